This is an optimization exercise on Yosys and OpenROAD, whose aim is small area and few clock cycles, not a production implementation. At most, simulation tests tie the RTL to the original design; equivalence was not proved. Order is by start time. A run may have started before the one above it ended, and the first run may already hold edits. The series may have gaps, and a smaller design here may also do less where the tests do not look. No functional check of the RTL was part of runs 5, 6 and 20. No driver is modelled on the clock port, so clocking that relies on it looks cheaper here than on a real chip.

==> design.v <==
module positive_edge_detector(
	clk,
	in,
	out
);
input clk;
input in;
output reg out;
reg in_delay;
always @ (posedge clk)
begin
	in_delay <= in;
end
always @ (posedge clk)
begin
	out <= in & ~in_delay;
end
endmodule
module data_reg #(
        parameter APB_DW = 8
)
(
        clk,
        rst,
        i_load,
        i_data,
        o_data
);
input                           clk;
input                           rst;
input                           i_load;
input [APB_DW - 1 : 0]          i_data;
output reg [APB_DW - 1 : 0]     o_data;
always @ (posedge clk, negedge rst)
begin
        if (rst == 1'b0) begin
                o_data <= 0;
        end else
        begin
                if(i_load == 1'b1) begin
                        o_data <= i_data;
                end
        end
end
endmodule
module demux #(
        parameter RATIO = 4,
        parameter logRATIO = 2
)
( 
        i_load, 
        i_load_sel, 
        o_load
);
input                   i_load;
input   [logRATIO-1:0]  i_load_sel;
output  [RATIO-1:0]     o_load; 
genvar i;
generate 
        for (i = 0; i < RATIO; i = i + 1) begin : demux_out 
                assign o_load[i] = i_load_sel == i ? i_load : 1'b0;
        end
endgenerate
endmodule
module hwdata_mux #(
        parameter AHB_DW = 32,
        parameter APB_DW = 8,
        parameter RATIO = 4,
        parameter logRATIO = 2
)
(
        in,
        sel,
        out
);
input [AHB_DW - 1 : 0]          in;
input [logRATIO - 1 : 0]        sel;
output [APB_DW - 1 : 0]         out;
wire [APB_DW - 1 : 0] in_partial [RATIO - 1 : 0];
genvar i;
generate
        for (i = 0; i < RATIO; i = i + 1) begin : mux_inputs
                assign in_partial[i] = in [(i + 1)*APB_DW - 1 : i*APB_DW];
        end
endgenerate
assign out = in_partial[sel];
endmodule
module hrdata_reg  #(
        parameter AHB_DW = 32,
        parameter APB_DW = 8
) 
(
        clk,
        rst,
        i_PRDATA,
        i_load,
        o_HRDATA
);
localparam RATIO = AHB_DW / APB_DW;
input                   clk;
input                   rst;
input [APB_DW - 1 : 0]  i_PRDATA;
input [RATIO - 1 : 0]   i_load;
output [AHB_DW - 1 : 0] o_HRDATA;
genvar i;
generate
        for (i = 0; i < RATIO; i = i + 1) begin : regs
                data_reg #(
                        .APB_DW(APB_DW)
                )
                r_data (
                        .clk(clk),
                        .rst(rst),
                        .i_load(i_load[i]),
                        .i_data(i_PRDATA),
                        .o_data(o_HRDATA[((i+1)*APB_DW - 1): i*APB_DW])
                );
        end
endgenerate
endmodule
module fifo_memory #(
        parameter AHB_AW = 32,
        parameter AHB_DW = 32,
        parameter FIFO_SIZE = 8
)
(
        clk,
        rst_n,
        i_haddr,
        i_hwdata,
        i_hsize,
        o_haddr,
        o_hwdata,
        o_hsize,
        o_fifo_full,
        o_fifo_empty,
        i_write,
        i_read
);
localparam FIFO_WIDTH = AHB_AW + AHB_DW + 3;
localparam logSIZE = clog2(FIFO_SIZE);
input                   clk;
input                   rst_n;
input [AHB_AW - 1 : 0]  i_haddr;
input [AHB_DW - 1 : 0]  i_hwdata;
input [2 : 0]           i_hsize;
input                   i_write;
input                   i_read;
output [AHB_AW - 1 : 0] o_haddr;
output [AHB_DW - 1 : 0] o_hwdata;
output [2 : 0]          o_hsize;
output reg              o_fifo_full;
output reg              o_fifo_empty;
reg [logSIZE : 0]               r_ptr_r;                                 
reg [logSIZE : 0]               w_ptr_r;                                 
reg [AHB_AW - 1 : 0]            fifo_mem_haddr_r [FIFO_SIZE - 1 : 0];    
reg [AHB_DW - 1 : 0]            fifo_mem_hwdata_r [FIFO_SIZE - 1 : 0];   
reg [2 : 0]                     fifo_mem_hsize_r [FIFO_SIZE - 1 : 0];    
wire    fifo_we_w;               
wire    fifo_re_w;               
wire    fifo_msb_comp_w;         
wire    pointer_equal_w;         
function integer clog2 (input integer n); 
integer j; 
begin 
        if(n > 1) begin
                n = n - 1;
                for (j = 0; n > 0; j = j + 1)        
                        n = n >> 1;
                clog2 = j;
        end else
        begin
                clog2 = 1;
        end
end
endfunction
assign fifo_msb_comp_w = w_ptr_r[logSIZE] ^ r_ptr_r[logSIZE];
assign fifo_we_w = (~o_fifo_full) & i_write;
assign fifo_re_w = (~o_fifo_empty) & i_read;
assign pointer_equal_w = (w_ptr_r[logSIZE - 1 : 0] - r_ptr_r [logSIZE - 1 : 0]) ? 1'b0 : 1'b1;
always @ (*)
begin
        o_fifo_full = fifo_msb_comp_w & pointer_equal_w;
        o_fifo_empty = (~fifo_msb_comp_w) & pointer_equal_w;
end 
always @ (posedge clk)
begin
        if(fifo_we_w) begin
                fifo_mem_haddr_r[w_ptr_r[logSIZE - 1 : 0]] <= i_haddr;
                fifo_mem_hwdata_r[w_ptr_r[logSIZE - 1 : 0]] <= i_hwdata;
                fifo_mem_hsize_r[w_ptr_r[logSIZE - 1 : 0]] <= i_hsize;
        end
end
assign o_haddr = fifo_mem_haddr_r[r_ptr_r[logSIZE - 1 : 0]];
assign o_hwdata = fifo_mem_hwdata_r[r_ptr_r[logSIZE - 1 : 0]];
assign o_hsize = fifo_mem_hsize_r[r_ptr_r[logSIZE - 1 : 0]];
always @ (posedge clk, negedge rst_n)
begin
        if (rst_n == 1'b0) begin
                r_ptr_r <= 0;
        end else
        begin
                if(fifo_re_w) begin
                        r_ptr_r <= r_ptr_r + 1'b1;
                end
        end
end
always @ (posedge clk, negedge rst_n)
begin
        if (rst_n == 1'b0) begin
                w_ptr_r <= 0;
        end else
        begin
                if(fifo_we_w) begin
                        w_ptr_r <= w_ptr_r + 1'b1;
                end
        end
end
endmodule
module internal_logic #(
        parameter AHB_AW = 32,
        parameter AHB_DW = 32
)
(
        hclk,
        rst_n,
        i_haddr_read,
        i_haddr_write,
        i_hsize_read,
        i_hsize_write,
        i_hready,
        o_haddr,
        o_hsize,
        i_fifo_empty,
        i_read_transfer,
        o_start_transfer
);
input hclk;
input rst_n;
input [AHB_AW - 1 : 0]  i_haddr_read;
input [AHB_AW - 1 : 0]  i_haddr_write;
input [2:0]             i_hsize_read;
input [2:0]             i_hsize_write;
input                   i_hready;
output [AHB_AW - 1 : 0] o_haddr;
output [2:0]            o_hsize;
input                   i_fifo_empty;
input                   i_read_transfer;
output                  o_start_transfer;
wire                    w_start_read_transfer;
wire                    w_start_write_transfer;
wire                    w_fifo_not_empty_detector;
wire                    w_start_read_transfer_detector;
wire                    w_start_write_transfer_detector;
reg                     r_hready_delay;
assign o_haddr = i_fifo_empty ? i_haddr_read : i_haddr_write;
assign o_hsize = i_fifo_empty ? i_hsize_read : i_hsize_write;
assign w_start_read_transfer = i_read_transfer & i_fifo_empty;
assign w_start_write_transfer = (r_hready_delay & (~i_fifo_empty)) | w_fifo_not_empty_detector;
always @ (posedge hclk)
begin
        r_hready_delay <= i_hready;
end
assign o_start_transfer = w_start_read_transfer_detector | w_start_write_transfer_detector;  
positive_edge_detector START_READ_TRANSFER(
        .clk(hclk),
        .in(w_start_read_transfer),
        .out(w_start_read_transfer_detector)
);
positive_edge_detector START_WRITE_TRANSFER(
        .clk(hclk),
        .in(w_start_write_transfer),
        .out(w_start_write_transfer_detector)
);
positive_edge_detector FIFO_NOT_EMPTY_DETECTOR(
        .clk(hclk),
        .in(~i_fifo_empty),
        .out(w_fifo_not_empty_detector)
);
endmodule
module ahb
#(
	parameter AHB_AW = 32,
	parameter AHB_DW = 32,
        parameter APB_DW = 8
)
(
	HCLK,				 
	HRESETn,			 
	i_HADDR,			 
	o_HADDR,			 
	i_HWRITE,			 
	i_HSIZE,			 
	o_HSIZE,			 
	o_HREADY,			 
	i_HREADY,			 
	i_HSEL,			         
	o_start_read_transfer, 	         
        o_start_write_transfer,          
        i_fifo_full,                     
        i_fifo_empty,                    
	i_HRESP,			 
	o_HRESP,			 
	i_HRDATA,		         
	o_HRDATA			 
);
input                   HCLK;
input                   HRESETn;
input [(AHB_AW-1):0]    i_HADDR;
input [2:0]             i_HSIZE;
input                   i_HWRITE;
input                   i_HREADY;
input                   i_HSEL;
input [(AHB_DW-1):0]    i_HRDATA;
input                   i_HRESP;
input                   i_fifo_full;
input                   i_fifo_empty;
output reg [(AHB_AW-1):0] o_HADDR;
output reg [2:0] o_HSIZE;
output reg o_start_read_transfer;
output reg o_start_write_transfer;
output reg o_HREADY;
output reg[(AHB_DW-1):0] o_HRDATA;
output o_HRESP;
localparam [1:0]
AHB_IDLE = 2'b00,
AHB_READ = 2'b01,
AHB_WRITE = 2'b10;
reg [1:0] r_current_state;
reg [1:0] r_next_state;
always @ (posedge HCLK, negedge HRESETn)
begin
	if(HRESETn == 0) begin
		r_current_state <= AHB_IDLE;
	end else
	begin
		r_current_state <= r_next_state;
	end
end
always @ (*)
begin
	r_next_state = r_current_state;
	case(r_current_state)
		AHB_IDLE: begin
			if (i_HSEL == 1'b1) begin 
				if (i_HWRITE == 1'b1) begin
                                        r_next_state = AHB_WRITE;
                                end else
                                begin
                                        r_next_state = AHB_READ;
                                end
			end
                end
		AHB_READ: begin
			if(i_HREADY == 1'b1 && i_fifo_empty == 1'b1) begin
                                if (i_HSEL == 1'b1) begin
                                        if (i_HWRITE == 1'b1) begin
                                                r_next_state = AHB_WRITE;
                                        end
                                end else
                                begin
                                        r_next_state = AHB_IDLE;
                                end
			end
		end
                AHB_WRITE: begin
                        if (i_fifo_full == 1'b0) begin
                                if (i_HSEL == 1'b0) begin
                                        r_next_state = AHB_IDLE;
                                end else
                                begin
                                        if (i_HWRITE == 1'b0) begin
                                                r_next_state = AHB_READ;
                                        end
                                end
                        end
                end
		default: begin
			r_next_state = AHB_IDLE;
		end
	endcase
end
always @ (*)
begin
	case(r_current_state)
		AHB_IDLE: begin
			o_start_read_transfer = 1'b0;
			o_HREADY = 1'b1;
                        o_start_write_transfer = 1'b0;
		end
		AHB_READ: begin
			o_HREADY = 1'b0;
			o_start_read_transfer = 1'b1;
                        o_start_write_transfer = 1'b0;
		end
                AHB_WRITE: begin
                        o_start_read_transfer = 1'b0;
                        o_start_write_transfer = 1'b1;
                        if (i_fifo_full == 1'b1) begin
                                o_HREADY = 1'b0;
                        end else
                        begin
                                o_HREADY = 1'b1;
                        end
                end
		default: begin
			o_start_read_transfer = 1'b0;
			o_HREADY = 1'b1;
                        o_start_write_transfer = 1'b0;
		end
	endcase
end
always @ (posedge HCLK, negedge HRESETn)
begin
        if(HRESETn == 1'b0) begin
		o_HADDR <= 0;
		o_HSIZE <= 0;
	end else
	begin
                if (o_HREADY == 1'b1 && i_HSEL == 1'b1) begin
                        o_HADDR <= i_HADDR;
			o_HSIZE <= i_HSIZE;
                end
	end
end
assign o_HRESP = i_HRESP;
always @ (*)
begin
        if(o_HSIZE < APB_DW) begin
                case(APB_DW)
			16: begin
                                if (o_HADDR[0] == 1'b1) begin
                                        o_HRDATA = {i_HRDATA[7:0],i_HRDATA[AHB_DW - 1 : 8]};
                                end else
                                begin
                                        o_HRDATA = i_HRDATA;
                                end
                        end
                        32: begin
                                case (o_HADDR[1:0])
                                        2'b00: begin
                                                o_HRDATA = i_HRDATA;
                                        end
                                        2'b01: begin
                                                o_HRDATA = {i_HRDATA[7:0],i_HRDATA[AHB_DW - 1 : 8]};
                                        end
                                        2'b10: begin
                                                o_HRDATA = {i_HRDATA[15:0],i_HRDATA[AHB_DW - 1 : 16]};
                                        end
                                        2'b11: begin
                                                o_HRDATA = {i_HRDATA[23:0],i_HRDATA[AHB_DW - 1 : 24]};
                                        end
                                        default: begin
                                                o_HRDATA = i_HADDR;
                                        end
                                endcase
                        end
                        default: begin
                                o_HRDATA = i_HRDATA;
                        end
                endcase
        end else
        begin
                o_HRDATA = i_HRDATA;
        end
end
endmodule
module apb
#(
        parameter AHB_AW = 32,
        parameter APB_AW = 32,
        parameter AHB_DW = 32,
        parameter APB_DW = 8
)
(
        PCLK,                    
        PRESETn,                 
        i_HADDR,                 
        i_HSIZE,                 
        i_HWDATA,                
        o_HRESP,                 
        o_HREADY,                
        i_start_transfer,        
        o_load,                  
        i_fifo_empty,            
        o_PADDR,                 
        o_PSEL,                  
        o_PENABLE,               
        o_PWRITE,                
        o_PWDATA,                
        i_PREADY,                
        i_PSLVERR                
);
localparam APB_DW_B = APB_DW / 8;        
localparam RATIO = AHB_DW / APB_DW;      
localparam logRATIO = clog2(RATIO);       
input [(AHB_AW-1):0]    i_HADDR;
input [2:0]             i_HSIZE;
input [AHB_DW - 1 : 0]  i_HWDATA;
input                   i_start_transfer;
output [RATIO - 1 : 0]  o_load;
input                   i_fifo_empty;
output o_HREADY;
output o_HRESP;
input PCLK;
input PRESETn;
input i_PREADY;
input i_PSLVERR;
output reg[(APB_AW-1):0] o_PADDR;
output reg o_PWRITE;
output reg o_PSEL;
output reg o_PENABLE;
output [(APB_DW - 1) : 0] o_PWDATA;
reg [7:0] r_cnt;
reg [7:0] r_hsize_byte_decoded;
reg [(logRATIO - 1):0] r_load_sel;
reg hready;
localparam [1:0]
APB_IDLE = 2'b00,
APB_SETUP = 2'b01,
APB_ACCESS = 2'b10;
reg [1:0] r_current_state;
reg [1:0] r_next_state;
function integer clog2 (input integer n); 
integer j; 
begin 
        if(n > 1) begin
                n = n - 1;
                for (j = 0; n > 0; j = j + 1)        
                        n = n >> 1;
                clog2 = j;
        end else
        begin
                clog2 = 1;
        end
end
endfunction
always @ (posedge PCLK, negedge PRESETn)
begin
        if(PRESETn == 0) begin
                r_current_state <= APB_IDLE;
        end else
        begin
                r_current_state <= r_next_state;
        end
end
always @ (*)
begin
        r_next_state = r_current_state;
        case(r_current_state)
                APB_IDLE: begin
                        if(i_start_transfer == 1'b1) begin
                                r_next_state = APB_SETUP;
                        end
                end
                APB_SETUP: begin
                        r_next_state = APB_ACCESS;
                end
                APB_ACCESS: begin
                        if(i_PREADY == 1'b1) begin
                                if(r_cnt == 0) begin
                                        r_next_state = APB_IDLE;
                                end else
                                begin
                                        r_next_state = APB_SETUP;
                                end
                        end
                end
                default: begin
                r_next_state = APB_IDLE;
                end
        endcase
end
always @ (*)
begin
        case(r_current_state)
                APB_IDLE: begin
                        hready = 1'b1;
                        o_PSEL = 1'b0;
                        o_PENABLE = 1'b0;
                end
                APB_SETUP: begin
                        hready = 1'b0;
                        o_PSEL = 1'b1;
                        o_PENABLE = 1'b0;
                end
                APB_ACCESS: begin
                        hready = 1'b0;
                        o_PSEL = 1'b1;
                        o_PENABLE = 1'b1;
                end
                default: begin
                        hready = 1'b1;
                        o_PSEL = 1'b0;
                        o_PENABLE = 1'b0;
                end
        endcase
end
always @ (*)
begin
        case(i_HSIZE)
                3'b000: begin
                        r_hsize_byte_decoded = 1;
                end
                3'b001: begin
                        r_hsize_byte_decoded = 2;
                end
                3'b010: begin
                        r_hsize_byte_decoded = 4;
                end
                3'b011: begin
                        r_hsize_byte_decoded = 8;
                end
                3'b100: begin
                        r_hsize_byte_decoded = 16;
                end
                3'b101: begin
                        r_hsize_byte_decoded = 32;
                end
                3'b110: begin
                        r_hsize_byte_decoded = 64;
                end
                3'b111: begin
                        r_hsize_byte_decoded = 128;
                end
                default: begin
                        r_hsize_byte_decoded = 4;
                end
        endcase
end
always @ (posedge PCLK, negedge PRESETn)
begin
        if(PRESETn == 1'b0) begin
                r_cnt <= 0;
                r_load_sel <= 0;
        end else
        begin
                case(r_current_state) 
                        APB_IDLE: begin
                                r_load_sel <= 0;
                                if(r_hsize_byte_decoded > APB_DW_B) begin
                                        r_cnt <= r_hsize_byte_decoded;
                                end else
                                begin
                                        r_cnt <= APB_DW_B;
                                end
                        end
                        APB_SETUP: begin
                                r_cnt <= r_cnt - APB_DW_B;
                        end
                        APB_ACCESS: begin
                                if (i_PREADY == 1'b1 && r_cnt > 0) begin
                                        r_load_sel <= r_load_sel + 1'b1;
                                end
                        end
                endcase
        end
end
always @ (posedge PCLK)
begin
        if (i_fifo_empty == 1'b1) begin
                o_PWRITE <= 1'b0;
        end else
        begin
                o_PWRITE <= 1'b1;
        end
end
always @ (posedge PCLK, negedge PRESETn)
begin
        if(PRESETn == 1'b0) begin
                o_PADDR <= 0;
        end else
        begin
                case(r_current_state)
                        APB_IDLE: begin
                                o_PADDR <= i_HADDR;  
                                case (APB_DW_B)
                                        2: begin
                                                o_PADDR [0] <= 1'b0;
                                        end
                                        4: begin
                                                o_PADDR [1:0] <= 2'b0;
                                        end
                                endcase
                        end
                        APB_ACCESS: begin
                                if (i_PREADY == 1'b1) begin
                                        o_PADDR <= o_PADDR + APB_DW_B;
                                end
                        end
                endcase
        end
end
assign o_HRESP = i_PSLVERR;
generate
        if(RATIO > 1) begin
                hwdata_mux #(
                        .AHB_DW(AHB_DW),
                        .APB_DW(APB_DW),
                        .RATIO(RATIO),
                        .logRATIO(logRATIO)
                )
                HWDATA_MUX(
                        .in(i_HWDATA),
                        .sel(r_load_sel),
                        .out(o_PWDATA)
                );
        end else
        begin
                assign o_PWDATA = i_HWDATA;
        end
endgenerate
demux #(
        .RATIO(RATIO),
        .logRATIO(logRATIO)
)
load_demux(
        .i_load(i_PREADY),
        .i_load_sel(r_load_sel),
        .o_load(o_load)
);
positive_edge_detector hready_detector(
        .clk(PCLK),
        .in(hready),
        .out(o_HREADY)
);
endmodule
module ahb_to_apb_bridge
#(
        parameter AHB_AW = 32,
        parameter APB_AW = 32,
        parameter AHB_DW = 32,
        parameter APB_DW = 8,
        parameter FIFO_SIZE = 8
)
(
        HCLK,        
        HRESETn,     
        HADDR,       
        HSIZE,       
        HWDATA,      
        HWRITE,      
        HRDATA,      
        HREADY,      
        HRESP,       
        HSELAPB,     
        PADDR,       
        PSEL,        
        PENABLE,     
        PWRITE,      
        PWDATA,      
        PRDATA,      
        PREADY,      
        PSLVERR      
);
localparam RATIO = AHB_DW / APB_DW;
input                   HCLK;
input                   HRESETn;
input [(AHB_AW-1):0]    HADDR;
input [2:0]             HSIZE;
input [(AHB_DW-1):0]    HWDATA;
input                   HWRITE;
input                   HSELAPB;
output [(AHB_DW-1):0]   HRDATA;
output                  HREADY;
output                  HRESP;
input [(APB_DW-1):0]    PRDATA;
input                   PREADY;
input                   PSLVERR;
output [(APB_AW-1):0]   PADDR;
output                  PSEL;
output                  PENABLE;
output                  PWRITE;
output [(APB_DW-1):0]   PWDATA;
wire                    w_hwrite_ahb_to_apb;
wire [AHB_DW - 1 : 0]   w_hrdata_apb_to_ahb;
wire [AHB_AW - 1 : 0]   w_haddr;
wire [2:0]              w_hsize;
wire                    w_hready;
wire                    w_fifo_empty;
wire                    w_fifo_full;
wire [AHB_DW - 1 : 0]   w_hrdata_hrdata_r_to_ahb;
wire                    w_hresp_apb_to_ahb;
wire                    w_read_transfer_ahb_to_internal_logic;
wire                    w_write_transfer_ahb_to_fifo;
wire [AHB_AW - 1 : 0]   w_haddr_fifo_to_internal_logic;
wire [AHB_DW - 1 : 0]   w_hwdata_fifo_to_apb;
wire [2:0]              w_hsize_fifo_to_internal_logic;
wire [AHB_AW - 1 : 0]   w_haddr_internal_logic_to_apb;
wire [2:0]              w_hsize_internal_logic_to_apb;
wire                    w_start_transfer_internal_logic_to_apb;
wire [RATIO - 1 : 0]    w_load_apb_to_hrdata_r;
ahb #(
        .AHB_AW(AHB_AW),
        .AHB_DW(AHB_DW),
        .APB_DW(APB_DW))
AHB (
        .HCLK(HCLK),
        .HRESETn(HRESETn),
        .i_HADDR(HADDR),
        .o_HADDR(w_haddr),
        .i_HSIZE(HSIZE),
        .o_HSIZE(w_hsize),
        .i_HWRITE(HWRITE),
        .i_HRDATA(w_hrdata_hrdata_r_to_ahb),
        .o_HRDATA(HRDATA),
        .i_HREADY(w_hready),
        .o_HREADY(HREADY),
        .i_HRESP(w_hresp_apb_to_ahb),
        .o_HRESP(HRESP),
        .i_HSEL(HSELAPB),
        .o_start_read_transfer(w_read_transfer_ahb_to_internal_logic),
        .o_start_write_transfer(w_write_transfer_ahb_to_fifo),
        .i_fifo_full(w_fifo_full),
        .i_fifo_empty(w_fifo_empty)
);
fifo_memory #(
        .AHB_AW(AHB_AW),
        .AHB_DW(AHB_DW),
        .FIFO_SIZE(FIFO_SIZE))
FIFO_MEMORY(
        .clk(HCLK),
        .rst_n(HRESETn),
        .i_haddr(w_haddr),
        .i_hwdata(HWDATA),
        .i_hsize(w_hsize),
        .o_haddr(w_haddr_fifo_to_internal_logic),
        .o_hwdata(w_hwdata_fifo_to_apb),
        .o_hsize(w_hsize_fifo_to_internal_logic),
        .o_fifo_full(w_fifo_full),
        .o_fifo_empty(w_fifo_empty),
        .i_write(w_write_transfer_ahb_to_fifo),
        .i_read(w_hready)
);
internal_logic #(
        .AHB_AW(AHB_AW),
        .AHB_DW(AHB_DW))
INTERNAL_LOGIC(
        .hclk(HCLK),
        .rst_n(HRESETn),
        .i_haddr_read(w_haddr),
        .i_haddr_write(w_haddr_fifo_to_internal_logic),
        .i_hsize_read(w_hsize),
        .i_hsize_write(w_hsize_fifo_to_internal_logic),
        .i_hready(w_hready),
        .o_haddr(w_haddr_internal_logic_to_apb),
        .o_hsize(w_hsize_internal_logic_to_apb),
        .i_fifo_empty(w_fifo_empty),
        .i_read_transfer(w_read_transfer_ahb_to_internal_logic),
        .o_start_transfer(w_start_transfer_internal_logic_to_apb)
); 
hrdata_reg #(
        .AHB_DW(AHB_DW),
        .APB_DW(APB_DW))
HRDATA_REG (
        .clk(HCLK),
        .rst(HRESETn),
        .i_PRDATA(PRDATA),
        .i_load(w_load_apb_to_hrdata_r),
        .o_HRDATA(w_hrdata_hrdata_r_to_ahb)
);
apb #(
        .AHB_AW(AHB_AW),
        .APB_AW(APB_AW),
        .AHB_DW(AHB_DW),
        .APB_DW(APB_DW))
APB (
        .PCLK(HCLK),                         
        .PRESETn(HRESETn),                   
        .i_HADDR(w_haddr_internal_logic_to_apb),             
        .i_HSIZE(w_hsize_internal_logic_to_apb),            
        .i_HWDATA(w_hwdata_fifo_to_apb),          
        .o_HRESP(w_hresp_apb_to_ahb),            
        .o_HREADY(w_hready),          
        .i_start_transfer(w_start_transfer_internal_logic_to_apb),    
        .i_fifo_empty(w_fifo_empty),
        .o_PADDR(PADDR),                       
        .o_PENABLE(PENABLE),                   
        .o_PSEL(PSEL),                         
        .i_PREADY(PREADY),                     
        .o_PWRITE(PWRITE),                     
        .i_PSLVERR(PSLVERR),                   
        .o_PWDATA(PWDATA),                     
        .o_load(w_load_apb_to_hrdata_r)
);
endmodule
==> run.sh <==
#!/bin/bash
# synth_recipe.tcl (not shown) runs the flow's synth.tcl, then flattens the netlist and writes it again
# the make line also repeats each setting of config.mk as NAME=value (left out here)
make -C /OpenROAD-flow-scripts/flow DESIGN_CONFIG=/design/flow/config.mk WORK_HOME=/design/flow/orfs CLKGATE_MAP_FILE= SYNTH_SCRIPT=/design/flow/synth_recipe.tcl finish
==> config.mk <==
export PLATFORM = sky130hd
export DESIGN_NAME = ahb_to_apb_bridge
export DESIGN_NICKNAME = ahb_to_apb_bridge
export VERILOG_FILES = /design/flow/design.v
export SDC_FILE = /design/flow/constraint.sdc
export NUM_CORES = 4
export LEC_CHECK = 0
export CAP_MARGIN = 20
export CORE_MARGIN = 2
export CORE_UTILIZATION = 40
export SLEW_MARGIN = 20
==> constraint.sdc <==
create_clock -name core_clock -period 6.0 [get_ports {HCLK}]
set_input_delay 1.2000 -clock core_clock [delete_from_list [all_inputs] [get_ports {HCLK}]]
set_output_delay 1.2000 -clock core_clock [all_outputs]
set_load 0.01 [all_outputs]
==> out/qor.log, run 1 <==
INFO  synthesis      synth_area_per_cell=18.5squm
INFO  finish         fin_nets=1730
INFO  detailed_routing drtPass1Iterations=5
INFO  clocking       post_cts_hold_buffer_count=0
INFO  floorplan      std_cell_rows=94
INFO  outcome        run_status=timing/DRC/antenna clean
INFO  timing         finalSetupViolations=0
INFO  clocking       clkSlewWorstSetupHoldPaths=0.06ns
INFO  floorplan      die_y_extent=263microns
INFO  grt            first_global_vias=14795
INFO  grt            maximum_number_of_pins_on_one_net_before_global_route_repair=81
INFO  grt            grt_pass1_wl=96600microns
INFO  worst_setup_path critical-path-max-stage-delay=0.72ns
INFO  clocking       clock_path_buffers=3
INFO  clocking       cts_root_buffer=clkbuf_16
INFO  floorplan      fp.dieW=263microns
INFO  worst_setup_path path_buf_inv=2
INFO  clocking       post_cts.repair.setup_buffers=0
INFO  synthesis      synth_seq_cells=666
INFO  synthesis      leading_cell_types_by_count_after_synthesis=edfxtp_1 (536), mux4_2 (133), dfrtp_1 (121)
INFO  synthesis      synth_enable_flop_cells=536
INFO  synthesis      synth.most_common_cell=edfxtp_1
INFO  clocking       cts_resized=0
INFO  timing         worst_pin_slew=1.08ns
INFO  floorplan      placeableCoreArea=0.0661sqmm
INFO  grt            grt_antenna_before_repair=7
INFO  detailed_routing wirelength=63900microns
INFO  clocking       cts-buffers-inserted=71
INFO  timing         setup-tns-final=0ns
INFO  worst_setup_path critPathCaptureType=output pin
INFO  worst_setup_path r2r_cells=8
INFO  worst_setup_path worst_setup_path_start_kind=flip-flop
INFO  clocking       clock_sinks=666
INFO  detailed_routing drc=0
INFO  detailed_routing detail_route.iter0.violations=1279
INFO  finish         num-fill-cells=5531
INFO  worst_setup_path critical_path.cell_chain=buf_4, mux4_2, a22o_1, a221oi_1, a22oi_1, clkdlybuf4s50_1
INFO  grt            grtUsageTotal=0.187
INFO  synthesis      syn_inst=1448
INFO  run            cap_violations=0
INFO  min_path       min_path_cells=1
INFO  timing         total_count_of_max_transition_violations_in_the_final_report=0
INFO  timing         period_needed=4.68ns
INFO  grt            grt_overflow=0
INFO  finish         drive_above_1_share=0.214
INFO  min_path       class_of_the_worst_hold_path=reg -> reg
INFO  floorplan      num_io_pins=158
INFO  placed_design  dp.final_hpwl=37500microns
INFO  timing         timing.slew.headroom=0.275
INFO  finish         synthToLayoutAreaGrowth=18.4%
INFO  placed_design  gp_routability_congestion=0.792
INFO  synthesis      netlist.top_cell.by_area=edfxtp_1
INFO  worst_setup_path crit_fanout=24
INFO  placed_design  io_buffer_count=155
INFO  detailed_routing total_number_of_vias=14413
INFO  synthesis      ys_types=65
INFO  synthesis      netlist.area_leader.share=0.600
INFO  detailed_routing final_antenna_net_count=0
INFO  worst_setup_path worstPathArrival=3.48ns
INFO  synthesis      postSynth.asyncResetShare=0.182
INFO  synthesis      netlist_area=0.0268sqmm
INFO  worst_setup_path critical_path.slowest_cell=dfrtp_4
INFO  synthesis      synthesis.yosys.warnings=7
INFO  floorplan      initial_standard_cell_utilization_of_the_core=0.406
INFO  worst_setup_path critical_path.top_delay_family=buffers and inverters
INFO  timing         min_period_over_period=0.780
INFO  synthesis      postSynth.topFlopCell=edfxtp_1
INFO  worst_setup_path timing_worst_setup_path_type=reg -> out
INFO  clocking       tritoncts=done
INFO  worst_setup_path worst-path-stages=6
INFO  timing         max_freq=0.214GHz
INFO  clocking       skew_pair_late_insertion_delay=0.61ns
INFO  detailed_routing vias_per_cell=5.65
INFO  detailed_routing drt-wirelength-per-cell=25.0microns
INFO  synthesis      synth.top_cells.by_area=edfxtp_1 (60%), dfrtp_1 (11%), mux4_2 (11%), mux2_2 (1.8%), mux2_4 (1.7%)
INFO  synthesis      synth_nets=1545
INFO  synthesis      synth.yosys.seq_area_share=0.719
INFO  timing         finalHoldViolCount=0
INFO  timing         grt_setup_unrepaired=false
INFO  timing         final_clock_skew=0.0324ns
INFO  worst_setup_path worst_ep_required_time=4.80ns
INFO  clocking       cts.htree.levels=3
INFO  floorplan      die_outline_area=0.0692sqmm
INFO  finish         num_antenna_cells=0
-- path summary, 6_finish.rpt --
| kind | slack (ns) | start | to |
|---|---|---|---|
| setup / recovery | 1.32 | FIFO_MEMORY.r_ptr_r[0]$_DFFE_PN0P_ | PWDATA[4] |
| hold / removal | 0.38 | APB.hready_detector.in_delay$_DFF_P_ | APB.hready_detector.out$_DFF_P_ |
| setup reg to reg | 2.07 | FIFO_MEMORY.r_ptr_r[1]$_DFFE_PN0P_ | AHB.o_HADDR[17]$_DFFE_PN0P_ |
| hold reg to reg | 0.38 | APB.hready_detector.in_delay$_DFF_P_ | APB.hready_detector.out$_DFF_P_ |
| max in group asynchronous | 4.27 | HRESETn | HRDATA_REG.regs[0].r_data.o_data[1]$_DFFE_PN0P_ |
| min in group asynchronous | 0.66 | HRESETn | APB.r_cnt[4]$_DFFE_PN0P_ |
-- worst reg2reg max path, cell delays in order, from the launching register on --
cell     delay, ns
dfrtp_4       0.91
inv_1         0.18
ha_1          0.23
nor2b_1       0.25
xor2_2        0.42
o41a_1        0.30
and2_2        0.64
buf_4         0.48
mux2_2        0.42
-- sequential cells by signal, summed over array words and instances, names as in the netlist, 2 cells and up --
name / flops
FIFO_MEMORY.fifo_mem_haddr_r: 256
FIFO_MEMORY.fifo_mem_hwdata_r: 256
AHB.o_HADDR: 32
APB.o_PADDR: 32
HRDATA_REG.regs.r_data.o_data: 32
FIFO_MEMORY.fifo_mem_hsize_r: 24
APB.r_cnt: 8
FIFO_MEMORY.r_ptr_r: 4
FIFO_MEMORY.w_ptr_r: 4
AHB.o_HSIZE: 3
AHB.r_current_state: 2
APB.r_current_state: 2
APB.r_load_sel: 2
-- placed cells by master, fill, tap and decap left out, types with 7 or more instances in the layout --
master / n
edfxtp_1: 536
clkdlybuf4s50_1: 154
mux4_2: 133
dfrtp_1: 118
nand2_1: 86
clkbuf_16: 75
mux2_2: 42
mux2i_1: 39
nor2_1: 33
buf_4: 33
mux2_4: 30
nand3_1: 28
o21ai_0: 23
a221oi_1: 20
a21oi_1: 20
and3_1: 20
a22oi_1: 19
clkbuf_1: 19
inv_1: 18
nor3_1: 16
ha_1: 16
o22ai_1: 13
clkinv_1: 11
dfxtp_1: 9
nor2b_1: 9
xnor2_1: 9
nand4_1: 9
and2_1: 7
a32oi_1: 7
nand2b_1: 7
xor2_1: 7
clkinv_2: 7
-- layout make-up --
type	count	area [sq um]	area share
sequential	666	19300	0.608
clock buffer	99	2020	0.0635
clock inverter	29	295	0.00929
timing repair buffer	190	1830	0.0575
multi-input combinational	684	7160	0.225
inverter	20	75.1	0.00236
tap	864	1080	0.0340
-- metal layers --
metal / global-route usage / up-vias / wire [microns]
li1: - / 6225 / -
met1: 0.260 / 7603 / 27500
met2: 0.300 / 473 / 30800
met3: 0.0394 / 108 / 4200
met4: 0.0479 / 4 / 1400
met5: 0 / - / 29
-- per-stage QoR --
stage	util	setup slack, ns	cells	hold slack (ns)	instance area (sq um)
floorplan	-	-1.53	1448	0.363	26900
global placement	0.446	1.91	2423	0.374	29400
CTS	0.481	1.25	2551	0.382	31800
finish	0.481	1.32	2552	0.382	31800
detailed placement	0.446	1.92	2423	0.370	29400
global route	0.481	1.06	2552	0.396	31800
-- logic make-up (layout without fill, tap and decap cells) --
| kind of cell | Yosys count | in the layout | share of synthesized area |
|---|---|---|---|
| and+or+nand+nor | 250 | 250 | 0.0463 |
| adders and majority gates | 16 | 16 | 0.00746 |
| muxes | 244 | 244 | 0.161 |
| buffers and inverters | 98 | 338 | 0.0178 |
| xor gates and xnor gates | 18 | 18 | 0.00643 |
| DFF | 666 | 666 | 0.719 |
| AOI/OAI and AO/OA | 156 | 156 | 0.0420 |
Testbench counts, summed over its fixed seeds: cycles 57,776.
Power of run 1 is not shown: the default activity estimate is doubtful for this run.
==> run 2, diff against run 1 <==
==> design.v (replaced) <==
module ahb_to_apb_bridge (
        input             HCLK,
        input             HRESETn,
        input      [31:0] HADDR,
        input      [2:0]  HSIZE,
        input      [31:0] HWDATA,
        input             HWRITE,
        output     [31:0] HRDATA,
        output            HREADY,
        output            HRESP,
        input             HSELAPB,
        output     [31:0] PADDR,
        output            PSEL,
        output reg        PENABLE,
        output            PWRITE,
        output     [7:0]  PWDATA,
        input      [7:0]  PRDATA,
        input             PREADY,
        input             PSLVERR
);
assign HRESP = PSLVERR;
reg  [31:0] s_addr;
reg  [1:0]  s_size;
reg         s_wr;
reg         dp;                  
wire acc = HSELAPB & HREADY;     
always @(posedge HCLK)
        if (acc) begin
                s_addr <= HADDR;
                s_size <= HSIZE[1:0];
                s_wr   <= HWRITE;
        end
reg  [31:0] f_addr [0:7];
reg  [31:0] f_data [0:7];
reg  [1:0]  f_size [0:7];
reg  [3:0]  wptr;
reg  [3:0]  rptr;
wire f_empty = (wptr == rptr);
wire f_full  = (wptr[3] != rptr[3]) && (wptr[2:0] == rptr[2:0]);
wire [31:0] h_addr = f_addr[rptr[2:0]];
wire [31:0] h_data = f_data[rptr[2:0]];
wire [1:0]  h_size = f_size[rptr[2:0]];
reg  [1:0]  beat;
reg         psel_r;
wire        rd_now   = HSELAPB & ~HWRITE & ~psel_r & ~dp & f_empty & HRESETn;
assign PSEL = psel_r | rd_now;
wire [31:0] src_addr = f_empty ? (dp ? s_addr : HADDR) : h_addr;
wire [1:0]  src_size = f_empty ? s_size : h_size;
wire        last     = (beat == {src_size[1], src_size[1] | src_size[0]});
wire        beat_end = PENABLE & PREADY;
wire        xfer_end = beat_end & last;
wire        pop      = xfer_end & ~f_empty;
wire        rd_done  = xfer_end & f_empty;
assign HREADY = ~dp | (s_wr ? (~f_full | pop) : rd_done);
wire push = dp & s_wr & HREADY;
always @(posedge HCLK)
        if (push) begin
                f_addr[wptr[2:0]] <= s_addr;
                f_data[wptr[2:0]] <= HWDATA;
                f_size[wptr[2:0]] <= s_size;
        end
assign PADDR  = src_addr + {30'd0, beat};
assign PWRITE = ~f_empty | (dp ? s_wr : HWRITE);
assign PWDATA = f_empty ? HWDATA[7:0] : h_data[8*beat +: 8];
wire [3:0] wptr_n = wptr + {3'd0, push};
wire [3:0] rptr_n = rptr + {3'd0, pop};
wire dp_next = acc | (dp & ~HREADY);
wire more    = (wptr_n != rptr_n) | dp_next;    
always @(posedge HCLK or negedge HRESETn)
        if (!HRESETn) begin
                dp      <= 1'b0;
                wptr    <= 4'd0;
                rptr    <= 4'd0;
                psel_r  <= 1'b0;
                PENABLE <= 1'b0;
                beat    <= 2'd0;
        end else begin
                dp <= dp_next;
                wptr <= wptr_n;
                rptr <= rptr_n;
                if (!psel_r) begin
                        psel_r  <= more;
                        PENABLE <= rd_now;
                        beat    <= 2'd0;
                end else if (!PENABLE) begin
                        PENABLE <= 1'b1;
                end else if (PREADY) begin
                        PENABLE <= 1'b0;
                        if (last) begin
                                psel_r <= more;
                                beat <= 2'd0;
                        end else
                                beat <= beat + 2'd1;
                end
        end
reg [7:0] r0, r1, r2;
always @(posedge HCLK)
        if (beat_end) begin
                if (beat == 2'd0) r0 <= PRDATA;
                if (beat == 2'd1) r1 <= PRDATA;
                if (beat == 2'd2) r2 <= PRDATA;
        end
assign HRDATA = {PRDATA, r2,
                 (beat == 2'd1) ? PRDATA : r1,
                 (beat == 2'd0) ? PRDATA : r0};
endmodule
==> run 2 against run 1 <==
Still clean. Core utilization up 0.093 points. Via count fell by 16%. Critical path depth up 8. Register-to-register slack got worse by 1.1 ns. Critical path type is now in -> out.
==> out/qor.log, run 2 <==
INFO  detailed_routing drt-wirelength-per-cell=24.0microns
INFO  clocking       clock_path_buffers=3
INFO  synthesis      synth.top_cells.by_area=edfxtp_1 (71%), mux4_2 (9.1%), mux4_1 (4.9%), mux2i_1 (2.4%), dfrtp_1 (1.3%)
INFO  clocking       cts-buffers-inserted=66
INFO  timing         min_period_over_period=0.968
INFO  synthesis      synth_seq_cells=600
INFO  synthesis      ys_types=71
INFO  finish         layout_common_cells=edfxtp_1 (587), clkdlybuf4s50_1 (147), mux4_2 (100), clkbuf_16 (68), mux2i_1 (60)
INFO  synthesis      netlist.top_cell.by_area=edfxtp_1
INFO  worst_setup_path worstPathArrival=4.61ns
INFO  finish         leading_cell_type_in_the_layout_fill_and_taps_excluded=edfxtp_1
INFO  worst_setup_path critical_path.cell_chain=clkdlybuf4s50_1, mux2i_1, a21oi_1, ha_1, inv_1, fa_1, or4_1, o31ai_2, nor2b_4, buf_4, nand3_1, xor2_1, buf_4, clkdlybuf4s50_1
INFO  timing         grt_setup_unrepaired=false
INFO  finish         post-route-cell-area=0.0296sqmm
INFO  min_path       class_of_the_worst_hold_path=reg -> reg
INFO  placed_design  worst_setup_slack_before_clock_tree_synthesis=-0.147ns
INFO  grt            grt_overflow=0
INFO  grt            grt_pass1_wl=81100microns
INFO  detailed_routing total_number_of_vias=12143
INFO  timing         finalHoldViolCount=0
INFO  clocking       clock_sinks=600
INFO  synthesis      synth_enable_flop_cells=587
INFO  grt            grt_antenna_before_repair=3
INFO  floorplan      placeableCoreArea=0.0615sqmm
INFO  timing         max_freq=0.172GHz
INFO  synthesis      synth_area_per_cell=20.7squm
INFO  detailed_routing detailroute.wirelength.met3=2480microns
INFO  synthesis      synth.most_common_cell=edfxtp_1
INFO  floorplan      die_outline_area=0.0641sqmm
INFO  floorplan      initial_standard_cell_utilization_of_the_core=0.404
INFO  timing         total_count_of_max_transition_violations_in_the_final_report=0
INFO  finish         synthToLayoutAreaGrowth=19.3%
INFO  worst_setup_path worst_ep_required_time=4.80ns
INFO  synthesis      syn_inst=1201
INFO  worst_setup_path crit_fanout=4
INFO  synthesis      synth.yosys.seq_area_share=0.723
INFO  worst_setup_path critPathCaptureType=output pin
INFO  floorplan      std_cell_rows=91
INFO  detailed_routing drc=0
INFO  worst_setup_path timing_worst_setup_path_type=in -> out
INFO  timing         period_needed=5.81ns
INFO  worst_setup_path critical_path.top_delay_family=buffers and inverters
INFO  synthesis      postSynth.asyncResetShare=0.0217
INFO  clocking       tritoncts=done
INFO  timing         final_clock_skew=0.0143ns
INFO  floorplan      num_io_pins=158
INFO  synthesis      postSynth.topFlopCell=edfxtp_1
INFO  grt            first_global_vias=12765
INFO  synthesis      netlist_area=0.0248sqmm
INFO  outcome        run_status=timing/DRC/antenna clean
INFO  detailed_routing route.top_layer_used=met5
INFO  placed_design  dp.final_hpwl=29900microns
INFO  finish         fin_util=0.482
INFO  finish         num-fill-cells=5102
INFO  detailed_routing final_antenna_net_count=0
INFO  detailed_routing vias_per_cell=5.43
INFO  detailed_routing routed-wl-met2=27100microns
INFO  floorplan      die_y_extent=253microns
INFO  timing         worst_pin_slew=1.08ns
INFO  worst_setup_path critical-path-max-stage-delay=0.56ns
INFO  floorplan      fp.dieW=253microns
INFO  synthesis      leading_cell_types_by_count_after_synthesis=edfxtp_1 (587), mux4_2 (100), mux2i_1 (60)
INFO  timing         timing.slew.headroom=0.282
INFO  detailed_routing drtPass1Iterations=6
INFO  synthesis      netlist.area_leader.share=0.710
INFO  clocking       cts.htree.levels=3
INFO  finish         fin_nets=1489
INFO  worst_setup_path worst_setup_path_start_kind=input pin
INFO  placed_design  io_buffer_count=154
INFO  detailed_routing wirelength=53700microns
INFO  clocking       cts_root_buffer=clkbuf_16
INFO  grt            grtUsageTotal=0.172
INFO  clocking       skew_pair_late_insertion_delay=0.60ns
INFO  synthesis      synth_nets=1292
INFO  clocking       clkSlewWorstSetupHoldPaths=0.06ns
INFO  worst_setup_path critical_path.slowest_cell=or4_1
INFO  finish         drive_above_1_share=0.214
INFO  placed_design  gp_routability_congestion=0.749
INFO  timing         finalSetupViolations=0
INFO  synthesis      synthesis.yosys.warnings=1
INFO  grt            maximum_number_of_pins_on_one_net_before_global_route_repair=71
INFO  detailed_routing wirelength_met1=23100microns
INFO  clocking       post_cts_hold_buffer_count=0
INFO  placed_design  placed_area=0.0274sqmm
INFO  run            cap_violations=0
INFO  detailed_routing detail_route.iter0.violations=829
INFO  worst_setup_path path_buf_inv=5
INFO  timing         post-route-worst-setup-slack=0.190ns
run 2: cell types whose count changed after synthesis, sizes merged, moves of 11 or more:
cell,before,now
mux2i,39,60
xnor2,9,28
nor3,20,7
mux2,72,24
a221oi,20,0
edfxtp,536,587
nand2,86,35
mux4,133,146
and3,20,5
a22oi,19,1
dfrtp,121,13
o22ai,13,2
inv,19,7
run 2: logic make-up (layout without fill, tap and decap cells):
group,Yosys count,in the layout,share of synthesized area
other,0,1,0
multiplexers,230,230,0.174
flip-flops,600,600,0.723
XOR/XNOR,43,43,0.0152
adder cells (fa/ha/maj),10,10,0.00534
AND/OR/NAND/NOR,157,157,0.0362
buffers and inverters,80,326,0.0222
AO/OA/AOI/OAI,81,81,0.0235
run 2: layout make-up:
cell class / count / area (sq um) / area share
multi-input cells: 521 / 6460 / 0.218
clock buffers: 85 / 1770 / 0.0596
flip-flops and latches: 600 / 18000 / 0.607
diodes: 1 / 2.50 / 0.0000845
inverters: 7 / 26.3 / 0.000887
clock inverters: 32 / 349 / 0.0118
repair buffers: 202 / 2060 / 0.0695
well taps: 790 / 988 / 0.0334
run 2: path summary, 6_finish.rpt:
kind / startpoint / endpoint / slack (ns) / cells after the start
setup / recovery: HADDR[0] / PADDR[30] / 0.19 / 14
hold / removal: rptr[3]$_DFF_PN0_ / rptr[3]$_DFF_PN0_ / 0.53 / 1
setup reg to reg: rptr[1]$_DFF_PN0_ / psel_r$_DFF_PN0_ / 0.93 / 15
hold reg to reg: rptr[3]$_DFF_PN0_ / rptr[3]$_DFF_PN0_ / 0.53 / 1
max in group asynchronous: HRESETn / rptr[1]$_DFF_PN0_ / 4.48 / 1
min in group asynchronous: HRESETn / rptr[0]$_DFF_PN0_ / 1.02 / 1
run 2: what timing repair did:
action / CTS / global route
resized for setup: 5 / 17
endpoints found under the setup margin: 10 / 13
buffers inserted: 0 / 0
pin swaps: 0 / 0
run 2: metrics by stage:
step	setup TNS (ns)	hold slack, ns	std cells
after floorplan	-271.07	0.500	1201
after global placement	-0.483	0.521	2120
after detailed placement	-0.514	0.521	2120
after CTS	0	0.534	2237
after global routing	0	0.559	2237
final	0	0.533	2238
run 2: routing by layer:
metal,vias up,global-route usage
met1,6389,0.229
met2,281,0.288
met3,70,0.0351
met5,-,0
li1,5397,-
met4,6,0.0445
run 2: worst reg2reg max path, delay by kind of cell (launching register included):
kind	cells	cell delay [ns]
multiplexers	2	0.73
flip-flops	1	0.43
XOR/XNOR	2	0.34
AO/OA/AOI/OAI	3	1.22
buffers and inverters	3	1.19
adder cells (fa/ha/maj)	2	0.42
AND/OR/NAND/NOR	3	0.61
Testbench counts for the RTL of run 2, summed over its fixed seeds: cycles 32,537.
Power of run 2 is not shown: the default activity estimate is doubtful for this run.
==> run 3, diff against run 2 <==
--- a/design.v
+++ b/design.v
@@ -33,3 +33,6 @@
 reg  [31:0] f_addr [0:7];
-reg  [31:0] f_data [0:7];
+reg  [7:0]  f_d0 [0:7];          
+reg  [7:0]  f_d1 [0:7];
+reg  [7:0]  f_d2 [0:7];
+reg  [7:0]  f_d3 [0:7];
 reg  [1:0]  f_size [0:7];
@@ -39,5 +42,17 @@
 wire f_full  = (wptr[3] != rptr[3]) && (wptr[2:0] == rptr[2:0]);
-wire [31:0] h_addr = f_addr[rptr[2:0]];
-wire [31:0] h_data = f_data[rptr[2:0]];
-wire [1:0]  h_size = f_size[rptr[2:0]];
+wire [7:0]  rsel = 8'd1 << rptr[2:0];
+reg  [31:0] h_addr;
+reg  [31:0] h_data;
+reg  [1:0]  h_size;
+integer j;
+always @(*) begin
+        h_addr = 32'd0;
+        h_data = 32'd0;
+        h_size = 2'd0;
+        for (j = 0; j < 8; j = j + 1) begin
+                h_addr = h_addr | ({32{rsel[j]}} & f_addr[j]);
+                h_data = h_data | ({32{rsel[j]}} & {f_d3[j], f_d2[j], f_d1[j], f_d0[j]});
+                h_size = h_size | ({2{rsel[j]}} & f_size[j]);
+        end
+end
 reg  [1:0]  beat;
@@ -46,3 +61,4 @@
 assign PSEL = psel_r | rd_now;
-wire [31:0] src_addr = f_empty ? (dp ? s_addr : HADDR) : h_addr;
+wire [31:0] src_addr = ({32{~f_empty}} & h_addr) | ({32{f_empty & dp}} & s_addr) |
+                       ({32{f_empty & ~dp}} & HADDR);
 wire [1:0]  src_size = f_empty ? s_size : h_size;
@@ -55,11 +71,20 @@
 wire push = dp & s_wr & HREADY;
-always @(posedge HCLK)
+wire rd_st = beat_end & f_empty;
+always @(posedge HCLK) begin
         if (push) begin
                 f_addr[wptr[2:0]] <= s_addr;
-                f_data[wptr[2:0]] <= HWDATA;
                 f_size[wptr[2:0]] <= s_size;
+                f_d3[wptr[2:0]]   <= HWDATA[31:24];
         end
+        if (push | rd_st & (beat == 2'd0)) f_d0[wptr[2:0]] <= push ? HWDATA[7:0]   : PRDATA;
+        if (push | rd_st & (beat == 2'd1)) f_d1[wptr[2:0]] <= push ? HWDATA[15:8]  : PRDATA;
+        if (push | rd_st & (beat == 2'd2)) f_d2[wptr[2:0]] <= push ? HWDATA[23:16] : PRDATA;
+end
 assign PADDR  = src_addr + {30'd0, beat};
 assign PWRITE = ~f_empty | (dp ? s_wr : HWRITE);
-assign PWDATA = f_empty ? HWDATA[7:0] : h_data[8*beat +: 8];
+assign PWDATA = ({8{f_empty}} & HWDATA[7:0]) |
+                ({8{~f_empty & (beat == 2'd0)}} & h_data[7:0]) |
+                ({8{~f_empty & (beat == 2'd1)}} & h_data[15:8]) |
+                ({8{~f_empty & (beat == 2'd2)}} & h_data[23:16]) |
+                ({8{~f_empty & (beat == 2'd3)}} & h_data[31:24]);
 wire [3:0] wptr_n = wptr + {3'd0, push};
@@ -95,12 +120,5 @@
         end
-reg [7:0] r0, r1, r2;
-always @(posedge HCLK)
-        if (beat_end) begin
-                if (beat == 2'd0) r0 <= PRDATA;
-                if (beat == 2'd1) r1 <= PRDATA;
-                if (beat == 2'd2) r2 <= PRDATA;
-        end
-assign HRDATA = {PRDATA, r2,
-                 (beat == 2'd1) ? PRDATA : r1,
-                 (beat == 2'd0) ? PRDATA : r0};
+assign HRDATA = {PRDATA, h_data[23:16],
+                 (beat == 2'd1) ? PRDATA : h_data[15:8],
+                 (beat == 2'd0) ? PRDATA : h_data[7:0]};
 endmodule
==> run 3 against run 2 <==
Sequential share of layout area down 0.30 points. Fmax down 0.13%. Register-to-register slack better by 0.55 ns. Still clean.
==> out/qor.log, run 3 <==
INFO  grt            grt_overflow=0
INFO  worst_setup_path critical-path-max-stage-delay=0.60ns
INFO  clocking       cts-buffers-inserted=57
INFO  worst_setup_path path_buf_inv=2
INFO  timing         finalHoldViolCount=0
INFO  grt            grt_pass1_wl=96900microns
INFO  timing         grt_setup_unrepaired=false
INFO  synthesis      synth_seq_cells=576
INFO  finish         drive_above_1_share=0.181
INFO  clocking       tritoncts=done
INFO  floorplan      placeableCoreArea=0.0590sqmm
INFO  synthesis      synth.top_cells.by_area=edfxtp_1 (71%), a22oi_1 (3.6%), mux2_2 (3.4%), mux2i_1 (2.3%), mux4_2 (1.5%)
INFO  timing         max_freq=0.172GHz
INFO  clocking       cts.htree.levels=2
INFO  synthesis      postSynth.topFlopCell=edfxtp_1
INFO  synthesis      netlist.top_cell.by_area=edfxtp_1
INFO  run            cap_violations=0
INFO  timing         final_clock_skew=0.0256ns
INFO  grt            grt_antenna_before_repair=3
INFO  worst_setup_path critPathCaptureType=output pin
INFO  placed_design  dp.final_hpwl=41700microns
INFO  timing         worst_pin_slew=0.700ns
INFO  synthesis      synth_nets=1538
INFO  grt            maximum_number_of_pins_on_one_net_before_global_route_repair=43
INFO  synthesis      ys_types=85
INFO  finish         flip_flop_count_of_the_largest_register_all_copies_and_words_added=256
INFO  synthesis      postSynth.asyncResetShare=0.0226
INFO  finish         num_antenna_cells=0
INFO  clocking       skew_pair_late_insertion_delay=0.62ns
INFO  synthesis      synth.most_common_cell=edfxtp_1
INFO  timing         setup-tns-final=0ns
INFO  worst_setup_path crit_fanout=25
INFO  detailed_routing drc=0
INFO  placed_design  io_buffer_count=154
INFO  detailed_routing drt-wirelength-per-cell=26.7microns
INFO  synthesis      netlist_area=0.0239sqmm
INFO  synthesis      synth_enable_flop_cells=563
INFO  worst_setup_path critical_path.slowest_cell=clkdlybuf4s50_1
INFO  floorplan      die_outline_area=0.0618sqmm
INFO  detailed_routing final_antenna_net_count=0
INFO  timing         period_needed=5.82ns
INFO  min_path       class_of_the_worst_hold_path=reg -> reg
INFO  finish         fin_nets=1752
INFO  detailed_routing vias_per_cell=5.76
INFO  finish         synthToLayoutAreaGrowth=19.5%
INFO  synthesis      synth_area_per_cell=16.5squm
INFO  detailed_routing total_number_of_vias=14229
INFO  floorplan      fp.dieW=249microns
INFO  detailed_routing detail_route.iter0.violations=1315
INFO  clocking       post_cts_hold_buffer_count=0
INFO  worst_setup_path worstPathArrival=4.62ns
INFO  floorplan      std_cell_rows=89
INFO  timing         total_count_of_max_transition_violations_in_the_final_report=0
INFO  clocking       cts_root_buffer=clkbuf_16
INFO  synthesis      leading_cell_types_by_count_after_synthesis=edfxtp_1 (563), a22oi_1 (115), mux2_2 (72)
INFO  detailed_routing wirelength=66000microns
INFO  detailed_routing drtPass1Iterations=6
INFO  outcome        run_status=timing/DRC/antenna clean
INFO  timing         min_period_over_period=0.970
INFO  clocking       clock_sinks=576
INFO  finish         num-fill-cells=5026
INFO  synthesis      syn_inst=1446
INFO  worst_setup_path timing_worst_setup_path_type=reg -> out
INFO  finish         layout_common_cells=edfxtp_1 (563), clkdlybuf4s50_1 (154), a22oi_1 (115), buf_4 (84), mux2_2 (72)
INFO  floorplan      die_y_extent=249microns
INFO  worst_setup_path critical_path.cell_chain=xnor2_1, and4_4, buf_4, o31ai_1, or4b_1, or3_4, nor3_1, xor2_1, clkdlybuf4s50_1
INFO  floorplan      initial_standard_cell_utilization_of_the_core=0.405
INFO  synthesis      synthesis.yosys.warnings=1
INFO  worst_setup_path worst_setup_path_start_kind=flip-flop
INFO  clocking       clock_path_buffers=3
INFO  synthesis      synth.yosys.seq_area_share=0.721
INFO  grt            first_global_vias=14415
INFO  synthesis      netlist.area_leader.share=0.707
INFO  finish         leading_cell_type_in_the_layout_fill_and_taps_excluded=edfxtp_1
INFO  timing         finalSetupViolations=0
INFO  placed_design  gp_routability_congestion=0.818
INFO  clocking       clkSlewWorstSetupHoldPaths=0.06ns
INFO  worst_setup_path critical_path.top_delay_family=simple AND/OR/NAND/NOR gates
INFO  timing         timing.slew.headroom=0.529
INFO  floorplan      num_io_pins=158
INFO  worst_setup_path worst_ep_required_time=4.80ns
INFO  grt            grtUsageTotal=0.210
==> run 3: per-stage QoR <==
step	cells	worst slack (ns)	hold WS (ns)	utilization	cell area, sq um
after detailed placement	2364	0.154	0.586	0.453	26700
after floorplan	1446	0.896	0.505	-	23900
after global placement	2364	0.157	0.564	0.453	26700
after CTS	2463	0.00352	0.598	0.483	28500
final	2471	0.182	0.588	0.484	28600
after global routing	2471	0.00375	0.618	0.484	28600
==> run 3: area by class of cell <==
cell class	instances	area (sq um)	share of cell area
Clock buffer	70	1500	0.0524
Inverter	8	33.8	0.00118
Timing Repair Buffer	256	2510	0.0877
Clock inverter	27	214	0.00749
Multi-Input combinational cell	761	6110	0.214
Tap cell	773	967	0.0339
Sequential cell	576	17200	0.604
==> run 3: final timing paths <==
| path | from | slack, ns | end | cells past startpoint |
|---|---|---|---|---|
| setup reg to reg | rptr[0]$_DFF_PN0_ | 1.48 | psel_r$_DFF_PN0_ | 15 |
| hold / removal | psel_r$_DFF_PN0_ | 0.59 | PENABLE$_DFF_PN0_ | 1 |
| max in group asynchronous | HRESETn | 4.52 | rptr[0]$_DFF_PN0_ | 1 |
| hold reg to reg | psel_r$_DFF_PN0_ | 0.59 | PENABLE$_DFF_PN0_ | 1 |
| setup / recovery | rptr[2]$_DFF_PN0_ | 0.18 | PADDR[26] | 9 |
| min in group asynchronous | HRESETn | 0.98 | PENABLE$_DFF_PN0_ | 1 |
==> run 3: metal layers <==
metal / wire length (microns) / up-vias / global-route usage
met5: 37 / - / 0
met4: 1190 / 6 / 0.0496
met3: 4410 / 85 / 0.0351
met2: 32300 / 563 / 0.350
met1: 28000 / 7294 / 0.288
li1: - / 6281 / -
==> run 3: cells by family (layout without fill, tap and decap cells) <==
kind of cell,count (synthesis),after routing,share of synthesized area
fa+ha+maj,11,11,0.00607
compound gates,329,329,0.102
buf+inv,109,361,0.0283
simple gates,235,235,0.0558
xor+xnor,42,42,0.0154
mux,144,144,0.0724
flops,576,576,0.721
==> run 3: timing repair <==
| item | 4_1_cts | 5_1_grt |
|---|---|---|
| pin swaps | 0 | 3 |
| resized for setup | 4 | 7 |
| buffers inserted | 2 | 8 |
| endpoints found under the setup margin | 19 | 13 |
==> run 3: worst reg2reg max path: stages, from the launching register on <==
cell and delay, ns:
dfrtp_4 0.57, buf_4 0.25, inv_1 0.34, buf_4 0.27
nand2_1 0.08, a31oi_1 0.54, mux2i_1 0.23, o21ai_2 0.27
a31o_2 0.60, inv_1 0.11, ha_1 0.23, ha_1 0.19
xor2_1 0.24, xnor2_1 0.15, nand4_1 0.10, a211o_1 0.23
Testbench counts for the RTL of run 3, summed over its fixed seeds: cycles 32,537.
Power of run 3 is not shown: the default activity estimate is doubtful for this run.
==> run 4, diff against run 3 <==
--- a/config.mk
+++ b/config.mk
@@ -10,2 +10,3 @@
 export CORE_UTILIZATION = 40
+export CTS_BUF_LIST = sky130_fd_sc_hd__clkbuf_4
 export SLEW_MARGIN = 20
==> run 4 against run 3 <==
Still clean on timing, DRC and antenna. Critical path depth up 5. Count of clock-buffer cells in the layout is 141 higher. Core utilization increased by 1.1 points. Fmax fell by 2.4%. Sequential cell count unchanged. Sequential share of layout area fell by 1.4 points. Synthesized cell count is the same. Global-route usage grew 0.86 points. Register-to-register slack is essentially flat. Critical endpoint is now PADDR[31]. Largest cell class unchanged.
==> out/qor.log, run 4 <==
INFO  timing         timing.hold.ws=0.578ns
INFO  worst_setup_path r2r_cells=16
INFO  timing         setup-tns-final=0ns
INFO  synthesis      synth_seq_cells=576
INFO  worst_setup_path critical_path.reg2reg.startpoint=rptr[0]$_DFF_PN0_
INFO  grt            grt_pass1_wl=99800microns
INFO  detailed_routing drc=0
INFO  finish         leading_cell_type_in_the_layout_fill_and_taps_excluded=edfxtp_1
INFO  worst_setup_path critical_path.cell_chain=buf_16, nor2b_1, buf_4, a221oi_1, a31o_1, a31oi_2, buf_4, or4b_1, or3_4, buf_4, buf_4, nor4_4, xnor2_1, dlygate4sd2_1
INFO  synthesis      synth_enable_flop_cells=563
INFO  placed_design  placed_area=0.0267sqmm
INFO  worst_setup_path critical_path.slowest_cell=dfrtp_4
INFO  grt            first_global_vias=15413
INFO  worst_setup_path path_buf_inv=6
INFO  synthesis      synth_nets=1538
INFO  worst_setup_path worstPathArrival=4.76ns
INFO  timing         max_freq=0.168GHz
INFO  worst_setup_path worstSetupStartpoint=rptr[0]$_DFF_PN0_
INFO  grt            grt_use_met3=0.0529
INFO  worst_setup_path worst-path-stages=14
INFO  worst_setup_path timing_worst_setup_path_type=reg -> out
INFO  clocking       tritoncts=done
INFO  placed_design  dp.final_hpwl=41700microns
INFO  synthesis      netlist.top_cell.by_area=edfxtp_1
INFO  finish         post-route-cell-area=0.0292sqmm
INFO  run            cap_violations=0
INFO  clocking       clock_sinks=576
INFO  floorplan      die_y_extent=249microns
INFO  finish         flip_flop_count_of_the_largest_register_all_copies_and_words_added=256
INFO  floorplan      fp.dieW=249microns
INFO  synthesis      synth.top_cells.by_area=edfxtp_1 (71%), a22oi_1 (3.6%), mux2_2 (3.4%), mux2i_1 (2.3%), mux4_2 (1.5%)
INFO  clocking       cts_root_buffer=clkbuf_4
INFO  clocking       cts.htree.levels=4
INFO  floorplan      placeableCoreArea=0.0590sqmm
INFO  clocking       clkSlewWorstSetupHoldPaths=0.06ns
INFO  synthesis      syn_inst=1446
INFO  worst_setup_path critical-path-max-stage-delay=0.56ns
INFO  detailed_routing final_antenna_net_count=0
INFO  detailed_routing drtPass1Iterations=5
INFO  worst_setup_path worst_ep_required_time=4.80ns
INFO  timing         min_period_over_period=0.994
INFO  synthesis      synth.most_common_cell=edfxtp_1
INFO  worst_setup_path timing.reg2reg.setup_slack=1.47ns
INFO  grt            use_met2=0.357
INFO  timing         total_count_of_max_transition_violations_in_the_final_report=0
INFO  detailed_routing drt-wirelength-per-cell=25.6microns
INFO  worst_setup_path critical-path-top-cell-by-count=buf_4
INFO  worst_setup_path crit_fanout=17
INFO  floorplan      initial_standard_cell_utilization_of_the_core=0.405
INFO  floorplan      std_cell_rows=89
INFO  finish         synthToLayoutAreaGrowth=22.3%
INFO  grt            grtUsageTotal=0.219
INFO  detailed_routing wirelength=68300microns
INFO  grt            global_route.usage.met1=0.289
INFO  worst_setup_path worst_setup_path_start_kind=flip-flop
INFO  synthesis      synthesis.yosys.warnings=1
INFO  outcome        run_status=timing/DRC/antenna clean
INFO  timing         timing.slew.headroom=0.491
INFO  min_path       min_path_cells=1
INFO  finish         layout_common_cells=edfxtp_1 (563), clkbuf_4 (212), clkdlybuf4s50_1 (136), a22oi_1 (115), buf_4 (115)
INFO  clocking       clock_path_buffers=3
INFO  floorplan      num_io_pins=158
INFO  timing         finalSetupViolations=0
INFO  timing         finalHoldViolCount=0
INFO  timing         final_clock_skew=0.0700ns
INFO  finish         drive_above_1_share=0.273
INFO  synthesis      synth.yosys.seq_area_share=0.721
INFO  synthesis      netlist.area_leader.share=0.707
INFO  detailed_routing detail_route.iter0.violations=1374
INFO  placed_design  gp_routability_congestion=0.818
INFO  floorplan      die_outline_area=0.0618sqmm
INFO  timing         grt_setup_unrepaired=true
INFO  detailed_routing total_number_of_vias=15092
INFO  worst_setup_path critical_path.top_delay_family=simple AND/OR/NAND/NOR gates
INFO  clocking       cts-buffers-inserted=148
INFO  worst_setup_path rr_endpoint=psel_r$_DFF_PN0_
INFO  clocking       skew_pair_late_insertion_delay=1.01ns
INFO  placed_design  io_buffer_count=154
INFO  synthesis      postSynth.topFlopCell=edfxtp_1
INFO  grt            grt_antenna_before_repair=5
INFO  finish         fin_nets=1880
INFO  synthesis      synth_area_per_cell=16.5squm
INFO  synthesis      postSynth.asyncResetShare=0.0226
INFO  grt            maximum_number_of_pins_on_one_net_before_global_route_repair=43
INFO  grt            busiest_layer=met2
INFO  worst_setup_path crit_path_capture=PADDR[31]
INFO  worst_setup_path critPathCaptureType=output pin
INFO  finish         fin_util=0.495
INFO  synthesis      ys_types=85
INFO  detailed_routing vias_per_cell=5.65
INFO  synthesis      leading_cell_types_by_count_after_synthesis=edfxtp_1 (563), a22oi_1 (115), mux2_2 (72)
INFO  grt            grt_overflow=0
INFO  synthesis      netlist_area=0.0239sqmm
INFO  timing         period_needed=5.96ns
INFO  min_path       class_of_the_worst_hold_path=reg -> reg
INFO  timing         worst_pin_slew=0.756ns
## run 4: per-layer routing
metal  up-vias  part of all wire
met4         6             0.017
li1       6650                 -
met3        98             0.075
met1      7663              0.42
met5         -           0.00050
met2       675              0.49
## run 4: stage by stage
stage	setup slack (ns)	cells
5_1_grt	-0.161	2667
6_report	0.0368	2670
4_1_cts	-0.0309	2635
3_3_place_gp	0.157	2364
2_1_floorplan	0.896	1446
3_5_place_dp	0.154	2364
## run 4: cell type report
class | instances | area (sq um)
well taps | 773 | 967
repair buffers | 293 | 2900
clock inverters | 41 | 283
multi-input cells | 761 | 6210
fillers | 5068 | 29800
flip-flops and latches | 576 | 17200
clock buffers | 211 | 1580
diodes | 7 | 17.5
inverters | 8 | 37.5
## run 4: worst min path at each step
stage / slack [ns] / end / start
detailed placement: 0.59 / rptr[3]$_DFF_PN0_ / rptr[3]$_DFF_PN0_
CTS: 0.53 / wptr[2]$_DFF_PN0_ / HRESETn
finish: 0.58 / beat[0]$_DFFE_PN0P_ / psel_r$_DFF_PN0_
global placement: 0.56 / rptr[3]$_DFF_PN0_ / rptr[3]$_DFF_PN0_
floorplan: 0.50 / PENABLE$_DFF_PN0_ / psel_r$_DFF_PN0_
global route: 0.60 / beat[0]$_DFFE_PN0P_ / HRESETn
## run 4: cell families after synthesis
| kind of cell | Yosys count | synth area share |
|---|---|---|
| AND/OR/NAND/NOR | 235 | 0.0558 |
| flip-flops | 576 | 0.721 |
| AO/OA/AOI/OAI | 329 | 0.102 |
| buffers and inverters | 109 | 0.0283 |
| multiplexers | 144 | 0.0724 |
| adder cells (fa/ha/maj) | 11 | 0.00607 |
| XOR/XNOR | 42 | 0.0154 |
## run 4: what timing repair did
item | 4_1_cts | 5_1_grt
pin swaps | 5 | 8
hold buffers | 0 | 0
setup endpoints to repair | 29 | 16
cloned | 0 | 2
buffers inserted | 19 | 26
resized for setup | 20 | 39
Power of run 4 is not shown: the default activity estimate is doubtful for this run.
==> run 5, diff against run 4 <==
--- a/design.v
+++ b/design.v
@@ -40,3 +40,3 @@
 reg  [3:0]  rptr;
-wire f_empty = (wptr == rptr);
+reg  f_empty;                    
 wire f_full  = (wptr[3] != rptr[3]) && (wptr[2:0] == rptr[2:0]);
@@ -92,3 +92,4 @@
 wire dp_next = acc | (dp & ~HREADY);
-wire more    = (wptr_n != rptr_n) | dp_next;    
+wire one    = (rptr + 4'd1 == wptr);           
+wire more    = dp_next | push | ~f_empty & ~(pop & one);    
 always @(posedge HCLK or negedge HRESETn)
@@ -96,2 +97,3 @@
                 dp      <= 1'b0;
+                f_empty <= 1'b1;
                 wptr    <= 4'd0;
@@ -103,2 +105,3 @@
                 dp <= dp_next;
+                f_empty <= f_empty ? ~push : (pop & one & ~push);
                 wptr <= wptr_n;
--- a/config.mk
+++ b/config.mk
@@ -10,3 +10,2 @@
 export CORE_UTILIZATION = 40
-export CTS_BUF_LIST = sky130_fd_sc_hd__clkbuf_4
 export SLEW_MARGIN = 20
==> run 5 against run 4 <==
Fmax grew 3.0%. Non-clock buffer count fell by 67. Critical path depth decreased by 1. Count of clock-buffer cells in the layout is 135 lower. Core utilization fell by 1.2 points. First-iteration DRC count rose by 7.1%.
==> out/qor.log, run 5 <==
INFO  synthesis      postSynth.topFlopCell=edfxtp_1
INFO  timing         min_period_over_period=0.965
INFO  clocking       cts-buffers-inserted=59
INFO  floorplan      std_cell_rows=89
INFO  synthesis      synthesis.yosys.warnings=1
INFO  finish         seq_area=0.0173sqmm
INFO  synthesis      netlist.area_leader.share=0.713
INFO  worst_setup_path timing_worst_setup_path_type=reg -> out
INFO  worst_setup_path critPathCaptureType=output pin
INFO  synthesis      synth_enable_flop_cells=563
INFO  floorplan      fp.dieW=247microns
INFO  finish         synthToLayoutAreaGrowth=19.9%
INFO  grt            grtUsageTotal=0.208
INFO  clocking       skew_pair_late_insertion_delay=0.62ns
INFO  synthesis      synth_area_per_cell=16.7squm
INFO  synthesis      leading_cell_types_by_count_after_synthesis=edfxtp_1 (563), a22oi_1 (72), nand2_1 (68)
INFO  placed_design  worst_setup_slack_before_clock_tree_synthesis=0.165ns
INFO  timing         worst_pin_slew=0.873ns
INFO  synthesis      synth.yosys.seq_area_share=0.728
INFO  grt            grt_pass1_wl=92900microns
INFO  clocking       clock_sinks=577
INFO  grt            first_global_vias=13874
INFO  clocking       clkSlewWorstSetupHoldPaths=0.06ns
INFO  min_path       class_of_the_worst_hold_path=reg -> reg
INFO  clocking       clock_path_buffers=3
INFO  timing         max_freq=0.173GHz
INFO  finish         leading_cell_type_in_the_layout_fill_and_taps_excluded=edfxtp_1
INFO  placed_design  dp.final_hpwl=36900microns
INFO  worst_setup_path worst_setup_path_start_kind=flip-flop
INFO  timing         total_count_of_max_transition_violations_in_the_final_report=0
INFO  timing         final_clock_skew=0.0232ns
INFO  placed_design  io_buffer_count=154
INFO  timing         finalHoldViolCount=0
INFO  grt            maximum_number_of_pins_on_one_net_before_global_route_repair=74
INFO  detailed_routing detail_route.iter0.violations=1471
INFO  detailed_routing wirelength=64600microns
INFO  placed_design  gp_routability_congestion=0.778
INFO  detailed_routing drt-wirelength-per-cell=26.6microns
INFO  detailed_routing drc=0
INFO  run            cap_violations=0
INFO  synthesis      ys_types=73
INFO  timing         timing.slew.headroom=0.418
INFO  detailed_routing final_antenna_net_count=0
INFO  grt            grt_overflow=0
INFO  worst_setup_path crit_fanout=20
INFO  detailed_routing drtPass1Iterations=6
INFO  clocking       tritoncts=done
INFO  outcome        run_status=timing/DRC/antenna clean
INFO  finish         layout_common_cells=edfxtp_1 (563), clkdlybuf4s50_1 (151), a22oi_1 (72), nand2_1 (67), mux2i_1 (65)
INFO  finish         flip_flop_count_of_the_largest_register_all_copies_and_words_added=256
INFO  timing         finalSetupViolations=0
INFO  synthesis      netlist_area=0.0237sqmm
INFO  floorplan      placeableCoreArea=0.0588sqmm
INFO  finish         fin_util=0.484
INFO  worst_setup_path worst_ep_required_time=4.80ns
INFO  finish         num-fill-cells=4955
INFO  synthesis      syn_inst=1422
INFO  synthesis      postSynth.asyncResetShare=0.0243
INFO  clocking       cts_root_buffer=clkbuf_16
INFO  synthesis      netlist.top_cell.by_area=edfxtp_1
INFO  finish         multiInputGateArea=0.00593sqmm
INFO  timing         setup-tns-final=0ns
INFO  synthesis      synth_nets=1520
INFO  clocking       cts.htree.levels=2
INFO  detailed_routing vias_per_cell=5.82
INFO  timing         post-route-worst-setup-slack=0.210ns
INFO  finish         fin_nets=1703
INFO  grt            grt_antenna_before_repair=3
INFO  synthesis      synth_seq_cells=577
INFO  timing         period_needed=5.79ns
INFO  clocking       post_cts_hold_buffer_count=0
INFO  floorplan      die_y_extent=247microns
INFO  floorplan      initial_standard_cell_utilization_of_the_core=0.403
INFO  detailed_routing total_number_of_vias=14125
INFO  synthesis      synth.top_cells.by_area=edfxtp_1 (71%), mux2i_1 (2.7%), a22oi_1 (2.3%), a222oi_1 (2.0%), mux2_2 (1.8%)
INFO  floorplan      die_outline_area=0.0612sqmm
INFO  worst_setup_path worstPathArrival=4.59ns
INFO  synthesis      synth.most_common_cell=edfxtp_1
INFO  floorplan      num_io_pins=158
INFO  finish         drive_above_1_share=0.160
-- run 5: cell count changes after synthesis, moves of 19 or more --
cell / previous run / this run
o22ai_1: 5 / 56
a222oi_1: 3 / 48
a22oi_1: 115 / 72
mux2_2: 72 / 38
nand3_1: 37 / 10
mux2_4: 0 / 20
nand3b_1: 4 / 23
-- run 5: cells by family (layout without fill, tap and decap cells) --
kind of cell / after synthesis / after routing / share of synthesized area
AO/OA/AOI/OAI: 345 / 345 / 0.111
flip-flops: 577 / 577 / 0.728
adder cells (fa/ha/maj): 17 / 17 / 0.00929
buffers and inverters: 121 / 352 / 0.0296
AND/OR/NAND/NOR: 191 / 191 / 0.0454
other: 0 / 1 / 0
multiplexers: 128 / 128 / 0.0605
XOR/XNOR: 43 / 43 / 0.0159
-- run 5: path summary, 6_finish.rpt --
| path | from | to | slack (ns) | cells after the start |
|---|---|---|---|---|
| worst max-delay path | rptr[0]$_DFF_PN0_ | PADDR[28] | 0.21 | 13 |
| worst min-delay path | rptr[3]$_DFF_PN0_ | rptr[3]$_DFF_PN0_ | 0.49 | 1 |
| worst max register to register | rptr[0]$_DFF_PN0_ | f_addr[1][4]$_DFFE_PP_ | 1.53 | 12 |
| worst min register to register | rptr[3]$_DFF_PN0_ | rptr[3]$_DFF_PN0_ | 0.49 | 1 |
| max in group asynchronous | HRESETn | f_empty$_DFF_PN1_ | 4.81 | 2 |
| min in group asynchronous | HRESETn | PENABLE$_DFF_PN0_ | 0.95 | 2 |
-- run 5: worst max-delay path, stage by stage (launching register included) --
cell	delay, ns
dfrtp_2	0.47
inv_1	0.13
ha_1	0.21
buf_4	0.32
and2b_1	0.38
a32o_1	0.18
o32ai_1	0.08
buf_4	0.17
nor4_4	0.44
nand4_2	0.29
buf_4	0.27
nor4_2	0.30
xnor2_1	0.15
clkdlybuf4s50_1	0.56
-- run 5: per-stage QoR --
step,std cells,hold WS [ns],area [sq um]
final,2427,0.491,28400
after global routing,2427,0.527,28400
after CTS,2423,0.494,28300
after detailed placement,2312,0.487,26400
after global placement,2312,0.483,26400
after floorplan,1422,0.466,23700
-- run 5: area by class of cell --
type	count	area share
clock inverters	33	0.0105
flip-flops and latches	577	0.607
well taps	773	0.0340
multi-input cells	724	0.209
repair buffers	226	0.0826
clock buffers	76	0.0549
inverters	17	0.00238
diodes	1	0.0000880
-- run 5: what timing repair did --
item	CTS	global route
cloned	1	1
pin swaps	1	5
endpoints found under the hold margin	0	0
endpoints found under the setup margin	15	23
buffers inserted	1	2
resized for setup	3	19
-- run 5: layer usage --
metal | share of wire | routed length [microns] | track usage | vias up
li1 | - | - | - | 6198
met2 | 0.47 | 30300 | 0.329 | 554
met5 | 0.00034 | 22 | 0 | -
met4 | 0.032 | 2060 | 0.0715 | 4
met1 | 0.43 | 27500 | 0.288 | 7270
met3 | 0.072 | 4650 | 0.0410 | 99
Power of run 5 is not shown: the default activity estimate is doubtful for this run.
==> run 6, diff against run 5 <==
--- a/config.mk
+++ b/config.mk
@@ -10,2 +10,3 @@
 export CORE_UTILIZATION = 40
+export GPL_TIMING_DRIVEN = 0
 export SLEW_MARGIN = 20
==> run 6 against run 5 <==
Still clean on timing, DRC and antenna. Register-to-register slack got worse by 0.42 ns. First-iteration DRC count increased by 9.6%. Final cell count increased by 2.5%. Synthesized cell count unchanged. Fmax decreased by 1.8%. Via count increased by 3.4%. Worst setup slack got worse by 0.10 ns. Sequential share of layout area decreased by 1.6 points. Critical path depth increased by 5. Core utilization increased by 1.3 points. Critical path type unchanged.
==> out/qor.log, run 6 <==
INFO  run            cap_violations=0
INFO  detailed_routing vias_per_cell=5.87
INFO  synthesis      synth.yosys.seq_area_share=0.728
INFO  finish         layout_common_cells=edfxtp_1 (563), clkdlybuf4s50_1 (130), a22oi_1 (72), nand2_1 (67), mux2i_1 (65)
INFO  synthesis      postSynth.asyncResetShare=0.0243
INFO  placed_design  gp_routability_congestion=0.870
INFO  grt            global_route.usage.met1=0.313
INFO  timing         finalSetupViolations=0
INFO  floorplan      initial_standard_cell_utilization_of_the_core=0.403
INFO  detailed_routing drt-wirelength-per-cell=27.7microns
INFO  finish         drive_above_1_share=0.198
INFO  timing         total_count_of_max_transition_violations_in_the_final_report=0
INFO  synthesis      synth_seq_cells=577
INFO  placed_design  io_buffer_count=155
INFO  min_path       class_of_the_worst_hold_path=reg -> reg
INFO  worst_setup_path crit_fanout=19
INFO  placed_design  dp.final_hpwl=46100microns
INFO  floorplan      die_outline_area=0.0612sqmm
INFO  timing         max_freq=0.170GHz
INFO  synthesis      netlist.area_leader.share=0.713
INFO  synthesis      synth_nets=1520
INFO  worst_setup_path critPathCaptureType=output pin
INFO  worst_setup_path critical-path-max-stage-delay=0.61ns
INFO  grt            busiest_layer=met2
INFO  finish         fin_nets=1766
INFO  timing         finalHoldViolCount=0
INFO  grt            maximum_number_of_pins_on_one_net_before_global_route_repair=38
INFO  detailed_routing total_number_of_vias=14605
INFO  clocking       clock_sinks=577
INFO  floorplan      die_y_extent=247microns
INFO  finish         flip_flop_count_of_the_largest_register_all_copies_and_words_added=256
INFO  worst_setup_path critical_path.slowest_cell=or4b_4
INFO  detailed_routing detail_route.iter0.violations=1612
INFO  clocking       cts_root_buffer=clkbuf_16
INFO  synthesis      netlist_area=0.0237sqmm
INFO  synthesis      synth_area_per_cell=16.7squm
INFO  synthesis      postSynth.topFlopCell=edfxtp_1
INFO  worst_setup_path worst_setup_path_start_kind=flip-flop
INFO  finish         post-route-cell-area=0.0292sqmm
INFO  timing         grt_setup_unrepaired=false
INFO  detailed_routing drc=0
INFO  clocking       tritoncts=done
INFO  floorplan      std_cell_rows=89
INFO  timing         period_needed=5.89ns
INFO  timing         timing.slew.headroom=0.253
INFO  outcome        run_status=timing/DRC/antenna clean
INFO  synthesis      ys_types=73
INFO  clocking       skew_pair_late_insertion_delay=0.62ns
INFO  worst_setup_path critical_path.cell_chain=ha_2, ha_2, buf_6, buf_8, clkbuf_16, a222oi_1, nand2_1, nor3_2, a21oi_2, ha_1, a21oi_2, or4b_4, buf_12, nor3_4, buf_4, nor4b_4, xnor2_1, buf_2
INFO  floorplan      num_io_pins=158
INFO  clocking       cts-buffers-inserted=57
INFO  grt            first_global_vias=14318
INFO  synthesis      syn_inst=1422
INFO  finish         synthToLayoutAreaGrowth=23.2%
INFO  clocking       clock_path_buffers=3
INFO  detailed_routing final_antenna_net_count=0
INFO  detailed_routing drtPass1Iterations=7
INFO  synthesis      synth.top_cells.by_area=edfxtp_1 (71%), mux2i_1 (2.7%), a22oi_1 (2.3%), a222oi_1 (2.0%), mux2_2 (1.8%)
INFO  worst_setup_path worst_ep_required_time=4.80ns
INFO  worst_setup_path r2r_cells=18
INFO  synthesis      synth.most_common_cell=edfxtp_1
INFO  grt            grt_antenna_before_repair=2
INFO  synthesis      synthesis.yosys.warnings=1
INFO  floorplan      placeableCoreArea=0.0588sqmm
INFO  worst_setup_path timing_worst_setup_path_type=reg -> out
INFO  timing         final_clock_skew=0.0236ns
INFO  synthesis      synth_enable_flop_cells=563
INFO  grt            grt_use_met3=0.0372
INFO  grt            grt_pass1_wl=99000microns
INFO  placed_design  placed_area=0.0267sqmm
INFO  clocking       clkSlewWorstSetupHoldPaths=0.06ns
INFO  timing         min_period_over_period=0.982
INFO  detailed_routing wirelength=69000microns
INFO  finish         leading_cell_type_in_the_layout_fill_and_taps_excluded=edfxtp_1
INFO  min_path       min_path_cells=1
INFO  synthesis      netlist.top_cell.by_area=edfxtp_1
INFO  grt            grt_overflow=0
INFO  finish         num_antenna_cells=0
INFO  floorplan      fp.dieW=247microns
INFO  clocking       cts.htree.levels=2
INFO  worst_setup_path worstPathArrival=4.69ns
INFO  grt            grtUsageTotal=0.224
INFO  synthesis      leading_cell_types_by_count_after_synthesis=edfxtp_1 (563), a22oi_1 (72), nand2_1 (68)
INFO  grt            use_met2=0.362
INFO  timing         worst_pin_slew=1.12ns
==> run 6: cell counts after synthesis <==
Identical to the previous run, type by type.
==> run 6: through the flow <==
| stage | util | TNS, ns | setup slack, ns | instances | hold WS, ns |
|---|---|---|---|---|---|
| floorplan | - | 0 | 0.304 | 1422 | 0.466 |
| global placement | 0.446 | -1130.06 | -4.50 | 2350 | 0.484 |
| detailed placement | 0.454 | -124.23 | -3.30 | 2367 | 0.489 |
| CTS | 0.496 | -0.313 | -0.122 | 2487 | 0.497 |
| global route | 0.497 | 0 | 0.00796 | 2487 | 0.511 |
| finish | 0.497 | 0 | 0.107 | 2487 | 0.492 |
==> run 6: worst paths after layout <==
| path | startpoint | slack, ns | to |
|---|---|---|---|
| min in group asynchronous | HRESETn | 1.03 | wptr[3]$_DFF_PN0_ |
| min | rptr[3]$_DFF_PN0_ | 0.49 | rptr[3]$_DFF_PN0_ |
| max reg2reg | rptr[2]$_DFF_PN0_ | 1.11 | f_addr[2][10]$_DFFE_PP_ |
| min reg2reg | rptr[3]$_DFF_PN0_ | 0.49 | rptr[3]$_DFF_PN0_ |
| max in group asynchronous | HRESETn | 4.43 | rptr[2]$_DFF_PN0_ |
| max | rptr[0]$_DFF_PN0_ | 0.11 | PADDR[15] |
==> run 6: timing repair <==
item / CTS / global route
endpoints found under the setup margin: 81 / 22
buffers inserted: 23 / 12
pin swaps: 13 / 15
resized for setup: 191 / 28
hold buffers: 0 / 0
cloned: 1 / 0
==> run 6: per-layer routing <==
metal	vias up	wire length [microns]
met4	4	1760
met3	125	5220
met2	647	33100
met1	7505	28900
li1	6324	-
met5	-	22
==> run 6: worst max-delay path: cells and delay by family, from the launching register on <==
kind | cells | cell delay (ns)
XOR/XNOR | 1 | 0.14
AO/OA/AOI/OAI | 3 | 0.46
AND/OR/NAND/NOR | 5 | 1.24
adder cells (fa/ha/maj) | 3 | 0.73
buffers and inverters | 6 | 1.08
flip-flops | 1 | 0.43
==> run 6: final cells by class <==
type	count	area, sq um
plain buffers	84	812
clock buffers	72	1530
clock inverters	33	325
fillers	4875	29600
inverters	17	77.6
multi-input cells	724	6060
flip-flops and latches	577	17300
well taps	773	967
repair buffers	207	2180
==> run 6: logic make-up (layout without fill, tap and decap cells) <==
logic type / Yosys count / count (layout) / synth area share
simple gates: 191 / 191 / 0.0454
compound gates: 345 / 345 / 0.111
xor+xnor: 43 / 43 / 0.0159
flops: 577 / 577 / 0.728
buf+inv: 121 / 413 / 0.0296
fa+ha+maj: 17 / 17 / 0.00929
mux: 128 / 128 / 0.0605
Power of run 6 is not shown: the default activity estimate is doubtful for this run.
==> run 7, diff against run 6 <==
--- a/design.v
+++ b/design.v
@@ -37,3 +37,3 @@
 reg  [7:0]  f_d3 [0:7];
-reg  [1:0]  f_size [0:7];
+reg         f_word [0:7];        
 reg  [3:0]  wptr;
@@ -45,3 +45,3 @@
 reg  [31:0] h_data;
-reg  [1:0]  h_size;
+reg         h_word;
 integer j;
@@ -50,3 +50,3 @@
         h_data = 32'd0;
-        h_size = 2'd0;
+        h_word = 1'b0;
         for (j = 0; j < 8; j = j + 1) begin
@@ -54,3 +54,3 @@
                 h_data = h_data | ({32{rsel[j]}} & {f_d3[j], f_d2[j], f_d1[j], f_d0[j]});
-                h_size = h_size | ({2{rsel[j]}} & f_size[j]);
+                h_word = h_word | (rsel[j] & f_word[j]);
         end
@@ -63,2 +63,3 @@
                        ({32{f_empty & ~dp}} & HADDR);
+wire [1:0]  h_size   = {h_word, ~h_word & h_data[31]};
 wire [1:0]  src_size = f_empty ? s_size : h_size;
@@ -75,4 +76,4 @@
                 f_addr[wptr[2:0]] <= s_addr;
-                f_size[wptr[2:0]] <= s_size;
-                f_d3[wptr[2:0]]   <= HWDATA[31:24];
+                f_word[wptr[2:0]] <= s_size[1];
+                f_d3[wptr[2:0]]   <= {s_size[1] ? HWDATA[31] : s_size[0], HWDATA[30:24]};
         end
--- a/config.mk
+++ b/config.mk
@@ -10,3 +10,4 @@
 export CORE_UTILIZATION = 40
-export GPL_TIMING_DRIVEN = 0
+export CTS_CLUSTER_DIAMETER = 120
+export CTS_CLUSTER_SIZE = 30
 export SLEW_MARGIN = 20
==> run 7 against run 6 <==
Still clean. Cell area decreased by 8.5%. Non-clock buffer count is 81 lower. Global-route usage fell by 2.4 points. Sequential cell count is 8 lower. Routed wire length down 9.6%. Via count down 6.4%. Final cell count fell by 6.8%. Register-to-register slack improved by 0.39 ns. Area after synthesis shrank 0.68%. Sequential share of layout area is 4.6 points higher. Worst setup slack improved by 0.11 ns. Highest routed layer is now met4.
==> out/qor.log, run 7 <==
INFO  timing         timing.slew.headroom=0.314
INFO  synthesis      synth_seq_cells=569
INFO  placed_design  placed_area=0.0258sqmm
INFO  grt            first_global_vias=13426
INFO  synthesis      synth.top_cells.by_area=edfxtp_1 (71%), mux2_2 (3.1%), mux2i_1 (2.4%), a221oi_1 (2.3%), a222oi_1 (2.2%)
INFO  finish         synthToLayoutAreaGrowth=13.4%
INFO  worst_setup_path timing.reg2reg.setup_slack=1.50ns
INFO  clocking       clkSlewWorstSetupHoldPaths=0.12ns
INFO  synthesis      leading_cell_types_by_count_after_synthesis=edfxtp_1 (555), mux2_2 (64), a221oi_1 (63)
INFO  worst_setup_path r2r_cells=12
INFO  placed_design  dp.final_hpwl=36400microns
INFO  detailed_routing drtPass1Iterations=7
INFO  clocking       cts_root_buffer=clkbuf_16
INFO  min_path       class_of_the_worst_hold_path=reg -> reg
INFO  grt            grt_antenna_before_repair=1
INFO  timing         final_clock_skew=0.0231ns
INFO  floorplan      num_io_pins=158
INFO  worst_setup_path crit_path_capture=PADDR[30]
INFO  floorplan      placeableCoreArea=0.0579sqmm
INFO  worst_setup_path crit_fanout=36
INFO  floorplan      std_cell_rows=88
INFO  floorplan      initial_standard_cell_utilization_of_the_core=0.407
INFO  finish         fin_nets=1634
INFO  synthesis      synth.yosys.seq_area_share=0.723
INFO  placed_design  placed_cells=2258
INFO  finish         leading_cell_type_in_the_layout_fill_and_taps_excluded=edfxtp_1
INFO  run            cap_violations=0
INFO  finish         drive_above_1_share=0.133
INFO  grt            grtUsageTotal=0.199
INFO  worst_setup_path worst_setup_path_start_kind=flip-flop
INFO  clocking       clock_sinks=569
INFO  timing         total_count_of_max_transition_violations_in_the_final_report=0
INFO  placed_design  io_buffer_count=154
INFO  finish         post-route-cell-area=0.0267sqmm
INFO  timing         finalSetupViolations=0
INFO  clocking       clock_path_buffers=3
INFO  timing         max_freq=0.173GHz
INFO  detailed_routing drc=0
INFO  synthesis      synth_area_per_cell=16.7squm
INFO  clocking       cts-buffers-inserted=22
INFO  synthesis      synth_nets=1506
INFO  synthesis      syn_inst=1408
INFO  detailed_routing detail_route.iter0.violations=1546
INFO  worst_setup_path worstPathArrival=4.59ns
INFO  detailed_routing vias_per_cell=5.90
INFO  finish         instances_no_fill=2318
INFO  timing         min_period_over_period=0.964
INFO  finish         num-fill-cells=5078
INFO  floorplan      fp.dieW=247microns
INFO  timing         setup-tns-final=0ns
INFO  clocking       tritoncts=done
INFO  synthesis      postSynth.asyncResetShare=0.0246
INFO  floorplan      die_outline_area=0.0608sqmm
INFO  synthesis      postSynth.topFlopCell=edfxtp_1
INFO  clocking       cts.htree.levels=1
INFO  detailed_routing total_number_of_vias=13677
INFO  worst_setup_path critPathCaptureType=output pin
INFO  synthesis      ys_types=80
INFO  floorplan      die_y_extent=247microns
INFO  synthesis      netlist.area_leader.share=0.708
INFO  worst_setup_path worst_ep_required_time=4.80ns
INFO  timing         period_needed=5.79ns
INFO  synthesis      synthesis.yosys.warnings=1
INFO  detailed_routing drt-wirelength-per-cell=26.9microns
INFO  worst_setup_path worstSetupStartpoint=rptr[2]$_DFF_PN0_
INFO  finish         seq_area=0.0170sqmm
INFO  finish         flip_flop_count_of_the_largest_register_all_copies_and_words_added=256
INFO  detailed_routing final_antenna_net_count=0
INFO  detailed_routing wirelength=62300microns
INFO  synthesis      synth_enable_flop_cells=555
INFO  outcome        run_status=timing/DRC/antenna clean
INFO  synthesis      netlist.top_cell.by_area=edfxtp_1
INFO  worst_setup_path rr_endpoint=f_d1[0][3]$_DFFE_PP_
INFO  finish         layout_common_cells=edfxtp_1 (555), clkdlybuf4s50_1 (153), mux2_2 (64), a221oi_1 (63), mux2i_1 (57)
INFO  grt            grt_pass1_wl=90000microns
INFO  synthesis      synth.most_common_cell=edfxtp_1
INFO  grt            grt_overflow=0
INFO  synthesis      netlist_area=0.0236sqmm
INFO  clocking       skew_pair_late_insertion_delay=0.59ns
INFO  worst_setup_path critical_path.reg2reg.startpoint=rptr[1]$_DFF_PN0_
INFO  worst_setup_path timing_worst_setup_path_type=reg -> out
INFO  placed_design  gp_routability_congestion=0.798
INFO  timing         worst_pin_slew=1.03ns
INFO  timing         finalHoldViolCount=0
INFO  finish         multiInputGateArea=0.00591sqmm
INFO  grt            maximum_number_of_pins_on_one_net_before_global_route_repair=100
run 7: worst min path at each step:
stage / from / end / slack, ns / cells past startpoint
2_1_floorplan: wptr[3]$_DFF_PN0_ / wptr[3]$_DFF_PN0_ / 0.47 / 1
3_3_place_gp: rptr[3]$_DFF_PN0_ / rptr[3]$_DFF_PN0_ / 0.49 / 1
3_5_place_dp: wptr[3]$_DFF_PN0_ / wptr[3]$_DFF_PN0_ / 0.49 / 1
4_1_cts: wptr[3]$_DFF_PN0_ / wptr[3]$_DFF_PN0_ / 0.51 / 1
5_1_grt: rptr[3]$_DFF_PN0_ / rptr[3]$_DFF_PN0_ / 0.52 / 1
6_report: wptr[3]$_DFF_PN0_ / wptr[3]$_DFF_PN0_ / 0.51 / 1
run 7: layout make-up:
class	instances	area share
Multi-Input combinational cell	717	0.221
Sequential cell	569	0.637
Timing Repair Buffer	210	0.0792
Clock buffer	40	0.0239
Tap cell	765	0.0358
Inverter	16	0.00225
Antenna cell	1	0.0000937
run 7: logic make-up after synthesis:
logic type,count (synthesis),share of synthesized area
xor gates and xnor gates,43,0.0160
adders and majority gates,17,0.00935
DFF,569,0.723
muxes,127,0.0587
buffers and inverters,122,0.0315
AOI/OAI and AO/OA,353,0.123
and+or+nand+nor,177,0.0394
run 7: routing by layer:
metal	part of all wire	vias up	wire length, microns	global-route usage
li1	-	6017	-	-
met1	0.44	7015	27400	0.287
met2	0.47	591	29400	0.327
met3	0.072	54	4490	0.0262
met4	0.017	0	1070	0.0379
met5	0	-	0	0
run 7: metrics by stage:
stage	hold slack [ns]	setup WS, ns	utilization
final	0.506	0.214	0.461
after global routing	0.515	-0.0225	0.461
after CTS	0.505	0.0141	0.458
after detailed placement	0.487	0.249	0.446
after global placement	0.486	0.237	0.446
after floorplan	0.466	0.436	-
run 7: repair_timing:
| item | 4_1_cts | 5_1_grt |
|---|---|---|
| setup buffers | 3 | 14 |
| pin swaps | 1 | 4 |
| setup endpoints to repair | 8 | 20 |
| hold buffers | 0 | 0 |
| gates resized for setup | 3 | 8 |
| cloned | 1 | 1 |
run 7: worst max-delay path, cell delays in order (launching register included):
cell             delay (ns)
dfrtp_4                0.62
inv_2                  0.11
ha_2                   0.23
buf_6                  0.38
a221oi_1               0.18
o21ai_1                0.13
o22ai_1                0.25
a2111oi_4              0.52
nand4_4                0.33
nor4_1                 0.43
xnor2_1                0.19
clkdlybuf4s50_1        0.57
Testbench counts for the RTL of run 7, summed over its fixed seeds: cycles 32,537.
Power of run 7 is not shown: the default activity estimate is doubtful for this run.
==> run 8, diff against run 7 <==
==> flow/run.sh (new file) <==
#!/bin/bash
# The standard layout (standard.sh), with plain buf_2 cells as the port buffers.
export BUFFER_PORTS_ARGS="-buffer_cell sky130_fd_sc_hd__buf_2"
bash standard.sh > standard.log 2>&1
==> standard.sh (new file) <==
#!/bin/bash
# synth_recipe.tcl (not shown) runs the flow's synth.tcl, then flattens the netlist and writes it again
# the make line also repeats each setting of config.mk as NAME=value (left out here)
make -C /OpenROAD-flow-scripts/flow DESIGN_CONFIG=/design/flow/config.mk WORK_HOME=/design/flow/orfs CLKGATE_MAP_FILE= SYNTH_SCRIPT=/design/flow/synth_recipe.tcl "${@:-finish}"
--- a/config.mk
+++ b/config.mk
@@ -10,3 +10,3 @@
 export CORE_UTILIZATION = 40
-export CTS_CLUSTER_DIAMETER = 120
+export CTS_CLUSTER_DIAMETER = 60
 export CTS_CLUSTER_SIZE = 30
removed: run.sh
==> run 8 against run 7 <==
First-iteration DRC count shrank 6.0%. Critical endpoint is now PADDR[28]. Critical path depth increased by 5. Count of clock-buffer cells in the layout unchanged.
==> out/qor.log, run 8 <==
INFO  outcome        run_status=timing/DRC/antenna clean
INFO  timing         min_period_over_period=0.939
INFO  clocking       skew_pair_late_insertion_delay=0.59ns
INFO  clocking       cts.htree.levels=2
INFO  clocking       clkSlewWorstSetupHoldPaths=0.08ns
INFO  clocking       cts_root_buffer=clkbuf_16
INFO  run            cap_violations=0
INFO  synthesis      postSynth.topFlopCell=edfxtp_1
INFO  min_path       hold-path-endpoint=rptr[3]$_DFF_PN0_
INFO  synthesis      synth.top_cells.by_area=edfxtp_1 (71%), mux2_2 (3.1%), mux2i_1 (2.4%), a221oi_1 (2.3%), a222oi_1 (2.2%)
INFO  synthesis      postSynth.asyncResetShare=0.0246
INFO  clocking       clock_path_buffers=3
INFO  clocking       tritoncts=done
INFO  grt            grtUsageTotal=0.201
INFO  grt            grt_antenna_before_repair=0
INFO  clocking       cts-buffers-inserted=36
INFO  synthesis      netlist.area_leader.share=0.708
INFO  placed_design  dp.final_hpwl=36100microns
INFO  finish         seq_area=0.0170sqmm
INFO  synthesis      synthesis.yosys.warnings=1
INFO  timing         setup-tns-final=0ns
INFO  synthesis      netlist_area=0.0236sqmm
INFO  finish         drive_above_1_share=0.242
INFO  placed_design  io_buffer_count=154
INFO  worst_setup_path timing_worst_setup_path_type=reg -> out
INFO  synthesis      synth_enable_flop_cells=555
INFO  worst_setup_path r2r_cells=11
INFO  detailed_routing drtPass1Iterations=6
INFO  placed_design  gp_routability_congestion=0.795
INFO  synthesis      synth_area_per_cell=16.7squm
INFO  floorplan      die_y_extent=247microns
INFO  floorplan      std_cell_rows=88
INFO  synthesis      parity_gate_share_of_the_synthesized_area_counting_xor_and_xnor_cells=0.0160
INFO  timing         final_clock_skew=0.0379ns
INFO  worst_setup_path crit_fanout=25
INFO  timing         finalSetupViolations=0
INFO  timing         worst_pin_slew=1.03ns
INFO  timing         period_needed=5.64ns
INFO  timing         grt_setup_unrepaired=false
INFO  finish         num-fill-cells=5076
INFO  clocking       post_cts_hold_buffer_count=0
INFO  synthesis      synth_seq_cells=569
INFO  synthesis      basic_gate_share_of_the_synthesized_area_counting_and_or_nand_and_nor_cells=0.0394
INFO  grt            maximum_number_of_pins_on_one_net_before_global_route_repair=97
INFO  synthesis      synth_nets=1506
INFO  synthesis      synth.most_common_cell=edfxtp_1
INFO  worst_setup_path worstPathArrival=4.44ns
INFO  grt            first_global_vias=13587
INFO  detailed_routing vias_per_cell=5.92
INFO  synthesis      syn_inst=1408
INFO  finish         layout_common_cells=edfxtp_1 (555), buf_2 (154), mux2_2 (64), a221oi_1 (63), mux2i_1 (57)
INFO  timing         max_freq=0.177GHz
INFO  worst_setup_path worstSetupStartpoint=rptr[1]$_DFF_PN0_
INFO  floorplan      die_outline_area=0.0608sqmm
INFO  timing         total_count_of_max_transition_violations_in_the_final_report=0
INFO  min_path       worst_hold_startpoint=rptr[3]$_DFF_PN0_
INFO  synthesis      synth.yosys.seq_area_share=0.723
INFO  finish         fin_nets=1632
INFO  min_path       class_of_the_worst_hold_path=reg -> reg
INFO  floorplan      num_io_pins=158
INFO  finish         multiInputGateArea=0.00590sqmm
INFO  min_path       min_path_cells=1
INFO  worst_setup_path critical_path.reg2reg.startpoint=rptr[1]$_DFF_PN0_
INFO  worst_setup_path timing.reg2reg.setup_slack=1.22ns
INFO  synthesis      post_synth_mux_area_share=0.0587
INFO  synthesis      netlist.top_cell.by_area=edfxtp_1
INFO  floorplan      fp.dieW=247microns
INFO  synthesis      ys_types=80
INFO  worst_setup_path worst_setup_path_start_kind=flip-flop
INFO  synthesis      compound_gate_fraction_of_synth_area=0.123
INFO  finish         leading_cell_type_in_the_layout_fill_and_taps_excluded=edfxtp_1
INFO  detailed_routing drc=0
INFO  timing         finalHoldViolCount=0
INFO  synthesis      leading_cell_types_by_count_after_synthesis=edfxtp_1 (555), mux2_2 (64), a221oi_1 (63)
INFO  detailed_routing detail_route.iter0.violations=1453
INFO  floorplan      initial_standard_cell_utilization_of_the_core=0.407
INFO  finish         flip_flop_count_of_the_largest_register_all_copies_and_words_added=256
INFO  finish         num_antenna_cells=0
INFO  timing         timing.slew.headroom=0.309
INFO  worst_setup_path rr_endpoint=f_d2[1][5]$_DFFE_PP_
INFO  detailed_routing final_antenna_net_count=0
INFO  worst_setup_path critPathCaptureType=output pin
INFO  detailed_routing total_number_of_vias=13786
INFO  clocking       clock_sinks=569
INFO  synthesis      synth_fa_ha_area_frac=0.00935
INFO  worst_setup_path worst_ep_required_time=4.80ns
INFO  grt            grt_overflow=0
INFO  floorplan      placeableCoreArea=0.0579sqmm
INFO  detailed_routing drt-wirelength-per-cell=26.3microns
INFO  finish         synthToLayoutAreaGrowth=11.8%
INFO  synthesis      synth_top_family_by_area=compound AO/OA/AOI/OAI gates
INFO  detailed_routing wirelength=61300microns
INFO  grt            grt_pass1_wl=90100microns
-- run 8: cell counts after synthesis --
No cell type changed its count.
-- run 8: per-layer routing --
metal  part of all wire  global-route usage
met2               0.48               0.326
met1               0.44               0.288
met5                  0                   0
met4              0.018              0.0489
met3              0.069              0.0259
-- run 8: what timing repair did --
| item | CTS | global route |
|---|---|---|
| gates resized for setup | 0 | 2 |
| buffers inserted | 0 | 2 |
| setup endpoints to repair | 0 | 3 |
-- run 8: how the worst max path moves through the flow --
stage / endpoint / cells after the start / slack [ns]
detailed placement: PADDR[28] / 16 / 0.90
CTS: PADDR[28] / 16 / 0.23
finish: PADDR[28] / 16 / 0.36
floorplan: PADDR[28] / 21 / 0.44
global placement: PADDR[28] / 16 / 0.99
global route: PADDR[28] / 15 / 0.03
-- run 8: area by class of cell --
class                           instances  area share
Inverter                               16     0.00228
Timing Repair Buffer                  194      0.0440
Clock inverter                         26      0.0111
Tap cell                              765      0.0364
Multi-Input combinational cell        717       0.224
Clock buffer                           40      0.0356
Sequential cell                       569       0.647
-- run 8: kinds of logic (layout without fill, tap and decap cells) --
family | after synthesis | count (layout)
fa+ha+maj | 17 | 17
simple gates | 177 | 177
mux | 127 | 127
compound gates | 353 | 353
flops | 569 | 569
xor+xnor | 43 | 43
buf+inv | 122 | 276
-- run 8: critical path, stage by stage (launching register included) --
cell	delay [ns]
dfrtp_1	0.48
inv_1	0.18
ha_4	0.40
nor2b_2	0.23
nand2_1	0.07
nand2_1	0.06
nor3_1	0.04
a21oi_1	0.16
ha_1	0.22
fa_1	0.32
o211ai_2	0.15
a2111oi_2	0.36
buf_4	0.22
nand3_2	0.28
nor4_2	0.32
xnor2_1	0.19
buf_2	0.17
-- run 8: metrics by stage --
step	hold WS, ns	setup WS, ns	instances	area (sq um)	util
6_report	0.500	0.364	2327	26300	0.455
5_1_grt	0.530	0.0288	2327	26300	0.455
4_1_cts	0.497	0.228	2325	26300	0.454
3_5_place_dp	0.491	0.895	2259	25100	0.433
3_3_place_gp	0.482	0.989	2259	25100	0.433
2_1_floorplan	0.466	0.436	1408	23600	-
Power of run 8 is not shown: the default activity estimate is doubtful for this run.
==> run 9, diff against run 8 <==
==> flow/run.sh (replaced) <==
#!/bin/bash
# The standard layout (standard.sh), with plain buf_1 cells as the port buffers.
export BUFFER_PORTS_ARGS="-buffer_cell sky130_fd_sc_hd__buf_1"
bash standard.sh > standard.log 2>&1
--- a/config.mk
+++ b/config.mk
@@ -10,3 +10,3 @@
 export CORE_UTILIZATION = 40
-export CTS_CLUSTER_DIAMETER = 60
+export CTS_CLUSTER_DIAMETER = 120
 export CTS_CLUSTER_SIZE = 30
==> run 9 against run 8 <==
Largest cell class unchanged. Via count fell by 1.2%. Critical endpoint is now PADDR[26]. Core utilization fell by 1.3 points. Still clean. Count of clock-buffer cells in the layout did not move. Hold slack improved by 0.0034 ns. Die area did not move. Fmax barely moved. Register-to-register slack got worse by 0.16 ns. Non-clock buffer count fell by 4. Critical path depth rose by 1. Final cell count fell by 1.3%. Worst setup slack barely moved. Routed wire length fell by 1.0%.
==> out/qor.log, run 9 <==
INFO  grt            grt_use_met3=0.0325
INFO  clocking       cts.htree.levels=1
INFO  synthesis      postSynth.asyncResetShare=0.0246
INFO  synthesis      synth_enable_flop_cells=555
INFO  timing         finalHoldViolCount=0
INFO  grt            grt_overflow=0
INFO  placed_design  placed_area=0.0249sqmm
INFO  synthesis      synth_area_per_cell=16.7squm
INFO  detailed_routing final_antenna_net_count=0
INFO  worst_setup_path critical_path.reg2reg.startpoint=rptr[0]$_DFF_PN0_
INFO  finish         drive_above_1_share=0.121
INFO  placed_design  gp_routability_congestion=0.793
INFO  synthesis      synth.yosys.seq_area_share=0.723
INFO  grt            busiest_layer=met2
INFO  detailed_routing drtPass1Iterations=6
INFO  clocking       clkSlewWorstSetupHoldPaths=0.12ns
INFO  timing         total_count_of_max_transition_violations_in_the_final_report=0
INFO  min_path       hold-path-endpoint=rptr[3]$_DFF_PN0_
INFO  grt            maximum_number_of_pins_on_one_net_before_global_route_repair=119
INFO  min_path       class_of_the_worst_hold_path=reg -> reg
INFO  detailed_routing drc=0
INFO  detailed_routing wirelength=60600microns
INFO  finish         post-route-cell-area=0.0255sqmm
INFO  clocking       clock_path_buffers=3
INFO  timing         period_needed=5.64ns
INFO  detailed_routing total_number_of_vias=13619
INFO  clocking       clock_sinks=569
INFO  finish         flip_flop_count_of_the_largest_register_all_copies_and_words_added=256
INFO  synthesis      syn_inst=1408
INFO  worst_setup_path worstPathArrival=4.44ns
INFO  synthesis      netlist.top_cell.by_area=edfxtp_1
INFO  clocking       tritoncts=done
INFO  timing         grt_setup_unrepaired=false
INFO  min_path       worst_hold_startpoint=rptr[3]$_DFF_PN0_
INFO  grt            grtUsageTotal=0.196
INFO  worst_setup_path critical_path.cell_chain=inv_1, ha_4, nor2b_2, buf_4, nand2_1, nand2_1, nor3_1, a21oi_1, ha_1, fa_1, o211ai_2, a2111oi_2, buf_4, nand3_2, nor3_1, xnor2_1, buf_1
INFO  timing         setup-tns-final=0ns
INFO  clocking       cts-buffers-inserted=22
INFO  clocking       cts_root_buffer=clkbuf_16
INFO  finish         seq_area=0.0170sqmm
INFO  floorplan      die_outline_area=0.0608sqmm
INFO  worst_setup_path critical-path-max-stage-delay=0.49ns
INFO  outcome        run_status=timing/DRC/antenna clean
INFO  detailed_routing detail_route.iter0.violations=1500
INFO  grt            first_global_vias=13249
INFO  synthesis      synth_seq_cells=569
INFO  min_path       min_path_cells=1
INFO  grt            grt_pass1_wl=88500microns
INFO  synthesis      netlist_area=0.0236sqmm
INFO  timing         min_period_over_period=0.939
INFO  synthesis      ys_types=80
INFO  synthesis      synth.top_cells.by_area=edfxtp_1 (71%), mux2_2 (3.1%), mux2i_1 (2.4%), a221oi_1 (2.3%), a222oi_1 (2.2%)
INFO  synthesis      synth_nets=1506
INFO  detailed_routing drt-wirelength-per-cell=26.4microns
INFO  floorplan      placeableCoreArea=0.0579sqmm
INFO  synthesis      leading_cell_types_by_count_after_synthesis=edfxtp_1 (555), mux2_2 (64), a221oi_1 (63)
INFO  finish         leading_cell_type_in_the_layout_fill_and_taps_excluded=edfxtp_1
INFO  finish         multiInputGateArea=0.00590sqmm
INFO  run            cap_violations=0
INFO  worst_setup_path rr_endpoint=f_d2[1][5]$_DFFE_PP_
INFO  worst_setup_path critPathCaptureType=output pin
INFO  worst_setup_path timing.reg2reg.setup_slack=1.06ns
INFO  worst_setup_path r2r_cells=11
INFO  worst_setup_path path_buf_inv=4
INFO  synthesis      synthesis.yosys.warnings=1
INFO  placed_design  io_buffer_count=154
INFO  synthesis      netlist.area_leader.share=0.708
INFO  finish         num_antenna_cells=0
INFO  worst_setup_path worst_ep_required_time=4.80ns
INFO  clocking       skew_pair_late_insertion_delay=0.58ns
INFO  worst_setup_path critical_path.top_delay_family=simple AND/OR/NAND/NOR gates
INFO  floorplan      die_y_extent=247microns
INFO  grt            grt_antenna_before_repair=0
INFO  floorplan      initial_standard_cell_utilization_of_the_core=0.407
INFO  timing         timing.slew.headroom=0.290
INFO  worst_setup_path crit_fanout=14
INFO  finish         synthToLayoutAreaGrowth=8.48%
INFO  finish         fin_nets=1614
INFO  grt            use_met2=0.316
INFO  floorplan      fp.dieW=247microns
INFO  floorplan      std_cell_rows=88
INFO  finish         num-fill-cells=5179
INFO  worst_setup_path timing_worst_setup_path_type=reg -> out
INFO  detailed_routing vias_per_cell=5.93
INFO  timing         final_clock_skew=0.0208ns
INFO  placed_design  dp.final_hpwl=35500microns
INFO  clocking       post_cts_hold_buffer_count=0
INFO  timing         worst_pin_slew=1.05ns
INFO  synthesis      postSynth.topFlopCell=edfxtp_1
INFO  synthesis      synth.most_common_cell=edfxtp_1
INFO  floorplan      num_io_pins=158
INFO  timing         max_freq=0.177GHz
INFO  worst_setup_path critical_path.slowest_cell=dfrtp_1
INFO  finish         layout_common_cells=edfxtp_1 (555), buf_1 (154), mux2_2 (64), a221oi_1 (63), mux2i_1 (57)
INFO  timing         finalSetupViolations=0
INFO  worst_setup_path worst_setup_path_start_kind=flip-flop
INFO  grt            global_route.usage.met1=0.280
[run 9: cell families (layout without fill, tap and decap cells)]
logic type / count (synthesis) / in the layout / synth area share
AOI/OAI and AO/OA: 353 / 353 / 0.123
xor gates and xnor gates: 43 / 43 / 0.0160
adders and majority gates: 17 / 17 / 0.00935
buffers and inverters: 122 / 246 / 0.0315
DFF: 569 / 569 / 0.723
muxes: 127 / 127 / 0.0587
and+or+nand+nor: 177 / 177 / 0.0394
[run 9: worst max-delay path by stage]
stage / from / to / slack (ns) / cells past startpoint
after global routing: rptr[0]$_DFF_PN0_ / PADDR[30] / 0.05 / 15
final: rptr[1]$_DFF_PN0_ / PADDR[26] / 0.36 / 17
after CTS: rptr[0]$_DFF_PN0_ / PADDR[28] / 0.11 / 11
after global placement: rptr[1]$_DFF_PN0_ / PADDR[30] / 0.82 / 11
after floorplan: rptr[2]$_DFF_PN0_ / PADDR[28] / 0.44 / 21
after detailed placement: rptr[0]$_DFF_PN0_ / PADDR[28] / 0.79 / 11
[run 9: routing by layer]
layer	vias to the layer above	routed length, microns
met5	-	0
met1	6980	26600
met2	596	28100
met4	0	1200
met3	62	4730
li1	5981	-
[run 9: cell type report]
class | instances | area share
multi-input cells | 717 | 0.231
flip-flops and latches | 569 | 0.666
clock buffers | 40 | 0.0250
well taps | 765 | 0.0375
repair buffers | 190 | 0.0381
inverters | 16 | 0.00235
[run 9: per-stage QoR]
| stage | instances | setup WS (ns) | util | hold WS (ns) |
|---|---|---|---|---|
| finish | 2297 | 0.363 | 0.441 | 0.503 |
| global route | 2297 | 0.0505 | 0.441 | 0.552 |
| detailed placement | 2253 | 0.792 | 0.429 | 0.484 |
| floorplan | 1408 | 0.436 | - | 0.466 |
| global placement | 2253 | 0.818 | 0.429 | 0.482 |
| CTS | 2293 | 0.107 | 0.440 | 0.502 |
[run 9: repair_timing]
action | CTS | global route
gates resized for setup | 0 | 3
buffers inserted | 0 | 4
endpoints found under the setup margin | 0 | 13
endpoints found under the hold margin | 0 | 0
Power of run 9 is not shown: the default activity estimate is doubtful for this run.
==> run 10, diff against run 9 <==
--- a/config.mk
+++ b/config.mk
@@ -9,3 +9,3 @@
 export CORE_MARGIN = 2
-export CORE_UTILIZATION = 40
+export CORE_UTILIZATION = 60
 export CTS_CLUSTER_DIAMETER = 120
==> run 10 against run 9 <==
Still clean. Core utilization is 21 points higher. Non-clock buffer count is 5 higher. Sequential cell count stayed put. First-iteration DRC count is 4.1% lower. Sequential share of layout area is 0.85 points higher. Via count is 0.18% lower. Clock skew is 0.0036 ns lower. Cell area is 1.3% lower. Die area is 33% lower. Area after synthesis stayed put. Fmax is 1.9% lower. Routed wire length is 4.7% lower.
==> out/qor.log, run 10 <==
INFO  timing         finalSetupViolations=0
INFO  finish         synthToLayoutAreaGrowth=7.11%
INFO  run            cap_violations=0
INFO  timing         max_freq=0.174GHz
INFO  timing         grt_setup_unrepaired=false
INFO  grt            grt_overflow=0
INFO  finish         num-fill-cells=2776
INFO  timing         total_count_of_max_transition_violations_in_the_final_report=0
INFO  worst_setup_path r2r_cells=11
INFO  floorplan      die_y_extent=202microns
INFO  timing         setup-tns-final=0ns
INFO  grt            grt_pass1_wl=85700microns
INFO  worst_setup_path timing_worst_setup_path_type=reg -> out
INFO  min_path       worst_hold_startpoint=rptr[3]$_DFF_PN0_
INFO  placed_design  gp_routability_congestion=0.833
INFO  finish         seq_area=0.0170sqmm
INFO  grt            grt_antenna_before_repair=2
INFO  synthesis      synth_seq_cells=569
INFO  clocking       post_cts_hold_buffer_count=0
INFO  synthesis      synth_enable_flop_cells=555
INFO  worst_setup_path crit_fanout=93
INFO  timing         period_needed=5.75ns
INFO  clocking       cts_root_buffer=clkbuf_16
INFO  finish         leading_cell_type_in_the_layout_fill_and_taps_excluded=edfxtp_1
INFO  synthesis      synthesis.yosys.warnings=1
INFO  clocking       cts_resized=0
INFO  placed_design  io_buffer_count=154
INFO  timing         timing.slew.headroom=0.334
INFO  detailed_routing drc=0
INFO  floorplan      initial_standard_cell_utilization_of_the_core=0.608
INFO  timing         final_clock_skew=0.0172ns
INFO  synthesis      leading_cell_types_by_count_after_synthesis=edfxtp_1 (555), mux2_2 (64), a221oi_1 (63)
INFO  clocking       clock_sinks=569
INFO  worst_setup_path rr_endpoint=f_d2[2][2]$_DFFE_PP_
INFO  worst_setup_path critical_path.reg2reg.startpoint=rptr[1]$_DFF_PN0_
INFO  placed_design  dp.final_hpwl=34200microns
INFO  synthesis      synth.yosys.seq_area_share=0.723
INFO  worst_setup_path critPathCaptureType=output pin
INFO  worst_setup_path worstPathArrival=4.55ns
INFO  floorplan      placeableCoreArea=0.0387sqmm
INFO  min_path       class_of_the_worst_hold_path=reg -> reg
INFO  finish         flip_flop_count_of_the_largest_register_all_copies_and_words_added=256
INFO  detailed_routing final_antenna_net_count=0
INFO  synthesis      netlist.top_cell.by_area=edfxtp_1
INFO  finish         fin_nets=1619
INFO  floorplan      fp.dieW=202microns
INFO  grt            maximum_number_of_pins_on_one_net_before_global_route_repair=104
INFO  clocking       clkSlewWorstSetupHoldPaths=0.12ns
INFO  synthesis      synth_nets=1506
INFO  synthesis      synth.most_common_cell=edfxtp_1
INFO  synthesis      synth_area_per_cell=16.7squm
INFO  synthesis      ys_types=80
INFO  finish         layout_common_cells=edfxtp_1 (555), buf_1 (154), mux2_2 (64), a221oi_1 (63), mux2i_1 (57)
INFO  finish         multiInputGateArea=0.00589sqmm
INFO  clocking       tritoncts=done
INFO  clocking       clock_path_buffers=3
INFO  min_path       min_path_cells=1
INFO  detailed_routing vias_per_cell=6.61
INFO  detailed_routing total_number_of_vias=13594
INFO  floorplan      die_outline_area=0.0409sqmm
INFO  timing         min_period_over_period=0.958
INFO  finish         drive_above_1_share=0.122
INFO  synthesis      postSynth.asyncResetShare=0.0246
INFO  synthesis      synth.top_cells.by_area=edfxtp_1 (71%), mux2_2 (3.1%), mux2i_1 (2.4%), a221oi_1 (2.3%), a222oi_1 (2.2%)
INFO  clocking       cts.htree.levels=1
INFO  detailed_routing drt-wirelength-per-cell=28.1microns
INFO  detailed_routing detail_route.iter0.violations=1439
INFO  synthesis      netlist_area=0.0236sqmm
INFO  outcome        run_status=timing/DRC/antenna clean
INFO  synthesis      netlist.area_leader.share=0.708
INFO  worst_setup_path worst_ep_required_time=4.80ns
INFO  floorplan      std_cell_rows=72
INFO  detailed_routing wirelength=57800microns
INFO  worst_setup_path timing.reg2reg.setup_slack=1.27ns
INFO  grt            grtUsageTotal=0.281
INFO  clocking       skew_pair_late_insertion_delay=0.57ns
INFO  floorplan      num_io_pins=158
INFO  detailed_routing drtPass1Iterations=6
INFO  synthesis      postSynth.topFlopCell=edfxtp_1
INFO  timing         worst_pin_slew=0.995ns
INFO  min_path       hold-path-endpoint=rptr[3]$_DFF_PN0_
INFO  synthesis      syn_inst=1408
INFO  grt            first_global_vias=13356
INFO  worst_setup_path worst_setup_path_start_kind=flip-flop
INFO  clocking       cts-buffers-inserted=22
INFO  timing         finalHoldViolCount=0
-- run 10: layer usage --
| metal | routed length [microns] | track usage |
|---|---|---|
| met2 | 27800 | 0.461 |
| met3 | 4400 | 0.0374 |
| met4 | 1200 | 0.0628 |
| met1 | 24400 | 0.409 |
| met5 | 7 | 0 |
-- run 10: final cells by class --
cell class | instances | area share
antenna | 1 | 0.0000992
clock buffer | 40 | 0.0253
inverter | 16 | 0.00238
multi-input combinational | 717 | 0.233
sequential | 569 | 0.675
tap | 518 | 0.0257
timing repair buffer | 195 | 0.0384
-- run 10: how the worst max path moves through the flow --
stage	from	cells past startpoint	slack [ns]	end
after global routing	rptr[1]$_DFF_PN0_	16	0.04	PADDR[28]
after floorplan	rptr[2]$_DFF_PN0_	21	0.44	PADDR[28]
after CTS	rptr[1]$_DFF_PN0_	16	0.07	PADDR[28]
after global placement	rptr[1]$_DFF_PN0_	16	0.71	PADDR[28]
final	rptr[1]$_DFF_PN0_	11	0.25	PADDR[31]
after detailed placement	rptr[1]$_DFF_PN0_	16	0.72	PADDR[28]
-- run 10: kinds of logic (layout without fill, tap and decap cells) --
logic type	Yosys count	in the layout	share of synthesized area
xor+xnor	43	43	0.0160
buf+inv	122	251	0.0315
flops	569	569	0.723
simple gates	177	177	0.0394
other cells	0	1	0
fa+ha+maj	17	17	0.00935
mux	127	127	0.0587
compound gates	353	353	0.123
-- run 10: timing repair --
action	4_1_cts	5_1_grt
setup buffers	0	3
hold endpoints to repair	0	0
endpoints found under the setup margin	0	9
-- run 10: critical path: stages, from the launching register on --
cell and delay [ns]:
dfrtp_1 0.48, inv_1 0.19, ha_4 0.44, buf_12 0.46, a22oi_1 0.13, o21ai_1 0.19
o22ai_1 0.23, nor4_4 0.60, nand3_4 0.25, nor4b_2 0.37, xor2_1 0.33, buf_1 0.20
-- run 10: through the flow --
stage,hold WS (ns),util,setup WS (ns),cell area [sq um],instances
after detailed placement,0.483,0.634,0.715,24600,2012
after CTS,0.503,0.650,0.0730,25200,2052
final,0.503,0.651,0.253,25200,2056
after global placement,0.482,0.634,0.710,24600,2012
after global routing,0.524,0.651,0.0361,25200,2055
after floorplan,0.466,-,0.436,23600,1408
Power of run 10 is not shown: the default activity estimate is doubtful for this run.
==> run 11, diff against run 10 <==
==> flow/run.sh (replaced) <==
#!/bin/bash
# The standard layout (standard.sh) with two changes:
#  - synthesis maps the logic with flow/abc_area.script (area-oriented ABC
#    mapping without ABC's own buffering and gate sizing; OpenROAD repairs
#    timing and slew later in the flow as usual);
#  - the port buffers are plain buf_1 cells.
set -e
mkdir -p scripts
for f in "$FLOW_HOME"/scripts/*; do ln -sf "$f" scripts/; done
rm -f scripts/abc_area.script
cp flow/abc_area.script scripts/abc_area.script
export SCRIPTS_DIR="$PWD/scripts"
export ABC_AREA=1
export BUFFER_PORTS_ARGS="-buffer_cell sky130_fd_sc_hd__buf_1"
bash standard.sh > standard.log 2>&1
==> flow/abc_area.script (new file) <==
strash
&get -n
&st
&dc2
&syn2
&dch
&nf -R 1000
&put
topo
--- a/config.mk
+++ b/config.mk
@@ -9,3 +9,3 @@
 export CORE_MARGIN = 2
-export CORE_UTILIZATION = 60
+export CORE_UTILIZATION = 40
 export CTS_CLUSTER_DIAMETER = 120
==> run 11 against run 10 <==
Via count shrank 2.7%. Synthesized cell count fell by 8.8%. Sequential cell count unchanged. Routed wire length up 2.2%. Global-route usage decreased by 7.7 points. Worst setup slack got worse by 0.061 ns. First-iteration DRC count is 12% higher. Critical path type unchanged.
==> out/qor.log, run 11 <==
INFO  outcome        run_status=timing/DRC/antenna clean
INFO  floorplan      std_cell_rows=85
INFO  worst_setup_path rr_endpoint=f_d2[1][2]$_DFFE_PP_
INFO  synthesis      netlist.top_cell.by_area=edfxtp_1
INFO  min_path       hold-path-endpoint=rptr[3]$_DFF_PN0_
INFO  finish         instances_no_fill=2253
INFO  worst_setup_path timing_worst_setup_path_type=reg -> out
INFO  floorplan      fp.dieW=237microns
INFO  detailed_routing wirelength_met1=24800microns
INFO  synthesis      postSynth.asyncResetShare=0.0246
INFO  finish         leading_cell_type_in_the_layout_fill_and_taps_excluded=edfxtp_1
INFO  timing         min_period_over_period=0.968
INFO  detailed_routing drc=0
INFO  worst_setup_path crit_fanout=8
INFO  finish         fin_nets=1637
INFO  synthesis      postSynth.topFlopCell=edfxtp_1
INFO  timing         grt_setup_unrepaired=true
INFO  grt            grtUsageTotal=0.204
INFO  clocking       clock_path_buffers=3
INFO  timing         max_freq=0.172GHz
INFO  floorplan      initial_standard_cell_utilization_of_the_core=0.405
INFO  clocking       tritoncts=done
INFO  clocking       clkSlewWorstSetupHoldPaths=0.12ns
INFO  placed_design  io_buffer_count=154
INFO  finish         multiInputGateArea=0.00490sqmm
INFO  clocking       cts_root_buffer=clkbuf_16
INFO  synthesis      synth_nets=1382
INFO  detailed_routing final_antenna_net_count=0
INFO  grt            grt_antenna_before_repair=4
INFO  synthesis      synth.yosys.seq_area_share=0.781
INFO  detailed_routing detailroute.wirelength.met3=4540microns
INFO  detailed_routing drt-wirelength-per-cell=26.2microns
INFO  finish         fin_util=0.462
INFO  detailed_routing detail_route.iter0.violations=1606
INFO  worst_setup_path critPathCaptureType=output pin
INFO  synthesis      synth_seq_cells=569
INFO  placed_design  gp_routability_congestion=0.862
INFO  clocking       cts-buffers-inserted=22
INFO  finish         layout_common_cells=edfxtp_1 (555), buf_1 (149), nand2_1 (134), a222oi_1 (100), a22oi_1 (79)
INFO  clocking       skew_pair_late_insertion_delay=0.58ns
INFO  timing         post-route-worst-setup-slack=0.192ns
INFO  worst_setup_path r2r_cells=18
INFO  finish         synthToLayoutAreaGrowth=14.1%
INFO  synthesis      synth.top_cells.by_area=edfxtp_1 (76%), a222oi_1 (4.6%), a22oi_1 (2.7%), nand2_1 (2.4%), dfrtp_1 (1.5%)
INFO  min_path       worst_hold_startpoint=rptr[3]$_DFF_PN0_
INFO  detailed_routing routed-wl-met2=28500microns
INFO  synthesis      ys_types=42
INFO  run            cap_violations=0
INFO  finish         flip_flop_count_of_the_largest_register_all_copies_and_words_added=256
INFO  timing         finalSetupViolations=0
INFO  timing         finalHoldViolCount=0
INFO  detailed_routing drtPass1Iterations=6
INFO  grt            grt_overflow=0
INFO  worst_setup_path critical-path-max-stage-delay=0.46ns
INFO  detailed_routing wirelength=59100microns
INFO  placed_design  placed_cells=2191
INFO  timing         period_needed=5.81ns
INFO  synthesis      netlist.area_leader.share=0.765
INFO  detailed_routing vias_per_cell=5.87
INFO  finish         seq_area=0.0170sqmm
INFO  floorplan      placeableCoreArea=0.0538sqmm
INFO  synthesis      synthesis.yosys.warnings=1
INFO  synthesis      synth_area_per_cell=17.0squm
INFO  grt            grt_pass1_wl=85000microns
INFO  floorplan      die_outline_area=0.0564sqmm
INFO  synthesis      synth_enable_flop_cells=555
INFO  floorplan      die_y_extent=237microns
INFO  timing         total_count_of_max_transition_violations_in_the_final_report=0
INFO  placed_design  worst_setup_slack_before_clock_tree_synthesis=0.214ns
INFO  min_path       class_of_the_worst_hold_path=reg -> reg
INFO  finish         num-fill-cells=4703
INFO  worst_setup_path critical_path.top_delay_family=simple AND/OR/NAND/NOR gates
INFO  timing         worst_pin_slew=0.860ns
INFO  synthesis      syn_inst=1284
INFO  placed_design  dp.final_hpwl=35300microns
INFO  worst_setup_path path_buf_inv=3
INFO  worst_setup_path worstPathArrival=4.61ns
INFO  detailed_routing route.top_layer_used=met5
INFO  synthesis      synth.most_common_cell=edfxtp_1
INFO  timing         timing.slew.headroom=0.421
INFO  timing         setup-tns-final=0ns
INFO  worst_setup_path critical_path.slowest_cell=dfrtp_2
INFO  worst_setup_path worst_ep_required_time=4.80ns
INFO  synthesis      leading_cell_types_by_count_after_synthesis=edfxtp_1 (555), nand2_1 (137), a222oi_1 (100)
INFO  clocking       cts.htree.levels=1
INFO  timing         final_clock_skew=0.0197ns
INFO  floorplan      num_io_pins=158
INFO  synthesis      netlist_area=0.0218sqmm
INFO  worst_setup_path worst_setup_path_start_kind=flip-flop
INFO  clocking       clock_sinks=569
INFO  worst_setup_path critical_path.cell_chain=buf_4, ha_4, nor2b_4, a222oi_1, nand3_1, nor2_4, a21oi_2, ha_1, a21oi_1, nor4_2, buf_4, nand4_1, or3_4, nor2_4, and3_4, nand2_2, nor3_4, xnor2_1, buf_2
INFO  clocking       post_cts_hold_buffer_count=0
INFO  grt            first_global_vias=13253
INFO  detailed_routing total_number_of_vias=13232
INFO  min_path       min_path_cells=1
INFO  grt            maximum_number_of_pins_on_one_net_before_global_route_repair=50
INFO  worst_setup_path timing.reg2reg.setup_slack=1.07ns
INFO  worst_setup_path critical_path.reg2reg.startpoint=rptr[1]$_DFF_PN0_
INFO  finish         drive_above_1_share=0.102
run 11: cell types whose count changed after synthesis, moves of 18 or more:
cell / delta
a21oi_1: -21
a221oi_1: -42
a222oi_1: +48
a22oi_1: +31
buf_2: -19
buf_4: -21
clkbuf_1: -28
mux2_2: -64
mux2i_1: -30
nand2_1: +95
nand3_1: +18
o22ai_1: -20
run 11: worst register-to-register path: cells and delay by family (launching register included):
family	cells	cell delay, ns
AOI/OAI and AO/OA	4	1.02
adders and majority gates	2	0.47
and+or+nand+nor	6	0.89
xor gates and xnor gates	1	0.14
DFF	1	0.44
buffers and inverters	5	1.72
run 11: how the worst max path moves through the flow:
stage / slack (ns) / to / cells after the start / start
floorplan: -0.02 / PADDR[31] / 17 / rptr[1]$_DFF_PN0_
global placement: 0.27 / PADDR[31] / 19 / rptr[1]$_DFF_PN0_
detailed placement: 0.21 / PADDR[31] / 19 / rptr[1]$_DFF_PN0_
CTS: -0.02 / PADDR[31] / 19 / rptr[0]$_DFF_PN0_
global route: -0.04 / PADDR[31] / 19 / rptr[0]$_DFF_PN0_
finish: 0.19 / PADDR[31] / 19 / rptr[0]$_DFF_PN0_
run 11: what timing repair did:
action                                  in CTS  in global routing
pin swaps                                    1                 12
endpoints found under the setup margin      12                 10
cloned                                       1                  1
gates resized for setup                     19                 30
setup buffers                                3                 15
run 11: cell type report:
class,count,share of cell area
Antenna cell,2,0.000201
Clock buffer,40,0.0257
Inverter,12,0.00181
Multi-Input combinational cell,694,0.197
Sequential cell,569,0.685
Tap cell,696,0.0350
Timing Repair Buffer,240,0.0556
run 11: logic make-up after synthesis:
group                    Yosys count  synth area share
buffers and inverters             21           0.00517
XOR/XNOR                          43            0.0173
AND/OR/NAND/NOR                  315            0.0651
adder cells (fa/ha/maj)           17            0.0101
multiplexers                      36            0.0171
flip-flops                       569             0.781
AO/OA/AOI/OAI                    283             0.104
run 11: per-stage QoR:
step | cell area [sq um] | hold slack, ns
2_1_floorplan | 21800 | 0.466
3_3_place_gp | 23900 | 0.482
3_5_place_dp | 23900 | 0.483
4_1_cts | 24600 | 0.504
5_1_grt | 24900 | 0.512
6_report | 24900 | 0.499
run 11: metal layers:
layer  track usage  up-vias
li1              -     5851
met1         0.278     6724
met2         0.339      577
met3        0.0388       76
met4        0.0509        4
met5             0        -
Power of run 11 is not shown: the default activity estimate is doubtful for this run.
==> run 12, diff against run 11 <==
--- a/design.v
+++ b/design.v
@@ -38,7 +38,7 @@
 reg         f_word [0:7];        
-reg  [3:0]  wptr;
-reg  [3:0]  rptr;
+reg  [2:0]  wptr;                
+reg  [7:0]  rsel;                
 reg  f_empty;                    
-wire f_full  = (wptr[3] != rptr[3]) && (wptr[2:0] == rptr[2:0]);
-wire [7:0]  rsel = 8'd1 << rptr[2:0];
+wire [7:0] wsel = 8'd1 << wptr;
+wire f_full  = ~f_empty & |(rsel & wsel);
 reg  [31:0] h_addr;
@@ -75,9 +75,9 @@
         if (push) begin
-                f_addr[wptr[2:0]] <= s_addr;
-                f_word[wptr[2:0]] <= s_size[1];
-                f_d3[wptr[2:0]]   <= {s_size[1] ? HWDATA[31] : s_size[0], HWDATA[30:24]};
+                f_addr[wptr] <= s_addr;
+                f_word[wptr] <= s_size[1];
+                f_d3[wptr]   <= {s_size[1] ? HWDATA[31] : s_size[0], HWDATA[30:24]};
         end
-        if (push | rd_st & (beat == 2'd0)) f_d0[wptr[2:0]] <= push ? HWDATA[7:0]   : PRDATA;
-        if (push | rd_st & (beat == 2'd1)) f_d1[wptr[2:0]] <= push ? HWDATA[15:8]  : PRDATA;
-        if (push | rd_st & (beat == 2'd2)) f_d2[wptr[2:0]] <= push ? HWDATA[23:16] : PRDATA;
+        if (push | rd_st & (beat == 2'd0)) f_d0[wptr] <= push ? HWDATA[7:0]   : PRDATA;
+        if (push | rd_st & (beat == 2'd1)) f_d1[wptr] <= push ? HWDATA[15:8]  : PRDATA;
+        if (push | rd_st & (beat == 2'd2)) f_d2[wptr] <= push ? HWDATA[23:16] : PRDATA;
 end
@@ -90,6 +90,4 @@
                 ({8{~f_empty & (beat == 2'd3)}} & h_data[31:24]);
-wire [3:0] wptr_n = wptr + {3'd0, push};
-wire [3:0] rptr_n = rptr + {3'd0, pop};
 wire dp_next = acc | (dp & ~HREADY);
-wire one    = (rptr + 4'd1 == wptr);           
+wire one    = |(rsel & {wsel[0], wsel[7:1]});   
 wire more    = dp_next | push | ~f_empty & ~(pop & one);    
@@ -99,4 +97,4 @@
                 f_empty <= 1'b1;
-                wptr    <= 4'd0;
-                rptr    <= 4'd0;
+                wptr    <= 3'd0;
+                rsel    <= 8'd1;
                 psel_r  <= 1'b0;
@@ -107,4 +105,4 @@
                 f_empty <= f_empty ? ~push : (pop & one & ~push);
-                wptr <= wptr_n;
-                rptr <= rptr_n;
+                if (push) wptr <= wptr + 3'd1;
+                if (pop)  rsel <= {rsel[6:0], rsel[7]};
                 if (!psel_r) begin
==> run 12 against run 11 <==
Still clean on timing, DRC and antenna. Routed wire length shrank 0.79%. Hold slack gained 0.085 ns. Clock skew grew 0.0041 ns. Die area shrank 0.57%. Critical path type unchanged. Largest cell class unchanged.
==> out/qor.log, run 12 <==
INFO  placed_design  dp.final_hpwl=34100microns
INFO  clocking       cts.htree.levels=1
INFO  clocking       cts_root_buffer=clkbuf_16
INFO  floorplan      fp.dieW=237microns
INFO  worst_setup_path critical_path.top_delay_family=simple AND/OR/NAND/NOR gates
INFO  worst_setup_path crit_fanout=4
INFO  finish         num_antenna_cells=0
INFO  timing         total_count_of_max_transition_violations_in_the_final_report=0
INFO  synthesis      synth.yosys.seq_area_share=0.789
INFO  worst_setup_path critical_path.slowest_cell=dfrtp_2
INFO  synthesis      synth_area_per_cell=17.4squm
INFO  synthesis      syn_inst=1248
INFO  min_path       class_of_the_worst_hold_path=in -> async
INFO  synthesis      synth_seq_cells=572
INFO  floorplan      die_y_extent=237microns
INFO  timing         min_period_over_period=0.956
INFO  timing         timing.slew.headroom=0.215
INFO  synthesis      postSynth.topFlopCell=edfxtp_1
INFO  synthesis      synthesis.yosys.warnings=1
INFO  worst_setup_path timing_worst_setup_path_type=reg -> out
INFO  finish         drive_above_1_share=0.0770
INFO  worst_setup_path critical-path-max-stage-delay=0.46ns
INFO  worst_setup_path worstSetupStartpoint=rsel[2]$_DFFE_PN0P_
INFO  run            cap_violations=0
INFO  clocking       clock_sinks=572
INFO  detailed_routing drtPass1Iterations=6
INFO  worst_setup_path path_buf_inv=3
INFO  synthesis      synth.most_common_cell=edfxtp_1
INFO  detailed_routing total_number_of_vias=13202
INFO  timing         max_freq=0.174GHz
INFO  timing         final_clock_skew=0.0238ns
INFO  synthesis      ys_types=42
INFO  grt            grt_antenna_before_repair=2
INFO  synthesis      synth_enable_flop_cells=555
INFO  finish         leading_cell_type_in_the_layout_fill_and_taps_excluded=edfxtp_1
INFO  worst_setup_path critical_path.cell_chain=a22o_1, a221oi_2, a31oi_1, a221o_1, ha_1, a21oi_1, nor2_1, nand2_1, or3_4, or3_4, nor4_2, buf_4, nand2_1, nor3_2, buf_4, nand2_1, xor2_1, clkbuf_2
INFO  floorplan      num_io_pins=158
INFO  timing         finalSetupViolations=0
INFO  outcome        run_status=timing/DRC/antenna clean
INFO  placed_design  io_buffer_count=154
INFO  finish         layout_common_cells=edfxtp_1 (555), buf_1 (153), a22oi_1 (123), nand2_1 (109), a221oi_1 (58)
INFO  grt            maximum_number_of_pins_on_one_net_before_global_route_repair=69
INFO  synthesis      synth_nets=1342
INFO  detailed_routing final_antenna_net_count=0
INFO  detailed_routing drt-wirelength-per-cell=26.8microns
INFO  finish         fin_nets=1571
INFO  worst_setup_path worstPathArrival=4.54ns
INFO  timing         finalHoldViolCount=0
INFO  detailed_routing vias_per_cell=6.03
INFO  clocking       clock_path_buffers=3
INFO  timing         period_needed=5.74ns
INFO  worst_setup_path worst_setup_path_start_kind=flip-flop
INFO  worst_setup_path critPathCaptureType=output pin
INFO  detailed_routing detail_route.iter0.violations=1744
INFO  clocking       clkSlewWorstSetupHoldPaths=0.11ns
INFO  placed_design  placed_cells=2143
INFO  grt            first_global_vias=13039
INFO  finish         synthToLayoutAreaGrowth=12.6%
INFO  clocking       tritoncts=done
INFO  finish         flip_flop_count_of_the_largest_register_all_copies_and_words_added=256
INFO  timing         worst_pin_slew=1.18ns
INFO  floorplan      die_outline_area=0.0560sqmm
INFO  grt            grt_overflow=0
INFO  synthesis      netlist_area=0.0217sqmm
INFO  worst_setup_path critical_path.reg2reg.startpoint=rsel[7]$_DFFE_PN0P_
INFO  grt            grtUsageTotal=0.205
INFO  placed_design  gp_routability_congestion=0.810
INFO  synthesis      synth.top_cells.by_area=edfxtp_1 (77%), a22oi_1 (4.3%), a222oi_1 (2.5%), a221oi_1 (2.4%), nand2_1 (1.9%)
INFO  detailed_routing wirelength=58600microns
INFO  floorplan      initial_standard_cell_utilization_of_the_core=0.403
INFO  clocking       cts-buffers-inserted=23
INFO  synthesis      netlist.top_cell.by_area=edfxtp_1
INFO  synthesis      postSynth.asyncResetShare=0.0297
INFO  worst_setup_path critical-path-top-cell-by-count=nand2_1
INFO  grt            grt_pass1_wl=85600microns
INFO  finish         instances_no_fill=2190
INFO  clocking       skew_pair_late_insertion_delay=0.58ns
INFO  worst_setup_path worst_ep_required_time=4.80ns
INFO  floorplan      std_cell_rows=85
INFO  floorplan      placeableCoreArea=0.0537sqmm
INFO  synthesis      leading_cell_types_by_count_after_synthesis=edfxtp_1 (555), a22oi_1 (123), nand2_1 (109)
INFO  detailed_routing drc=0
INFO  synthesis      netlist.area_leader.share=0.769
## run 12: cell type report
| cell class | instances | area [sq um] |
|---|---|---|
| clock buffers | 39 | 636 |
| repair buffers | 213 | 1110 |
| clock inverters | 3 | 37.5 |
| flip-flops and latches | 572 | 17100 |
| multi-input cells | 659 | 4590 |
| fillers | 4647 | 29300 |
| well taps | 696 | 871 |
| inverters | 8 | 33.8 |
## run 12: per-stage QoR
stage	hold WS, ns	util	setup TNS [ns]	worst slack [ns]	area, sq um
2_1_floorplan	0.462	-	0	0.0489	21700
3_3_place_gp	0.576	0.439	0	0.126	23600
3_5_place_dp	0.578	0.439	0	0.162	23600
4_1_cts	0.570	0.452	0	0.0163	24300
5_1_grt	0.586	0.454	-0.0459	-0.0279	24400
6_report	0.584	0.454	0	0.263	24400
## run 12: kinds of logic after synthesis
| family | synth area share |
|---|---|
| AND/OR/NAND/NOR | 0.0479 |
| XOR/XNOR | 0.0133 |
| AO/OA/AOI/OAI | 0.133 |
| flip-flops | 0.789 |
| adder cells (fa/ha/maj) | 0.00785 |
| buffers and inverters | 0.00450 |
| multiplexers | 0.00468 |
## run 12: per-layer routing
layer / track usage / vias up / share of wire
met4: 0.0359 / 4 / 0.017
met5: 0 / - / 0.00029
met2: 0.340 / 608 / 0.48
met1: 0.291 / 6786 / 0.42
met3: 0.0325 / 67 / 0.082
li1: - / 5737 / -
## run 12: repair_timing
item                       in CTS  in global routing
setup buffers                   1                  3
hold buffers                    0                  0
gates cloned                    0                  1
gates resized for setup         2                 11
setup endpoints to repair       9                  9
pin swaps                       1                  1
## run 12: path summary, 6_finish.rpt
path / to / slack (ns) / depth (start not counted)
max in group asynchronous: f_empty$_DFF_PN1_ / 5.12 / 2
min in group core_clock: PENABLE$_DFF_PN0_ / 0.59 / 1
setup / recovery: PADDR[29] / 0.26 / 18
hold / removal: rsel[5]$_DFFE_PN0P_ / 0.58 / 2
setup reg to reg: f_d0[1][6]$_DFFE_PP_ / 0.97 / 16
hold reg to reg: PENABLE$_DFF_PN0_ / 0.59 / 1
## run 12: worst register-to-register path: stages (launching register included)
cell and delay (ns):
dfrtp_2 0.40, buf_4 0.48, buf_4 0.60, a22oi_1 0.15
nand3_1 0.15, nor2_1 0.05, a221oi_1 0.31, o21ai_0 0.12
a21o_1 0.18, or2_0 0.28, clkinv_1 0.09, o21ai_0 0.07
nand2_1 0.11, a21oi_1 0.11, nor2_2 0.49, a31oi_1 0.23
nor2_1 0.83
Testbench counts for the RTL of run 12, summed over its fixed seeds: cycles 32,537.
Power of run 12 is not shown: the default activity estimate is doubtful for this run.
==> run 13, diff against run 12 <==
--- a/flow/run.sh
+++ b/flow/run.sh
@@ -5,3 +5,4 @@
 #    timing and slew later in the flow as usual);
-#  - the port buffers are plain buf_1 cells.
+#  - the port buffers are plain buf_1 cells;
+#  - clock tree synthesis inserts no dummy loads.
 set -e
@@ -13,2 +14,3 @@
 export ABC_AREA=1
+export CTS_ARGS="-sink_clustering_enable -repair_clock_nets -sink_clustering_size 30 -sink_clustering_max_diameter 120 -dont_use_dummy_load"
 export BUFFER_PORTS_ARGS="-buffer_cell sky130_fd_sc_hd__buf_1"
==> run 13 against run 12 <==
Still clean. Core utilization is 0.18 points lower. Fmax is 0.13% lower. Sequential share of layout area is 0.28 points higher. Hold slack better by 0.0016 ns. Clock skew is 0.021 ns higher. Non-clock buffer count stayed put. First-iteration DRC count is 0.11% higher. Final cell count is 0.87% lower.
==> out/qor.log, run 13 <==
INFO  worst_setup_path critical_path.top_delay_family=simple AND/OR/NAND/NOR gates
INFO  finish         layout_common_cells=edfxtp_1 (555), buf_1 (153), a22oi_1 (123), nand2_1 (109), a221oi_1 (58)
INFO  synthesis      netlist_area=0.0217sqmm
INFO  worst_setup_path critical_path.cell_chain=a22o_1, a221oi_2, a31oi_1, a221o_1, ha_1, a21oi_1, nor2_1, nand2_1, or3_4, or3_4, nor4_2, buf_4, nand2_1, nor3_2, buf_4, nand2_1, xor2_1, clkbuf_2
INFO  timing         total_count_of_max_transition_violations_in_the_final_report=0
INFO  detailed_routing total_number_of_vias=13163
INFO  synthesis      leading_cell_types_by_count_after_synthesis=edfxtp_1 (555), a22oi_1 (123), nand2_1 (109)
INFO  clocking       cts_root_buffer=clkbuf_16
INFO  floorplan      std_cell_rows=85
INFO  detailed_routing final_antenna_net_count=0
INFO  synthesis      synth_fa_ha_area_frac=0.00785
INFO  detailed_routing wirelength=58500microns
INFO  timing         worst_pin_slew=1.20ns
INFO  finish         leading_cell_type_in_the_layout_fill_and_taps_excluded=edfxtp_1
INFO  floorplan      num_io_pins=158
INFO  detailed_routing drc=0
INFO  synthesis      synth_seq_cells=572
INFO  worst_setup_path critical_path.slowest_cell=dfrtp_2
INFO  timing         period_needed=5.74ns
INFO  worst_setup_path worst_setup_path_start_kind=flip-flop
INFO  grt            use_met2=0.340
INFO  clocking       cts-buffers-inserted=23
INFO  timing         final_clock_skew=0.0452ns
INFO  synthesis      netlist.area_leader.share=0.769
INFO  floorplan      placeableCoreArea=0.0537sqmm
INFO  synthesis      postSynth.asyncResetShare=0.0297
INFO  outcome        run_status=timing/DRC/antenna clean
INFO  grt            grt_overflow=0
INFO  clocking       clkSlewWorstSetupHoldPaths=0.11ns
INFO  clocking       post_cts_hold_buffer_count=0
INFO  detailed_routing detail_route.iter0.violations=1746
INFO  synthesis      synthesis.yosys.warnings=1
INFO  grt            grt_use_met3=0.0324
INFO  worst_setup_path worst_ep_required_time=4.80ns
INFO  finish         flip_flop_count_of_the_largest_register_all_copies_and_words_added=256
INFO  synthesis      synth.yosys.seq_area_share=0.789
INFO  synthesis      synth_enable_flop_cells=555
INFO  worst_setup_path critical-path-top-cell-by-count=nand2_1
INFO  timing         min_period_over_period=0.957
INFO  finish         fin_nets=1571
INFO  clocking       clock_path_buffers=3
INFO  floorplan      die_outline_area=0.0560sqmm
INFO  placed_design  dp.final_hpwl=34100microns
INFO  synthesis      synth_nets=1342
INFO  worst_setup_path crit_fanout=4
INFO  synthesis      netlist.top_cell.by_area=edfxtp_1
INFO  floorplan      initial_standard_cell_utilization_of_the_core=0.403
INFO  worst_setup_path timing_worst_setup_path_type=reg -> out
INFO  grt            grtUsageTotal=0.205
INFO  synthesis      post_synth_mux_area_share=0.00468
INFO  clocking       tritoncts=done
INFO  synthesis      synth.top_cells.by_area=edfxtp_1 (77%), a22oi_1 (4.3%), a222oi_1 (2.5%), a221oi_1 (2.4%), nand2_1 (1.9%)
INFO  min_path       class_of_the_worst_hold_path=in -> async
INFO  grt            first_global_vias=13011
INFO  detailed_routing vias_per_cell=6.06
INFO  synthesis      basic_gate_share_of_the_synthesized_area_counting_and_or_nand_and_nor_cells=0.0479
INFO  grt            busiest_layer=met2
INFO  finish         post-route-cell-area=0.0243sqmm
INFO  grt            global_route.usage.met1=0.290
INFO  synthesis      parity_gate_share_of_the_synthesized_area_counting_xor_and_xnor_cells=0.0133
INFO  timing         finalHoldViolCount=0
INFO  synthesis      compound_gate_fraction_of_synth_area=0.133
INFO  finish         num-fill-cells=4657
INFO  synthesis      ys_types=42
INFO  synthesis      synth.most_common_cell=edfxtp_1
INFO  synthesis      syn_inst=1248
INFO  run            cap_violations=0
INFO  finish         synthToLayoutAreaGrowth=12.1%
INFO  finish         num_antenna_cells=0
INFO  floorplan      fp.dieW=237microns
INFO  grt            grt_pass1_wl=85600microns
INFO  placed_design  placed_area=0.0236sqmm
INFO  timing         timing.slew.headroom=0.202
INFO  clocking       cts.htree.levels=1
INFO  timing         finalSetupViolations=0
INFO  timing         timing.hold.ws=0.585ns
INFO  placed_design  io_buffer_count=154
INFO  grt            maximum_number_of_pins_on_one_net_before_global_route_repair=69
INFO  synthesis      synth_area_per_cell=17.4squm
INFO  clocking       skew_pair_late_insertion_delay=0.58ns
INFO  detailed_routing drt-wirelength-per-cell=26.9microns
INFO  worst_setup_path critical-path-max-stage-delay=0.46ns
INFO  synthesis      synth_top_family_by_area=compound AO/OA/AOI/OAI gates
INFO  synthesis      postSynth.topFlopCell=edfxtp_1
INFO  detailed_routing drtPass1Iterations=8
INFO  placed_design  gp_routability_congestion=0.810
INFO  timing         max_freq=0.174GHz
INFO  worst_setup_path worstPathArrival=4.54ns
INFO  grt            grt_antenna_before_repair=2
INFO  worst_setup_path path_buf_inv=3
INFO  finish         drive_above_1_share=0.0759
INFO  clocking       clock_sinks=572
INFO  worst_setup_path critPathCaptureType=output pin
INFO  floorplan      die_y_extent=237microns
==> run 13: repair_timing <==
action,CTS,global route
setup buffers,1,3
pin swaps,1,1
gates resized for setup,2,11
cloned,0,1
setup endpoints to repair,7,9
==> run 13: cells by family after synthesis <==
logic type,Yosys count
flip-flops,572
AO/OA/AOI/OAI,365
AND/OR/NAND/NOR,239
XOR/XNOR,33
buffers and inverters,17
adder cells (fa/ha/maj),13
multiplexers,9
==> run 13: layout make-up <==
| class | instances | area (sq um) | area share |
|---|---|---|---|
| sequential | 572 | 17100 | 0.704 |
| multi-input combinational | 659 | 4590 | 0.189 |
| timing repair buffer | 213 | 1110 | 0.0457 |
| tap | 696 | 871 | 0.0359 |
| clock buffer | 23 | 576 | 0.0237 |
| inverter | 8 | 33.8 | 0.00139 |
==> run 13: final timing paths <==
check                                    start              endpoint  slack, ns  cells past startpoint
min                                    HRESETn   rsel[5]$_DFFE_PN0P_       0.59                      2
min reg2reg                   psel_r$_DFF_PN0_     PENABLE$_DFF_PN0_       0.61                      1
max in group asynchronous              HRESETn     f_empty$_DFF_PN1_       5.10                      2
max                        rsel[2]$_DFFE_PN0P_             PADDR[29]       0.26                     18
min in group core_clock       psel_r$_DFF_PN0_     PENABLE$_DFF_PN0_       0.61                      1
max reg2reg                rsel[7]$_DFFE_PN0P_  f_d0[1][4]$_DFFE_PP_       0.97                     16
==> run 13: layer usage <==
metal | wire length, microns | part of all wire | up-vias
li1 | - | - | 5719
met3 | 4610 | 0.079 | 69
met5 | 17 | 0.00029 | -
met2 | 28000 | 0.48 | 602
met1 | 24800 | 0.42 | 6769
met4 | 1030 | 0.018 | 4
==> run 13: per-stage QoR <==
stage | util | setup slack [ns] | TNS [ns] | cells
after floorplan | - | 0.0489 | 0 | 1248
after global placement | 0.439 | 0.126 | 0 | 2143
after detailed placement | 0.439 | 0.162 | 0 | 2143
after CTS | 0.450 | 0.0154 | 0 | 2167
after global routing | 0.452 | -0.0132 | -0.0164 | 2171
final | 0.452 | 0.256 | 0 | 2171
Power of run 13 is not shown: the default activity estimate is doubtful for this run.
==> run 14, diff against run 13 <==
--- a/config.mk
+++ b/config.mk
@@ -12,2 +12,3 @@
 export CTS_CLUSTER_SIZE = 30
+export GPL_TIMING_DRIVEN = 0
 export SLEW_MARGIN = 20
==> run 14 against run 13 <==
Still clean. Non-clock buffer count grew 20. Global-route usage is 1.1 points higher. Critical path depth fell by 1. Die area is the same. Clock skew increased by 0.026 ns. Sequential cell count unchanged. Final cell count rose by 0.92%. Register-to-register slack hardly changed. Hold slack got worse by 0.024 ns. Highest routed layer unchanged.
==> out/qor.log, run 14 <==
INFO  outcome        run_status=timing/DRC/antenna clean
INFO  min_path       class_of_the_worst_hold_path=in -> async
INFO  synthesis      synth.most_common_cell=edfxtp_1
INFO  run            cap_violations=0
INFO  timing         setup-tns-final=0ns
INFO  worst_setup_path worst-path-stages=17
INFO  synthesis      synth_nets=1342
INFO  timing         total_count_of_max_transition_violations_in_the_final_report=0
INFO  timing         finalHoldViolCount=0
INFO  synthesis      synth.yosys.seq_area_share=0.789
INFO  worst_setup_path worstPathArrival=4.69ns
INFO  placed_design  placed_cells=2130
INFO  synthesis      netlist.top_cell.by_area=edfxtp_1
INFO  floorplan      num_io_pins=158
INFO  synthesis      synth_enable_flop_cells=555
INFO  synthesis      syn_inst=1248
INFO  clocking       cts_root_buffer=clkbuf_16
INFO  synthesis      synth_seq_cells=572
INFO  placed_design  placed_area=0.0240sqmm
INFO  worst_setup_path timing.reg2reg.setup_slack=0.98ns
INFO  finish         layout_common_cells=edfxtp_1 (555), buf_1 (150), a22oi_1 (123), nand2_1 (108), a221oi_1 (58)
INFO  timing         min_period_over_period=0.981
INFO  worst_setup_path crit_fanout=32
INFO  clocking       clock_sinks=572
INFO  finish         instances_no_fill=2191
INFO  timing         finalSetupViolations=0
INFO  grt            grt_overflow=0
INFO  worst_setup_path critPathCaptureType=output pin
INFO  placed_design  gp_routability_congestion=0.790
INFO  synthesis      postSynth.asyncResetShare=0.0297
INFO  synthesis      synthesis.yosys.warnings=1
INFO  timing         worst_pin_slew=1.11ns
INFO  synthesis      ys_types=42
INFO  timing         max_freq=0.170GHz
INFO  detailed_routing vias_per_cell=6.20
INFO  finish         fin_nets=1591
INFO  synthesis      synth_area_per_cell=17.4squm
INFO  detailed_routing drt-wirelength-per-cell=28.3microns
INFO  detailed_routing detail_route.iter0.violations=1872
INFO  worst_setup_path worst_ep_required_time=4.80ns
INFO  clocking       cts.htree.levels=1
INFO  placed_design  io_buffer_count=155
INFO  detailed_routing total_number_of_vias=13589
INFO  grt            grt_pass1_wl=89700microns
INFO  grt            grtUsageTotal=0.216
INFO  clocking       post_cts_hold_buffer_count=0
INFO  clocking       tritoncts=done
INFO  worst_setup_path critical_path.slowest_cell=dfrtp_4
INFO  worst_setup_path critical_path.reg2reg.startpoint=rsel[0]$_DFFE_PN1P_
INFO  floorplan      fp.dieW=237microns
INFO  detailed_routing wirelength=62000microns
INFO  finish         post-route-cell-area=0.0252sqmm
INFO  floorplan      die_y_extent=237microns
INFO  placed_design  dp.final_hpwl=36200microns
INFO  floorplan      initial_standard_cell_utilization_of_the_core=0.403
INFO  detailed_routing final_antenna_net_count=0
INFO  worst_setup_path r2r_cells=18
INFO  timing         grt_setup_unrepaired=true
INFO  clocking       skew_pair_late_insertion_delay=0.59ns
INFO  floorplan      die_outline_area=0.0560sqmm
INFO  timing         period_needed=5.89ns
INFO  floorplan      placeableCoreArea=0.0537sqmm
INFO  worst_setup_path critical_path.top_delay_family=simple AND/OR/NAND/NOR gates
INFO  worst_setup_path critical-path-max-stage-delay=0.61ns
INFO  timing         timing.hold.ws=0.562ns
INFO  finish         num_antenna_cells=0
INFO  finish         drive_above_1_share=0.0963
INFO  worst_setup_path timing_worst_setup_path_type=reg -> out
INFO  floorplan      std_cell_rows=85
INFO  timing         final_clock_skew=0.0708ns
INFO  synthesis      netlist.area_leader.share=0.769
INFO  finish         flip_flop_count_of_the_largest_register_all_copies_and_words_added=256
INFO  synthesis      postSynth.topFlopCell=edfxtp_1
INFO  clocking       clock_path_buffers=3
INFO  detailed_routing drc=0
INFO  synthesis      leading_cell_types_by_count_after_synthesis=edfxtp_1 (555), a22oi_1 (123), nand2_1 (109)
INFO  finish         synthToLayoutAreaGrowth=16.3%
INFO  worst_setup_path critical-path-top-cell-by-count=buf_4
INFO  clocking       clkSlewWorstSetupHoldPaths=0.12ns
INFO  worst_setup_path path_buf_inv=5
INFO  timing         timing.slew.headroom=0.258
INFO  clocking       cts-buffers-inserted=23
INFO  grt            grt_antenna_before_repair=2
INFO  synthesis      netlist_area=0.0217sqmm
INFO  finish         leading_cell_type_in_the_layout_fill_and_taps_excluded=edfxtp_1
INFO  detailed_routing drtPass1Iterations=9
INFO  worst_setup_path critical_path.cell_chain=buf_12, a22oi_1, a31oi_1, a221o_1, buf_4, buf_4, fa_2, nand2_1, or3_4, or4_4, nor4_4, buf_4, nand2_1, nor2_2, nand3b_1, xnor2_1, clkbuf_2
INFO  grt            maximum_number_of_pins_on_one_net_before_global_route_repair=41
INFO  grt            first_global_vias=13068
INFO  worst_setup_path worst_setup_path_start_kind=flip-flop
INFO  synthesis      synth.top_cells.by_area=edfxtp_1 (77%), a22oi_1 (4.3%), a222oi_1 (2.5%), a221oi_1 (2.4%), nand2_1 (1.9%)
INFO  worst_setup_path rr_endpoint=f_addr[2][17]$_DFFE_PP_
run 14: cell types whose count changed in the layout (fill, tap and decap cells not counted), moves of 2 or more:
cell,delta
buf_2,+3
dfrtp_4,+7
buf_16,+25
buf_12,+7
nor4_1,-2
dfrtp_2,-7
nor4_4,+2
buf_4,-21
buf_1,-3
nor3_2,-2
buf_8,+5
run 14: per-stage QoR:
step	utilization	setup slack [ns]
floorplan	-	0.0489
global placement	0.431	-4.12
detailed placement	0.447	-1.41
CTS	0.466	0.00524
global route	0.469	-0.0300
finish	0.469	0.112
run 14: routing by layer:
metal	vias up	wire (microns)	part of all wire	track usage
met1	7015	25500	0.41	0.306
li1	5777	-	-	-
met3	89	5380	0.087	0.0363
met2	704	29500	0.48	0.351
met5	-	24	0.00039	0
met4	4	1580	0.026	0.0524
run 14: cells by family after synthesis:
| family | count (synthesis) | synth area share |
|---|---|---|
| AOI/OAI and AO/OA | 365 | 0.133 |
| xor gates and xnor gates | 33 | 0.0133 |
| adders and majority gates | 13 | 0.00785 |
| buffers and inverters | 17 | 0.00450 |
| DFF | 572 | 0.789 |
| muxes | 9 | 0.00468 |
| and+or+nand+nor | 239 | 0.0479 |
run 14: how the worst max path moves through the flow:
stage,startpoint,endpoint
2_1_floorplan,f_empty$_DFF_PN1_,PADDR[31]
3_3_place_gp,rsel[1]$_DFFE_PN0P_,f_addr[0][11]$_DFFE_PP_
3_5_place_dp,f_empty$_DFF_PN1_,PADDR[31]
4_1_cts,rsel[0]$_DFFE_PN1P_,PADDR[30]
5_1_grt,f_empty$_DFF_PN1_,PADDR[30]
6_report,rsel[1]$_DFFE_PN0P_,PADDR[30]
run 14: what timing repair did:
item,CTS,global route
setup endpoints to repair,24,8
resized for setup,14,12
gates cloned,1,2
setup buffers,28,7
pin swaps,4,5
run 14: layout make-up:
cell class                      count  area (sq um)
Fill cell                        4534         28500
Sequential cell                   572         17100
Multi-Input combinational cell    659          4660
Timing Repair Buffer              224          1870
Tap cell                          696           871
Clock buffer                       23           576
Buffer                              9          67.6
Inverter                            8          31.3
Power of run 14 is not shown: the default activity estimate is doubtful for this run.
==> run 15, diff against run 14 <==
--- a/config.mk
+++ b/config.mk
@@ -9,6 +9,5 @@
 export CORE_MARGIN = 2
-export CORE_UTILIZATION = 40
+export CORE_UTILIZATION = 55
 export CTS_CLUSTER_DIAMETER = 120
 export CTS_CLUSTER_SIZE = 30
-export GPL_TIMING_DRIVEN = 0
 export SLEW_MARGIN = 20
==> run 15 against run 14 <==
Still clean. Global-route usage increased by 6.1 points. First-iteration DRC count fell by 27%. Worst setup slack gained 0.14 ns. Routed wire length shrank 7.5%. Critical path depth did not move. Area after synthesis did not move. Hold slack improved by 0.014 ns. Critical path type unchanged. Critical endpoint is now PADDR[27].
==> out/qor.log, run 15 <==
INFO  clocking       tritoncts=done
INFO  placed_design  placed_area=0.0234sqmm
INFO  detailed_routing final_antenna_net_count=0
INFO  placed_design  io_buffer_count=154
INFO  clocking       skew_pair_late_insertion_delay=0.57ns
INFO  timing         worst_pin_slew=0.972ns
INFO  timing         min_period_over_period=0.957
INFO  worst_setup_path r2r_cells=17
INFO  finish         post-route-cell-area=0.0241sqmm
INFO  finish         fin_nets=1579
INFO  worst_setup_path critical-path-max-stage-delay=0.46ns
INFO  synthesis      leading_cell_types_by_count_after_synthesis=edfxtp_1 (555), a22oi_1 (123), nand2_1 (109)
INFO  clocking       cts_root_buffer=clkbuf_16
INFO  clocking       cts-buffers-inserted=23
INFO  grt            maximum_number_of_pins_on_one_net_before_global_route_repair=69
INFO  detailed_routing drc=0
INFO  placed_design  dp.final_hpwl=33000microns
INFO  synthesis      netlist.top_cell.by_area=edfxtp_1
INFO  worst_setup_path critical_path.top_delay_family=simple AND/OR/NAND/NOR gates
INFO  placed_design  placed_cells=1971
INFO  outcome        run_status=timing/DRC/antenna clean
INFO  worst_setup_path path_buf_inv=3
INFO  timing         final_clock_skew=0.0707ns
INFO  timing         finalHoldViolCount=0
INFO  synthesis      synth_seq_cells=572
INFO  synthesis      postSynth.topFlopCell=edfxtp_1
INFO  run            cap_violations=0
INFO  timing         setup-tns-final=0ns
INFO  grt            grt_antenna_before_repair=0
INFO  timing         timing.slew.headroom=0.350
INFO  detailed_routing vias_per_cell=6.60
INFO  detailed_routing drt-wirelength-per-cell=28.7microns
INFO  timing         timing.hold.ws=0.576ns
INFO  timing         finalSetupViolations=0
INFO  worst_setup_path rr_endpoint=f_addr[2][12]$_DFFE_PP_
INFO  placed_design  gp_routability_congestion=0.971
INFO  finish         drive_above_1_share=0.0816
INFO  timing         total_count_of_max_transition_violations_in_the_final_report=0
INFO  synthesis      netlist.area_leader.share=0.769
INFO  grt            grtUsageTotal=0.278
INFO  floorplan      die_y_extent=202microns
INFO  synthesis      syn_inst=1248
INFO  floorplan      die_outline_area=0.0410sqmm
INFO  synthesis      synthesis.yosys.warnings=1
INFO  synthesis      synth.most_common_cell=edfxtp_1
INFO  finish         num_antenna_cells=0
INFO  worst_setup_path critical_path.slowest_cell=dfrtp_2
INFO  worst_setup_path critical_path.reg2reg.startpoint=rsel[1]$_DFFE_PN0P_
INFO  worst_setup_path crit_fanout=4
INFO  detailed_routing total_number_of_vias=13216
INFO  floorplan      fp.dieW=202microns
INFO  worst_setup_path timing_worst_setup_path_type=reg -> out
INFO  finish         instances_no_fill=2001
INFO  finish         flip_flop_count_of_the_largest_register_all_copies_and_words_added=256
INFO  worst_setup_path timing.reg2reg.setup_slack=0.68ns
INFO  min_path       class_of_the_worst_hold_path=in -> async
INFO  grt            grt_overflow=0
INFO  worst_setup_path critPathCaptureType=output pin
INFO  worst_setup_path worst_ep_required_time=4.80ns
INFO  detailed_routing detail_route.iter0.violations=1372
INFO  finish         synthToLayoutAreaGrowth=11.2%
INFO  clocking       post_cts_hold_buffer_count=0
INFO  synthesis      synth.top_cells.by_area=edfxtp_1 (77%), a22oi_1 (4.3%), a222oi_1 (2.5%), a221oi_1 (2.4%), nand2_1 (1.9%)
INFO  synthesis      synth_nets=1342
INFO  synthesis      synth_enable_flop_cells=555
INFO  synthesis      ys_types=42
INFO  clocking       clock_sinks=572
INFO  worst_setup_path worst-path-stages=17
INFO  clocking       clock_path_buffers=3
INFO  clocking       cts.htree.levels=1
INFO  synthesis      synth.yosys.seq_area_share=0.789
INFO  floorplan      std_cell_rows=72
INFO  clocking       clkSlewWorstSetupHoldPaths=0.11ns
INFO  worst_setup_path worstPathArrival=4.54ns
INFO  synthesis      netlist_area=0.0217sqmm
INFO  timing         period_needed=5.74ns
INFO  synthesis      postSynth.asyncResetShare=0.0297
INFO  synthesis      synth_area_per_cell=17.4squm
INFO  grt            grt_pass1_wl=84100microns
INFO  finish         layout_common_cells=edfxtp_1 (555), buf_1 (153), a22oi_1 (123), nand2_1 (108), buf_4 (62)
INFO  floorplan      num_io_pins=158
INFO  worst_setup_path critical_path.cell_chain=a22o_1, a221oi_2, a31oi_1, a221o_1, ha_1, a21oi_1, nor2_1, nand2_1, or3_4, or3_4, nor4_2, buf_4, nand2_2, nor3_4, buf_4, xnor2_1, buf_1
INFO  floorplan      initial_standard_cell_utilization_of_the_core=0.559
INFO  timing         grt_setup_unrepaired=false
INFO  grt            first_global_vias=12765
INFO  finish         leading_cell_type_in_the_layout_fill_and_taps_excluded=edfxtp_1
INFO  detailed_routing drtPass1Iterations=5
INFO  worst_setup_path worst_setup_path_start_kind=flip-flop
INFO  timing         max_freq=0.174GHz
INFO  detailed_routing wirelength=57400microns
INFO  floorplan      placeableCoreArea=0.0387sqmm
run 15: cell count changes in the layout (fill, tap and decap cells not counted), moves of 2 or more:
| cell | previous run | this run |
|---|---|---|
| buf_4 | 32 | 62 |
| buf_16 | 26 | 1 |
| buf_12 | 11 | 0 |
| dfrtp_2 | 0 | 7 |
| dfrtp_4 | 7 | 0 |
| buf_8 | 5 | 0 |
| buf_1 | 150 | 153 |
| buf_2 | 3 | 0 |
| buf_6 | 1 | 3 |
| nor4_1 | 1 | 3 |
| nor4_4 | 2 | 0 |
run 15: worst max-delay path by stage:
stage                                    from   endpoint  slack, ns
after floorplan             f_empty$_DFF_PN1_  PADDR[31]       0.05
after global placement               HADDR[1]  PADDR[31]       0.13
after detailed placement             HADDR[1]  PADDR[31]       0.07
after CTS                   f_empty$_DFF_PN1_  PADDR[30]       0.01
after global routing      rsel[1]$_DFFE_PN0P_  PADDR[30]     0.0008
final                     rsel[2]$_DFFE_PN0P_  PADDR[27]       0.26
run 15: final cells by class:
cell class                      instances  area, sq um
Inverter                                8         31.3
Timing Repair Buffer                  221         1130
Fill cell                            2980        14600
Clock buffer                           23          576
Tap cell                              518          648
Multi-Input combinational cell        659         4600
Sequential cell                       572        17100
run 15: through the flow:
stage / util / worst slack, ns
floorplan: - / 0.0489
finish: 0.622 / 0.256
detailed placement: 0.603 / 0.0666
global route: 0.622 / 0.000777
CTS: 0.619 / 0.0103
global placement: 0.603 / 0.128
run 15: per-layer routing:
| layer | wire length [microns] | track usage | share of wire |
|---|---|---|---|
| met1 | 23600 | 0.393 | 0.41 |
| met2 | 28600 | 0.481 | 0.50 |
| met3 | 4280 | 0.0266 | 0.075 |
| met4 | 892 | 0.0506 | 0.016 |
| met5 | 0 | 0 | 0 |
run 15: cell families after synthesis:
logic type,share of synthesized area
multiplexers,0.00468
buffers and inverters,0.00450
AO/OA/AOI/OAI,0.133
AND/OR/NAND/NOR,0.0479
XOR/XNOR,0.0133
adder cells (fa/ha/maj),0.00785
flip-flops,0.789
run 15: what timing repair did:
action / in CTS / in global routing
setup endpoints to repair: 8 / 9
setup buffers: 0 / 6
resized for setup: 4 / 14
hold endpoints to repair: 0 / 0
pin swaps: 1 / 2
cloned: 0 / 1
Power of run 15 is not shown: the default activity estimate is doubtful for this run.
==> run 16, diff against run 15 <==
--- a/design.v
+++ b/design.v
@@ -38,7 +38,5 @@
 reg         f_word [0:7];        
-reg  [2:0]  wptr;                
-reg  [7:0]  rsel;                
+reg  [7:0]  rsel;
 reg  f_empty;                    
-wire [7:0] wsel = 8'd1 << wptr;
-wire f_full  = ~f_empty & |(rsel & wsel);
+wire f_full  = rsel[7];
 reg  [31:0] h_addr;
@@ -73,11 +71,29 @@
 wire rd_st = beat_end & f_empty;
+wire st0 = push | rd_st & (beat == 2'd0);
+wire st1 = push | rd_st & (beat == 2'd1);
+wire st2 = push | rd_st & (beat == 2'd2);
+integer m;
 always @(posedge HCLK) begin
         if (push) begin
-                f_addr[wptr] <= s_addr;
-                f_word[wptr] <= s_size[1];
-                f_d3[wptr]   <= {s_size[1] ? HWDATA[31] : s_size[0], HWDATA[30:24]};
+                f_addr[0] <= s_addr;
+                f_word[0] <= s_size[1];
+                f_d3[0]   <= {s_size[1] ? HWDATA[31] : s_size[0], HWDATA[30:24]};
+                for (m = 1; m < 8; m = m + 1) begin
+                        f_addr[m] <= f_addr[m-1];
+                        f_word[m] <= f_word[m-1];
+                        f_d3[m]   <= f_d3[m-1];
+                end
         end
-        if (push | rd_st & (beat == 2'd0)) f_d0[wptr] <= push ? HWDATA[7:0]   : PRDATA;
-        if (push | rd_st & (beat == 2'd1)) f_d1[wptr] <= push ? HWDATA[15:8]  : PRDATA;
-        if (push | rd_st & (beat == 2'd2)) f_d2[wptr] <= push ? HWDATA[23:16] : PRDATA;
+        if (st0) begin
+                f_d0[0] <= push ? HWDATA[7:0] : PRDATA;
+                for (m = 1; m < 8; m = m + 1) f_d0[m] <= f_d0[m-1];
+        end
+        if (st1) begin
+                f_d1[0] <= push ? HWDATA[15:8] : PRDATA;
+                for (m = 1; m < 8; m = m + 1) f_d1[m] <= f_d1[m-1];
+        end
+        if (st2) begin
+                f_d2[0] <= push ? HWDATA[23:16] : PRDATA;
+                for (m = 1; m < 8; m = m + 1) f_d2[m] <= f_d2[m-1];
+        end
 end
@@ -91,3 +107,3 @@
 wire dp_next = acc | (dp & ~HREADY);
-wire one    = |(rsel & {wsel[0], wsel[7:1]});   
+wire one    = rsel[0];                         
 wire more    = dp_next | push | ~f_empty & ~(pop & one);    
@@ -97,3 +113,2 @@
                 f_empty <= 1'b1;
-                wptr    <= 3'd0;
                 rsel    <= 8'd1;
@@ -105,4 +120,4 @@
                 f_empty <= f_empty ? ~push : (pop & one & ~push);
-                if (push) wptr <= wptr + 3'd1;
-                if (pop)  rsel <= {rsel[6:0], rsel[7]};
+                if (push & ~pop & ~f_empty) rsel <= {rsel[6:0], 1'b0};
+                if (pop & ~push & ~one)     rsel <= {1'b0, rsel[7:1]};
                 if (!psel_r) begin
--- a/config.mk
+++ b/config.mk
@@ -9,3 +9,3 @@
 export CORE_MARGIN = 2
-export CORE_UTILIZATION = 55
+export CORE_UTILIZATION = 40
 export CTS_CLUSTER_DIAMETER = 120
==> run 16 against run 15 <==
Sequential share of layout area increased by 0.48 points. Critical path type unchanged. Highest routed layer unchanged. Routed wire length fell by 10%. Synthesized cell count is 3.4% lower. Cell area down 1.1%. Core utilization decreased by 17 points. Largest cell class unchanged. Still clean on timing, DRC and antenna. Via count shrank 4.0%.
==> out/qor.log, run 16 <==
INFO  floorplan      std_cell_rows=84
INFO  grt            grt_pass1_wl=77300microns
INFO  worst_setup_path worst_setup_path_start_kind=flip-flop
INFO  placed_design  gp_routability_congestion=0.797
INFO  clocking       skew_pair_late_insertion_delay=0.57ns
INFO  min_path       hold-path-endpoint=f_addr[2][19]$_DFFE_PN_
INFO  floorplan      die_y_extent=235microns
INFO  worst_setup_path critPathCaptureType=output pin
INFO  grt            maximum_number_of_pins_on_one_net_before_global_route_repair=132
INFO  timing         worst_pin_slew=1.12ns
INFO  synthesis      netlist.area_leader.share=0.782
INFO  floorplan      num_io_pins=158
INFO  clocking       cts-buffers-inserted=22
INFO  worst_setup_path timing.reg2reg.setup_slack=1.03ns
INFO  synthesis      synth.yosys.seq_area_share=0.799
INFO  synthesis      postSynth.topFlopCell=edfxtp_1
INFO  grt            busiest_layer=met2
INFO  worst_setup_path critical_path.reg2reg.startpoint=rsel[0]$_DFFE_PN1P_
INFO  timing         final_clock_skew=0.0271ns
INFO  grt            grt_use_met3=0.0236
INFO  finish         fin_util=0.453
INFO  worst_setup_path timing_worst_setup_path_type=reg -> out
INFO  detailed_routing drt-wirelength-per-cell=24.4microns
INFO  synthesis      postSynth.asyncResetShare=0.0246
INFO  finish         layout_common_cells=edfxtp_1 (555), buf_1 (154), nand2_1 (118), a22oi_1 (110), a221oi_1 (64)
INFO  clocking       clock_sinks=569
INFO  floorplan      fp.dieW=235microns
INFO  grt            use_met2=0.286
INFO  synthesis      netlist.top_cell.by_area=edfxtp_1
INFO  synthesis      synth_nets=1293
INFO  timing         finalSetupViolations=0
INFO  worst_setup_path worstPathArrival=4.55ns
INFO  run            cap_violations=0
INFO  detailed_routing vias_per_cell=6.01
INFO  synthesis      syn_inst=1205
INFO  worst_setup_path r2r_cells=12
INFO  finish         leading_cell_type_in_the_layout_fill_and_taps_excluded=edfxtp_1
INFO  min_path       class_of_the_worst_hold_path=reg -> reg
INFO  placed_design  dp.final_hpwl=31700microns
INFO  synthesis      netlist_area=0.0213sqmm
INFO  outcome        run_status=timing/DRC/antenna clean
INFO  clocking       clkSlewWorstSetupHoldPaths=0.11ns
INFO  detailed_routing detail_route.iter0.violations=1404
INFO  grt            grt_overflow=0
INFO  synthesis      leading_cell_types_by_count_after_synthesis=edfxtp_1 (555), nand2_1 (122), a22oi_1 (110)
INFO  clocking       clock_path_buffers=3
INFO  detailed_routing wirelength=51500microns
INFO  grt            global_route.usage.met1=0.267
INFO  finish         fin_nets=1512
INFO  timing         max_freq=0.174GHz
INFO  floorplan      placeableCoreArea=0.0527sqmm
INFO  grt            first_global_vias=12401
INFO  synthesis      synth.top_cells.by_area=edfxtp_1 (78%), a22oi_1 (3.9%), a221oi_1 (2.6%), a222oi_1 (2.5%), nand2_1 (2.1%)
INFO  finish         drive_above_1_share=0.0661
INFO  synthesis      synth.most_common_cell=edfxtp_1
INFO  floorplan      initial_standard_cell_utilization_of_the_core=0.405
INFO  grt            grtUsageTotal=0.179
INFO  timing         min_period_over_period=0.958
INFO  clocking       tritoncts=done
INFO  synthesis      synthesis.yosys.warnings=7
INFO  detailed_routing final_antenna_net_count=0
INFO  timing         setup-tns-final=0ns
INFO  floorplan      die_outline_area=0.0551sqmm
INFO  worst_setup_path worst_ep_required_time=4.80ns
INFO  grt            grt_antenna_before_repair=1
INFO  worst_setup_path rr_endpoint=f_d2[0][7]$_DFFE_PP_
INFO  synthesis      synth_seq_cells=569
INFO  clocking       cts.htree.levels=1
INFO  min_path       worst_hold_startpoint=f_addr[1][19]$_DFFE_PN_
INFO  synthesis      ys_types=43
INFO  finish         flip_flop_count_of_the_largest_register_all_copies_and_words_added=256
INFO  detailed_routing drtPass1Iterations=6
INFO  min_path       min_path_cells=0
INFO  timing         finalHoldViolCount=0
INFO  detailed_routing total_number_of_vias=12684
INFO  finish         synthToLayoutAreaGrowth=11.9%
INFO  synthesis      synth_enable_flop_cells=555
INFO  synthesis      synth_area_per_cell=17.7squm
INFO  worst_setup_path crit_fanout=19
INFO  placed_design  io_buffer_count=154
INFO  clocking       cts_root_buffer=clkbuf_16
INFO  timing         timing.slew.headroom=0.254
INFO  detailed_routing drc=0
INFO  timing         total_count_of_max_transition_violations_in_the_final_report=0
INFO  timing         period_needed=5.75ns
==> run 16: cell types whose count changed in the layout (fill, tap and decap cells not counted), sizes merged, moves of 5 or more <==
cell	before	now
a221oi	59	64
a22oi	123	110
a31oi	32	37
buf	219	203
ha	12	6
mux2	9	1
mux2i	0	5
nand2	109	122
nand3	25	11
nor2	61	38
xnor2	23	17
xor2	10	15
==> run 16: per-layer routing <==
metal  share of wire  vias to the layer above
met4           0.015                        0
li1                -                     5545
met5               0                        -
met2            0.47                      530
met3           0.072                       41
met1            0.45                     6568
==> run 16: how the worst max path moves through the flow <==
| stage | start | slack [ns] | endpoint | cells after the start |
|---|---|---|---|---|
| after floorplan | f_empty$_DFF_PN1_ | 0.33 | PADDR[30] | 15 |
| after global placement | HADDR[1] | 0.26 | PADDR[31] | 14 |
| after detailed placement | HADDR[1] | 0.29 | PADDR[31] | 14 |
| after CTS | rsel[2]$_DFFE_PN0P_ | 0.03 | PADDR[31] | 15 |
| after global routing | rsel[7]$_DFFE_PN0P_ | -0.07 | PADDR[31] | 15 |
| final | f_empty$_DFF_PN1_ | 0.25 | PADDR[30] | 18 |
==> run 16: layout make-up <==
cell class	instances	area, sq um
fillers	4597	28800
flip-flops and latches	569	17000
multi-input cells	618	4230
repair buffers	204	1100
well taps	688	861
clock buffers	22	551
inverters	9	47.5
diodes	1	2.50
==> run 16: cells by family (layout without fill, tap and decap cells) <==
group / after synthesis / after routing / synth area share
XOR/XNOR: 32 / 32 / 0.0132
flip-flops: 569 / 569 / 0.799
other: 0 / 1 / 0
adder cells (fa/ha/maj): 7 / 7 / 0.00446
buffers and inverters: 18 / 235 / 0.00476
multiplexers: 6 / 6 / 0.00288
AND/OR/NAND/NOR: 214 / 214 / 0.0435
AO/OA/AOI/OAI: 359 / 359 / 0.132
==> run 16: metrics by stage <==
stage	hold slack, ns	cells	cell area (sq um)	worst slack [ns]
2_1_floorplan	0.426	1205	21300	0.328
3_3_place_gp	0.427	2082	23200	0.263
3_5_place_dp	0.433	2082	23200	0.295
4_1_cts	0.455	2104	23700	0.0328
5_1_grt	0.462	2111	23800	-0.0702
6_report	0.455	2111	23800	0.251
==> run 16: worst max-delay path, stage by stage (launching register included) <==
cell	delay (ns)
dfstp_2	0.58
clkinv_2	0.17
nor2_2	0.16
buf_8	0.22
a221o_1	0.18
ha_2	0.23
fa_1	0.22
nand2_1	0.08
or3_1	0.45
or3_1	0.48
nor2_1	0.13
buf_4	0.17
nand3_1	0.15
nor2_1	0.13
nand2_1	0.11
nor2_1	0.11
nand2_1	0.07
xnor2_1	0.18
buf_1	0.17
==> run 16: what timing repair did <==
action | in CTS | in global routing
hold buffers | 0 | 0
resized for setup | 4 | 10
pin swaps | 0 | 1
buffers inserted | 0 | 5
endpoints found under the setup margin | 5 | 4
gates cloned | 0 | 1
Testbench counts for the RTL of run 16, summed over its fixed seeds: cycles 32,537.
Power of run 16 is not shown: the default activity estimate is doubtful for this run.
==> run 17, diff against run 16 <==
--- a/flow/run.sh
+++ b/flow/run.sh
@@ -14,3 +14,3 @@
 export ABC_AREA=1
-export CTS_ARGS="-sink_clustering_enable -repair_clock_nets -sink_clustering_size 30 -sink_clustering_max_diameter 120 -dont_use_dummy_load"
+export CTS_ARGS="-sink_clustering_enable -repair_clock_nets -sink_clustering_size 20 -sink_clustering_max_diameter 80 -dont_use_dummy_load -buf_list sky130_fd_sc_hd__clkbuf_8"
 export BUFFER_PORTS_ARGS="-buffer_cell sky130_fd_sc_hd__buf_1"
==> run 17 against run 16 <==
Still clean. Count of clock-buffer cells in the layout is 12 higher. First-iteration DRC count is 1.5% higher. Sequential cell count stayed put. Register-to-register slack worse by 0.06 ns. Critical path depth stayed put.
==> out/qor.log, run 17 <==
INFO  synthesis      netlist.area_leader.share=0.782
INFO  clocking       cts_root_buffer=clkbuf_8
INFO  finish         drive_above_1_share=0.0772
INFO  synthesis      postSynth.asyncResetShare=0.0246
INFO  synthesis      synth_enable_flop_cells=555
INFO  floorplan      std_cell_rows=84
INFO  detailed_routing total_number_of_vias=12768
INFO  timing         finalSetupViolations=0
INFO  timing         finalHoldViolCount=0
INFO  worst_setup_path timing_worst_setup_path_type=reg -> out
INFO  worst_setup_path crit_fanout=19
INFO  grt            grtUsageTotal=0.181
INFO  synthesis      postSynth.topFlopCell=edfxtp_1
INFO  clocking       cts-buffers-inserted=34
INFO  worst_setup_path worstPathArrival=4.59ns
INFO  floorplan      initial_standard_cell_utilization_of_the_core=0.405
INFO  grt            grt_antenna_before_repair=1
INFO  run            cap_violations=0
INFO  timing         period_needed=5.79ns
INFO  detailed_routing final_antenna_net_count=0
INFO  timing         total_count_of_max_transition_violations_in_the_final_report=0
INFO  floorplan      num_io_pins=158
INFO  clocking       clock_path_buffers=3
INFO  detailed_routing drtPass1Iterations=7
INFO  finish         fin_nets=1528
INFO  finish         synthToLayoutAreaGrowth=11.8%
INFO  synthesis      synth.most_common_cell=edfxtp_1
INFO  timing         setup-tns-final=0ns
INFO  synthesis      synth.yosys.seq_area_share=0.799
INFO  timing         post-route-worst-setup-slack=0.210ns
INFO  floorplan      placeableCoreArea=0.0527sqmm
INFO  synthesis      syn_inst=1205
INFO  worst_setup_path timing.reg2reg.setup_slack=0.97ns
INFO  clocking       skew_pair_late_insertion_delay=0.60ns
INFO  detailed_routing detail_route.iter0.violations=1425
INFO  outcome        run_status=timing/DRC/antenna clean
INFO  clocking       clock_sinks=569
INFO  synthesis      synth_seq_cells=569
INFO  finish         layout_common_cells=edfxtp_1 (555), buf_1 (154), nand2_1 (118), a22oi_1 (110), a221oi_1 (64)
INFO  synthesis      netlist.top_cell.by_area=edfxtp_1
INFO  floorplan      die_outline_area=0.0551sqmm
INFO  timing         timing.hold.ws=0.434ns
INFO  timing         min_period_over_period=0.965
INFO  synthesis      synth_area_per_cell=17.7squm
INFO  detailed_routing wirelength=52000microns
INFO  timing         max_freq=0.173GHz
INFO  finish         flip_flop_count_of_the_largest_register_all_copies_and_words_added=256
INFO  finish         leading_cell_type_in_the_layout_fill_and_taps_excluded=edfxtp_1
INFO  placed_design  worst_setup_slack_before_clock_tree_synthesis=0.295ns
INFO  finish         seq_area=0.0170sqmm
INFO  worst_setup_path critPathCaptureType=output pin
INFO  finish         multiInputGateArea=0.00423sqmm
INFO  grt            maximum_number_of_pins_on_one_net_before_global_route_repair=132
INFO  synthesis      synth.top_cells.by_area=edfxtp_1 (78%), a22oi_1 (3.9%), a221oi_1 (2.6%), a222oi_1 (2.5%), nand2_1 (2.1%)
INFO  synthesis      synth_nets=1293
INFO  clocking       tritoncts=done
INFO  grt            grt_pass1_wl=77600microns
INFO  finish         post-route-cell-area=0.0238sqmm
INFO  placed_design  dp.final_hpwl=31700microns
INFO  grt            first_global_vias=12498
INFO  timing         timing.slew.headroom=0.363
INFO  timing         final_clock_skew=0.0687ns
INFO  clocking       cts.htree.levels=2
INFO  synthesis      leading_cell_types_by_count_after_synthesis=edfxtp_1 (555), nand2_1 (122), a22oi_1 (110)
INFO  placed_design  placed_area=0.0232sqmm
INFO  detailed_routing drc=0
INFO  placed_design  gp_routability_congestion=0.797
INFO  detailed_routing vias_per_cell=6.00
INFO  synthesis      ys_types=43
INFO  floorplan      fp.dieW=235microns
INFO  detailed_routing drt-wirelength-per-cell=24.4microns
INFO  worst_setup_path worst_ep_required_time=4.80ns
INFO  grt            grt_overflow=0
INFO  finish         num-fill-cells=4612
INFO  synthesis      synthesis.yosys.warnings=7
INFO  synthesis      netlist_area=0.0213sqmm
INFO  floorplan      die_y_extent=235microns
INFO  placed_design  io_buffer_count=154
INFO  worst_setup_path worst_setup_path_start_kind=flip-flop
INFO  clocking       clkSlewWorstSetupHoldPaths=0.12ns
INFO  timing         worst_pin_slew=0.953ns
INFO  min_path       class_of_the_worst_hold_path=reg -> reg
## run 17: final timing paths
| check | start | end | depth (start not counted) |
|---|---|---|---|
| max | f_empty$_DFF_PN1_ | PADDR[30] | 18 |
| max in group asynchronous | HRESETn | rsel[2]$_DFFE_PN0P_ | 1 |
| min reg2reg | f_d2[5][6]$_DFFE_PP_ | f_d2[6][6]$_DFFE_PP_ | 0 |
| min in group asynchronous | HRESETn | PENABLE$_DFF_PN0_ | 1 |
| max reg2reg | rsel[0]$_DFFE_PN1P_ | f_d2[0][7]$_DFFE_PP_ | 12 |
| min | f_d2[5][6]$_DFFE_PP_ | f_d2[6][6]$_DFFE_PP_ | 0 |
## run 17: per-layer routing
layer  vias to the layer above  global-route usage  wire length [microns]
li1                       5578                   -                      -
met2                       539               0.287                  24300
met4                         0              0.0389                    739
met5                         -                   0                      0
met1                      6608               0.267                  23100
met3                        43              0.0261                   3850
## run 17: cell families (layout without fill, tap and decap cells)
kind of cell / after synthesis / after routing / share of synthesized area
muxes: 6 / 6 / 0.00288
other: 0 / 1 / 0
AOI/OAI and AO/OA: 359 / 359 / 0.132
adders and majority gates: 7 / 7 / 0.00446
xor gates and xnor gates: 32 / 32 / 0.0132
buffers and inverters: 18 / 251 / 0.00476
DFF: 569 / 569 / 0.799
and+or+nand+nor: 214 / 214 / 0.0435
## run 17: repair_timing
action	4_1_cts	5_1_grt
hold buffers	0	0
setup buffers	0	9
pin swaps	0	1
endpoints found under the setup margin	6	5
gates resized for setup	4	12
cloned	0	1
## run 17: cell type report
| type | count | share of cell area |
|---|---|---|
| Antenna cell | 1 | 0.000105 |
| Multi-Input combinational cell | 618 | 0.178 |
| Inverter | 9 | 0.00200 |
| Tap cell | 688 | 0.0362 |
| Timing Repair Buffer | 208 | 0.0483 |
| Clock buffer | 34 | 0.0197 |
| Sequential cell | 569 | 0.716 |
## run 17: critical path: stages (launching register included)
cell      delay (ns)
dfstp_2         0.58
clkinv_2        0.17
nor2_2          0.18
buf_12          0.20
a221o_1         0.16
ha_2            0.23
fa_1            0.22
nand2_1         0.08
or3_1           0.45
or3_1           0.47
nor2_1          0.12
buf_4           0.17
nand3_1         0.15
nor2_1          0.13
nand2_1         0.11
nor2_1          0.11
nand2_1         0.07
xnor2_1         0.18
buf_1           0.17
## run 17: metrics by stage
| step | std cells | utilization |
|---|---|---|
| detailed placement | 2082 | 0.440 |
| global placement | 2082 | 0.440 |
| global route | 2127 | 0.452 |
| finish | 2127 | 0.452 |
| CTS | 2116 | 0.449 |
| floorplan | 1205 | - |
Power of run 17 is not shown: the default activity estimate is doubtful for this run.
==> run 18, diff against run 17 <==
--- a/flow/run.sh
+++ b/flow/run.sh
@@ -14,3 +14,3 @@
 export ABC_AREA=1
-export CTS_ARGS="-sink_clustering_enable -repair_clock_nets -sink_clustering_size 20 -sink_clustering_max_diameter 80 -dont_use_dummy_load -buf_list sky130_fd_sc_hd__clkbuf_8"
+export CTS_ARGS="-sink_clustering_enable -repair_clock_nets -sink_clustering_size 30 -sink_clustering_max_diameter 120 -dont_use_dummy_load"
 export BUFFER_PORTS_ARGS="-buffer_cell sky130_fd_sc_hd__buf_1"
==> flow/abc_area.script (replaced) <==
strash
&get -n
&st
&dc2
&syn2
&dch -f
&nf -R 1000
&put
strash
&get -n
&st
&dch
&nf -R 1000
&put
topo
==> run 18 against run 17 <==
Critical endpoint is now PADDR[31]. Global-route usage decreased by 0.32 points. Area after synthesis decreased by 0.15%. Critical path depth fell by 2. Clock skew is 0.0089 ns lower. Routed wire length shrank 2.0%. Final cell count fell by 2.8%. Count of clock-buffer cells in the layout shrank 11. Sequential cell count unchanged. Critical path type unchanged. Core utilization shrank 0.31 points. Worst setup slack improved by 0.026 ns. Register-to-register slack gained 0.21 ns.
==> out/qor.log, run 18 <==
INFO  outcome        run_status=timing/DRC/antenna clean
INFO  synthesis      synth.top_cells.by_area=edfxtp_1 (78%), a22oi_1 (5.1%), a222oi_1 (3.2%), nand2_1 (2.0%), a221oi_1 (1.7%)
INFO  finish         num_antenna_cells=0
INFO  floorplan      placeableCoreArea=0.0526sqmm
INFO  floorplan      std_cell_rows=84
INFO  grt            first_global_vias=12230
INFO  synthesis      ys_types=40
INFO  detailed_routing drt-wirelength-per-cell=24.6microns
INFO  placed_design  io_buffer_count=154
INFO  detailed_routing drc=0
INFO  synthesis      synthesis.yosys.warnings=7
INFO  worst_setup_path timing_worst_setup_path_type=reg -> out
INFO  worst_setup_path worst_setup_path_start_kind=flip-flop
INFO  finish         layout_common_cells=edfxtp_1 (555), buf_1 (154), a22oi_1 (144), nand2_1 (109), a222oi_1 (69)
INFO  floorplan      fp.dieW=235microns
INFO  floorplan      num_io_pins=158
INFO  finish         seq_area=0.0170sqmm
INFO  finish         flip_flop_count_of_the_largest_register_all_copies_and_words_added=256
INFO  finish         leading_cell_type_in_the_layout_fill_and_taps_excluded=edfxtp_1
INFO  finish         multiInputGateArea=0.00420sqmm
INFO  synthesis      synth_area_per_cell=18.0squm
INFO  detailed_routing total_number_of_vias=12507
INFO  synthesis      leading_cell_types_by_count_after_synthesis=edfxtp_1 (555), a22oi_1 (144), nand2_1 (112)
INFO  detailed_routing final_antenna_net_count=0
INFO  finish         num-fill-cells=4634
INFO  clocking       cts-buffers-inserted=23
INFO  grt            maximum_number_of_pins_on_one_net_before_global_route_repair=116
INFO  finish         fin_util=0.449
INFO  timing         finalSetupViolations=0
INFO  timing         final_clock_skew=0.0598ns
INFO  timing         grt_setup_unrepaired=true
INFO  worst_setup_path worst_ep_required_time=4.80ns
INFO  timing         max_freq=0.173GHz
INFO  clocking       cts.htree.levels=1
INFO  grt            grt_overflow=0
INFO  timing         min_period_over_period=0.961
INFO  detailed_routing detail_route.iter0.violations=1488
INFO  floorplan      die_outline_area=0.0550sqmm
INFO  grt            grt_antenna_before_repair=0
INFO  clocking       skew_pair_late_insertion_delay=0.57ns
INFO  synthesis      synth.most_common_cell=edfxtp_1
INFO  worst_setup_path critPathCaptureType=output pin
INFO  placed_design  gp_routability_congestion=0.775
INFO  clocking       cts_root_buffer=clkbuf_16
INFO  worst_setup_path critical_path.cell_chain=nor2b_2, buf_6, a221oi_1, nor4_2, nor3b_1, buf_4, and2_0, nand2_1, nor3_1, buf_4, nand3b_1, nor3_1, nand2_1, nor2_1, xnor2_1, buf_1
INFO  timing         timing.slew.headroom=0.329
INFO  finish         synthToLayoutAreaGrowth=10.9%
INFO  finish         drive_above_1_share=0.0551
INFO  min_path       class_of_the_worst_hold_path=reg -> reg
INFO  worst_setup_path critical_path.slowest_cell=dfstp_2
INFO  detailed_routing vias_per_cell=6.05
INFO  floorplan      die_y_extent=235microns
INFO  worst_setup_path crit_fanout=30
INFO  clocking       post_cts.repair.setup_buffers=0
INFO  synthesis      synth_nets=1267
INFO  synthesis      netlist.top_cell.by_area=edfxtp_1
INFO  synthesis      postSynth.topFlopCell=edfxtp_1
INFO  finish         instances_no_fill=2068
INFO  grt            grt_pass1_wl=77000microns
INFO  timing         period_needed=5.76ns
INFO  clocking       tritoncts=done
INFO  synthesis      synth_seq_cells=569
INFO  placed_design  dp.final_hpwl=29700microns
INFO  clocking       clkSlewWorstSetupHoldPaths=0.12ns
INFO  synthesis      synth_enable_flop_cells=555
INFO  timing         worst_pin_slew=1.00ns
INFO  clocking       clock_sinks=569
INFO  timing         finalHoldViolCount=0
INFO  worst_setup_path worstPathArrival=4.56ns
INFO  synthesis      syn_inst=1179
INFO  finish         fin_nets=1470
INFO  grt            grtUsageTotal=0.178
INFO  synthesis      netlist.area_leader.share=0.783
INFO  detailed_routing wirelength=51000microns
INFO  detailed_routing drtPass1Iterations=7
INFO  worst_setup_path critical-path-max-stage-delay=0.59ns
INFO  synthesis      postSynth.asyncResetShare=0.0246
INFO  synthesis      netlist_area=0.0213sqmm
INFO  timing         total_count_of_max_transition_violations_in_the_final_report=0
INFO  floorplan      initial_standard_cell_utilization_of_the_core=0.405
INFO  placed_design  placed_cells=2045
INFO  clocking       clock_path_buffers=3
INFO  synthesis      synth.yosys.seq_area_share=0.800
INFO  run            cap_violations=0
-- run 18: changes by cell type after synthesis, sizes merged, moves of 7 or more --
cell,delta
xor2,-7
a41oi,+22
o22ai,-7
a22o,-28
a222oi,+16
nor2,-15
a22oi,+34
a21oi,-10
nand2,-10
a221oi,-23
nand3,+11
xnor2,+8
a31oi,-29
-- run 18: repair_timing --
action,in CTS,in global routing
gates resized for setup,0,7
hold endpoints to repair,0,0
hold buffers,0,0
endpoints found under the setup margin,0,4
-- run 18: layer usage --
| layer | GRT usage | share of wire |
|---|---|---|
| met5 | 0 | 0 |
| met4 | 0.0343 | 0.019 |
| met3 | 0.0303 | 0.081 |
| met2 | 0.282 | 0.47 |
| met1 | 0.260 | 0.43 |
-- run 18: kinds of logic (layout without fill, tap and decap cells) --
| kind of cell | Yosys count | in the layout | synth area share |
|---|---|---|---|
| AOI/OAI and AO/OA | 336 | 336 | 0.128 |
| xor gates and xnor gates | 33 | 33 | 0.0136 |
| adders and majority gates | 7 | 7 | 0.00447 |
| buffers and inverters | 16 | 217 | 0.00441 |
| DFF | 569 | 569 | 0.800 |
| muxes | 11 | 11 | 0.00553 |
| and+or+nand+nor | 207 | 207 | 0.0441 |
-- run 18: stage by stage --
stage	setup slack [ns]	area (sq um)	hold WS (ns)	TNS (ns)
floorplan	0.0575	21300	0.426	0
global placement	0.291	23000	0.427	0
detailed placement	0.283	23000	0.433	0
CTS	0.0178	23600	0.406	0
global route	-0.0889	23600	0.413	-0.0945
finish	0.236	23600	0.398	0
-- run 18: area by class of cell --
class                      count  share of cell area
sequential                   569               0.722
multi-input combinational    594               0.178
timing repair buffer         187              0.0380
tap                          688              0.0365
clock buffer                  23              0.0244
inverter                       7             0.00164
-- run 18: critical path, delay by kind of cell (launching register included) --
kind	cells	cell delay, ns
XOR/XNOR	1	0.13
buffers and inverters	4	0.84
AO/OA/AOI/OAI	1	0.26
AND/OR/NAND/NOR	10	2.16
flip-flops	1	0.59
-- run 18: worst paths after layout --
check | startpoint | cells after the start | slack [ns] | to
worst max-delay path | f_empty$_DFF_PN1_ | 16 | 0.24 | PADDR[31]
worst min-delay path | f_addr[3][31]$_DFFE_PN_ | 0 | 0.40 | f_addr[4][31]$_DFFE_PN_
worst max register to register | rsel[2]$_DFFE_PN0P_ | 13 | 1.18 | f_d3[0][2]$_DFFE_PN_
worst min register to register | f_addr[3][31]$_DFFE_PN_ | 0 | 0.40 | f_addr[4][31]$_DFFE_PN_
max in group asynchronous | HRESETn | 1 | 4.72 | rsel[3]$_DFFE_PN0P_
min in group asynchronous | HRESETn | 1 | 0.70 | rsel[1]$_DFFE_PN0P_
Power of run 18 is not shown: the default activity estimate is doubtful for this run.
==> run 19, diff against run 18 <==
==> flow/abc_area.script (replaced) <==
strash
&get -n
&st
&dc2
&syn2
&dch -f
&nf -R 1000
&put
strash
&get -n
&st
&dch -f
&nf -R 1000
&put
strash
&get -n
&st
&dch -f
&nf -R 1000
&put
topo
==> run 19 against run 18 <==
Hold slack better by 0.057 ns. Core utilization up 0.44 points. Synthesized cell count up 0.76%. Register-to-register slack worse by 0.11 ns. Count of clock-buffer cells in the layout down 1. Sequential cell count unchanged. Final cell count up 1.9%. Sequential share of layout area down 0.80 points. Critical path depth unchanged. Worst setup slack better by 0.10 ns. Still clean on timing, DRC and antenna. Clock skew down 0.031 ns.
==> out/qor.log, run 19 <==
INFO  detailed_routing vias_per_cell=5.99
INFO  detailed_routing final_antenna_net_count=0
INFO  grt            grt_antenna_before_repair=1
INFO  worst_setup_path worstSetupStartpoint=rsel[0]$_DFFE_PN1P_
INFO  timing         finalHoldViolCount=0
INFO  floorplan      die_outline_area=0.0552sqmm
INFO  floorplan      fp.dieW=235microns
INFO  synthesis      netlist.area_leader.share=0.782
INFO  finish         fin_nets=1508
INFO  detailed_routing total_number_of_vias=12616
INFO  grt            first_global_vias=12416
INFO  run            cap_violations=0
INFO  worst_setup_path timing_worst_setup_path_type=reg -> out
INFO  finish         instances_no_fill=2107
INFO  floorplan      std_cell_rows=84
INFO  min_path       class_of_the_worst_hold_path=reg -> reg
INFO  finish         leading_cell_type_in_the_layout_fill_and_taps_excluded=edfxtp_1
INFO  synthesis      ys_types=38
INFO  detailed_routing detail_route.iter0.violations=2039
INFO  clocking       clock_path_buffers=3
INFO  detailed_routing drtPass1Iterations=7
INFO  timing         timing.slew.headroom=0.451
INFO  worst_setup_path crit_path_capture=PADDR[30]
INFO  synthesis      postSynth.topFlopCell=edfxtp_1
INFO  synthesis      synth_enable_flop_cells=555
INFO  clocking       clock_sinks=569
INFO  timing         period_needed=5.66ns
INFO  worst_setup_path worstPathArrival=4.46ns
INFO  synthesis      synth.yosys.seq_area_share=0.798
INFO  timing         min_period_over_period=0.944
INFO  placed_design  io_buffer_count=154
INFO  synthesis      netlist.top_cell.by_area=edfxtp_1
INFO  grt            grt_pass1_wl=78400microns
INFO  worst_setup_path critPathCaptureType=output pin
INFO  clocking       cts-buffers-inserted=22
INFO  finish         layout_common_cells=edfxtp_1 (555), buf_1 (154), a222oi_1 (128), nand2_1 (112), buf_4 (57)
INFO  floorplan      die_y_extent=235microns
INFO  grt            grtUsageTotal=0.183
INFO  min_path       min_path_cells=0
INFO  synthesis      syn_inst=1188
INFO  timing         finalSetupViolations=0
INFO  grt            grt_overflow=0
INFO  synthesis      post_synth_mux_area_share=0.0189
INFO  timing         setup-tns-final=0ns
INFO  grt            maximum_number_of_pins_on_one_net_before_global_route_repair=102
INFO  worst_setup_path worst_setup_path_start_kind=flip-flop
INFO  synthesis      synth_top_family_by_area=compound AO/OA/AOI/OAI gates
INFO  clocking       clkSlewWorstSetupHoldPaths=0.11ns
INFO  synthesis      synthesis.yosys.warnings=7
INFO  floorplan      placeableCoreArea=0.0527sqmm
INFO  placed_design  placed_cells=2074
INFO  worst_setup_path critical_path.reg2reg.startpoint=f_empty$_DFF_PN1_
INFO  finish         synthToLayoutAreaGrowth=12.0%
INFO  placed_design  placed_area=0.0232sqmm
INFO  finish         num-fill-cells=4605
INFO  worst_setup_path timing.reg2reg.setup_slack=1.07ns
INFO  synthesis      synth.most_common_cell=edfxtp_1
INFO  timing         total_count_of_max_transition_violations_in_the_final_report=0
INFO  placed_design  gp_routability_congestion=0.774
INFO  timing         max_freq=0.177GHz
INFO  synthesis      parity_gate_share_of_the_synthesized_area_counting_xor_and_xnor_cells=0.0136
INFO  clocking       cts_root_buffer=clkbuf_16
INFO  detailed_routing wirelength=52200microns
INFO  worst_setup_path rr_endpoint=rsel[3]$_DFFE_PN0P_
INFO  floorplan      initial_standard_cell_utilization_of_the_core=0.405
INFO  synthesis      synth_seq_cells=569
INFO  synthesis      synth_nets=1276
INFO  synthesis      leading_cell_types_by_count_after_synthesis=edfxtp_1 (555), a222oi_1 (128), nand2_1 (115)
INFO  synthesis      postSynth.asyncResetShare=0.0246
INFO  clocking       cts.htree.levels=1
INFO  synthesis      compound_gate_fraction_of_synth_area=0.110
INFO  detailed_routing drt-wirelength-per-cell=24.8microns
INFO  detailed_routing drc=0
INFO  finish         post-route-cell-area=0.0239sqmm
INFO  clocking       skew_pair_late_insertion_delay=0.58ns
INFO  timing         worst_pin_slew=0.824ns
INFO  timing         final_clock_skew=0.0284ns
INFO  synthesis      basic_gate_share_of_the_synthesized_area_counting_and_or_nand_and_nor_cells=0.0502
INFO  synthesis      netlist_area=0.0213sqmm
INFO  worst_setup_path crit_fanout=5
INFO  finish         drive_above_1_share=0.0748
INFO  synthesis      synth.top_cells.by_area=edfxtp_1 (78%), a222oi_1 (6.0%), nand2_1 (2.0%), a221oi_1 (1.7%), dfrtp_1 (1.4%)
INFO  clocking       tritoncts=done
INFO  outcome        run_status=timing/DRC/antenna clean
INFO  synthesis      synth_fa_ha_area_frac=0.00446
INFO  floorplan      num_io_pins=158
INFO  worst_setup_path worst_ep_required_time=4.80ns
INFO  placed_design  dp.final_hpwl=31500microns
INFO  synthesis      synth_area_per_cell=17.9squm
INFO  worst_setup_path r2r_cells=17
INFO  finish         flip_flop_count_of_the_largest_register_all_copies_and_words_added=256
-- run 19: changes by cell type after synthesis, sizes merged, moves of 20 or more --
cell    previous run  this run
a222oi            69       128
a22oi            144        27
a41oi             29         0
mux2               6        26
nand3             22        49
o21ai             18        43
-- run 19: cells by family (layout without fill, tap and decap cells) --
group / Yosys count / in the layout
AO/OA/AOI/OAI: 284 / 284
XOR/XNOR: 33 / 33
adder cells (fa/ha/maj): 7 / 7
buffers and inverters: 18 / 248
flip-flops: 569 / 569
multiplexers: 37 / 37
other: 0 / 1
AND/OR/NAND/NOR: 240 / 240
-- run 19: how the worst min path moves through the flow --
stage	start	endpoint	slack, ns
finish	s_addr[23]$_DFFE_PP_	f_addr[0][23]$_DFFE_PN_	0.46
detailed placement	s_addr[11]$_DFFE_PP_	f_addr[0][11]$_DFFE_PN_	0.43
CTS	f_addr[4][15]$_DFFE_PN_	f_addr[5][15]$_DFFE_PN_	0.46
global route	f_addr[4][15]$_DFFE_PN_	f_addr[5][15]$_DFFE_PN_	0.46
floorplan	s_addr[10]$_DFFE_PP_	f_addr[0][10]$_DFFE_PN_	0.42
global placement	s_addr[2]$_DFFE_PP_	f_addr[0][2]$_DFFE_PN_	0.43
-- run 19: worst max-delay path, cell delays in order, from the launching register on --
cell      delay (ns)
dfstp_2         0.64
a222oi_1        0.12
and3_1          0.18
a21oi_1         0.12
ha_1            0.22
fa_1            0.24
nor3b_2         0.19
nor3b_2         0.21
nand3_1         0.15
nand2b_1        0.22
or2_0           0.28
or3_1           0.44
nor4_2          0.29
buf_4           0.17
nand3b_1        0.09
xor2_1          0.16
buf_1           0.17
-- run 19: layer usage --
metal,part of all wire,wire (microns),vias up,global-route usage
met5,0,0,-,0
met4,0.014,709,0,0.0320
met3,0.083,4340,34,0.0298
met2,0.47,24500,603,0.295
met1,0.43,22600,6455,0.265
li1,-,-,5524,-
-- run 19: timing repair --
action / in CTS / in global routing
resized for setup: 0 / 10
hold buffers: 0 / 0
setup endpoints to repair: 0 / 4
buffers inserted: 0 / 9
-- run 19: metrics by stage --
stage          utilization  worst slack (ns)  hold slack (ns)
4_1_cts              0.451            0.0337            0.457
3_5_place_dp         0.440             0.129            0.432
2_1_floorplan            -             0.219            0.422
5_1_grt              0.453          -0.00253            0.461
3_3_place_gp         0.440             0.118            0.425
6_report             0.453             0.337            0.456
-- run 19: area by class of cell --
type | instances | area [sq um] | share of cell area
sequential | 569 | 17000 | 0.714
inverter | 9 | 46.3 | 0.00194
multi-input combinational | 601 | 4240 | 0.178
tap | 688 | 861 | 0.0361
antenna | 1 | 2.50 | 0.000105
clock buffer | 22 | 551 | 0.0231
timing repair buffer | 217 | 1140 | 0.0477
Power of run 19 is not shown: the default activity estimate is doubtful for this run.
==> run 20, diff against run 19 <==
--- a/design.v
+++ b/design.v
@@ -38,5 +38,6 @@
 reg         f_word [0:7];        
-reg  [7:0]  rsel;
+reg  [2:0]  hpos;
+wire [7:0]  rsel = 8'd1 << hpos;
 reg  f_empty;                    
-wire f_full  = rsel[7];
+wire f_full  = (hpos == 3'd7);
 reg  [31:0] h_addr;
@@ -107,3 +108,3 @@
 wire dp_next = acc | (dp & ~HREADY);
-wire one    = rsel[0];                         
+wire one    = (hpos == 3'd0);                  
 wire more    = dp_next | push | ~f_empty & ~(pop & one);    
@@ -113,3 +114,3 @@
                 f_empty <= 1'b1;
-                rsel    <= 8'd1;
+                hpos    <= 3'd0;
                 psel_r  <= 1'b0;
@@ -120,4 +121,4 @@
                 f_empty <= f_empty ? ~push : (pop & one & ~push);
-                if (push & ~pop & ~f_empty) rsel <= {rsel[6:0], 1'b0};
-                if (pop & ~push & ~one)     rsel <= {1'b0, rsel[7:1]};
+                if (push & ~pop & ~f_empty) hpos <= hpos + 3'd1;
+                if (pop & ~push & ~one)     hpos <= hpos - 3'd1;
                 if (!psel_r) begin
==> flow/abc_area.script (replaced) <==
strash
&get -n
&st
&dc2
&syn2
&dch -f
&nf -R 1000
&put
strash
&get -n
&st
&dch
&nf -R 1000
&put
topo
==> run 20 against run 19 <==
Still clean on timing, DRC and antenna. Via count grew 2.1%. Sequential share of layout area shrank 1.3 points. Clock skew grew 0.0026 ns. Area after synthesis grew 1.0%. Core utilization shrank 0.25 points. Count of clock-buffer cells in the layout is the same. First-iteration DRC count shrank 33%. Die area grew 0.99%. Routed wire length grew 1.7%. Worst setup slack lost 0.063 ns. Non-clock buffer count shrank 14.
==> out/qor.log, run 20 <==
INFO  outcome        run_status=timing/DRC/antenna clean
INFO  worst_setup_path r2r_cells=15
INFO  clocking       clock_sinks=564
INFO  timing         finalSetupViolations=0
INFO  worst_setup_path critical_path.top_delay_family=buffers and inverters
INFO  synthesis      synth.top_cells.by_area=edfxtp_1 (77%), a22oi_1 (3.3%), nand2_1 (2.2%), a221oi_1 (2.2%), a22o_1 (1.6%)
INFO  synthesis      postSynth.topFlopCell=edfxtp_1
INFO  synthesis      postSynth.asyncResetShare=0.0160
INFO  clocking       clock_path_buffers=3
INFO  finish         leading_cell_type_in_the_layout_fill_and_taps_excluded=edfxtp_1
INFO  grt            grt_antenna_before_repair=0
INFO  synthesis      synth_nets=1365
INFO  synthesis      netlist_area=0.0215sqmm
INFO  detailed_routing detail_route.iter0.violations=1362
INFO  finish         flip_flop_count_of_the_largest_register_all_copies_and_words_added=256
INFO  synthesis      synth.most_common_cell=edfxtp_1
INFO  synthesis      synthesis.yosys.warnings=7
INFO  min_path       min_path_cells=0
INFO  grt            first_global_vias=12552
INFO  grt            maximum_number_of_pins_on_one_net_before_global_route_repair=144
INFO  finish         num_antenna_cells=0
INFO  worst_setup_path critical-path-max-stage-delay=0.57ns
INFO  worst_setup_path worst_setup_path_start_kind=flip-flop
INFO  synthesis      synth_enable_flop_cells=555
INFO  synthesis      ys_types=48
INFO  timing         timing.slew.headroom=0.371
INFO  detailed_routing drtPass1Iterations=6
INFO  floorplan      die_outline_area=0.0557sqmm
INFO  floorplan      num_io_pins=158
INFO  finish         fin_nets=1583
INFO  synthesis      synth.yosys.seq_area_share=0.785
INFO  floorplan      fp.dieW=236microns
INFO  clocking       cts-buffers-inserted=22
INFO  run            cap_violations=0
INFO  worst_setup_path crit_fanout=36
INFO  worst_setup_path path_buf_inv=5
INFO  finish         drive_above_1_share=0.0684
INFO  synthesis      syn_inst=1276
INFO  detailed_routing vias_per_cell=5.89
INFO  synthesis      netlist.area_leader.share=0.774
INFO  timing         finalHoldViolCount=0
INFO  timing         worst_pin_slew=0.944ns
INFO  worst_setup_path worst-path-stages=14
INFO  synthesis      synth_area_per_cell=16.9squm
INFO  finish         synthToLayoutAreaGrowth=12.0%
INFO  clocking       skew_pair_late_insertion_delay=0.58ns
INFO  placed_design  gp_routability_congestion=0.791
INFO  grt            grt_overflow=0
INFO  synthesis      netlist.top_cell.by_area=edfxtp_1
INFO  detailed_routing drt-wirelength-per-cell=24.3microns
INFO  worst_setup_path worstPathArrival=4.53ns
INFO  floorplan      die_y_extent=236microns
INFO  floorplan      std_cell_rows=85
INFO  worst_setup_path timing_worst_setup_path_type=reg -> out
INFO  finish         layout_common_cells=edfxtp_1 (555), buf_1 (154), nand2_1 (124), a22oi_1 (94), a21oi_1 (55)
INFO  detailed_routing final_antenna_net_count=0
INFO  clocking       tritoncts=done
INFO  min_path       class_of_the_worst_hold_path=reg -> reg
INFO  clocking       cts.htree.levels=1
INFO  worst_setup_path critPathCaptureType=output pin
INFO  synthesis      synth_seq_cells=564
INFO  placed_design  io_buffer_count=154
INFO  clocking       post_cts_hold_buffer_count=0
INFO  timing         final_clock_skew=0.0311ns
INFO  floorplan      initial_standard_cell_utilization_of_the_core=0.402
INFO  timing         setup-tns-final=0ns
INFO  floorplan      placeableCoreArea=0.0535sqmm
INFO  synthesis      leading_cell_types_by_count_after_synthesis=edfxtp_1 (555), nand2_1 (127), a22oi_1 (94)
INFO  grt            grt_pass1_wl=78700microns
INFO  detailed_routing wirelength=53100microns
INFO  timing         grt_setup_unrepaired=false
INFO  timing         min_period_over_period=0.954
INFO  timing         period_needed=5.73ns
INFO  worst_setup_path worst_ep_required_time=4.80ns
INFO  clocking       clkSlewWorstSetupHoldPaths=0.12ns
INFO  timing         total_count_of_max_transition_violations_in_the_final_report=0
INFO  placed_design  dp.final_hpwl=32000microns
INFO  grt            grtUsageTotal=0.185
INFO  clocking       cts_root_buffer=clkbuf_16
INFO  detailed_routing total_number_of_vias=12880
INFO  timing         max_freq=0.175GHz
INFO  worst_setup_path critical_path.slowest_cell=a21oi_1
INFO  detailed_routing drc=0
INFO  worst_setup_path critical_path.cell_chain=clkinv_2, nor3_4, buf_6, buf_4, a22oi_1, nand4_1, mux2_1, a21oi_1, xnor2_1, nand4_1, o21ai_0, a21oi_1, clkinv_1, buf_1
run 20: final cells by class:
| class | count | area, sq um |
|---|---|---|
| clock buffers | 22 | 551 |
| inverters | 27 | 119 |
| flip-flops and latches | 564 | 16900 |
| repair buffers | 203 | 1120 |
| well taps | 696 | 871 |
| fillers | 4683 | 29400 |
| multi-input cells | 676 | 4570 |
run 20: metal layers:
layer	part of all wire	vias up	wire length (microns)	global-route usage
met5	0	-	0	0
met4	0.017	0	903	0.0338
met3	0.071	47	3750	0.0295
met2	0.47	538	25200	0.303
met1	0.44	6586	23300	0.263
li1	-	5709	-	-
run 20: path summary, 6_finish.rpt:
path	start	end	slack [ns]
max	hpos[0]$_DFFE_PN0P_	HREADY	0.27
min	f_d2[4][0]$_DFFE_PP_	f_d2[5][0]$_DFFE_PP_	0.46
max reg2reg	hpos[0]$_DFFE_PN0P_	f_addr[3][31]$_DFFE_PN_	0.91
min reg2reg	f_d2[4][0]$_DFFE_PP_	f_d2[5][0]$_DFFE_PP_	0.46
max in group asynchronous	HRESETn	hpos[1]$_DFFE_PN0P_	5.01
min in group asynchronous	HRESETn	dp$_DFF_PN0_	0.57
run 20: kinds of logic (layout without fill, tap and decap cells):
family / after synthesis / after routing / synth area share
multiplexers: 16 / 16 / 0.0103
adder cells (fa/ha/maj): 8 / 8 / 0.00535
AND/OR/NAND/NOR: 256 / 256 / 0.0535
buffers and inverters: 36 / 252 / 0.00785
XOR/XNOR: 31 / 31 / 0.0126
AO/OA/AOI/OAI: 365 / 365 / 0.126
flip-flops: 564 / 564 / 0.785
run 20: per-stage QoR:
step           instance area (sq um)  instances  utilization  hold WS, ns  setup slack [ns]
2_1_floorplan                  21600       1276            -        0.421           0.00312
3_3_place_gp                   23400       2161        0.438        0.425             0.512
3_5_place_dp                   23400       2161        0.438        0.432             0.510
4_1_cts                        24100       2188        0.450        0.458           0.00325
5_1_grt                        24100       2188        0.451        0.455            0.0126
6_report                       24100       2188        0.451        0.455             0.274
run 20: what timing repair did:
action	in CTS	in global routing
cloned	2	0
pin swaps	2	1
buffers inserted	3	0
setup endpoints to repair	6	8
gates resized for setup	4	15
Power of run 20 is not shown: the default activity estimate is doubtful for this run.

[static timing again, ports no longer ideal]
How much do the figures lean on ideal ports? The routed layouts below were timed once more, with nothing changed but the port constraints.
Step 1: set_driving_cell puts a clkbuf_16 on HCLK and a buf_2 on each other input, an assumption about the parent block.
Step 2, shift: input delay + t, output delay - t, t = (earliest + latest rising clock arrival at the registers) / 2. This alone moves slack from input paths to output paths.
Slacks: ideal ports / drivers / drivers and shift; pairs: ideal ports / drivers.
| run | t, ns | slack for setup (ns) | worst setup path at the end | worst register clock-pin slew, ns |
|---|---|---|---|---|
| run 1 | 0.661 | 1.321 / 1.257 / 1.918 | register to output | 0.06 / 0.06 |
| run 2 | 0.641 | 0.190 / 0.110 / 0.110 | input to output | 0.06 / 0.06 |
| run 3 | 0.673 | 0.182 / 0.120 / 0.328 | input to output | 0.06 / 0.06 |
| run 4 | 1.025 | 0.037 / -0.018 / 0.547 | input to output | 0.07 / 0.07 |
| run 5 | 0.664 | 0.210 / 0.157 / 0.531 | input to output | 0.07 / 0.07 |
| run 6 | 0.665 | 0.107 / 0.048 / 0.653 | input to output | 0.06 / 0.06 |
| run 7 | 0.635 | 0.214 / 0.155 / 0.235 | input to output | 0.12 / 0.12 |
| run 8 | 0.633 | 0.364 / 0.304 / 0.937 | register to output | 0.10 / 0.10 |
| run 9 | 0.639 | 0.363 / 0.298 / 0.936 | register to output | 0.12 / 0.12 |
| run 10 | 0.617 | 0.253 / 0.198 / 0.814 | register to output | 0.12 / 0.12 |
| run 11 | 0.625 | 0.192 / 0.135 / 0.760 | register to output | 0.12 / 0.12 |
| run 12 | 0.628 | 0.263 / 0.205 / 0.401 | input to output | 0.12 / 0.12 |
| run 13 | 0.615 | 0.255 / 0.198 / 0.392 | input to output | 0.11 / 0.11 |
| run 14 | 0.610 | 0.112 / 0.055 / 0.463 | input to output | 0.12 / 0.12 |
| run 15 | 0.598 | 0.256 / 0.198 / 0.512 | input to output | 0.11 / 0.11 |
| run 16 | 0.619 | 0.251 / 0.194 / 0.483 | input to output | 0.12 / 0.12 |
| run 17 | 0.622 | 0.210 / 0.157 / 0.491 | input to output | 0.12 / 0.12 |
| run 18 | 0.595 | 0.236 / 0.184 / 0.322 | input to output | 0.12 / 0.12 |
| run 19 | 0.624 | 0.337 / 0.277 / 0.306 | input to output | 0.12 / 0.12 |
| run 20 | 0.621 | 0.274 / 0.217 / 0.838 | register to output | 0.12 / 0.12 |
After both steps setup and hold are still met in every run listed. For run 2, which loses most, drivers alone change the setup slack by -0.080 ns; drivers and shift together by -0.080 ns.
